Source: an optimization exercise on an open RTL-to-GDS flow (aim: small area). Production flows keep margins and buffers that such runs may drop.
The RTL was checked by simulation tests, not by an equivalence proof against the original design.
Order is by start time. A run may have started before the one above it ended, and the first run may already hold edits.
The series may have gaps, and a smaller design here may also do less where the tests do not look.

==> design/flow/design.v <==
`timescale 1ns/1ns
module ov5640_sccb(
    input                   sysclk      ,    
    input                   rst_n       ,
    input                   start       ,
    input       [31:0]      cfg_data    ,
    output reg  [ 7:0]      rd_data     ,
    output reg              busy        ,
    output reg              done        ,
    output reg              cmos_sclk   ,
    input                   cmos_sdat_in ,
    output                  cmos_sdat_out,
    output                  cmos_sdat_oe 
);
localparam                  READ_JUMP_FROM  =   55  ;
localparam                  READ_JUMP_TO    =   76  ;
localparam                  WRITE_END_CNT   =   75  ;
localparam                  READ_END_CNT    =   117 ;
reg         [6:0]           cnt         ;
wire                        read        ;
reg                         cmos_sdat_r ;
reg         [31:0]          cfg_data_r  ;
reg                         sdat_dir    ;    
always @(posedge sysclk or negedge rst_n) begin
    if (rst_n == 1'b0) begin
        cfg_data_r <=  32'd0 ;
    end else if (start == 1'b1) begin
        cfg_data_r <=  cfg_data ;
    end
end
always @(posedge sysclk or negedge rst_n) begin
    if (rst_n == 1'b0) begin
        busy    <=  1'b0    ;
    end else if (start == 1'b1) begin
        busy    <=  1'b1    ;
    end else if (cnt == WRITE_END_CNT || cnt == READ_END_CNT) begin
        busy    <=  1'b0    ;
    end
end
always @(posedge sysclk or negedge rst_n) begin
    if (rst_n == 1'b0) begin
        done    <=  1'b0    ;
    end else if (cnt == WRITE_END_CNT || cnt == READ_END_CNT) begin
        done    <=  1'b1    ;
    end else begin
        done    <=  1'b0    ;
    end
end
always @(posedge sysclk or negedge rst_n) begin
    if (rst_n == 1'b0) begin
        cnt     <=  7'd0    ;
    end else if (cnt == WRITE_END_CNT || cnt == READ_END_CNT) begin
        cnt     <=  7'd0    ;
    end else if (read == 1'b1 && cnt == READ_JUMP_FROM) begin
        cnt     <=  READ_JUMP_TO    ;
    end else if (busy   == 1'b1) begin
        cnt     <=  cnt + 1'd1  ;
    end
end
assign read = cfg_data_r[24] ;
always @(negedge sysclk or negedge rst_n) begin
    if (rst_n == 1'b0) begin
        cmos_sclk   <=  1'b1    ;
    end else if (cnt >= READ_JUMP_TO+1 && cnt <= READ_JUMP_TO + 3) begin
        cmos_sclk   <=  1'b1    ;
    end else if (cnt >= 2) begin
        cmos_sclk   <=  ~cmos_sclk  ;
    end else begin
        cmos_sclk   <=  1'b1    ;
    end
end
always @(posedge sysclk or negedge rst_n) begin
    if (rst_n == 1'b0) begin
        cmos_sdat_r   <=  1'b1    ;
    end else if (busy == 1'b1) begin
        case (cnt[6:1])
              0:    cmos_sdat_r     <=  ~cnt[0]     ;   
              1:    cmos_sdat_r     <=  cfg_data_r[31] ;   
              2:    cmos_sdat_r     <=  cfg_data_r[30] ; 
              3:    cmos_sdat_r     <=  cfg_data_r[29] ; 
              4:    cmos_sdat_r     <=  cfg_data_r[28] ; 
              5:    cmos_sdat_r     <=  cfg_data_r[27] ; 
              6:    cmos_sdat_r     <=  cfg_data_r[26] ; 
              7:    cmos_sdat_r     <=  cfg_data_r[25] ; 
              8:    cmos_sdat_r     <=  1'b0        ; 
             10:    cmos_sdat_r     <=  cfg_data_r[23] ;   
             11:    cmos_sdat_r     <=  cfg_data_r[22] ; 
             12:    cmos_sdat_r     <=  cfg_data_r[21] ; 
             13:    cmos_sdat_r     <=  cfg_data_r[20] ; 
             14:    cmos_sdat_r     <=  cfg_data_r[19] ; 
             15:    cmos_sdat_r     <=  cfg_data_r[18] ; 
             16:    cmos_sdat_r     <=  cfg_data_r[17] ; 
             17:    cmos_sdat_r     <=  cfg_data_r[16] ; 
             19:    cmos_sdat_r     <=  cfg_data_r[15] ;   
             20:    cmos_sdat_r     <=  cfg_data_r[14] ; 
             21:    cmos_sdat_r     <=  cfg_data_r[13] ; 
             22:    cmos_sdat_r     <=  cfg_data_r[12] ; 
             23:    cmos_sdat_r     <=  cfg_data_r[11] ; 
             24:    cmos_sdat_r     <=  cfg_data_r[10] ; 
             25:    cmos_sdat_r     <=  cfg_data_r[09] ; 
             26:    cmos_sdat_r     <=  cfg_data_r[08] ; 
             28:    cmos_sdat_r     <=  cfg_data_r[07] ;   
             29:    cmos_sdat_r     <=  cfg_data_r[06] ; 
             30:    cmos_sdat_r     <=  cfg_data_r[05] ; 
             31:    cmos_sdat_r     <=  cfg_data_r[04] ; 
             32:    cmos_sdat_r     <=  cfg_data_r[03] ; 
             33:    cmos_sdat_r     <=  cfg_data_r[02] ; 
             34:    cmos_sdat_r     <=  cfg_data_r[01] ; 
             35:    cmos_sdat_r     <=  cfg_data_r[00] ; 
             37:    cmos_sdat_r     <=  cnt[0]      ;   
             38:    cmos_sdat_r     <=  cnt[0]      ;   
             39:    cmos_sdat_r     <=  ~cnt[0]     ;   
             40:    cmos_sdat_r     <=  cfg_data_r[31] ;   
             41:    cmos_sdat_r     <=  cfg_data_r[30] ; 
             42:    cmos_sdat_r     <=  cfg_data_r[29] ; 
             43:    cmos_sdat_r     <=  cfg_data_r[28] ; 
             44:    cmos_sdat_r     <=  cfg_data_r[27] ; 
             45:    cmos_sdat_r     <=  cfg_data_r[26] ; 
             46:    cmos_sdat_r     <=  cfg_data_r[25] ; 
             47:    cmos_sdat_r     <=  1'b1        ; 
             58:    cmos_sdat_r     <=  cnt[0]      ;   
            default: cmos_sdat_r    <=  1'b1        ;
        endcase
    end else begin
        cmos_sdat_r <=  1'b1    ;
    end
end
always @(posedge sysclk or negedge rst_n) begin
    if (rst_n == 1'b0) begin
        sdat_dir    <=  1'b0    ;
    end else begin
        case (cnt[6:1])
            9, 18, 27, 36, 48, 49, 50, 51, 52, 53, 54, 55, 56:   sdat_dir    <=  1'b1    ; 
            default: sdat_dir   <=  1'b0    ;
        endcase
    end
end
assign cmos_sdat_out = cmos_sdat_r  ;
assign cmos_sdat_oe  = ~sdat_dir    ;
always @(posedge sysclk or negedge rst_n) begin
    if (rst_n == 1'b0) begin
        rd_data <=  8'd0    ;
    end else if (sdat_dir == 1'b1 && cmos_sclk == 1'b1) begin
        rd_data <=  {rd_data[6:0], cmos_sdat_in}   ;
    end
end
endmodule
`timescale 1ns/1ns
module ov5640_cfg(
    input                   sysclk          ,   
    input                   rst_n           ,
    output                  cmos_sclk       ,
    input                   cmos_sdat_in    ,
    output                  cmos_sdat_out   ,
    output                  cmos_sdat_oe    ,
    output reg              cfg_done        ,
    output      [7:0]       rd_data         
);
localparam          CFG_REG_NUM =   304 ;
wire    [31:0]      cfg_reg[0:CFG_REG_NUM-1]    ;
reg     [ 8:0]      cfg_reg_addr                ;
wire                busy    ;
reg                 busy_r  ;
wire                done    ;
reg                 start   ;
always @(posedge sysclk) begin
    busy_r  <=  busy    ;
end
always @(posedge sysclk or negedge rst_n) begin
    if (rst_n == 1'b0) begin
        start   <=  1'b0    ;
    end else if (busy_r == 1'b0 && cfg_done == 1'b0) begin
        start   <=  1'b1    ;
    end else begin
        start   <=  1'b0    ;
    end
end
always @(posedge sysclk or negedge rst_n) begin
    if (rst_n == 1'b0) begin
        cfg_reg_addr    <=  9'd0    ;
    end else if (cfg_reg_addr == CFG_REG_NUM-1) begin
        cfg_reg_addr    <=  cfg_reg_addr    ;
    end else if (done == 1'b1) begin
        cfg_reg_addr    <=  cfg_reg_addr + 9'd1 ;
    end
end
always @(posedge sysclk or negedge rst_n) begin
    if (rst_n == 1'b0) begin
        cfg_done    <=  1'b0    ;
    end else if (cfg_reg_addr == CFG_REG_NUM-1 && done == 1'b1) begin
        cfg_done    <=  1'b1    ;
    end
end
ov5640_sccb u_ov5640_sccb(
    .sysclk                 (   sysclk                      ),        
    .rst_n                  (   rst_n                       ),
    .start                  (   start                       ),
    .cfg_data               (   cfg_reg[cfg_reg_addr]       ),
    .cmos_sclk              (   cmos_sclk                   ),
    .cmos_sdat_in           (   cmos_sdat_in                ),
    .cmos_sdat_out          (   cmos_sdat_out               ),
    .cmos_sdat_oe           (   cmos_sdat_oe                ),
    .done                   (   done                        ),
    .busy                   (   busy                        ),
    .rd_data                (   rd_data                     ) 
);
assign  cfg_reg[000]  =       {8'h78, 16'h3103, 8'h11};
assign  cfg_reg[001]  =       {8'h78, 16'h3008, 8'h82};
assign  cfg_reg[002]  =       {8'h78, 16'h3008, 8'h42};
assign  cfg_reg[003]  =       {8'h78, 16'h3103, 8'h03};
assign  cfg_reg[004]  =       {8'h78, 16'h3017, 8'hff};
assign  cfg_reg[005]  =       {8'h78, 16'h3018, 8'hff};
assign  cfg_reg[006]  =       {8'h78, 16'h3034, 8'h1A};
assign  cfg_reg[007]  =       {8'h78, 16'h3037, 8'h13};        
assign  cfg_reg[008]  =       {8'h78, 16'h3108, 8'h01};        
assign  cfg_reg[009]  =       {8'h78, 16'h3630, 8'h36};
assign  cfg_reg[010]  =       {8'h78, 16'h3631, 8'h0e};
assign  cfg_reg[011]  =       {8'h78, 16'h3632, 8'he2};
assign  cfg_reg[012]  =       {8'h78, 16'h3633, 8'h12};
assign  cfg_reg[013]  =       {8'h78, 16'h3621, 8'he0};
assign  cfg_reg[014]  =       {8'h78, 16'h3704, 8'ha0};
assign  cfg_reg[015]  =       {8'h78, 16'h3703, 8'h5a};
assign  cfg_reg[016]  =       {8'h78, 16'h3715, 8'h78};
assign  cfg_reg[017]  =       {8'h78, 16'h3717, 8'h01};
assign  cfg_reg[018]  =       {8'h78, 16'h370b, 8'h60};
assign  cfg_reg[019]  =       {8'h78, 16'h3705, 8'h1a};
assign  cfg_reg[020]  =       {8'h78, 16'h3905, 8'h02};
assign  cfg_reg[021]  =       {8'h78, 16'h3906, 8'h10};
assign  cfg_reg[022]  =       {8'h78, 16'h3901, 8'h0a};
assign  cfg_reg[023]  =       {8'h78, 16'h3731, 8'h12};
assign  cfg_reg[024]  =       {8'h78, 16'h3600, 8'h08};
assign  cfg_reg[025]  =       {8'h78, 16'h3601, 8'h33};
assign  cfg_reg[026]  =       {8'h78, 16'h302d, 8'h60};
assign  cfg_reg[027]  =       {8'h78, 16'h3620, 8'h52};
assign  cfg_reg[028]  =       {8'h78, 16'h371b, 8'h20};
assign  cfg_reg[029]  =       {8'h78, 16'h471c, 8'h50};
assign  cfg_reg[030]  =       {8'h78, 16'h3a13, 8'h43};
assign  cfg_reg[031]  =       {8'h78, 16'h3a18, 8'h00};
assign  cfg_reg[032]  =       {8'h78, 16'h3a19, 8'hf8};
assign  cfg_reg[033]  =       {8'h78, 16'h3635, 8'h13};
assign  cfg_reg[034]  =       {8'h78, 16'h3636, 8'h03};
assign  cfg_reg[035]  =       {8'h78, 16'h3634, 8'h40};
assign  cfg_reg[036]  =       {8'h78, 16'h3622, 8'h01};
assign  cfg_reg[037]  =       {8'h78, 16'h3c01, 8'h34};
assign  cfg_reg[038]  =       {8'h78, 16'h3c04, 8'h28};
assign  cfg_reg[039]  =       {8'h78, 16'h3c05, 8'h98};     
assign  cfg_reg[040]  =       {8'h78, 16'h3c06, 8'h00};
assign  cfg_reg[041]  =       {8'h78, 16'h3c07, 8'h08};
assign  cfg_reg[042]  =       {8'h78, 16'h3c08, 8'h00};
assign  cfg_reg[043]  =       {8'h78, 16'h3c09, 8'h1c};
assign  cfg_reg[044]  =       {8'h78, 16'h3c0a, 8'h9c};
assign  cfg_reg[045]  =       {8'h78, 16'h3c0b, 8'h40};
assign  cfg_reg[046]  =       {8'h78, 16'h3810, 8'h00};
assign  cfg_reg[047]  =       {8'h78, 16'h3811, 8'h10};
assign  cfg_reg[048]  =       {8'h78, 16'h3812, 8'h00};
assign  cfg_reg[049]  =       {8'h78, 16'h3708, 8'h64};
assign  cfg_reg[050]  =       {8'h78, 16'h4001, 8'h02};
assign  cfg_reg[051]  =       {8'h78, 16'h4005, 8'h1a};
assign  cfg_reg[052]  =       {8'h78, 16'h3000, 8'h00};
assign  cfg_reg[053]  =       {8'h78, 16'h3004, 8'hff};
assign  cfg_reg[054]  =       {8'h78, 16'h300e, 8'h58};
assign  cfg_reg[055]  =       {8'h78, 16'h302e, 8'h00};
assign  cfg_reg[056]  =       {8'h78, 16'h4300, 8'h61};   
assign  cfg_reg[057]  =       {8'h78, 16'h501f, 8'h01};
assign  cfg_reg[058]  =       {8'h78, 16'h440e, 8'h00};
assign  cfg_reg[059]  =       {8'h78, 16'h5000, 8'ha7};    
assign  cfg_reg[060]  =       {8'h78, 16'h3a0f, 8'h30};
assign  cfg_reg[061]  =       {8'h78, 16'h3a10, 8'h28};
assign  cfg_reg[062]  =       {8'h78, 16'h3a1b, 8'h30};
assign  cfg_reg[063]  =       {8'h78, 16'h3a1e, 8'h26};
assign  cfg_reg[064]  =       {8'h78, 16'h3a11, 8'h60};
assign  cfg_reg[065]  =       {8'h78, 16'h3a1f, 8'h14};
assign  cfg_reg[066]  =       {8'h78, 16'h5800, 8'h23};
assign  cfg_reg[067]  =       {8'h78, 16'h5801, 8'h14};
assign  cfg_reg[068]  =       {8'h78, 16'h5802, 8'h0f};
assign  cfg_reg[069]  =       {8'h78, 16'h5803, 8'h0f};  
assign  cfg_reg[070]  =       {8'h78, 16'h5804, 8'h12};
assign  cfg_reg[071]  =       {8'h78, 16'h5805, 8'h26};
assign  cfg_reg[072]  =       {8'h78, 16'h5806, 8'h0c};
assign  cfg_reg[073]  =       {8'h78, 16'h5807, 8'h08};
assign  cfg_reg[074]  =       {8'h78, 16'h5808, 8'h05};
assign  cfg_reg[075]  =       {8'h78, 16'h5809, 8'h05};
assign  cfg_reg[076]  =       {8'h78, 16'h580a, 8'h08};
assign  cfg_reg[077]  =       {8'h78, 16'h580b, 8'h0d};
assign  cfg_reg[078]  =       {8'h78, 16'h580c, 8'h08};
assign  cfg_reg[079]  =       {8'h78, 16'h580d, 8'h03};    
assign  cfg_reg[080]  =       {8'h78, 16'h580e, 8'h00};
assign  cfg_reg[081]  =       {8'h78, 16'h580f, 8'h00};
assign  cfg_reg[082]  =       {8'h78, 16'h5810, 8'h03};
assign  cfg_reg[083]  =       {8'h78, 16'h5811, 8'h09};
assign  cfg_reg[084]  =       {8'h78, 16'h5812, 8'h07};
assign  cfg_reg[085]  =       {8'h78, 16'h5813, 8'h03};
assign  cfg_reg[086]  =       {8'h78, 16'h5814, 8'h00};
assign  cfg_reg[087]  =       {8'h78, 16'h5815, 8'h01};
assign  cfg_reg[088]  =       {8'h78, 16'h5816, 8'h03};
assign  cfg_reg[089]  =       {8'h78, 16'h5817, 8'h08};  
assign  cfg_reg[090]  =       {8'h78, 16'h5818, 8'h0d};
assign  cfg_reg[091]  =       {8'h78, 16'h5819, 8'h08};
assign  cfg_reg[092]  =       {8'h78, 16'h581a, 8'h05};
assign  cfg_reg[093]  =       {8'h78, 16'h581b, 8'h06};
assign  cfg_reg[094]  =       {8'h78, 16'h581c, 8'h08};
assign  cfg_reg[095]  =       {8'h78, 16'h581d, 8'h0e};
assign  cfg_reg[096]  =       {8'h78, 16'h581e, 8'h29};
assign  cfg_reg[097]  =       {8'h78, 16'h581f, 8'h17};
assign  cfg_reg[098]  =       {8'h78, 16'h5820, 8'h11};
assign  cfg_reg[099]  =       {8'h78, 16'h5821, 8'h11};     
assign  cfg_reg[100]  =       {8'h78, 16'h5822, 8'h15};
assign  cfg_reg[101]  =       {8'h78, 16'h5823, 8'h28};
assign  cfg_reg[102]  =       {8'h78, 16'h5824, 8'h46};
assign  cfg_reg[103]  =       {8'h78, 16'h5825, 8'h26};
assign  cfg_reg[104]  =       {8'h78, 16'h5826, 8'h08};
assign  cfg_reg[105]  =       {8'h78, 16'h5827, 8'h26};
assign  cfg_reg[106]  =       {8'h78, 16'h5828, 8'h64};
assign  cfg_reg[107]  =       {8'h78, 16'h5829, 8'h26};
assign  cfg_reg[108]  =       {8'h78, 16'h582a, 8'h24};
assign  cfg_reg[109]  =       {8'h78, 16'h582b, 8'h22};       
assign  cfg_reg[110]  =       {8'h78, 16'h582c, 8'h24};
assign  cfg_reg[111]  =       {8'h78, 16'h582d, 8'h24};
assign  cfg_reg[112]  =       {8'h78, 16'h582e, 8'h06};
assign  cfg_reg[113]  =       {8'h78, 16'h582f, 8'h22};
assign  cfg_reg[114]  =       {8'h78, 16'h5830, 8'h40};
assign  cfg_reg[115]  =       {8'h78, 16'h5831, 8'h42};
assign  cfg_reg[116]  =       {8'h78, 16'h5832, 8'h24};
assign  cfg_reg[117]  =       {8'h78, 16'h5833, 8'h26};
assign  cfg_reg[118]  =       {8'h78, 16'h5834, 8'h24};
assign  cfg_reg[119]  =       {8'h78, 16'h5835, 8'h22};        
assign  cfg_reg[120]  =       {8'h78, 16'h5836, 8'h22};
assign  cfg_reg[121]  =       {8'h78, 16'h5837, 8'h26};
assign  cfg_reg[122]  =       {8'h78, 16'h5838, 8'h44};
assign  cfg_reg[123]  =       {8'h78, 16'h5839, 8'h24};
assign  cfg_reg[124]  =       {8'h78, 16'h583a, 8'h26};
assign  cfg_reg[125]  =       {8'h78, 16'h583b, 8'h28};
assign  cfg_reg[126]  =       {8'h78, 16'h583c, 8'h42};
assign  cfg_reg[127]  =       {8'h78, 16'h583d, 8'hce};
assign  cfg_reg[128]  =       {8'h78, 16'h5180, 8'hff};
assign  cfg_reg[129]  =       {8'h78, 16'h5181, 8'hf2};   
assign  cfg_reg[130]  =       {8'h78, 16'h5182, 8'h00};
assign  cfg_reg[131]  =       {8'h78, 16'h5183, 8'h14};
assign  cfg_reg[132]  =       {8'h78, 16'h5184, 8'h25};
assign  cfg_reg[133]  =       {8'h78, 16'h5185, 8'h24};
assign  cfg_reg[134]  =       {8'h78, 16'h5186, 8'h09};
assign  cfg_reg[135]  =       {8'h78, 16'h5187, 8'h09};
assign  cfg_reg[136]  =       {8'h78, 16'h5188, 8'h09};
assign  cfg_reg[137]  =       {8'h78, 16'h5189, 8'h75};
assign  cfg_reg[138]  =       {8'h78, 16'h518a, 8'h54};
assign  cfg_reg[139]  =       {8'h78, 16'h518b, 8'he0};   
assign  cfg_reg[140]  =       {8'h78, 16'h518c, 8'hb2};
assign  cfg_reg[141]  =       {8'h78, 16'h518d, 8'h42};
assign  cfg_reg[142]  =       {8'h78, 16'h518e, 8'h3d};
assign  cfg_reg[143]  =       {8'h78, 16'h518f, 8'h56};
assign  cfg_reg[144]  =       {8'h78, 16'h5190, 8'h46};
assign  cfg_reg[145]  =       {8'h78, 16'h5191, 8'hf8};
assign  cfg_reg[146]  =       {8'h78, 16'h5192, 8'h04};
assign  cfg_reg[147]  =       {8'h78, 16'h5193, 8'h70};
assign  cfg_reg[148]  =       {8'h78, 16'h5194, 8'hf0};
assign  cfg_reg[149]  =       {8'h78, 16'h5195, 8'hf0};   
assign  cfg_reg[150]  =       {8'h78, 16'h5196, 8'h03};
assign  cfg_reg[151]  =       {8'h78, 16'h5197, 8'h01};
assign  cfg_reg[152]  =       {8'h78, 16'h5198, 8'h04};
assign  cfg_reg[153]  =       {8'h78, 16'h5199, 8'h12};
assign  cfg_reg[154]  =       {8'h78, 16'h519a, 8'h04};
assign  cfg_reg[155]  =       {8'h78, 16'h519b, 8'h00};
assign  cfg_reg[156]  =       {8'h78, 16'h519c, 8'h06};
assign  cfg_reg[157]  =       {8'h78, 16'h519d, 8'h82};
assign  cfg_reg[158]  =       {8'h78, 16'h519e, 8'h38};
assign  cfg_reg[159]  =       {8'h78, 16'h5480, 8'h01};   
assign  cfg_reg[160]  =       {8'h78, 16'h5481, 8'h08};
assign  cfg_reg[161]  =       {8'h78, 16'h5482, 8'h14};
assign  cfg_reg[162]  =       {8'h78, 16'h5483, 8'h28};
assign  cfg_reg[163]  =       {8'h78, 16'h5484, 8'h51};
assign  cfg_reg[164]  =       {8'h78, 16'h5485, 8'h65};
assign  cfg_reg[165]  =       {8'h78, 16'h5486, 8'h71};
assign  cfg_reg[166]  =       {8'h78, 16'h5487, 8'h7d};
assign  cfg_reg[167]  =       {8'h78, 16'h5488, 8'h87};
assign  cfg_reg[168]  =       {8'h78, 16'h5489, 8'h91};
assign  cfg_reg[169]  =       {8'h78, 16'h548a, 8'h9a};   
assign  cfg_reg[170]  =       {8'h78, 16'h548b, 8'haa};
assign  cfg_reg[171]  =       {8'h78, 16'h548c, 8'hb8};
assign  cfg_reg[172]  =       {8'h78, 16'h548d, 8'hcd};
assign  cfg_reg[173]  =       {8'h78, 16'h548e, 8'hdd};
assign  cfg_reg[174]  =       {8'h78, 16'h548f, 8'hea};
assign  cfg_reg[175]  =       {8'h78, 16'h5490, 8'h1d};
assign  cfg_reg[176]  =       {8'h78, 16'h5381, 8'h1e};
assign  cfg_reg[177]  =       {8'h78, 16'h5382, 8'h5b};
assign  cfg_reg[178]  =       {8'h78, 16'h5383, 8'h08};
assign  cfg_reg[179]  =       {8'h78, 16'h5384, 8'h0a};  
assign  cfg_reg[180]  =       {8'h78, 16'h5385, 8'h7e};
assign  cfg_reg[181]  =       {8'h78, 16'h5386, 8'h88};
assign  cfg_reg[182]  =       {8'h78, 16'h5387, 8'h7c};
assign  cfg_reg[183]  =       {8'h78, 16'h5388, 8'h6c};
assign  cfg_reg[184]  =       {8'h78, 16'h5389, 8'h10};
assign  cfg_reg[185]  =       {8'h78, 16'h538a, 8'h01};
assign  cfg_reg[186]  =       {8'h78, 16'h538b, 8'h98};
assign  cfg_reg[187]  =       {8'h78, 16'h5580, 8'h06};
assign  cfg_reg[188]  =       {8'h78, 16'h5583, 8'h40};
assign  cfg_reg[189]  =       {8'h78, 16'h5584, 8'h10};  
assign  cfg_reg[190]  =       {8'h78, 16'h5589, 8'h10};
assign  cfg_reg[191]  =       {8'h78, 16'h558a, 8'h00};
assign  cfg_reg[192]  =       {8'h78, 16'h558b, 8'hf8};
assign  cfg_reg[193]  =       {8'h78, 16'h501d, 8'h40};
assign  cfg_reg[194]  =       {8'h78, 16'h5300, 8'h08};
assign  cfg_reg[195]  =       {8'h78, 16'h5301, 8'h30};
assign  cfg_reg[196]  =       {8'h78, 16'h5302, 8'h10};
assign  cfg_reg[197]  =       {8'h78, 16'h5303, 8'h00};
assign  cfg_reg[198]  =       {8'h78, 16'h5304, 8'h08};
assign  cfg_reg[199]  =       {8'h78, 16'h5305, 8'h30};  
assign  cfg_reg[200]  =       {8'h78, 16'h5306, 8'h08};
assign  cfg_reg[201]  =       {8'h78, 16'h5307, 8'h16};
assign  cfg_reg[202]  =       {8'h78, 16'h5309, 8'h08};
assign  cfg_reg[203]  =       {8'h78, 16'h530a, 8'h30};
assign  cfg_reg[204]  =       {8'h78, 16'h530b, 8'h04};
assign  cfg_reg[205]  =       {8'h78, 16'h530c, 8'h06};
assign  cfg_reg[206]  =       {8'h78, 16'h5025, 8'h00};
assign  cfg_reg[207]  =       {8'h78, 16'h3008, 8'h02};
assign  cfg_reg[208]  =       {8'h78, 16'h3035, 8'h11};
assign  cfg_reg[209]  =       {8'h78, 16'h3036, 8'h46}; 
assign  cfg_reg[210]  =       {8'h78, 16'h3c07, 8'h08};
assign  cfg_reg[211]  =       {8'h78, 16'h3820, 8'h41};
assign  cfg_reg[212]  =       {8'h78, 16'h3821, 8'h07};
assign  cfg_reg[213]  =       {8'h78, 16'h3814, 8'h31};
assign  cfg_reg[214]  =       {8'h78, 16'h3815, 8'h31};
assign  cfg_reg[215]  =       {8'h78, 16'h3800, 8'h00};
assign  cfg_reg[216]  =       {8'h78, 16'h3801, 8'h00};
assign  cfg_reg[217]  =       {8'h78, 16'h3802, 8'h00};
assign  cfg_reg[218]  =       {8'h78, 16'h3803, 8'h04};
assign  cfg_reg[219]  =       {8'h78, 16'h3804, 8'h0a};  
assign  cfg_reg[220]  =       {8'h78, 16'h3805, 8'h3f};
assign  cfg_reg[221]  =       {8'h78, 16'h3806, 8'h07};
assign  cfg_reg[222]  =       {8'h78, 16'h3807, 8'h9b};
assign  cfg_reg[223]  =       {8'h78, 16'h3808, 8'h03};
assign  cfg_reg[224]  =       {8'h78, 16'h3809, 8'h20};
assign  cfg_reg[225]  =       {8'h78, 16'h380a, 8'h02};
assign  cfg_reg[226]  =       {8'h78, 16'h380b, 8'h58};
assign  cfg_reg[227]  =       {8'h78, 16'h380c, 8'h07};
assign  cfg_reg[228]  =       {8'h78, 16'h380d, 8'h68};
assign  cfg_reg[229]  =       {8'h78, 16'h380e, 8'h03}; 
assign  cfg_reg[230]  =       {8'h78, 16'h380f, 8'hd8};
assign  cfg_reg[231]  =       {8'h78, 16'h3813, 8'h06};
assign  cfg_reg[232]  =       {8'h78, 16'h3618, 8'h00};
assign  cfg_reg[233]  =       {8'h78, 16'h3612, 8'h29};
assign  cfg_reg[234]  =       {8'h78, 16'h3709, 8'h52};
assign  cfg_reg[235]  =       {8'h78, 16'h370c, 8'h03};
assign  cfg_reg[236]  =       {8'h78, 16'h3a02, 8'h17};
assign  cfg_reg[237]  =       {8'h78, 16'h3a03, 8'h10};
assign  cfg_reg[238]  =       {8'h78, 16'h3a14, 8'h17};
assign  cfg_reg[239]  =       {8'h78, 16'h3a15, 8'h10}; 
assign  cfg_reg[240]  =       {8'h78, 16'h4004, 8'h02};
assign  cfg_reg[241]  =       {8'h78, 16'h3002, 8'h1c};
assign  cfg_reg[242]  =       {8'h78, 16'h3006, 8'hc3};
assign  cfg_reg[243]  =       {8'h78, 16'h4713, 8'h03};
assign  cfg_reg[244]  =       {8'h78, 16'h4407, 8'h04};
assign  cfg_reg[245]  =       {8'h78, 16'h460b, 8'h35};
assign  cfg_reg[246]  =       {8'h78, 16'h460c, 8'h22};
assign  cfg_reg[247]  =       {8'h78, 16'h4837, 8'h22};
assign  cfg_reg[248]  =       {8'h78, 16'h3824, 8'h02}; 
assign  cfg_reg[249]  =       {8'h78, 16'h5001, 8'ha3}; 
assign  cfg_reg[250]  =       {8'h78, 16'h3503, 8'h00};
assign  cfg_reg[251]  =       {8'h78, 16'h3035, 8'h21};        
assign  cfg_reg[252]  =       {8'h78, 16'h3036, 8'h69};
assign  cfg_reg[253]  =       {8'h78, 16'h3c07, 8'h07};
assign  cfg_reg[254]  =       {8'h78, 16'h3820, 8'h47};
assign  cfg_reg[255]  =       {8'h78, 16'h3821, 8'h07};
assign  cfg_reg[256]  =       {8'h78, 16'h3814, 8'h31};
assign  cfg_reg[257]  =       {8'h78, 16'h3815, 8'h31};
assign  cfg_reg[258]  =       {8'h78, 16'h3800, 8'h00};        
assign  cfg_reg[259]  =       {8'h78, 16'h3801, 8'h00};        
assign  cfg_reg[260]  =       {8'h78, 16'h3802, 8'h00};        
assign  cfg_reg[261]  =       {8'h78, 16'h3803, 8'hfa};        
assign  cfg_reg[262]  =       {8'h78, 16'h3804, 8'h0a};        
assign  cfg_reg[263]  =       {8'h78, 16'h3805, 8'h3f};        
assign  cfg_reg[264]  =       {8'h78, 16'h3806, 8'h06};        
assign  cfg_reg[265]  =       {8'h78, 16'h3807, 8'ha9};        
assign  cfg_reg[266]  =       {8'h78, 16'h3808, 8'h04};        
assign  cfg_reg[267]  =       {8'h78, 16'h3809, 8'h00};        
assign  cfg_reg[268]  =       {8'h78, 16'h380a, 8'h02};        
assign  cfg_reg[269]  =       {8'h78, 16'h380b, 8'hd0};        
assign  cfg_reg[270]  =       {8'h78, 16'h380c, 8'h07};        
assign  cfg_reg[271]  =       {8'h78, 16'h380d, 8'h64};        
assign  cfg_reg[272]  =       {8'h78, 16'h380e, 8'h02};        
assign  cfg_reg[273]  =       {8'h78, 16'h380f, 8'he4};        
assign  cfg_reg[274]  =       {8'h78, 16'h3813, 8'h04};        
assign  cfg_reg[275]  =       {8'h78, 16'h3618, 8'h00};
assign  cfg_reg[276]  =       {8'h78, 16'h3612, 8'h29};
assign  cfg_reg[277]  =       {8'h78, 16'h3709, 8'h52};
assign  cfg_reg[278]  =       {8'h78, 16'h370c, 8'h03};
assign  cfg_reg[279]  =       {8'h78, 16'h3a02, 8'h02}; 
assign  cfg_reg[280]  =       {8'h78, 16'h3a03, 8'he0};
assign  cfg_reg[281]  =       {8'h78, 16'h3a08, 8'h00};
assign  cfg_reg[282]  =       {8'h78, 16'h3a09, 8'h6f};
assign  cfg_reg[283]  =       {8'h78, 16'h3a0a, 8'h00};
assign  cfg_reg[284]  =       {8'h78, 16'h3a0b, 8'h5c};
assign  cfg_reg[285]  =       {8'h78, 16'h3a0e, 8'h06};
assign  cfg_reg[286]  =       {8'h78, 16'h3a0d, 8'h08};
assign  cfg_reg[287]  =       {8'h78, 16'h3a14, 8'h02};
assign  cfg_reg[288]  =       {8'h78, 16'h3a15, 8'he0};
assign  cfg_reg[289]  =       {8'h78, 16'h4004, 8'h02}; 
assign  cfg_reg[290]  =       {8'h78, 16'h3002, 8'h1c};
assign  cfg_reg[291]  =       {8'h78, 16'h3006, 8'hc3};
assign  cfg_reg[292]  =       {8'h78, 16'h4713, 8'h03};
assign  cfg_reg[293]  =       {8'h78, 16'h4407, 8'h04};
assign  cfg_reg[294]  =       {8'h78, 16'h460b, 8'h37};
assign  cfg_reg[295]  =       {8'h78, 16'h460c, 8'h20};
assign  cfg_reg[296]  =       {8'h78, 16'h4837, 8'h16};
assign  cfg_reg[297]  =       {8'h78, 16'h3824, 8'h04};        
assign  cfg_reg[298]  =       {8'h78, 16'h5001, 8'h83};
assign  cfg_reg[299]  =       {8'h78, 16'h3503, 8'h00}; 
assign  cfg_reg[300]  =       {8'h78, 16'h3016, 8'h02};
assign  cfg_reg[301]  =       {8'h78, 16'h3b07, 8'h0a};
assign  cfg_reg[302]  =       {8'h78, 16'h3b00, 8'h83};
assign  cfg_reg[303]  =       {8'h78, 16'h3b00, 8'h00};
endmodule
==> design/flow/run.sh <==
#!/bin/bash
# synth_recipe.tcl (not shown) runs the flow's synth.tcl, then flattens the netlist and writes it again
# the make line also repeats each setting of config.mk as NAME=value (left out here)
make -C /OpenROAD-flow-scripts/flow DESIGN_CONFIG=/design/flow/config.mk WORK_HOME=/design/flow/orfs CLKGATE_MAP_FILE= SYNTH_SCRIPT=/design/flow/synth_recipe.tcl finish
==> design/flow/config.mk <==
export PLATFORM = sky130hd
export DESIGN_NAME = ov5640_cfg
export DESIGN_NICKNAME = ov5640_cfg
export VERILOG_FILES = /design/flow/design.v
export SDC_FILE = /design/flow/constraint.sdc
export NUM_CORES = 4
export LEC_CHECK = 0
export CAP_MARGIN = 20
export CORE_MARGIN = 2
export CORE_UTILIZATION = 25
export PLACE_DENSITY = 0.45
export SLEW_MARGIN = 20
==> design/flow/constraint.sdc <==
create_clock -name core_clock -period 10.0 [get_ports {sysclk}]
set_input_delay 2.0000 -clock core_clock [delete_from_list [all_inputs] [get_ports {sysclk}]]
set_output_delay 2.0000 -clock core_clock [all_outputs]
set_load 0.01 [all_outputs]
==> results.yml, run 1 <==
status:
  outcome: "no timing/DRC/antenna violations"
clock_network:
  post_cts_resized: 0
  cts_tree: "built"
  cts_max_level: 2
  cts_max_path_buffers: 2
  postCtsHoldBufs: 0
  cts_setup_buffers: 0
  numCtsBuffers: 5
  clk_pin_slew_ns: 0.07
  cts.sinks: 55
  cts-root-buf: "clkbuf_16"
  clock_latency_ns: 0.38
setup_path:
  worstPathRequired_ns: 8.00
  end_kind: "output pin"
  cp_max_fo: 3
  crit_buf_inv: 1
  path_cells: "clkdlybuf4s50_1"
  slowest_delay_ns: 0.53
  cp.arrival_ns: 6.45
  cp_top_family: "flip-flops"
  worstSetupStartpointType: "flop"
  slowest_stage: "dfstp_2"
  path_class: "reg -> out"
route:
  drtIter0Drc: 1986
  viasPerCell: 7.51
  wl_um: 76100
  drc_errors: 0
  drtPass1Iterations: 6
  wl_per_cell_um: 46.3
  vias: 12347
  ant_nets: 0
yosys:
  ys_seq_elements: 55
  synth_edf_count: 0
  syn_area_per_cell_sq_um: 7.08
  synth_flop_cell: "dfrtp_1"
  synth_nets: 1237
  synth-adder-area-share_pct: 1.30
  synth_xor_area_share_pct: 1.70
  synth_seq_area_share_pct: 15.8
  async_flop_share_pct: 98.2
  synthSimpleGateAreaFrac_pct: 38.8
  synth_compound_gate_area_share_pct: 32.1
  synthMuxAreaShare_pct: 1.77
  ys_types: 99
  synth_top_family_by_area: "simple AND/OR/NAND/NOR gates"
  syn_area_sq_um: 8680
  synthCells: 1225
  yosys_warnings: 2
global_routing:
  first_global_vias: 11678
  grt_overflow: 0
  grt_antenna_before_repair: 6
  grt_max_degree: 54
  grt_pass1_wl_um: 104000
  grt_util_all_layers_pct: 41.8
timing:
  hold_viol: 0
  worstMarginPinSlew_ns: 1.31
  slew_violations: 0
  relSlewSlack_pct: 12.5
  skew_ns: 0.0853
  rsz0062_at_grt: "no"
  tns_ns: 0
  setup_viol: 0
die:
  dieArea_sq_um: 36200
  core_sq_um: 34400
  die_y_um: 190
  ios: 15
  start_util_pct: 25.2
  fp.dieW_um: 190
  rows: 68
place:
  dp_hpwl_um: 55100
  port_buffers: 14
  gp_congestion: 1.15
hold_path:
  hp-class: "reg -> reg"
flow_run:
  cap_violations: 0
final_layout:
  drive_gt1_share_pct: 12.7
  syn_to_final_growth_pct: 8.44
  layout_common_cells: "130 x nor2_1, 121 x nand2_1, 80 x o21ai_0"
  fin_nets: 1196
  layout_commonest_cell: "nor2_1"
==> per-layer routing <==
layer  GRT usage, %  wire length, um  up-vias
li1               -                -     4712
met1           51.4            28700     6060
met2           60.1            30500     1195
met3           14.8             9650      374
met4           30.1             7180        6
met5              0               76        -
==> cell type report <==
type                       instances  area, sq um
timing repair buffer              73          576
inverter                          15         56.3
clock inverter                     4         25.0
sequential                        55         1380
multi-input combinational       1033         6670
fill                            3919        25000
antenna                            5         12.5
tap                              455          569
clock buffer                       5          125
==> stage by stage <==
step	std cells	setup WS, ns	utilization, %	hold slack [ns]	cell area (sq um)
after floorplan	1225	2.46	-	0.345	8680
after global placement	1631	1.93	26.8	0.363	9230
after detailed placement	1632	1.94	26.9	0.373	9240
after CTS	1640	1.53	27.3	0.384	9390
after global routing	1640	1.52	27.3	0.398	9400
final	1645	1.55	27.4	0.381	9410
==> kinds of logic (layout without fill, tap and decap cells) <==
group	after synthesis	count (layout)
compound gates	407	407
mux	14	14
simple gates	587	587
other cells	0	5
flops	55	55
fa+ha+maj	9	9
xor+xnor	16	16
buf+inv	137	97
==> final timing paths <==
check	startpoint	endpoint	slack (ns)	depth (start not counted)
worst max-delay path	u_ov5640_sccb.cmos_sclk	cmos_sclk	1.55	1
worst max register to register	u_ov5640_sccb.cnt[1]	u_ov5640_sccb.cmos_sclk	3.34	4
worst min-delay path	busy_r	start	0.38	1
worst min register to register	busy_r	start	0.38	1
min in group asynchronous	rst_n	cfg_reg_addr[6]	1.91	2
max in group asynchronous	rst_n	u_ov5640_sccb.cmos_sclk	3.37	1
==> worst reg2reg max path, delay by kind of cell (launching register included) <==
kind / cells / cell delay (ns)
DFF: 1 / 0.74
AOI/OAI and AO/OA: 2 / 0.35
buffers and inverters: 1 / 0.28
adders and majority gates: 1 / 0.27
==> sequential cells by signal (all words and copies together), names as in the netlist <==
name                       count
u_ov5640_sccb.done             1
u_ov5640_sccb.sdat_dir         1
cfg_reg_addr                   9
u_ov5640_sccb.busy             1
u_ov5640_sccb.cfg_data_r      23
u_ov5640_sccb.cmos_sclk        1
busy_r                         1
u_ov5640_sccb.cmos_sdat_r      1
u_ov5640_sccb.rd_data          8
start                          1
cfg_done                       1
u_ov5640_sccb.cnt              7
==> synthesized netlist by cell type, types with 10 or more instances <==
master	count	share of area (%)
o22ai_1	53	3.8
a22oi_1	17	1.5
nand3_1	49	2.8
a211oi_1	17	1.5
nor3b_1	11	0.95
o221ai_1	11	1.1
a2111oi_0	12	1.2
o32ai_1	11	1.1
nor3_1	58	3.3
a31oi_1	31	2.2
buf_6	16	2.1
xnor2_1	12	1.2
buf_2	44	2.5
buf_4	10	0.87
inv_1	14	0.61
nor2_1	131	5.7
nor2b_1	15	1.1
nand2b_1	16	1.2
mux2_2	11	1.4
nor4_1	23	1.7
o2111ai_1	11	1.1
nand2_1	121	5.2
nand4_1	34	2.5
o21ai_0	80	4.6
dfrtp_1	52	15
and3_1	10	0.72
a21oi_1	65	3.7
clkbuf_1	45	1.9
a221oi_1	14	1.4
o211ai_1	11	0.95
Power of run 1 is not shown: the default activity estimate is doubtful for this run.
==> inputs of run 2 (changes only) <==
==> design/flow/design.v (replaced) <==
`timescale 1ns/1ns
module ov5640_sccb(
    input                   sysclk      ,    
    input                   rst_n       ,
    input                   run         ,    
    input                   tbit        ,    
    output      [ 4:0]      sel         ,
    output                  nxt         ,
    output reg  [ 7:0]      rd_data     ,
    output reg              cmos_sclk   ,
    input                   cmos_sdat_in ,
    output                  cmos_sdat_out,
    output                  cmos_sdat_oe
);
reg         [1:0]           byt ;
reg         [3:0]           bc ;
reg                         h   ;
wire        tail    = bc[3] & (bc[2] | bc[1] | bc[0]);    
wire        ack     = bc[3] & ~(bc[2] | bc[1] | bc[0]);   
assign sel = {byt, bc[2:0]};
assign nxt = byt[1] & byt[0] & (bc == 4'd10);
always @(posedge sysclk or negedge rst_n) begin
    if (rst_n == 1'b0) begin
        byt <= 2'd3;
        bc <= 4'd11;
        h   <= 1'b0;
    end else if (run == 1'b1) begin
        if (tail) begin
            {byt, bc} <= {byt, bc} + 6'd1;
            h          <= (bc == 4'd14);
        end else begin
            h <= ~h;
            if (h) begin
                if (ack && byt != 2'd3) begin
                    byt <= byt + 2'd1;
                    bc <= 4'd0;
                end else begin
                    bc <= bc + 4'd1;
                end
            end
        end
    end
end
assign cmos_sdat_out = tail ? ~(bc[0] & (bc[1] ~^ bc[2])) : tbit;
assign cmos_sdat_oe  = ~ack;
always @(negedge sysclk or negedge rst_n) begin
    if (rst_n == 1'b0)
        cmos_sclk <= 1'b1;
    else
        cmos_sclk <= ~h;
end
always @(posedge sysclk or negedge rst_n) begin
    if (rst_n == 1'b0)
        rd_data <= 8'd0;
    else if (ack && !h)
        rd_data <= {rd_data[6:0], cmos_sdat_in};
end
endmodule
`timescale 1ns/1ns
module ov5640_cfg(
    input                   sysclk          ,
    input                   rst_n           ,
    output                  cmos_sclk       ,
    input                   cmos_sdat_in    ,
    output                  cmos_sdat_out   ,
    output                  cmos_sdat_oe    ,
    output                  cfg_done        ,
    output      [7:0]       rd_data
);
localparam          CFG_REG_NUM =   304 ;
reg     [ 8:0]      addr    ;    
wire    [ 4:0]      sel     ;    
wire                nxt     ;    
wire                tbit    ;
assign cfg_done = addr[8] & addr[5] & addr[4];
always @(posedge sysclk or negedge rst_n) begin
    if (rst_n == 1'b0)
        addr <= 9'd0;
    else if (nxt == 1'b1)
        addr <= addr + 9'd1;
end
ov5640_sccb u_ov5640_sccb(
    .sysclk         ( sysclk        ),
    .rst_n          ( rst_n         ),
    .run            ( ~cfg_done     ),
    .tbit           ( tbit          ),
    .sel            ( sel           ),
    .nxt            ( nxt           ),
    .rd_data        ( rd_data       ),
    .cmos_sclk      ( cmos_sclk     ),
    .cmos_sdat_in   ( cmos_sdat_in  ),
    .cmos_sdat_out  ( cmos_sdat_out ),
    .cmos_sdat_oe   ( cmos_sdat_oe  )
);
reg     [23:0]      w;
wire    [31:0]      word = {8'h78, w};
assign tbit = word[~sel];
always @(*) begin
    case (addr)
    9'd0  : w = {16'h3103, 8'h11};
    9'd1  : w = {16'h3008, 8'h82};
    9'd2  : w = {16'h3008, 8'h42};
    9'd3  : w = {16'h3103, 8'h03};
    9'd4  : w = {16'h3017, 8'hff};
    9'd5  : w = {16'h3018, 8'hff};
    9'd6  : w = {16'h3034, 8'h1a};
    9'd7  : w = {16'h3037, 8'h13};
    9'd8  : w = {16'h3108, 8'h01};
    9'd9  : w = {16'h3630, 8'h36};
    9'd10 : w = {16'h3631, 8'h0e};
    9'd11 : w = {16'h3632, 8'he2};
    9'd12 : w = {16'h3633, 8'h12};
    9'd13 : w = {16'h3621, 8'he0};
    9'd14 : w = {16'h3704, 8'ha0};
    9'd15 : w = {16'h3703, 8'h5a};
    9'd16 : w = {16'h3715, 8'h78};
    9'd17 : w = {16'h3717, 8'h01};
    9'd18 : w = {16'h370b, 8'h60};
    9'd19 : w = {16'h3705, 8'h1a};
    9'd20 : w = {16'h3905, 8'h02};
    9'd21 : w = {16'h3906, 8'h10};
    9'd22 : w = {16'h3901, 8'h0a};
    9'd23 : w = {16'h3731, 8'h12};
    9'd24 : w = {16'h3600, 8'h08};
    9'd25 : w = {16'h3601, 8'h33};
    9'd26 : w = {16'h302d, 8'h60};
    9'd27 : w = {16'h3620, 8'h52};
    9'd28 : w = {16'h371b, 8'h20};
    9'd29 : w = {16'h471c, 8'h50};
    9'd30 : w = {16'h3a13, 8'h43};
    9'd31 : w = {16'h3a18, 8'h00};
    9'd32 : w = {16'h3a19, 8'hf8};
    9'd33 : w = {16'h3635, 8'h13};
    9'd34 : w = {16'h3636, 8'h03};
    9'd35 : w = {16'h3634, 8'h40};
    9'd36 : w = {16'h3622, 8'h01};
    9'd37 : w = {16'h3c01, 8'h34};
    9'd38 : w = {16'h3c04, 8'h28};
    9'd39 : w = {16'h3c05, 8'h98};
    9'd40 : w = {16'h3c06, 8'h00};
    9'd41 : w = {16'h3c07, 8'h08};
    9'd42 : w = {16'h3c08, 8'h00};
    9'd43 : w = {16'h3c09, 8'h1c};
    9'd44 : w = {16'h3c0a, 8'h9c};
    9'd45 : w = {16'h3c0b, 8'h40};
    9'd46 : w = {16'h3810, 8'h00};
    9'd47 : w = {16'h3811, 8'h10};
    9'd48 : w = {16'h3812, 8'h00};
    9'd49 : w = {16'h3708, 8'h64};
    9'd50 : w = {16'h4001, 8'h02};
    9'd51 : w = {16'h4005, 8'h1a};
    9'd52 : w = {16'h3000, 8'h00};
    9'd53 : w = {16'h3004, 8'hff};
    9'd54 : w = {16'h300e, 8'h58};
    9'd55 : w = {16'h302e, 8'h00};
    9'd56 : w = {16'h4300, 8'h61};
    9'd57 : w = {16'h501f, 8'h01};
    9'd58 : w = {16'h440e, 8'h00};
    9'd59 : w = {16'h5000, 8'ha7};
    9'd60 : w = {16'h3a0f, 8'h30};
    9'd61 : w = {16'h3a10, 8'h28};
    9'd62 : w = {16'h3a1b, 8'h30};
    9'd63 : w = {16'h3a1e, 8'h26};
    9'd64 : w = {16'h3a11, 8'h60};
    9'd65 : w = {16'h3a1f, 8'h14};
    9'd66 : w = {16'h5800, 8'h23};
    9'd67 : w = {16'h5801, 8'h14};
    9'd68 : w = {16'h5802, 8'h0f};
    9'd69 : w = {16'h5803, 8'h0f};
    9'd70 : w = {16'h5804, 8'h12};
    9'd71 : w = {16'h5805, 8'h26};
    9'd72 : w = {16'h5806, 8'h0c};
    9'd73 : w = {16'h5807, 8'h08};
    9'd74 : w = {16'h5808, 8'h05};
    9'd75 : w = {16'h5809, 8'h05};
    9'd76 : w = {16'h580a, 8'h08};
    9'd77 : w = {16'h580b, 8'h0d};
    9'd78 : w = {16'h580c, 8'h08};
    9'd79 : w = {16'h580d, 8'h03};
    9'd80 : w = {16'h580e, 8'h00};
    9'd81 : w = {16'h580f, 8'h00};
    9'd82 : w = {16'h5810, 8'h03};
    9'd83 : w = {16'h5811, 8'h09};
    9'd84 : w = {16'h5812, 8'h07};
    9'd85 : w = {16'h5813, 8'h03};
    9'd86 : w = {16'h5814, 8'h00};
    9'd87 : w = {16'h5815, 8'h01};
    9'd88 : w = {16'h5816, 8'h03};
    9'd89 : w = {16'h5817, 8'h08};
    9'd90 : w = {16'h5818, 8'h0d};
    9'd91 : w = {16'h5819, 8'h08};
    9'd92 : w = {16'h581a, 8'h05};
    9'd93 : w = {16'h581b, 8'h06};
    9'd94 : w = {16'h581c, 8'h08};
    9'd95 : w = {16'h581d, 8'h0e};
    9'd96 : w = {16'h581e, 8'h29};
    9'd97 : w = {16'h581f, 8'h17};
    9'd98 : w = {16'h5820, 8'h11};
    9'd99 : w = {16'h5821, 8'h11};
    9'd100: w = {16'h5822, 8'h15};
    9'd101: w = {16'h5823, 8'h28};
    9'd102: w = {16'h5824, 8'h46};
    9'd103: w = {16'h5825, 8'h26};
    9'd104: w = {16'h5826, 8'h08};
    9'd105: w = {16'h5827, 8'h26};
    9'd106: w = {16'h5828, 8'h64};
    9'd107: w = {16'h5829, 8'h26};
    9'd108: w = {16'h582a, 8'h24};
    9'd109: w = {16'h582b, 8'h22};
    9'd110: w = {16'h582c, 8'h24};
    9'd111: w = {16'h582d, 8'h24};
    9'd112: w = {16'h582e, 8'h06};
    9'd113: w = {16'h582f, 8'h22};
    9'd114: w = {16'h5830, 8'h40};
    9'd115: w = {16'h5831, 8'h42};
    9'd116: w = {16'h5832, 8'h24};
    9'd117: w = {16'h5833, 8'h26};
    9'd118: w = {16'h5834, 8'h24};
    9'd119: w = {16'h5835, 8'h22};
    9'd120: w = {16'h5836, 8'h22};
    9'd121: w = {16'h5837, 8'h26};
    9'd122: w = {16'h5838, 8'h44};
    9'd123: w = {16'h5839, 8'h24};
    9'd124: w = {16'h583a, 8'h26};
    9'd125: w = {16'h583b, 8'h28};
    9'd126: w = {16'h583c, 8'h42};
    9'd127: w = {16'h583d, 8'hce};
    9'd128: w = {16'h5180, 8'hff};
    9'd129: w = {16'h5181, 8'hf2};
    9'd130: w = {16'h5182, 8'h00};
    9'd131: w = {16'h5183, 8'h14};
    9'd132: w = {16'h5184, 8'h25};
    9'd133: w = {16'h5185, 8'h24};
    9'd134: w = {16'h5186, 8'h09};
    9'd135: w = {16'h5187, 8'h09};
    9'd136: w = {16'h5188, 8'h09};
    9'd137: w = {16'h5189, 8'h75};
    9'd138: w = {16'h518a, 8'h54};
    9'd139: w = {16'h518b, 8'he0};
    9'd140: w = {16'h518c, 8'hb2};
    9'd141: w = {16'h518d, 8'h42};
    9'd142: w = {16'h518e, 8'h3d};
    9'd143: w = {16'h518f, 8'h56};
    9'd144: w = {16'h5190, 8'h46};
    9'd145: w = {16'h5191, 8'hf8};
    9'd146: w = {16'h5192, 8'h04};
    9'd147: w = {16'h5193, 8'h70};
    9'd148: w = {16'h5194, 8'hf0};
    9'd149: w = {16'h5195, 8'hf0};
    9'd150: w = {16'h5196, 8'h03};
    9'd151: w = {16'h5197, 8'h01};
    9'd152: w = {16'h5198, 8'h04};
    9'd153: w = {16'h5199, 8'h12};
    9'd154: w = {16'h519a, 8'h04};
    9'd155: w = {16'h519b, 8'h00};
    9'd156: w = {16'h519c, 8'h06};
    9'd157: w = {16'h519d, 8'h82};
    9'd158: w = {16'h519e, 8'h38};
    9'd159: w = {16'h5480, 8'h01};
    9'd160: w = {16'h5481, 8'h08};
    9'd161: w = {16'h5482, 8'h14};
    9'd162: w = {16'h5483, 8'h28};
    9'd163: w = {16'h5484, 8'h51};
    9'd164: w = {16'h5485, 8'h65};
    9'd165: w = {16'h5486, 8'h71};
    9'd166: w = {16'h5487, 8'h7d};
    9'd167: w = {16'h5488, 8'h87};
    9'd168: w = {16'h5489, 8'h91};
    9'd169: w = {16'h548a, 8'h9a};
    9'd170: w = {16'h548b, 8'haa};
    9'd171: w = {16'h548c, 8'hb8};
    9'd172: w = {16'h548d, 8'hcd};
    9'd173: w = {16'h548e, 8'hdd};
    9'd174: w = {16'h548f, 8'hea};
    9'd175: w = {16'h5490, 8'h1d};
    9'd176: w = {16'h5381, 8'h1e};
    9'd177: w = {16'h5382, 8'h5b};
    9'd178: w = {16'h5383, 8'h08};
    9'd179: w = {16'h5384, 8'h0a};
    9'd180: w = {16'h5385, 8'h7e};
    9'd181: w = {16'h5386, 8'h88};
    9'd182: w = {16'h5387, 8'h7c};
    9'd183: w = {16'h5388, 8'h6c};
    9'd184: w = {16'h5389, 8'h10};
    9'd185: w = {16'h538a, 8'h01};
    9'd186: w = {16'h538b, 8'h98};
    9'd187: w = {16'h5580, 8'h06};
    9'd188: w = {16'h5583, 8'h40};
    9'd189: w = {16'h5584, 8'h10};
    9'd190: w = {16'h5589, 8'h10};
    9'd191: w = {16'h558a, 8'h00};
    9'd192: w = {16'h558b, 8'hf8};
    9'd193: w = {16'h501d, 8'h40};
    9'd194: w = {16'h5300, 8'h08};
    9'd195: w = {16'h5301, 8'h30};
    9'd196: w = {16'h5302, 8'h10};
    9'd197: w = {16'h5303, 8'h00};
    9'd198: w = {16'h5304, 8'h08};
    9'd199: w = {16'h5305, 8'h30};
    9'd200: w = {16'h5306, 8'h08};
    9'd201: w = {16'h5307, 8'h16};
    9'd202: w = {16'h5309, 8'h08};
    9'd203: w = {16'h530a, 8'h30};
    9'd204: w = {16'h530b, 8'h04};
    9'd205: w = {16'h530c, 8'h06};
    9'd206: w = {16'h5025, 8'h00};
    9'd207: w = {16'h3008, 8'h02};
    9'd208: w = {16'h3035, 8'h11};
    9'd209: w = {16'h3036, 8'h46};
    9'd210: w = {16'h3c07, 8'h08};
    9'd211: w = {16'h3820, 8'h41};
    9'd212: w = {16'h3821, 8'h07};
    9'd213: w = {16'h3814, 8'h31};
    9'd214: w = {16'h3815, 8'h31};
    9'd215: w = {16'h3800, 8'h00};
    9'd216: w = {16'h3801, 8'h00};
    9'd217: w = {16'h3802, 8'h00};
    9'd218: w = {16'h3803, 8'h04};
    9'd219: w = {16'h3804, 8'h0a};
    9'd220: w = {16'h3805, 8'h3f};
    9'd221: w = {16'h3806, 8'h07};
    9'd222: w = {16'h3807, 8'h9b};
    9'd223: w = {16'h3808, 8'h03};
    9'd224: w = {16'h3809, 8'h20};
    9'd225: w = {16'h380a, 8'h02};
    9'd226: w = {16'h380b, 8'h58};
    9'd227: w = {16'h380c, 8'h07};
    9'd228: w = {16'h380d, 8'h68};
    9'd229: w = {16'h380e, 8'h03};
    9'd230: w = {16'h380f, 8'hd8};
    9'd231: w = {16'h3813, 8'h06};
    9'd232: w = {16'h3618, 8'h00};
    9'd233: w = {16'h3612, 8'h29};
    9'd234: w = {16'h3709, 8'h52};
    9'd235: w = {16'h370c, 8'h03};
    9'd236: w = {16'h3a02, 8'h17};
    9'd237: w = {16'h3a03, 8'h10};
    9'd238: w = {16'h3a14, 8'h17};
    9'd239: w = {16'h3a15, 8'h10};
    9'd240: w = {16'h4004, 8'h02};
    9'd241: w = {16'h3002, 8'h1c};
    9'd242: w = {16'h3006, 8'hc3};
    9'd243: w = {16'h4713, 8'h03};
    9'd244: w = {16'h4407, 8'h04};
    9'd245: w = {16'h460b, 8'h35};
    9'd246: w = {16'h460c, 8'h22};
    9'd247: w = {16'h4837, 8'h22};
    9'd248: w = {16'h3824, 8'h02};
    9'd249: w = {16'h5001, 8'ha3};
    9'd250: w = {16'h3503, 8'h00};
    9'd251: w = {16'h3035, 8'h21};
    9'd252: w = {16'h3036, 8'h69};
    9'd253: w = {16'h3c07, 8'h07};
    9'd254: w = {16'h3820, 8'h47};
    9'd255: w = {16'h3821, 8'h07};
    9'd256: w = {16'h3814, 8'h31};
    9'd257: w = {16'h3815, 8'h31};
    9'd258: w = {16'h3800, 8'h00};
    9'd259: w = {16'h3801, 8'h00};
    9'd260: w = {16'h3802, 8'h00};
    9'd261: w = {16'h3803, 8'hfa};
    9'd262: w = {16'h3804, 8'h0a};
    9'd263: w = {16'h3805, 8'h3f};
    9'd264: w = {16'h3806, 8'h06};
    9'd265: w = {16'h3807, 8'ha9};
    9'd266: w = {16'h3808, 8'h04};
    9'd267: w = {16'h3809, 8'h00};
    9'd268: w = {16'h380a, 8'h02};
    9'd269: w = {16'h380b, 8'hd0};
    9'd270: w = {16'h380c, 8'h07};
    9'd271: w = {16'h380d, 8'h64};
    9'd272: w = {16'h380e, 8'h02};
    9'd273: w = {16'h380f, 8'he4};
    9'd274: w = {16'h3813, 8'h04};
    9'd275: w = {16'h3618, 8'h00};
    9'd276: w = {16'h3612, 8'h29};
    9'd277: w = {16'h3709, 8'h52};
    9'd278: w = {16'h370c, 8'h03};
    9'd279: w = {16'h3a02, 8'h02};
    9'd280: w = {16'h3a03, 8'he0};
    9'd281: w = {16'h3a08, 8'h00};
    9'd282: w = {16'h3a09, 8'h6f};
    9'd283: w = {16'h3a0a, 8'h00};
    9'd284: w = {16'h3a0b, 8'h5c};
    9'd285: w = {16'h3a0e, 8'h06};
    9'd286: w = {16'h3a0d, 8'h08};
    9'd287: w = {16'h3a14, 8'h02};
    9'd288: w = {16'h3a15, 8'he0};
    9'd289: w = {16'h4004, 8'h02};
    9'd290: w = {16'h3002, 8'h1c};
    9'd291: w = {16'h3006, 8'hc3};
    9'd292: w = {16'h4713, 8'h03};
    9'd293: w = {16'h4407, 8'h04};
    9'd294: w = {16'h460b, 8'h37};
    9'd295: w = {16'h460c, 8'h20};
    9'd296: w = {16'h4837, 8'h16};
    9'd297: w = {16'h3824, 8'h04};
    9'd298: w = {16'h5001, 8'h83};
    9'd299: w = {16'h3503, 8'h00};
    9'd300: w = {16'h3016, 8'h02};
    9'd301: w = {16'h3b07, 8'h0a};
    9'd302: w = {16'h3b00, 8'h83};
    9'd303: w = {16'h3b00, 8'h00};
    default: w = 24'bx;
    endcase
end
endmodule
--- a/design/flow/config.mk
+++ b/design/flow/config.mk
@@ -6,4 +6,5 @@
 export NUM_CORES = 4
 export LEC_CHECK = 0
+export ABC_AREA = 1
 export CAP_MARGIN = 20
 export CORE_MARGIN = 2
@@ -11,2 +12,3 @@
 export PLACE_DENSITY = 0.45
 export SLEW_MARGIN = 20
+export SYNTH_MEMORY_MAX_BITS = 65536
==> run 2 against run 1 <==
Net effect: register-to-register slack better by 1.2 ns; hold slack better by 0.11 ns; clock skew down 0.0083 ns; critical path type unchanged; utilization down 0.52 points; still clean; setup slack better by 0.086 ns; sequential share of layout area fell by 5.2 points; via count shrank 25%; synthesized area is 27% lower; first-iteration DRC count fell by 24%; wire length fell by 41%; synthesized cell count rose by 0.82%; critical endpoint unchanged.
==> results.yml, run 2 <==
timing:
  holdWs_ns: 0.488
  hold_viol: 0
  tns_ns: 0
  setup_viol: 0
  worstMarginPinSlew_ns: 0.872
  rsz0062_at_grt: "no"
  slew_violations: 0
  fin_ws_ns: 1.64
  skew_ns: 0.0771
  relSlewSlack_pct: 41.7
clock_network:
  clk_pin_slew_ns: 0.07
  cts_tree: "built"
  cts.sinks: 25
  clock_latency_ns: 0.34
  post_cts_resized: 0
  numCtsBuffers: 3
  postCtsHoldBufs: 0
  cts_setup_buffers: 0
  cts_max_level: 1
  cts_max_path_buffers: 2
  cts-root-buf: "clkbuf_16"
yosys:
  synth_area_leaders: "nand2_1 29%, nand3_1 13%, dfrtp_1 7.5%"
  synthCells: 1235
  synth.most_common_cell: "nand2_1"
  synth_seq_area_share_pct: 9.95
  yosys_warnings: 2
  synth_flop_cell: "dfrtp_1"
  synth_edf_count: 0
  ys_top_cells_by_count: "491 x nand2_1, 165 x nand3_1, 100 x nor2_1"
  synth_nets: 1271
  async_flop_share_pct: 100
  ys_seq_elements: 25
  syn_area_sq_um: 6360
  ys_types: 42
  yosysTopAreaCellShare_pct: 29.0
  synth_top_area_cell: "nand2_1"
  syn_area_per_cell_sq_um: 5.15
route:
  met3WireLength_um: 5870
  wl_met2_um: 18400
  drtIter0Drc: 1501
  drc_errors: 0
  ant_nets: 0
  drtPass1Iterations: 9
  viasPerCell: 6.07
  wl_um: 44700
  vias: 9288
  wl_per_cell_um: 29.2
  wl_met1_um: 17700
  highest_layer: "met4"
setup_path:
  path_class: "reg -> out"
  end_kind: "output pin"
  cp.depth: 1
  cp.arrival_ns: 6.36
  slowest_delay_ns: 0.52
  slowest_stage: "clkdlybuf4s50_1"
  worstPathRequired_ns: 8.00
  worstSetupStartpointType: "flop"
  path_cells: "clkdlybuf4s50_1"
  cp_max_fo: 1
  r2r_cells: 1
  cp_top_family: "buffers and inverters"
  crit_buf_inv: 1
final_layout:
  syn_to_final_growth_pct: 5.96
  diodes: 0
  layout_common_cells: "491 x nand2_1, 165 x nand3_1, 99 x nor2_1"
  largest_reg_flops: 9
  fin_nets: 1238
  drive_gt1_share_pct: 5.66
  layout_commonest_cell: "nand2_1"
  top_regs: "addr x9, u_ov5640_sccb.rd_data x8, u_ov5640_sccb.bc x4"
  top_register: "addr"
  utilization_pct: 26.8
die:
  fp.dieW_um: 164
  die_y_um: 164
  core_sq_um: 25100
  start_util_pct: 25.3
  dieArea_sq_um: 26700
  ios: 15
  rows: 58
global_routing:
  first_global_vias: 8511
  grt_antenna_before_repair: 0
  grt_util_all_layers_pct: 33.1
  grt_pass1_wl_um: 63300
  grt_max_degree: 57
  grt_overflow: 0
hold_path:
  min_delay_path_depth: 2
  hp-class: "reg -> reg"
place:
  dp_hpwl_um: 32000
  pre_cts_ws_ns: 1.99
  gp_congestion: 1.04
  port_buffers: 14
status:
  outcome: "no timing/DRC/antenna violations"
flow_run:
  cap_violations: 0
-- run 2: changes by cell type after synthesis, moves of 24 or more --
cell	change
nand3_1	+116
nor3_1	-47
inv_1	+65
ha_1	+24
nand2_1	+370
clkbuf_1	-28
o22ai_1	-52
dfrtp_1	-33
nor2_1	-31
-- run 2: through the flow --
step / area (sq um) / instances
floorplan: 6360 / 1235
global placement: 6660 / 1527
detailed placement: 6660 / 1527
CTS: 6740 / 1531
global route: 6740 / 1531
finish: 6740 / 1531
-- run 2: area by class of cell --
type	count	area (sq um)
Clock inverter	2	12.5
Tap cell	330	413
Clock buffer	3	75.1
Fill cell	3049	18400
Sequential cell	25	639
Inverter	90	338
Timing Repair Buffer	33	283
Multi-Input combinational cell	1048	4980
-- run 2: cells by family (layout without fill, tap and decap cells) --
family,count (synthesis),count (layout),synth area share (%)
buf+inv,162,128,11.8
fa+ha+maj,33,33,6.49
flops,25,25,9.95
simple gates,805,805,53.2
xor+xnor,8,8,1.10
compound gates,202,202,17.5
-- run 2: per-layer routing --
layer / global-route usage (%) / vias up
met4: 16.9 / 0
li1: - / 3974
met1: 44.6 / 4341
met3: 8.51 / 178
met2: 48.4 / 795
met5: 0 / -
-- run 2: path summary, 6_finish.rpt --
path	from	end	slack, ns
min in group asynchronous	rst_n	u_ov5640_sccb.bc[2]	2.10
min reg2reg	u_ov5640_sccb.rd_data[7]	u_ov5640_sccb.rd_data[7]	0.49
max	u_ov5640_sccb.cmos_sclk	cmos_sclk	1.64
max reg2reg	u_ov5640_sccb.h	u_ov5640_sccb.cmos_sclk	4.54
max in group asynchronous	rst_n	u_ov5640_sccb.cmos_sclk	2.67
min	u_ov5640_sccb.rd_data[7]	u_ov5640_sccb.rd_data[7]	0.49
Power of run 2 is not shown: the default activity estimate is doubtful for this run.
==> inputs of run 3 (changes only) <==
==> design/flow/flow/run.sh (new file) <==
#!/bin/bash
# Own flow: the standard layout, except that synthesis maps the logic with an
# area-oriented ABC script (flow/area.abc) instead of ORFS's speed script. Everything
# else in synthesis (and so every register, its name and cell) is the standard one.
set -euo pipefail
W=$(pwd)
# ORFS's synth.tcl with the ABC script swapped after synth_preamble.tcl has set abc_args
sed "s#^source \$::env(SCRIPTS_DIR)/synth_preamble.tcl#&\nset abc_args [lreplace \$abc_args 1 1 $W/flow/area.abc]#" \
  "$FLOW_HOME/scripts/synth.tcl" > "$W/synth_area.tcl"
grep -q "flow/area.abc" "$W/synth_area.tcl"
# The standard flow's synthesis script, sourcing the modified synth.tcl
sed "s#source \$::env(SCRIPTS_DIR)/synth.tcl#source $W/synth_area.tcl#" \
  "$W/synth_recipe.tcl" > "$W/synth_recipe_area.tcl"
grep -q "synth_area.tcl" "$W/synth_recipe_area.tcl"
bash standard.sh synth SYNTH_SCRIPT="$W/synth_recipe_area.tcl" > "$W/synth.log" 2>&1
grep -q "flow/area.abc" "$W"/orfs/logs/*/ov5640_cfg/base/1_2_yosys.log
bash standard.sh > "$W/layout.log" 2>&1
==> design/flow/flow/area.abc (new file) <==
strash
&get -n
&deepsyn -T 120
&put
dch -f
map -a
strash
dch -f
map -a
topo
==> design/flow/standard.sh (new file) <==
#!/bin/bash
# synth_recipe.tcl (not shown) runs the flow's synth.tcl, then flattens the netlist and writes it again
# the make line also repeats each setting of config.mk as NAME=value (left out here)
make -C /OpenROAD-flow-scripts/flow DESIGN_CONFIG=/design/flow/config.mk WORK_HOME=/design/flow/orfs CLKGATE_MAP_FILE= SYNTH_SCRIPT=/design/flow/synth_recipe.tcl "${@:-finish}"
--- a/design/flow/config.mk
+++ b/design/flow/config.mk
@@ -6,5 +6,4 @@
 export NUM_CORES = 4
 export LEC_CHECK = 0
-export ABC_AREA = 1
 export CAP_MARGIN = 20
 export CORE_MARGIN = 2
removed: design/flow/run.sh
==> run 3 against run 2 <==
Net effect: non-clock buffer count increased by 26; wire length rose by 5.1%; synthesized area shrank 19%; global-route usage is 9.1 points higher; setup slack better by 0.012 ns; critical endpoint unchanged.
==> results.yml, run 3 <==
status:
  outcome: "no timing/DRC/antenna violations"
final_layout:
  layout_common_cells: "197 x nor2_1, 119 x clkinv_1, 96 x nand2_1"
  largest_reg_flops: 9
  register_area_sq_um: 633
  multiInputGateArea_sq_um: 4080
  syn_to_final_growth_pct: 17.6
  top_register: "addr"
  layout_commonest_cell: "nor2_1"
  fin_nets: 989
  drive_gt1_share_pct: 6.20
  top_regs: "addr x9, u_ov5640_sccb.rd_data x8, u_ov5640_sccb.bc x4"
  fillerInstances: 2355
setup_path:
  slowest_stage: "clkdlybuf4s50_1"
  worstSetupStartpointType: "flop"
  worstPathRequired_ns: 8.00
  end_kind: "output pin"
  crit_buf_inv: 1
  path_cells: "clkdlybuf4s50_1"
  cp_max_fo: 1
  slowest_delay_ns: 0.52
  cp_top_family: "buffers and inverters"
  cp.arrival_ns: 6.35
  path_class: "reg -> out"
die:
  start_util_pct: 25.5
  fp.dieW_um: 148
  core_sq_um: 20200
  rows: 52
  die_y_um: 148
  dieArea_sq_um: 21800
  ios: 15
route:
  drtIter0Drc: 1735
  vias: 8607
  wl_um: 47000
  ant_nets: 0
  wl_per_cell_um: 38.4
  drc_errors: 0
  drtPass1Iterations: 8
  viasPerCell: 7.03
global_routing:
  grt_antenna_before_repair: 2
  grtUsageMet3_pct: 17.1
  grt_most_used_layer: "met2"
  grt_overflow: 0
  grt_util_all_layers_pct: 42.2
  use_met1_pct: 53.0
  grt_pass1_wl_um: 64500
  met2_usage_pct: 59.0
  grt_max_degree: 37
  first_global_vias: 8078
yosys:
  async_flop_share_pct: 100
  yosys_warnings: 2
  ys_top_cells_by_count: "198 x nor2_1, 119 x clkinv_1, 96 x nand2_1"
  synth_top_area_cell: "nor2_1"
  synth_nets: 925
  ys_types: 35
  syn_area_per_cell_sq_um: 5.80
  ys_seq_elements: 25
  synth_flop_cell: "dfrtp_1"
  synthCells: 889
  synth.most_common_cell: "nor2_1"
  syn_area_sq_um: 5150
  synth_area_leaders: "nor2_1 14%, dfrtp_1 9.2%, clkinv_1 8.7%"
  yosysTopAreaCellShare_pct: 14.4
  synth_seq_area_share_pct: 12.3
  synth_edf_count: 0
place:
  port_buffers: 14
  dp_hpwl_um: 35200
  gp_congestion: 1.13
clock_network:
  cts_tree: "built"
  clock_latency_ns: 0.33
  post_cts_resized: 0
  cts-root-buf: "clkbuf_16"
  cts.sinks: 25
  cts_max_path_buffers: 2
  cts_setup_buffers: 0
  cts_max_level: 1
  postCtsHoldBufs: 0
  numCtsBuffers: 3
  clk_pin_slew_ns: 0.07
hold_path:
  hp-class: "reg -> reg"
timing:
  rsz0062_at_grt: "no"
  slew_violations: 0
  worstMarginPinSlew_ns: 1.21
  tns_ns: 0
  hold_viol: 0
  relSlewSlack_pct: 18.4
  skew_ns: 0.0686
  setup_viol: 0
flow_run:
  cap_violations: 0
[run 3: cell types whose count changed after synthesis, sizes merged, moves of 17 or more]
cell / previous run / this run
buf: 54 / 0
clkbuf: 17 / 0
clkinv: 1 / 119
inv: 90 / 0
nand2: 500 / 96
nand3: 170 / 37
nor2: 107 / 198
nor3: 11 / 45
o2111ai: 1 / 18
[run 3: per-stage QoR]
step | cell area [sq um] | hold slack, ns | cells | worst slack, ns | util (%)
after floorplan | 5150 | 0.518 | 889 | 2.48 | -
after global placement | 5970 | 0.490 | 1218 | 1.99 | 29.5
after detailed placement | 5970 | 0.497 | 1218 | 1.99 | 29.5
after CTS | 6060 | 0.513 | 1222 | 1.64 | 29.9
after global routing | 6060 | 0.553 | 1222 | 1.61 | 29.9
final | 6060 | 0.510 | 1224 | 1.65 | 30.0
[run 3: per-layer routing]
metal  part of all wire (%)  vias to the layer above
li1                       -                     3394
met1                     37                     3992
met2                     38                      925
met3                     16                      296
met4                    9.4                        0
met5                      0                        -
[run 3: worst min-delay path: cells and delay by family, from the launching register on]
| family | cells | cell delay (ns) |
|---|---|---|
| compound gates | 1 | 0.06 |
| simple gates | 1 | 0.06 |
| flops | 1 | 0.36 |
[run 3: path summary, 6_finish.rpt]
| path | to | start | cells past startpoint | slack, ns |
|---|---|---|---|---|
| max | cmos_sclk | u_ov5640_sccb.cmos_sclk | 1 | 1.65 |
| min | u_ov5640_sccb.rd_data[4] | u_ov5640_sccb.rd_data[3] | 2 | 0.51 |
| max reg2reg | u_ov5640_sccb.cmos_sclk | u_ov5640_sccb.h | 1 | 4.46 |
| min reg2reg | u_ov5640_sccb.rd_data[4] | u_ov5640_sccb.rd_data[3] | 2 | 0.51 |
| max in group asynchronous | u_ov5640_sccb.cmos_sclk | rst_n | 2 | 2.66 |
| min in group asynchronous | u_ov5640_sccb.h | rst_n | 2 | 2.10 |
[run 3: kinds of logic (layout without fill, tap and decap cells)]
logic type                 Yosys count  in the layout  synth area share (%)
adders and majority gates           33             33                  8.01
and+or+nand+nor                    400            400                  32.3
buffers and inverters              119            182                  8.67
DFF                                 25             25                  12.3
AOI/OAI and AO/OA                  306            306                  37.7
xor gates and xnor gates             6              6                  1.02
other                                0              2                     0
[run 3: area by class of cell]
class                      instances  area share (%)
multi-input combinational        745            67.3
tap                              270            5.57
clock inverter                     2           0.206
clock buffer                       3            1.24
antenna                            2          0.0826
inverter                         118            7.31
timing repair buffer              59            7.88
sequential                        25            10.4
Power of run 3 is not shown: the default activity estimate is doubtful for this run.
==> inputs of run 4 (changes only) <==
--- a/design/flow/design.v
+++ b/design/flow/design.v
@@ -14,27 +14,31 @@
 );
 reg         [1:0]           byt ;
-reg         [3:0]           bc ;
+reg         [3:0]           bc  ;
 reg                         h   ;
+reg                         sdat;    
+reg         [1:0]           byt_n;   
+reg         [3:0]           bc_n ;
+reg                         h_n  ;
 wire        tail    = bc[3] & (bc[2] | bc[1] | bc[0]);    
 wire        ack     = bc[3] & ~(bc[2] | bc[1] | bc[0]);   
-assign sel = {byt, bc[2:0]};
+wire        tail_n  = bc_n[3] & (bc_n[2] | bc_n[1] | bc_n[0]);
+assign sel = {byt_n, bc_n[2:0]};
 assign nxt = byt[1] & byt[0] & (bc == 4'd10);
-always @(posedge sysclk or negedge rst_n) begin
-    if (rst_n == 1'b0) begin
-        byt <= 2'd3;
-        bc <= 4'd11;
-        h   <= 1'b0;
-    end else if (run == 1'b1) begin
+always @(*) begin
+    byt_n = byt;
+    bc_n  = bc;
+    h_n   = h;
+    if (run == 1'b1) begin
         if (tail) begin
-            {byt, bc} <= {byt, bc} + 6'd1;
-            h          <= (bc == 4'd14);
+            {byt_n, bc_n} = {byt, bc} + 6'd1;
+            h_n           = (bc == 4'd14);
         end else begin
-            h <= ~h;
+            h_n = ~h;
             if (h) begin
                 if (ack && byt != 2'd3) begin
-                    byt <= byt + 2'd1;
-                    bc <= 4'd0;
+                    byt_n = byt + 2'd1;
+                    bc_n  = 4'd0;
                 end else begin
-                    bc <= bc + 4'd1;
+                    bc_n  = bc + 4'd1;
                 end
             end
@@ -42,5 +46,18 @@
     end
 end
-assign cmos_sdat_out = tail ? ~(bc[0] & (bc[1] ~^ bc[2])) : tbit;
+always @(posedge sysclk or negedge rst_n) begin
+    if (rst_n == 1'b0) begin
+        byt  <= 2'd3;
+        bc   <= 4'd11;
+        h    <= 1'b0;
+        sdat <= 1'b1;
+    end else begin
+        byt  <= byt_n;
+        bc   <= bc_n;
+        h    <= h_n;
+        sdat <= tail_n ? ~(bc_n[0] & (bc_n[1] ~^ bc_n[2])) : tbit;
+    end
+end
+assign cmos_sdat_out = sdat;
 assign cmos_sdat_oe  = ~ack;
 always @(negedge sysclk or negedge rst_n) begin
--- a/design/flow/config.mk
+++ b/design/flow/config.mk
@@ -9,4 +9,6 @@
 export CORE_MARGIN = 2
 export CORE_UTILIZATION = 25
+export CTS_BUF_LIST = sky130_fd_sc_hd__clkbuf_8
+export GPL_TIMING_DRIVEN = 0
 export PLACE_DENSITY = 0.45
 export SLEW_MARGIN = 20
==> run 4 against run 3 <==
Net effect: still clean on timing, DRC and antenna; final cell count down 2.9%; first-iteration DRC count down 8.8%; setup slack better by 0.0026 ns; hold slack better by 0.0042 ns; synthesized area up 0.29%; sequential share of layout area up 0.88 points; synthesized cell count up 0.34%; count of clock-buffer cells in the layout unchanged; global-route usage down 1.7 points; cell area down 3.4%; non-clock buffer count down 38; flip-flop and latch count up 1; highest routed layer is now met5.
==> results.yml, run 4 <==
timing:
  skew_ns: 0.0537
  worstMarginPinSlew_ns: 1.20
  hold_viol: 0
  setup_viol: 0
  slew_violations: 0
  rsz0062_at_grt: "no"
  relSlewSlack_pct: 20.3
clock_network:
  cts_setup_buffers: 0
  clk_pin_slew_ns: 0.09
  cts_max_level: 1
  cts-root-buf: "clkbuf_8"
  postCtsHoldBufs: 0
  cts_max_path_buffers: 2
  post_cts_resized: 0
  cts_tree: "built"
  clock_latency_ns: 0.33
  cts.sinks: 26
  numCtsBuffers: 3
die:
  dieArea_sq_um: 21800
  rows: 52
  fp.dieW_um: 148
  core_sq_um: 20200
  ios: 15
  die_y_um: 148
  start_util_pct: 25.5
yosys:
  yosys_warnings: 2
  synth_area_leaders: "nor2_1 12%, clkinv_1 9.2%, dfrtp_1 9.2%"
  yosysTopAreaCellShare_pct: 11.9
  async_flop_share_pct: 100
  syn_area_sq_um: 5170
  synth_nets: 925
  synth_seq_area_share_pct: 12.8
  syn_area_per_cell_sq_um: 5.79
  synth_edf_count: 0
  synthCells: 892
  ys_types: 35
  synth_top_area_cell: "nor2_1"
  synth.most_common_cell: "nor2_1"
  ys_top_cells_by_count: "164 x nor2_1, 127 x clkinv_1, 111 x nand2_1"
  ys_seq_elements: 26
  synth_flop_cell: "dfrtp_1"
place:
  dp_hpwl_um: 33000
  gp_congestion: 1.10
  port_buffers: 14
setup_path:
  slowest_stage: "clkdlybuf4s50_1"
  worstPathRequired_ns: 8.00
  cp_top_family: "buffers and inverters"
  crit_buf_inv: 1
  end_kind: "output pin"
  slowest_delay_ns: 0.52
  path_cells: "clkdlybuf4s50_1"
  cp_max_fo: 1
  path_class: "reg -> out"
  worstSetupStartpointType: "flop"
  cp.arrival_ns: 6.35
route:
  wl_per_cell_um: 37.9
  drtPass1Iterations: 8
  drtIter0Drc: 1583
  drc_errors: 0
  wl_um: 45100
  vias: 8393
  viasPerCell: 7.06
  ant_nets: 0
global_routing:
  first_global_vias: 7900
  grt_antenna_before_repair: 3
  grt_max_degree: 35
  grt_util_all_layers_pct: 40.5
  grt_pass1_wl_um: 62100
  grt_overflow: 0
final_layout:
  fin_nets: 951
  utilization_pct: 29.0
  syn_to_final_growth_pct: 13.3
  fillerInstances: 2361
  layout_common_cells: "155 x nor2_1, 123 x clkinv_1, 111 x nand2_1"
  largest_reg_flops: 9
  layout_commonest_cell: "nor2_1"
  top_regs: "addr x9, u_ov5640_sccb.rd_data x8, u_ov5640_sccb.bc x4"
  drive_gt1_share_pct: 4.36
  top_register: "addr"
flow_run:
  cap_violations: 0
hold_path:
  hp-class: "reg -> reg"
status:
  outcome: "no timing/DRC/antenna violations"
-- run 4: cell count changes in the layout (fill, tap and decap cells not counted), moves of 10 or more --
cell	delta
buf_4	-44
nand3_1	+27
nor2_1	-42
nor3_1	-15
nand4_1	+10
nand2_1	+15
-- run 4: cell families (layout without fill, tap and decap cells) --
family / after synthesis / count (layout) / synth area share, %
and+or+nand+nor: 395 / 395 / 32.2
AOI/OAI and AO/OA: 304 / 304 / 36.7
buffers and inverters: 127 / 152 / 9.22
adders and majority gates: 30 / 30 / 7.26
DFF: 26 / 26 / 12.8
xor gates and xnor gates: 8 / 8 / 1.36
muxes: 2 / 2 / 0.436
other: 0 / 1 / 0
-- run 4: path summary, 6_finish.rpt --
path / from / end / slack (ns) / cells after the start
max: u_ov5640_sccb.cmos_sclk / cmos_sclk / 1.65 / 1
max in group asynchronous: rst_n / u_ov5640_sccb.cmos_sclk / 2.94 / 1
min in group asynchronous: rst_n / addr[8] / 1.71 / 1
min reg2reg: u_ov5640_sccb.rd_data[7] / u_ov5640_sccb.rd_data[7] / 0.51 / 1
max reg2reg: addr[2] / u_ov5640_sccb.sdat / 2.55 / 14
min: u_ov5640_sccb.rd_data[7] / u_ov5640_sccb.rd_data[7] / 0.51 / 1
-- run 4: per-stage QoR --
| step | cells | hold slack, ns | setup TNS, ns | cell area (sq um) | setup WS [ns] |
|---|---|---|---|---|---|
| after floorplan | 892 | 0.528 | 0 | 5170 | 2.48 |
| after global placement | 1176 | 0.499 | -0.0159 | 5650 | -0.0159 |
| after detailed placement | 1183 | 0.499 | 0 | 5810 | 1.99 |
| after CTS | 1187 | 0.521 | 0 | 5850 | 1.64 |
| after global routing | 1187 | 0.545 | 0 | 5860 | 1.62 |
| final | 1188 | 0.514 | 0 | 5860 | 1.65 |
-- run 4: layout make-up --
type                    count  area (sq um)  area share [%]
diodes                      1          2.50          0.0427
inverters                 126           478            8.16
clock inverters             2          8.76           0.150
repair buffers             21           249            4.25
flip-flops and latches     26           663            11.3
well taps                 270           338            5.77
multi-input cells         739          4080            69.6
clock buffers               3          41.3           0.705
-- run 4: layer usage --
layer / GRT usage (%) / part of all wire (%) / up-vias
li1: - / - / 3298
met1: 50.2 / 37 / 3992
met2: 58.9 / 40 / 832
met3: 13.5 / 14 / 269
met4: 28.7 / 9.3 / 2
met5: 0 / 0.053 / -
Power of run 4 is not shown: the default activity estimate is doubtful for this run.
==> inputs of run 5 (changes only) <==
--- a/design/flow/design.v
+++ b/design/flow/design.v
@@ -29,17 +29,15 @@
     bc_n  = bc;
     h_n   = h;
-    if (run == 1'b1) begin
-        if (tail) begin
-            {byt_n, bc_n} = {byt, bc} + 6'd1;
-            h_n           = (bc == 4'd14);
-        end else begin
-            h_n = ~h;
-            if (h) begin
-                if (ack && byt != 2'd3) begin
-                    byt_n = byt + 2'd1;
-                    bc_n  = 4'd0;
-                end else begin
-                    bc_n  = bc + 4'd1;
-                end
+    if (tail) begin
+        {byt_n, bc_n} = {byt, bc} + {5'd0, run};
+        h_n           = (bc == 4'd14);
+    end else begin
+        h_n = ~h;
+        if (h) begin
+            if (ack && byt != 2'd3) begin
+                byt_n = byt + 2'd1;
+                bc_n  = 4'd0;
+            end else begin
+                bc_n  = bc + 4'd1;
             end
         end
--- a/design/flow/flow/run.sh
+++ b/design/flow/flow/run.sh
@@ -3,4 +3,5 @@
 # area-oriented ABC script (flow/area.abc) instead of ORFS's speed script. Everything
 # else in synthesis (and so every register, its name and cell) is the standard one.
+# Port buffers use sky130_fd_sc_hd__buf_2.
 set -euo pipefail
 W=$(pwd)
@@ -15,3 +16,4 @@
 bash standard.sh synth SYNTH_SCRIPT="$W/synth_recipe_area.tcl" > "$W/synth.log" 2>&1
 grep -q "flow/area.abc" "$W"/orfs/logs/*/ov5640_cfg/base/1_2_yosys.log
-bash standard.sh > "$W/layout.log" 2>&1
+# ports get the small buf_2 as their buffer instead of clkdlybuf4s50_1
+bash standard.sh finish "BUFFER_PORTS_ARGS=-buffer_cell sky130_fd_sc_hd__buf_2" > "$W/layout.log" 2>&1
--- a/design/flow/config.mk
+++ b/design/flow/config.mk
@@ -6,5 +6,5 @@
 export NUM_CORES = 4
 export LEC_CHECK = 0
-export CAP_MARGIN = 20
+export CAP_MARGIN = 10
 export CORE_MARGIN = 2
 export CORE_UTILIZATION = 25
@@ -12,4 +12,4 @@
 export GPL_TIMING_DRIVEN = 0
 export PLACE_DENSITY = 0.45
-export SLEW_MARGIN = 20
+export SLEW_MARGIN = 10
 export SYNTH_MEMORY_MAX_BITS = 65536
==> run 5 against run 4 <==
Net effect: still clean on timing, DRC and antenna; synthesized cell count grew 1.3%; first-iteration DRC count grew 0.19%; count of clock-buffer cells in the layout is the same; via count shrank 0.61%; critical path depth is the same; hold slack gained 0.0017 ns; wire length grew 1.8%; synthesized area grew 1.1%; final cell count grew 0.76%; critical path type unchanged; critical endpoint unchanged.
==> results.yml, run 5 <==
yosys:
  synth_nets: 939
  async_flop_share_pct: 100
  ys_seq_elements: 26
  ys_top_cells_by_count: "224 x nor2_1, 134 x clkinv_1, 83 x a21oi_1"
  syn_area_sq_um: 5230
  synth_top_area_cell: "nor2_1"
  synth.most_common_cell: "nor2_1"
  synthCells: 904
  synth_edf_count: 0
  synth_area_leaders: "nor2_1 16%, clkinv_1 9.6%, dfrtp_1 9.1%"
  ys_types: 37
  yosysTopAreaCellShare_pct: 16.1
  syn_area_per_cell_sq_um: 5.78
  synth_flop_cell: "dfrtp_1"
  synth_seq_area_share_pct: 12.6
  yosys_warnings: 2
setup_path:
  r2r_start: "addr[4]"
  path_cells: "buf_2"
  r2r_cells: 16
  cp.arrival_ns: 5.95
  end_kind: "output pin"
  worstSetupStartpointType: "flop"
  path_class: "reg -> out"
  r2r_setup_slack_ns: 2.18
  crit_buf_inv: 1
  setup.worst_path.end: "cmos_sclk"
  crit_path_start: "u_ov5640_sccb.cmos_sclk"
  cp.depth: 1
  worstPathRequired_ns: 8.00
  cp_max_fo: 1
  cp_top_family: "flip-flops"
  slowest_stage: "dfstp_2"
  slowest_delay_ns: 0.50
  r2r-end: "u_ov5640_sccb.sdat"
die:
  start_util_pct: 25.7
  ios: 15
  rows: 52
  fp.dieW_um: 149
  die_y_um: 149
  dieArea_sq_um: 22100
  core_sq_um: 20400
timing:
  worstMarginPinSlew_ns: 1.30
  hold_viol: 0
  skew_ns: 0.0527
  setup_viol: 0
  rsz0062_at_grt: "no"
  relSlewSlack_pct: 12.9
  tns_ns: 0
  slew_violations: 0
route:
  drtIter0Drc: 1586
  wl_per_cell_um: 38.3
  wl_um: 45900
  viasPerCell: 6.97
  vias: 8342
  drtPass1Iterations: 6
  drc_errors: 0
  ant_nets: 0
global_routing:
  grt_util_all_layers_pct: 40.9
  met2_usage_pct: 60.0
  grt_max_degree: 32
  use_met1_pct: 49.4
  grtUsageMet3_pct: 13.8
  grt_overflow: 0
  grt_antenna_before_repair: 0
  grt_most_used_layer: "met2"
  grt_pass1_wl_um: 62500
  first_global_vias: 7867
clock_network:
  postCtsHoldBufs: 0
  cts-root-buf: "clkbuf_8"
  cts_tree: "built"
  cts.sinks: 26
  numCtsBuffers: 3
  cts_setup_buffers: 0
  clock_latency_ns: 0.33
  clk_pin_slew_ns: 0.10
  post_cts_resized: 0
  cts_max_path_buffers: 2
  cts_max_level: 1
place:
  dp_hpwl_um: 34200
  gp_congestion: 1.10
  port_buffers: 14
status:
  outcome: "no timing/DRC/antenna violations"
flow_run:
  cap_violations: 0
final_layout:
  top_register: "addr"
  syn_to_final_growth_pct: 9.32
  top_regs: "addr x9, u_ov5640_sccb.rd_data x8, u_ov5640_sccb.bc x4"
  drive_gt1_share_pct: 3.68
  fin_nets: 959
  layout_common_cells: "222 x nor2_1, 134 x clkinv_1, 83 x a21oi_1"
  layout_commonest_cell: "nor2_1"
  largest_reg_flops: 9
hold_path:
  min_delay_path_depth: 2
  hp-class: "reg -> reg"
-- run 5: changes by cell type in the layout (fill, tap and decap cells not counted), sizes merged, moves of 4 or more --
cell / previous run / this run
nor2: 164 / 224
nand2: 111 / 76
nand3: 64 / 31
clkdlybuf4s50: 13 / 0
o2111ai: 19 / 8
nor3: 30 / 40
a2111oi: 2 / 11
buf: 8 / 15
clkinv: 128 / 135
nand4: 21 / 14
o21ai: 88 / 82
o32ai: 0 / 6
o22ai: 9 / 14
nor4: 5 / 9
-- run 5: cell families after synthesis --
logic type / share of synthesized area (%)
buffers and inverters: 9.63
adder cells (fa/ha/maj): 7.66
AO/OA/AOI/OAI: 37.1
flip-flops: 12.6
AND/OR/NAND/NOR: 31.2
XOR/XNOR: 1.17
multiplexers: 0.623
-- run 5: final cells by class --
class	instances	area, sq um
clock inverter	2	8.76
clock buffer	3	41.3
multi-input combinational	744	4070
tap	270	338
sequential	26	662
inverter	133	499
antenna	4	10.0
fill	2464	14700
timing repair buffer	15	85.1
-- run 5: worst min-delay path by stage --
stage	end	start
6_report	u_ov5640_sccb.rd_data[1]	u_ov5640_sccb.rd_data[0]
5_1_grt	u_ov5640_sccb.rd_data[7]	u_ov5640_sccb.rd_data[6]
4_1_cts	u_ov5640_sccb.rd_data[1]	u_ov5640_sccb.rd_data[0]
3_5_place_dp	u_ov5640_sccb.rd_data[1]	u_ov5640_sccb.rd_data[0]
3_3_place_gp	u_ov5640_sccb.rd_data[1]	u_ov5640_sccb.rd_data[0]
2_1_floorplan	u_ov5640_sccb.byt[1]	u_ov5640_sccb.byt[0]
-- run 5: layer usage --
metal	vias up	wire length (um)
li1	3331	-
met2	829	18400
met1	3900	16600
met5	-	0
met3	282	6170
met4	0	4800
-- run 5: stage by stage --
step	cell area [sq um]	std cells	utilization [%]	hold slack [ns]	setup slack (ns)
after global placement	5630	1188	27.7	0.489	1.23
final	5710	1197	28.0	0.516	2.05
after CTS	5700	1193	28.0	0.515	2.03
after global routing	5700	1193	28.0	0.558	2.02
after floorplan	5230	904	-	0.518	2.48
after detailed placement	5660	1189	27.8	0.490	2.39
Power of run 5 is not shown: the default activity estimate is doubtful for this run.
==> inputs of run 6 (changes only) <==
==> design/flow/flow/run.sh (replaced) <==
#!/bin/bash
# Own flow: the standard layout, except for two things.
# 1. Synthesis maps the logic with area-oriented ABC scripts (flow/area1..4.abc) instead of
#    ORFS's speed script: it is run once per script, each in a folder of its own, and the
#    run with the smallest cell area is kept as the synthesis of the layout. Everything else
#    in synthesis (and so every register, its name and cell) is the standard one.
# 2. Port buffers use sky130_fd_sc_hd__buf_2.
set -euo pipefail
W=$(pwd)
for k in 1 2 3 4; do
  # ORFS's synth.tcl with the ABC script swapped after synth_preamble.tcl has set abc_args
  sed "s#^source \$::env(SCRIPTS_DIR)/synth_preamble.tcl#&\nset abc_args [lreplace \$abc_args 1 1 $W/flow/area$k.abc]#" \
    "$FLOW_HOME/scripts/synth.tcl" > "$W/synth_area$k.tcl"
  grep -q "flow/area$k.abc" "$W/synth_area$k.tcl"
  # The standard flow's synthesis script, sourcing the modified synth.tcl
  sed "s#source \$::env(SCRIPTS_DIR)/synth.tcl#source $W/synth_area$k.tcl#" \
    "$W/synth_recipe.tcl" > "$W/synth_recipe_area$k.tcl"
  grep -q "synth_area$k.tcl" "$W/synth_recipe_area$k.tcl"
  # standard.sh with its own ORFS work folder
  sed "s#WORK_HOME=$W/orfs #WORK_HOME=$W/orfs_$k #" standard.sh > "$W/standard_$k.sh"
  grep -q "WORK_HOME=$W/orfs_$k " "$W/standard_$k.sh"
  bash "$W/standard_$k.sh" synth SYNTH_SCRIPT="$W/synth_recipe_area$k.tcl" > "$W/synth_$k.log" 2>&1 &
done
wait
best=""; best_area=""
for k in 1 2 3 4; do
  rpt=$(ls "$W"/orfs_$k/reports/*/ov5640_cfg/base/synth_stat.txt 2>/dev/null || true)
  [[ -n "$rpt" && -f "$(ls "$W"/orfs_$k/results/*/ov5640_cfg/base/1_synth.odb 2>/dev/null)" ]] || continue
  grep -q "flow/area$k.abc" "$W"/orfs_$k/logs/*/ov5640_cfg/base/1_2_yosys.log || continue
  a=$(grep "Chip area for module" "$rpt" | awk '{print $NF}')
  echo "synthesis $k: area $a" >> "$W/synth_choice.log"
  if [[ -z "$best" ]] || awk -v a="$a" -v b="$best_area" 'BEGIN{exit !(a < b)}'; then best=$k; best_area=$a; fi
done
[[ -n "$best" ]]
echo "kept synthesis $best ($best_area)" >> "$W/synth_choice.log"
cp -a "$W/orfs_$best" "$W/orfs"
# ports get the small buf_2 as their buffer instead of clkdlybuf4s50_1
bash standard.sh finish "BUFFER_PORTS_ARGS=-buffer_cell sky130_fd_sc_hd__buf_2" > "$W/layout.log" 2>&1
==> design/flow/flow/area1.abc (new file) <==
strash
&get -n
&deepsyn -T 120
&put
dch -f
map -a
strash
dch -f
map -a
topo
==> design/flow/flow/area2.abc (new file) <==
strash
dch -f
map -a
strash
dch -f
map -a
strash
dch -f
map -a
strash
dch -f
map -a
strash
dch -f
map -a
strash
dch -f
map -a
topo
==> design/flow/flow/area3.abc (new file) <==
strash
&get -n
&deepsyn -T 120 -S 7
&put
dch -f
map -a
strash
dch -f
map -a
topo
==> design/flow/flow/area4.abc (new file) <==
strash
dch -f
map -a
mfs
strash
dch -f
map -a
mfs
strash
dch -f
map -a
topo
removed: design/flow/flow/area.abc
==> run 6 against run 5 <==
Net effect: still clean on timing, DRC and antenna; hold slack improved by 0.0092 ns; critical endpoint unchanged; synthesized area decreased by 1.3%; sequential share of layout area about the same; largest cell class unchanged; wire length increased by 0.31%; non-clock buffer count increased by 4.
==> results.yml, run 6 <==
global_routing:
  grt_antenna_before_repair: 1
  grt_max_degree: 34
  grtUsageMet3_pct: 12.5
  first_global_vias: 7616
  met2_usage_pct: 59.7
  use_met1_pct: 51.6
  grt_overflow: 0
  grt_pass1_wl_um: 62600
  grt_most_used_layer: "met2"
  grt_util_all_layers_pct: 41.2
final_layout:
  fin_nets: 943
  layout_common_cells: "202 x nor2_1, 124 x clkinv_1, 82 x o21ai_0, 82 x a21oi_1, 77 x nand2_1"
  layout_commonest_cell: "nor2_1"
  top_register: "addr"
  final_cells: 1178
  drive_gt1_share_pct: 4.85
  syn_to_final_growth_pct: 10.8
  largest_reg_flops: 9
  top_regs: "addr x9, u_ov5640_sccb.rd_data x8, u_ov5640_sccb.bc x4"
yosys:
  synth.most_common_cell: "nor2_1"
  yosysTopAreaCellShare_pct: 15.1
  ys_top_cells_by_count: "207 x nor2_1, 126 x clkinv_1, 82 x a21oi_1, 82 x o21ai_0, 77 x nand2_1"
  synthCells: 884
  yosys_warnings: 2
  synth_area_leaders: "nor2_1 15%, dfrtp_1 9.2%, clkinv_1 9.2%"
  syn_area_sq_um: 5160
  ys_types: 35
  synth_flop_cell: "dfrtp_1"
  synth_seq_area_share_pct: 12.8
  synth_edf_count: 0
  syn_area_per_cell_sq_um: 5.84
  async_flop_share_pct: 100
  synth_top_area_cell: "nor2_1"
  synth_nets: 919
  ys_seq_elements: 26
route:
  viasPerCell: 7.00
  drtIter0Drc: 1380
  vias: 8247
  wl_um: 46000
  drc_errors: 0
  wl_per_cell_um: 39.1
  drtPass1Iterations: 6
  ant_nets: 0
setup_path:
  slowest_stage: "dfstp_2"
  r2r_start: "addr[5]"
  end_kind: "output pin"
  cp_top_family: "flip-flops"
  crit_buf_inv: 1
  worstPathRequired_ns: 8.00
  slowest_delay_ns: 0.50
  cp.arrival_ns: 5.95
  path_class: "reg -> out"
  path_cells: "buf_2"
  cp_max_fo: 1
  worstSetupStartpointType: "flop"
  cp.depth: 1
  r2r_setup_slack_ns: 2.33
  setup.worst_path.end: "cmos_sclk"
  r2r-end: "u_ov5640_sccb.sdat"
  r2r_cells: 13
  crit_path_start: "u_ov5640_sccb.cmos_sclk"
die:
  rows: 52
  die_y_um: 148
  dieArea_sq_um: 21800
  ios: 15
  core_sq_um: 20200
  fp.dieW_um: 148
  start_util_pct: 25.5
timing:
  tns_ns: 0
  rsz0062_at_grt: "no"
  skew_ns: 0.0523
  worstMarginPinSlew_ns: 1.25
  setup_viol: 0
  slew_violations: 0
  hold_viol: 0
  relSlewSlack_pct: 16.2
clock_network:
  postCtsHoldBufs: 0
  cts.sinks: 26
  cts_max_level: 1
  clock_latency_ns: 0.34
  numCtsBuffers: 3
  cts_setup_buffers: 0
  cts_tree: "built"
  cts_max_path_buffers: 2
  clk_pin_slew_ns: 0.10
  post_cts_resized: 0
  cts-root-buf: "clkbuf_8"
place:
  dp_hpwl_um: 34700
  port_buffers: 14
  dp.cells: 1173
  gp_congestion: 1.08
hold_path:
  hp-class: "reg -> reg"
flow_run:
  cap_violations: 0
status:
  outcome: "no timing/DRC/antenna violations"
-- run 6: worst min-delay path by stage --
| stage | start | end | slack [ns] | depth (start not counted) |
|---|---|---|---|---|
| 6_report | u_ov5640_sccb.rd_data[5] | u_ov5640_sccb.rd_data[6] | 0.53 | 2 |
| 5_1_grt | u_ov5640_sccb.rd_data[3] | u_ov5640_sccb.rd_data[4] | 0.55 | 2 |
| 4_1_cts | u_ov5640_sccb.rd_data[3] | u_ov5640_sccb.rd_data[4] | 0.53 | 2 |
| 3_5_place_dp | u_ov5640_sccb.rd_data[0] | u_ov5640_sccb.rd_data[1] | 0.51 | 2 |
| 3_3_place_gp | u_ov5640_sccb.rd_data[0] | u_ov5640_sccb.rd_data[1] | 0.49 | 2 |
| 2_1_floorplan | u_ov5640_sccb.bc[3] | u_ov5640_sccb.bc[3] | 0.51 | 2 |
-- run 6: logic make-up after synthesis --
group,synth area share (%)
buf+inv,9.17
xor+xnor,1.19
mux,0.631
simple gates,30.7
flops,12.8
compound gates,37.7
fa+ha+maj,7.76
-- run 6: stage by stage --
step                      utilization (%)  worst slack [ns]  instance area [sq um]  hold WS [ns]
final                                28.2              2.05                   5710         0.525
after global routing                 28.2              2.00                   5710         0.553
after CTS                            28.2              2.03                   5710         0.530
after detailed placement             28.0              2.39                   5660         0.506
after global placement               27.5              1.26                   5570         0.494
after floorplan                         -              2.48                   5160         0.506
-- run 6: final cells by class --
type / count / area, sq um
Antenna cell: 1 / 2.50
Clock buffer: 3 / 41.3
Timing Repair Buffer: 19 / 150
Fill cell: 2412 / 14500
Sequential cell: 26 / 663
Tap cell: 270 / 338
Inverter: 125 / 472
Clock inverter: 2 / 8.76
Multi-Input combinational cell: 732 / 4040
-- run 6: metal layers --
metal	part of all wire (%)	up-vias
li1	-	3274
met4	9.3	2
met2	40	811
met3	13	232
met5	0.026	-
met1	37	3928
-- run 6: worst reg2reg max path, delay by kind of cell, from the launching register on --
family / cells / cell delay [ns]
compound gates: 8 / 2.70
buf+inv: 2 / 2.27
flops: 1 / 1.17
simple gates: 3 / 1.45
Power of run 6 is not shown: the default activity estimate is doubtful for this run.
==> inputs of run 7 (changes only) <==
==> design/flow/flow/area1.abc (replaced) <==
strash
&get -n
&deepsyn -T 120
&put
&get -n
&dch -f
&nf -R 1000 -p -F 8 -A 8 -C 32
&put
strash
&get -n
&dch -f
&nf -R 1000 -p -F 8 -A 8 -C 32
&put
strash
&get -n
&dch -f
&nf -R 1000 -p -F 8 -A 8 -C 32
&put
topo
==> design/flow/flow/area2.abc (replaced) <==
strash
&get -n
&deepsyn -T 120 -S 3
&put
&get -n
&dch -f
&nf -R 1000 -p -F 8 -A 8 -C 32
&put
strash
&get -n
&dch -f
&nf -R 1000 -p -F 8 -A 8 -C 32
&put
strash
&get -n
&dch -f
&nf -R 1000 -p -F 8 -A 8 -C 32
&put
topo
==> design/flow/flow/area3.abc (replaced) <==
strash
&get -n
&deepsyn -T 120 -S 1
&put
&get -n
&dch -f
&nf -R 1000 -p -F 8 -A 8 -C 32
&put
strash
&get -n
&dch -f
&nf -R 1000 -p -F 8 -A 8 -C 32
&put
strash
&get -n
&dch -f
&nf -R 1000 -p -F 8 -A 8 -C 32
&put
topo
==> design/flow/flow/area4.abc (replaced) <==
strash
&get -n
&deepsyn -T 120
&put
dch -f
map -a
strash
dch -f
map -a
topo
==> run 7 against run 6 <==
Net effect: synthesized area fell by 2.3%; global-route usage decreased by 4.4 points; cell area shrank 1.3%; non-clock buffer count grew 2; final cell count down 9.8%; clock skew up 0.00073 ns; largest cell class unchanged; first-iteration DRC count is 13% higher.
==> results.yml, run 7 <==
clock_network:
  postCtsHoldBufs: 0
  cts.sinks: 26
  clk_pin_slew_ns: 0.09
  cts_setup_buffers: 0
  post_cts_resized: 0
  cts_tree: "built"
  cts-root-buf: "clkbuf_8"
  clock_latency_ns: 0.33
  cts_max_path_buffers: 2
  cts_max_level: 1
  numCtsBuffers: 3
setup_path:
  slowest_stage: "dfstp_2"
  r2r_cells: 13
  cp_top_family: "flip-flops"
  slowest_delay_ns: 0.50
  cp_max_fo: 1
  path_cells: "buf_2"
  worstPathRequired_ns: 8.00
  crit_buf_inv: 1
  worstSetupStartpointType: "flop"
  r2r_start: "addr[1]"
  end_kind: "output pin"
  r2r-end: "u_ov5640_sccb.sdat"
  path_class: "reg -> out"
  r2r_setup_slack_ns: 3.31
  crit_path_start: "u_ov5640_sccb.cmos_sclk"
  cp.arrival_ns: 5.94
route:
  met3WireLength_um: 5510
  wl_met2_um: 16300
  viasPerCell: 7.54
  drc_errors: 0
  ant_nets: 0
  wl_per_cell_um: 38.1
  highest_layer: "met4"
  drtIter0Drc: 1558
  wl_um: 40500
  vias: 8012
  wl_met1_um: 14700
  drtPass1Iterations: 9
yosys:
  synth_seq_area_share_pct: 13.1
  yosysTopAreaCellShare_pct: 9.43
  synth_area_leaders: "dfrtp_1 9.4%, o21ai_0 8.7%, nand2_1 8.7%"
  synth_edf_count: 0
  ys_top_cells_by_count: "117 x nand2_1, 88 x o21ai_0, 86 x a21oi_1, 86 x nor2_1"
  synth_flop_cell: "dfrtp_1"
  synth_top_area_cell: "dfrtp_1"
  ys_seq_elements: 26
  synth_nets: 807
  ys_types: 54
  synth.most_common_cell: "nand2_1"
  synthCells: 772
  syn_area_per_cell_sq_um: 6.53
  yosys_warnings: 2
  syn_area_sq_um: 5040
  async_flop_share_pct: 100
place:
  dp_hpwl_um: 28200
  gp_congestion: 1.07
  port_buffers: 14
die:
  core_sq_um: 19700
  fp.dieW_um: 146
  die_y_um: 146
  ios: 15
  rows: 51
  dieArea_sq_um: 21300
  start_util_pct: 25.6
final_layout:
  top_regs: "addr x9, u_ov5640_sccb.rd_data x8, u_ov5640_sccb.bc x4"
  syn_to_final_growth_pct: 11.9
  layout_common_cells: "116 x nand2_1, 88 x o21ai_0, 86 x a21oi_1"
  fin_nets: 833
  top_register: "addr"
  largest_reg_flops: 9
  drive_gt1_share_pct: 5.40
  layout_commonest_cell: "nand2_1"
global_routing:
  grt_overflow: 0
  grt_util_all_layers_pct: 36.8
  grt_max_degree: 75
  grt_antenna_before_repair: 0
  grt_pass1_wl_um: 57400
  first_global_vias: 7610
status:
  outcome: "no timing/DRC/antenna violations"
timing:
  relSlewSlack_pct: 9.81
  rsz0062_at_grt: "no"
  worstMarginPinSlew_ns: 1.35
  setup_viol: 0
  hold_viol: 0
  slew_violations: 0
  tns_ns: 0
  skew_ns: 0.0530
hold_path:
  hp-class: "reg -> reg"
  holdPathEnd: "u_ov5640_sccb.rd_data[7]"
  min_delay_path_depth: 1
  worstHoldStart: "u_ov5640_sccb.rd_data[7]"
flow_run:
  cap_violations: 0
## run 7: logic make-up after synthesis
| group | share of synthesized area [%] |
|---|---|
| AO/OA/AOI/OAI | 44.6 |
| XOR/XNOR | 1.74 |
| adder cells (fa/ha/maj) | 7.94 |
| buffers and inverters | 1.42 |
| flip-flops | 13.1 |
| multiplexers | 1.99 |
| AND/OR/NAND/NOR | 29.3 |
## run 7: per-stage QoR
stage	worst slack, ns	hold slack [ns]	instances	area, sq um	util [%]
detailed placement	2.40	0.470	1058	5590	28.5
global route	2.02	0.497	1062	5640	28.7
finish	2.06	0.487	1063	5640	28.7
CTS	2.05	0.493	1062	5640	28.7
global placement	1.49	0.468	1051	5440	27.7
floorplan	2.48	0.529	772	5040	-
## run 7: final cells by class
class                      instances  area, sq um
antenna                            1         2.50
clock buffer                       3         41.3
clock inverter                     2         8.76
fill                            2324        14000
inverter                          18         67.6
multi-input combinational        727         4330
sequential                        26          667
tap                              265          332
timing repair buffer              21          190
## run 7: worst max path at each step
stage	endpoint	slack [ns]	cells past startpoint
after floorplan	cmos_sclk	2.48	0
after global placement	u_ov5640_sccb.sdat	1.49	15
after detailed placement	cmos_sclk	2.40	1
after CTS	cmos_sclk	2.05	1
after global routing	cmos_sclk	2.02	1
final	cmos_sclk	2.06	1
## run 7: metal layers
| metal | up-vias | global-route usage [%] |
|---|---|---|
| li1 | 3118 | - |
| met1 | 3785 | 45.7 |
| met2 | 843 | 53.8 |
| met3 | 266 | 11.3 |
| met4 | 0 | 26.1 |
| met5 | - | 0 |
Power of run 7 is not shown: the default activity estimate is doubtful for this run.
==> inputs of run 8 (changes only) <==
--- a/design/flow/flow/area1.abc
+++ b/design/flow/flow/area1.abc
@@ -1,5 +1,5 @@
 strash
 &get -n
-&deepsyn -T 120
+&deepsyn -T 300
 &put
 &get -n
--- a/design/flow/flow/area2.abc
+++ b/design/flow/flow/area2.abc
@@ -1,5 +1,5 @@
 strash
 &get -n
-&deepsyn -T 120 -S 3
+&deepsyn -T 300 -S 3
 &put
 &get -n
--- a/design/flow/flow/area3.abc
+++ b/design/flow/flow/area3.abc
@@ -1,5 +1,5 @@
 strash
 &get -n
-&deepsyn -T 120 -S 1
+&deepsyn -T 300 -S 1
 &put
 &get -n
==> design/flow/flow/area4.abc (replaced) <==
strash
&get -n
&deepsyn -T 300 -S 5
&put
&get -n
&dch -f
&nf -R 1000 -p -F 8 -A 8 -C 32
&put
strash
&get -n
&dch -f
&nf -R 1000 -p -F 8 -A 8 -C 32
&put
strash
&get -n
&dch -f
&nf -R 1000 -p -F 8 -A 8 -C 32
&put
topo
--- a/design/flow/config.mk
+++ b/design/flow/config.mk
@@ -12,4 +12,4 @@
 export GPL_TIMING_DRIVEN = 0
 export PLACE_DENSITY = 0.45
-export SLEW_MARGIN = 10
+export SLEW_MARGIN = 0
 export SYNTH_MEMORY_MAX_BITS = 65536
==> run 8 against run 7 <==
Net effect: flip-flop and latch count unchanged; via count up 0.52%; hold slack better by 0.00071 ns; sequential share of layout area shrank 0.11 points; non-clock buffer count grew 3; critical path depth unchanged; die area down 0.70%; first-iteration DRC count rose by 7.8%; clock skew up 0.0016 ns; setup slack worse by 0.0029 ns; global-route usage down 0.091 points; critical path type unchanged; critical endpoint unchanged.
==> results.yml, run 8 <==
clock_network:
  numCtsBuffers: 3
  cts_tree: "built"
  post_cts_resized: 0
  cts-root-buf: "clkbuf_8"
  cts_max_path_buffers: 2
  postCtsHoldBufs: 0
  cts_setup_buffers: 0
  clock_latency_ns: 0.33
  cts.sinks: 26
  clk_pin_slew_ns: 0.09
  cts_max_level: 1
global_routing:
  grt_antenna_before_repair: 0
  grt_max_degree: 44
  grt_pass1_wl_um: 56500
  grt_overflow: 0
  grt_util_all_layers_pct: 36.7
  first_global_vias: 7513
yosys:
  synth_nets: 809
  synth_edf_count: 0
  synth_area_leaders: "a21oi_1 10%, dfrtp_1 9.5%, o21ai_0 9.1%"
  yosys_warnings: 2
  yosysTopAreaCellShare_pct: 10.1
  synthCells: 774
  synth_top_area_cell: "a21oi_1"
  async_flop_share_pct: 100
  synth_flop_cell: "dfrtp_1"
  synth.most_common_cell: "nand2_1"
  ys_types: 48
  ys_top_cells_by_count: "107 x nand2_1, 101 x a21oi_1, 97 x nor2_1"
  syn_area_per_cell_sq_um: 6.46
  ys_seq_elements: 26
  synth_seq_area_share_pct: 13.2
  syn_area_sq_um: 5000
setup_path:
  crit_buf_inv: 1
  path_cells: "buf_2"
  cp_top_family: "flip-flops"
  cp_max_fo: 1
  slowest_delay_ns: 0.50
  worstPathRequired_ns: 8.00
  path_class: "reg -> out"
  cp.arrival_ns: 5.94
  worstSetupStartpointType: "flop"
  slowest_stage: "dfstp_2"
  end_kind: "output pin"
timing:
  slew_violations: 0
  tns_ns: 0
  worstMarginPinSlew_ns: 1.43
  hold_viol: 0
  setup_viol: 0
  holdWs_ns: 0.487
  relSlewSlack_pct: 4.72
  skew_ns: 0.0547
  rsz0062_at_grt: "no"
final_layout:
  top_regs: "addr x9, u_ov5640_sccb.rd_data x8, u_ov5640_sccb.bc x4"
  drive_gt1_share_pct: 5.61
  fillerInstances: 2280
  diodes: 0
  syn_to_final_growth_pct: 13.4
  top_register: "addr"
  layout_common_cells: "107 x nand2_1, 101 x a21oi_1, 92 x nor2_1"
  fin_nets: 838
  largest_reg_flops: 9
  layout_commonest_cell: "nand2_1"
route:
  drtPass1Iterations: 6
  wl_per_cell_um: 38.1
  drc_errors: 0
  viasPerCell: 7.55
  vias: 8054
  drtIter0Drc: 1679
  ant_nets: 0
  wl_um: 40700
die:
  die_y_um: 145
  start_util_pct: 25.6
  dieArea_sq_um: 21200
  rows: 51
  core_sq_um: 19500
  fp.dieW_um: 145
  ios: 15
flow_run:
  cap_violations: 0
hold_path:
  hp-class: "reg -> reg"
place:
  dp_hpwl_um: 28300
  gp_congestion: 1.06
  port_buffers: 14
status:
  outcome: "no timing/DRC/antenna violations"
[run 8: cell count changes after synthesis, sizes merged, moves of 7 or more]
cell,delta
a21oi,+15
a221oi,+13
nor2,+11
nand2,-10
o221ai,+9
nand2b,-8
nand4,-7
o311ai,-7
[run 8: kinds of logic (layout without fill, tap and decap cells)]
logic type | after synthesis | after routing | synth area share [%]
AO/OA/AOI/OAI | 366 | 366 | 46.2
flip-flops | 26 | 26 | 13.2
adder cells (fa/ha/maj) | 32 | 32 | 8.00
XOR/XNOR | 10 | 10 | 1.75
multiplexers | 10 | 10 | 2.20
buffers and inverters | 23 | 51 | 1.73
AND/OR/NAND/NOR | 307 | 307 | 27.0
[run 8: path summary, 6_finish.rpt]
kind,startpoint,endpoint,slack (ns),depth (start not counted)
max in group asynchronous,rst_n,u_ov5640_sccb.cmos_sclk,2.94,1
hold / removal,u_ov5640_sccb.rd_data[7],u_ov5640_sccb.rd_data[7],0.49,1
setup reg to reg,addr[1],u_ov5640_sccb.sdat,2.97,14
min in group asynchronous,rst_n,u_ov5640_sccb.rd_data[3],1.71,1
hold reg to reg,u_ov5640_sccb.rd_data[7],u_ov5640_sccb.rd_data[7],0.49,1
setup / recovery,u_ov5640_sccb.cmos_sclk,cmos_sclk,2.06,1
[run 8: metal layers]
metal / track usage, % / part of all wire, % / vias up / wire [um]
met4: 24.2 / 8.7 / 0 / 3530
met5: 0 / 0 / - / 0
met1: 45.3 / 36 / 3828 / 14700
met2: 55.0 / 41 / 863 / 16600
met3: 11.4 / 14 / 238 / 5770
li1: - / - / 3125 / -
[run 8: metrics by stage]
stage          worst slack (ns)  std cells  util (%)  area [sq um]
2_1_floorplan              2.48        774         -          5000
3_5_place_dp               2.39       1062      28.7          5610
3_3_place_gp              0.841       1053      27.7          5410
4_1_cts                    2.04       1066      29.0          5660
6_report                   2.06       1067      29.0          5670
5_1_grt                    2.02       1067      29.0          5670
[run 8: area by class of cell]
| cell class | count | area (sq um) | area share, % |
|---|---|---|---|
| Timing Repair Buffer | 24 | 265 | 4.68 |
| Sequential cell | 26 | 664 | 11.7 |
| Multi-Input combinational cell | 725 | 4280 | 75.4 |
| Clock buffer | 3 | 41.3 | 0.728 |
| Inverter | 22 | 82.6 | 1.46 |
| Clock inverter | 2 | 8.76 | 0.154 |
| Tap cell | 265 | 332 | 5.85 |
Power of run 8 is not shown: the default activity estimate is doubtful for this run.
==> inputs of run 9 (changes only) <==
--- a/design/flow/flow/run.sh
+++ b/design/flow/flow/run.sh
@@ -5,5 +5,6 @@
 #    run with the smallest cell area is kept as the synthesis of the layout. Everything else
 #    in synthesis (and so every register, its name and cell) is the standard one.
-# 2. Port buffers use sky130_fd_sc_hd__buf_2.
+# 2. Flip-flops that drive many loads get a stronger drive strength (flow/upsize.py).
+# 3. Port buffers use sky130_fd_sc_hd__buf_2.
 set -euo pipefail
 W=$(pwd)
@@ -35,4 +36,7 @@
 echo "kept synthesis $best ($best_area)" >> "$W/synth_choice.log"
 cp -a "$W/orfs_$best" "$W/orfs"
+# flip-flops with many loads get a stronger drive strength of the same cell; make then
+# rebuilds 1_synth.odb from the edited netlist
+python3 "$W/flow/upsize.py" "$(ls "$W"/orfs/results/*/ov5640_cfg/base/1_2_yosys.v)" > "$W/upsize.log" 2>&1
 # ports get the small buf_2 as their buffer instead of clkdlybuf4s50_1
 bash standard.sh finish "BUFFER_PORTS_ARGS=-buffer_cell sky130_fd_sc_hd__buf_2" > "$W/layout.log" 2>&1
==> design/flow/flow/upsize.py (new file) <==
#!/usr/bin/env python3
"""Give the flip-flops that drive many loads a stronger drive strength of the same cell
(dfrtp_1 -> dfrtp_2 / dfrtp_4, dfstp_2 -> dfstp_4), so that the layout needs fewer slew
buffers. Edits the synthesized netlist in place; only the cells' drive strengths change."""
import re
import sys

path = sys.argv[1]
src = open(path).read()
inst_re = re.compile(r'^(\s*)(sky130_fd_sc_hd__\w+)(\s+)(\S+)(\s*\()(.*?)\);', re.S | re.M)
outputs = {'X', 'Y', 'Q', 'Q_N', 'SUM', 'COUT', 'HI', 'LO'}
loads = {}
insts = []
for m in inst_re.finditer(src):
    pins = re.findall(r'\.(\w+)\(([^()]*)\)', m.group(6))
    insts.append((m, pins))
    for p, n in pins:
        n = n.strip()
        if p not in outputs and n:
            loads[n] = loads.get(n, 0) + 1
bigger = {
    'sky130_fd_sc_hd__dfrtp_1': [(28, 'sky130_fd_sc_hd__dfrtp_4'), (14, 'sky130_fd_sc_hd__dfrtp_2')],
    'sky130_fd_sc_hd__dfstp_2': [(28, 'sky130_fd_sc_hd__dfstp_4')],
}
out = []
last = 0
changed = 0
for m, pins in insts:
    cell = m.group(2)
    if cell not in bigger:
        continue
    q = [n.strip() for p, n in pins if p == 'Q']
    if not q:
        continue
    fo = loads.get(q[0], 0)
    for limit, new in bigger[cell]:
        if fo >= limit:
            out.append(src[last:m.start(2)])
            out.append(new)
            last = m.end(2)
            changed += 1
            print(f'{m.group(4)}: {cell} -> {new} ({fo} loads)')
            break
out.append(src[last:])
open(path, 'w').write(''.join(out))
print(f'{changed} flip-flops upsized')
--- a/design/flow/config.mk
+++ b/design/flow/config.mk
@@ -12,4 +12,4 @@
 export GPL_TIMING_DRIVEN = 0
 export PLACE_DENSITY = 0.45
-export SLEW_MARGIN = 0
+export SLEW_MARGIN = 10
 export SYNTH_MEMORY_MAX_BITS = 65536
==> run 9 against run 8 <==
Net effect: cell area decreased by 1.6%; still clean; highest routed layer is now met5; die area increased by 0.46%; setup slack improved by 0.0072 ns.
==> results.yml, run 9 <==
status:
  outcome: "no timing/DRC/antenna violations"
yosys:
  async_flop_share_pct: 100
  syn_area_sq_um: 5030
  ys_top_cells_by_count: "107 x nand2_1, 101 x a21oi_1, 97 x nor2_1"
  synth_area_leaders: "a21oi_1 10%, dfrtp_1 9.5%, o21ai_0 9.1%"
  yosys_warnings: 2
  synth_seq_area_share_pct: 13.2
  yosysTopAreaCellShare_pct: 10.1
  synth_edf_count: 0
  ys_chip_area_sq_um: 5000
  syn_area_per_cell_sq_um: 6.50
  ys_types: 48
  ys_seq_elements: 26
  synthCells: 774
  synth_nets: 809
  synth_top_area_cell: "a21oi_1"
  synth_flop_cell: "dfrtp_1"
  synth.most_common_cell: "nand2_1"
setup_path:
  cp_max_fo: 1
  cp_top_family: "flip-flops"
  path_class: "reg -> out"
  worstSetupStartpointType: "flop"
  end_kind: "output pin"
  r2r-end: "u_ov5640_sccb.sdat"
  slowest_stage: "dfstp_2"
  r2r_setup_slack_ns: 3.30
  cp.arrival_ns: 5.93
  crit_path_start: "u_ov5640_sccb.cmos_sclk"
  setup.worst_path.end: "cmos_sclk"
  cp.depth: 1
  slowest_delay_ns: 0.50
  r2r_start: "addr[3]"
  r2r_cells: 12
  path_cells: "buf_2"
  worstPathRequired_ns: 8.00
  crit_buf_inv: 1
global_routing:
  first_global_vias: 7509
  grt_antenna_before_repair: 6
  grt_pass1_wl_um: 56000
  grt_max_degree: 61
  grt_overflow: 0
  grt_util_all_layers_pct: 35.8
final_layout:
  fillerInstances: 2296
  top_register: "addr"
  drive_gt1_share_pct: 5.78
  largest_reg_flops: 9
  syn_to_final_growth_pct: 11.0
  layout_common_cells: "107 x nand2_1, 101 x a21oi_1, 91 x o21ai_0"
  register_area_sq_um: 683
  top_regs: "addr x9, u_ov5640_sccb.rd_data x8, u_ov5640_sccb.bc x4"
  fin_nets: 832
  layout_commonest_cell: "nand2_1"
  stdcell_area_sq_um: 5580
  multiInputGateArea_sq_um: 4290
clock_network:
  cts-root-buf: "clkbuf_8"
  post_cts_resized: 0
  cts_max_level: 1
  clock_latency_ns: 0.32
  cts_max_path_buffers: 2
  postCtsHoldBufs: 0
  cts.sinks: 26
  numCtsBuffers: 3
  cts_setup_buffers: 0
  clk_pin_slew_ns: 0.09
  cts_tree: "built"
place:
  gp_congestion: 1.06
  dp_hpwl_um: 26800
  port_buffers: 14
  dpl_cell_area_sq_um: 5530
die:
  die_y_um: 146
  core_sq_um: 19600
  start_util_pct: 25.7
  fp.dieW_um: 146
  ios: 15
  rows: 51
  dieArea_sq_um: 21300
timing:
  rsz0062_at_grt: "no"
  setup_viol: 0
  holdWs_ns: 0.485
  skew_ns: 0.0539
  hold_viol: 0
  relSlewSlack_pct: 7.98
  tns_ns: 0
  slew_violations: 0
  worstMarginPinSlew_ns: 1.38
hold_path:
  hp-class: "reg -> reg"
  min_delay_path_depth: 1
route:
  drc_errors: 0
  viasPerCell: 7.54
  vias: 8009
  wl_um: 39800
  ant_nets: 0
  wl_per_cell_um: 37.5
  drtPass1Iterations: 18
  drtIter0Drc: 1813
flow_run:
  cap_violations: 0
run 9: cells by family after synthesis:
| family | share of synthesized area (%) |
|---|---|
| AOI/OAI and AO/OA | 46.2 |
| adders and majority gates | 8.00 |
| buffers and inverters | 1.73 |
| DFF | 13.2 |
| xor gates and xnor gates | 1.75 |
| and+or+nand+nor | 27.0 |
| muxes | 2.20 |
run 9: cell type report:
type / count / area share [%]
inverter: 22 / 1.48
sequential: 26 / 12.2
tap: 265 / 5.94
timing repair buffer: 18 / 2.56
antenna: 1 / 0.0448
clock inverter: 2 / 0.157
clock buffer: 3 / 0.740
multi-input combinational: 725 / 76.8
run 9: how the worst min path moves through the flow:
stage / slack (ns) / to / startpoint
4_1_cts: 0.49 / u_ov5640_sccb.rd_data[7] / u_ov5640_sccb.rd_data[7]
6_report: 0.49 / u_ov5640_sccb.rd_data[7] / u_ov5640_sccb.rd_data[7]
2_1_floorplan: 0.52 / u_ov5640_sccb.byt[1] / u_ov5640_sccb.byt[0]
3_5_place_dp: 0.47 / u_ov5640_sccb.rd_data[7] / u_ov5640_sccb.rd_data[7]
3_3_place_gp: 0.46 / u_ov5640_sccb.rd_data[7] / u_ov5640_sccb.rd_data[7]
5_1_grt: 0.51 / u_ov5640_sccb.rd_data[7] / u_ov5640_sccb.rd_data[7]
run 9: through the flow:
| step | setup WS, ns | util, % | std cells |
|---|---|---|---|
| 2_1_floorplan | 2.48 | - | 774 |
| 5_1_grt | 2.03 | 28.5 | 1062 |
| 3_5_place_dp | 2.40 | 28.2 | 1057 |
| 3_3_place_gp | 2.39 | 27.7 | 1053 |
| 6_report | 2.07 | 28.5 | 1062 |
| 4_1_cts | 2.05 | 28.5 | 1061 |
run 9: layer usage:
metal | part of all wire (%) | wire [um] | GRT usage (%) | vias up
li1 | - | - | - | 3111
met1 | 36 | 14100 | 44.0 | 3743
met2 | 40 | 15800 | 51.7 | 878
met3 | 15 | 5950 | 13.1 | 271
met4 | 9.6 | 3830 | 24.9 | 6
met5 | 0.17 | 69 | 0 | -
Power of run 9 is not shown: the default activity estimate is doubtful for this run.
==> inputs of run 10 (changes only) <==
--- a/design/flow/flow/run.sh
+++ b/design/flow/flow/run.sh
@@ -5,5 +5,5 @@
 #    run with the smallest cell area is kept as the synthesis of the layout. Everything else
 #    in synthesis (and so every register, its name and cell) is the standard one.
-# 2. Flip-flops that drive many loads get a stronger drive strength (flow/upsize.py).
+# 2. Cells that drive many loads get a stronger drive strength (flow/upsize.py).
 # 3. Port buffers use sky130_fd_sc_hd__buf_2.
 set -euo pipefail
@@ -36,5 +36,5 @@
 echo "kept synthesis $best ($best_area)" >> "$W/synth_choice.log"
 cp -a "$W/orfs_$best" "$W/orfs"
-# flip-flops with many loads get a stronger drive strength of the same cell; make then
+# cells with many loads get a stronger drive strength of the same cell; make then
 # rebuilds 1_synth.odb from the edited netlist
 python3 "$W/flow/upsize.py" "$(ls "$W"/orfs/results/*/ov5640_cfg/base/1_2_yosys.v)" > "$W/upsize.log" 2>&1
==> design/flow/flow/cells.txt (new file) <==
a2111o_1
a2111o_2
a2111o_4
a2111oi_0
a2111oi_1
a2111oi_2
a2111oi_4
a211o_1
a211o_2
a211o_4
a211oi_1
a211oi_2
a211oi_4
a21bo_1
a21bo_2
a21bo_4
a21boi_0
a21boi_1
a21boi_2
a21boi_4
a21o_1
a21o_2
a21o_4
a21oi_1
a21oi_2
a21oi_4
a221o_1
a221o_2
a221o_4
a221oi_1
a221oi_2
a221oi_4
a222oi_1
a22o_1
a22o_2
a22o_4
a22oi_1
a22oi_2
a22oi_4
a2bb2o_1
a2bb2o_2
a2bb2o_4
a2bb2oi_1
a2bb2oi_2
a2bb2oi_4
a311o_1
a311o_2
a311o_4
a311oi_1
a311oi_2
a311oi_4
a31o_1
a31o_2
a31o_4
a31oi_1
a31oi_2
a31oi_4
a32o_1
a32o_2
a32o_4
a32oi_1
a32oi_2
a32oi_4
a41o_1
a41o_2
a41o_4
a41oi_1
a41oi_2
a41oi_4
and2_0
and2_1
and2_2
and2_4
and2b_1
and2b_2
and2b_4
and3_1
and3_2
and3_4
and3b_1
and3b_2
and3b_4
and4_1
and4_2
and4_4
and4b_1
and4b_2
and4b_4
and4bb_1
and4bb_2
and4bb_4
buf_1
buf_12
buf_16
buf_2
buf_4
buf_6
buf_8
bufbuf_16
bufbuf_8
bufinv_16
bufinv_8
clkbuf_1
clkbuf_16
clkbuf_2
clkbuf_4
clkbuf_8
clkdlybuf4s15_1
clkdlybuf4s15_2
clkdlybuf4s18_1
clkdlybuf4s18_2
clkdlybuf4s25_1
clkdlybuf4s25_2
clkdlybuf4s50_1
clkdlybuf4s50_2
clkinv_1
clkinv_16
clkinv_2
clkinv_4
clkinv_8
clkinvlp_2
clkinvlp_4
conb_1
decap_12
decap_3
decap_4
decap_6
decap_8
dfbbn_1
dfbbn_2
dfbbp_1
dfrbp_1
dfrbp_2
dfrtn_1
dfrtp_1
dfrtp_2
dfrtp_4
dfsbp_1
dfsbp_2
dfstp_1
dfstp_2
dfstp_4
dfxbp_1
dfxbp_2
dfxtp_1
dfxtp_2
dfxtp_4
diode_2
dlclkp_1
dlclkp_2
dlclkp_4
dlrbn_1
dlrbn_2
dlrbp_1
dlrbp_2
dlrtn_1
dlrtn_2
dlrtn_4
dlrtp_1
dlrtp_2
dlrtp_4
dlxbn_1
dlxbn_2
dlxbp_1
dlxtn_1
dlxtn_2
dlxtn_4
dlxtp_1
dlygate4sd1_1
dlygate4sd2_1
dlygate4sd3_1
dlymetal6s2s_1
dlymetal6s4s_1
dlymetal6s6s_1
ebufn_1
ebufn_2
ebufn_4
ebufn_8
edfxbp_1
edfxtp_1
einvn_0
einvn_1
einvn_2
einvn_4
einvn_8
einvp_1
einvp_2
einvp_4
einvp_8
fa_1
fa_2
fa_4
fah_1
fahcin_1
fahcon_1
ha_1
ha_2
ha_4
inv_1
inv_12
inv_16
inv_2
inv_4
inv_6
inv_8
macro_sparecell
maj3_1
maj3_2
maj3_4
mux2_1
mux2_2
mux2_4
mux2_8
mux2i_1
mux2i_2
mux2i_4
mux4_1
mux4_2
mux4_4
nand2_1
nand2_2
nand2_4
nand2_8
nand2b_1
nand2b_2
nand2b_4
nand3_1
nand3_2
nand3_4
nand3b_1
nand3b_2
nand3b_4
nand4_1
nand4_2
nand4_4
nand4b_1
nand4b_2
nand4b_4
nand4bb_1
nand4bb_2
nand4bb_4
nor2_1
nor2_2
nor2_4
nor2_8
nor2b_1
nor2b_2
nor2b_4
nor3_1
nor3_2
nor3_4
nor3b_1
nor3b_2
nor3b_4
nor4_1
nor4_2
nor4_4
nor4b_1
nor4b_2
nor4b_4
nor4bb_1
nor4bb_2
nor4bb_4
o2111a_1
o2111a_2
o2111a_4
o2111ai_1
o2111ai_2
o2111ai_4
o211a_1
o211a_2
o211a_4
o211ai_1
o211ai_2
o211ai_4
o21a_1
o21a_2
o21a_4
o21ai_0
o21ai_1
o21ai_2
o21ai_4
o21ba_1
o21ba_2
o21ba_4
o21bai_1
o21bai_2
o21bai_4
o221a_1
o221a_2
o221a_4
o221ai_1
o221ai_2
o221ai_4
o22a_1
o22a_2
o22a_4
o22ai_1
o22ai_2
o22ai_4
o2bb2a_1
o2bb2a_2
o2bb2a_4
o2bb2ai_1
o2bb2ai_2
o2bb2ai_4
o311a_1
o311a_2
o311a_4
o311ai_0
o311ai_1
o311ai_2
o311ai_4
o31a_1
o31a_2
o31a_4
o31ai_1
o31ai_2
o31ai_4
o32a_1
o32a_2
o32a_4
o32ai_1
o32ai_2
o32ai_4
o41a_1
o41a_2
o41a_4
o41ai_1
o41ai_2
o41ai_4
or2_0
or2_1
or2_2
or2_4
or2b_1
or2b_2
or2b_4
or3_1
or3_2
or3_4
or3b_1
or3b_2
or3b_4
or4_1
or4_2
or4_4
or4b_1
or4b_2
or4b_4
or4bb_1
or4bb_2
or4bb_4
sdfbbn_1
sdfbbn_2
sdfbbp_1
sdfrbp_1
sdfrbp_2
sdfrtn_1
sdfrtp_1
sdfrtp_2
sdfrtp_4
sdfsbp_1
sdfsbp_2
sdfstp_1
sdfstp_2
sdfstp_4
sdfxbp_1
sdfxbp_2
sdfxtp_1
sdfxtp_2
sdfxtp_4
sdlclkp_1
sdlclkp_2
sdlclkp_4
sedfxbp_1
sedfxbp_2
sedfxtp_1
sedfxtp_2
sedfxtp_4
xnor2_1
xnor2_2
xnor2_4
xnor3_1
xnor3_2
xnor3_4
xor2_1
xor2_2
xor2_4
xor3_1
xor3_2
xor3_4
==> design/flow/flow/upsize.py (replaced) <==
#!/usr/bin/env python3
"""Give cells that drive many loads a stronger drive strength of the same cell (nor2_1 ->
nor2_2 / nor2_4, dfrtp_1 -> dfrtp_2 / dfrtp_4, ...), so that the layout needs fewer and
smaller slew buffers. Edits the synthesized netlist in place; only drive strengths change,
so every register keeps its name and cell type. flow/cells.txt lists the library's cells."""
import os
import re
import sys

path = sys.argv[1]
here = os.path.dirname(os.path.abspath(__file__))
lib = set(open(os.path.join(here, 'cells.txt')).read().split())
src = open(path).read()
inst_re = re.compile(r'^(\s*)(sky130_fd_sc_hd__\w+)(\s+)(\S+)(\s*\()(.*?)\);', re.S | re.M)
outputs = {'X', 'Y', 'Q', 'Q_N', 'SUM', 'COUT', 'HI', 'LO'}
loads = {}
insts = []
for m in inst_re.finditer(src):
    pins = re.findall(r'\.(\w+)\(([^()]*)\)', m.group(6))
    insts.append((m, pins))
    for p, n in pins:
        n = n.strip()
        if p not in outputs and n:
            loads[n] = loads.get(n, 0) + 1


def stronger(cell, fo):
    """The cell of the same function with the drive strength for fo loads, or None."""
    base, _, size = cell.rpartition('_')
    if not size.isdigit() or base.startswith('sky130_fd_sc_hd__ha') or base.startswith('sky130_fd_sc_hd__fa'):
        return None
    want = 4 if fo >= 26 else 2 if fo >= 14 else 0
    if want <= int(size):
        return None
    name = base.replace('sky130_fd_sc_hd__', '')
    for s in (want, 2):
        if s > int(size) and f'{name}_{s}' in lib:
            return f'{base}_{s}'
    return None


out = []
last = 0
changed = 0
for m, pins in insts:
    cell = m.group(2)
    fo = max([loads.get(n.strip(), 0) for p, n in pins if p in outputs] or [0])
    new = stronger(cell, fo)
    if new is None:
        continue
    out.append(src[last:m.start(2)])
    out.append(new)
    last = m.end(2)
    changed += 1
    print(f'{m.group(4)}: {cell} -> {new} ({fo} loads)')
out.append(src[last:])
open(path, 'w').write(''.join(out))
print(f'{changed} cells upsized')
==> run 10 against run 9 <==
Net effect: wire length rose by 3.5%; count of clock-buffer cells in the layout did not move; via count fell by 0.22%; critical path type unchanged; largest cell class unchanged; highest routed layer is now met4.
==> results.yml, run 10 <==
die:
  ios: 15
  start_util_pct: 25.3
  fp.dieW_um: 146
  die_y_um: 146
  core_sq_um: 20000
  rows: 52
  dieArea_sq_um: 21400
final_layout:
  fin_nets: 831
  largest_reg_flops: 9
  top_regs: "addr x9, u_ov5640_sccb.rd_data x8, u_ov5640_sccb.bc x4"
  syn_to_final_growth_pct: 10.2
  layout_commonest_cell: "nand2_1"
  top_register: "addr"
  drive_gt1_share_pct: 6.67
  layout_common_cells: "103 x nand2_1, 101 x a21oi_1, 92 x nor2_1"
clock_network:
  cts_max_level: 1
  cts_tree: "built"
  cts_setup_buffers: 0
  cts-root-buf: "clkbuf_8"
  clk_pin_slew_ns: 0.09
  post_cts_resized: 0
  cts_max_path_buffers: 2
  numCtsBuffers: 3
  postCtsHoldBufs: 0
  clock_latency_ns: 0.33
  cts.sinks: 26
yosys:
  synth_nets: 809
  yosys_warnings: 2
  syn_area_sq_um: 5070
  syn_area_per_cell_sq_um: 6.55
  synthCells: 774
setup_path:
  slowest_stage: "dfstp_2"
  crit_buf_inv: 1
  cp_top_family: "flip-flops"
  cp.arrival_ns: 5.95
  r2r_cells: 14
  path_cells: "buf_2"
  r2r_start: "addr[0]"
  r2r_setup_slack_ns: 3.57
  worstSetupStartpointType: "flop"
  slowest_delay_ns: 0.50
  worstPathRequired_ns: 8.00
  end_kind: "output pin"
  path_class: "reg -> out"
  cp_max_fo: 1
  r2r-end: "u_ov5640_sccb.sdat"
hold_path:
  hp-class: "reg -> reg"
  holdPathEnd: "u_ov5640_sccb.rd_data[7]"
  min_delay_path_depth: 1
  worstHoldStart: "u_ov5640_sccb.rd_data[7]"
global_routing:
  first_global_vias: 7570
  grt_antenna_before_repair: 1
  grt_pass1_wl_um: 57500
  grt_max_degree: 61
  grt_overflow: 0
  grt_util_all_layers_pct: 37.2
route:
  drc_errors: 0
  viasPerCell: 7.48
  wl_um: 41200
  drtIter0Drc: 1602
  drtPass1Iterations: 6
  wl_per_cell_um: 38.5
  ant_nets: 0
  vias: 7991
timing:
  skew_ns: 0.0560
  relSlewSlack_pct: 14.3
  setup_viol: 0
  worstMarginPinSlew_ns: 1.28
  tns_ns: 0
  hold_viol: 0
  rsz0062_at_grt: "no"
  holdWs_ns: 0.485
  slew_violations: 0
place:
  dp_hpwl_um: 28200
  port_buffers: 14
  gp_congestion: 1.04
flow_run:
  cap_violations: 0
status:
  outcome: "no timing/DRC/antenna violations"
==> run 10: how the worst max path moves through the flow <==
stage                                  from         to  slack (ns)  cells after the start
finish              u_ov5640_sccb.cmos_sclk  cmos_sclk        2.05                      1
detailed placement  u_ov5640_sccb.cmos_sclk  cmos_sclk        2.38                      1
floorplan           u_ov5640_sccb.cmos_sclk  cmos_sclk        2.48                      0
global route        u_ov5640_sccb.cmos_sclk  cmos_sclk        2.02                      1
CTS                 u_ov5640_sccb.cmos_sclk  cmos_sclk        2.04                      1
global placement    u_ov5640_sccb.cmos_sclk  cmos_sclk        2.39                      1
==> run 10: cell type report <==
cell class / count / area [sq um]
fill: 2357 / 14500
sequential: 26 / 686
multi-input combinational: 725 / 4290
clock inverter: 2 / 8.76
inverter: 22 / 90.1
tap: 270 / 338
antenna: 3 / 7.51
clock buffer: 3 / 41.3
timing repair buffer: 17 / 120
==> run 10: per-layer routing <==
layer	GRT usage, %	vias up	routed length (um)
li1	-	3114	-
met1	47.4	3835	15500
met2	55.5	796	16900
met3	9.81	246	5120
met4	24.2	0	3660
met5	0	-	0
==> run 10: through the flow <==
stage | utilization, % | area (sq um) | std cells | setup WS, ns
after detailed placement | 27.6 | 5520 | 1060 | 2.38
after global routing | 27.8 | 5580 | 1065 | 2.02
after CTS | 27.8 | 5570 | 1064 | 2.04
final | 27.9 | 5580 | 1068 | 2.05
after floorplan | - | 5070 | 774 | 2.48
after global placement | 27.3 | 5480 | 1058 | 2.39
==> run 10: worst reg2reg max path, cell delays in order (launching register included) <==
cell	delay, ns
dfrtp_2	0.80
clkinv_1	0.74
ha_1	1.27
nand2_1	0.30
nor2_1	0.85
a21oi_1	0.32
a32oi_1	0.31
o211ai_1	0.14
o211ai_1	0.14
a31oi_1	0.16
o311ai_0	0.62
nand3_1	0.24
o21ai_0	0.15
a222oi_1	0.13
a31oi_1	0.18
Power of run 10 is not shown: the default activity estimate is doubtful for this run.
==> inputs of run 11 (changes only) <==
==> design/flow/flow/run.sh (replaced) <==
#!/bin/bash
# Own flow: the standard layout, except for three things.
# 1. Synthesis maps the logic with area-oriented ABC scripts (flow/area1..4.abc) instead of
#    ORFS's speed script, once per script, each in an ORFS work folder of its own.
#    Everything else in synthesis (and so every register, its name and cell) is the
#    standard one.
# 2. Cells that drive many loads get a stronger drive strength (flow/upsize.py), either
#    flip-flops only or all cells.
# 3. Port buffers use sky130_fd_sc_hd__buf_2.
# Each synthesis, with each of the two upsizings, is placed up to the resizer's repair
# (3_4_place_resized); the one with the smallest cell area there (tap cells left out) is
# copied to orfs/ and finished there with standard.sh.
set -euo pipefail
W=$(pwd)
PORTS="BUFFER_PORTS_ARGS=-buffer_cell sky130_fd_sc_hd__buf_2"
for k in 1 2 3 4; do
  # ORFS's synth.tcl with the ABC script swapped after synth_preamble.tcl has set abc_args
  sed "s#^source \$::env(SCRIPTS_DIR)/synth_preamble.tcl#&\nset abc_args [lreplace \$abc_args 1 1 $W/flow/area$k.abc]#" \
    "$FLOW_HOME/scripts/synth.tcl" > "$W/synth_area$k.tcl"
  grep -q "flow/area$k.abc" "$W/synth_area$k.tcl"
  # The standard flow's synthesis script, sourcing the modified synth.tcl
  sed "s#source \$::env(SCRIPTS_DIR)/synth.tcl#source $W/synth_area$k.tcl#" \
    "$W/synth_recipe.tcl" > "$W/synth_recipe_area$k.tcl"
  grep -q "synth_area$k.tcl" "$W/synth_recipe_area$k.tcl"
  # standard.sh with its own ORFS work folder
  sed "s#WORK_HOME=$W/orfs #WORK_HOME=$W/orfs_$k #" standard.sh > "$W/standard_$k.sh"
  grep -q "WORK_HOME=$W/orfs_$k " "$W/standard_$k.sh"
  bash "$W/standard_$k.sh" synth SYNTH_SCRIPT="$W/synth_recipe_area$k.tcl" > "$W/synth_$k.log" 2>&1 &
done
wait
cands=""
for k in 1 2 3 4; do
  [[ -f "$(ls "$W"/orfs_$k/results/*/ov5640_cfg/base/1_synth.odb 2>/dev/null)" ]] || continue
  grep -q "flow/area$k.abc" "$W"/orfs_$k/logs/*/ov5640_cfg/base/1_2_yosys.log || continue
  for u in f a; do
    c=${k}$u
    cp -a "$W/orfs_$k" "$W/orfs_$c"
    sed "s#WORK_HOME=$W/orfs #WORK_HOME=$W/orfs_$c #" standard.sh > "$W/standard_$c.sh"
    grep -q "WORK_HOME=$W/orfs_$c " "$W/standard_$c.sh"
    if [[ $u == f ]]; then arg=flops; else arg=all; fi
    python3 "$W/flow/upsize.py" "$(ls "$W"/orfs_$c/results/*/ov5640_cfg/base/1_2_yosys.v)" $arg > "$W/upsize_$c.log" 2>&1
    cands="$cands $c"
  done
done
# place every candidate up to the repair, four at a time
n=0
for c in $cands; do
  bash "$W/standard_$c.sh" 3_4_place_resized "$PORTS" > "$W/place_$c.log" 2>&1 &
  n=$((n + 1))
  if (( n % 4 == 0 )); then wait; fi
done
wait
best=""; best_area=""
for c in $cands; do
  L="$(ls -d "$W"/orfs_$c/logs/*/ov5640_cfg/base)"
  [[ -f "$L/3_4_place_resized.log" && -f "$(ls "$W"/orfs_$c/results/*/ov5640_cfg/base/3_4_place_resized.odb 2>/dev/null)" ]] || continue
  a21=$(grep -o 'Design area [0-9.]*' "$L/2_1_floorplan.log" | tail -1 | awk '{print $3}')
  a23=$(grep -o 'Design area [0-9.]*' "$L/2_3_floorplan_tapcell.log" | tail -1 | awk '{print $3}')
  a34=$(grep -o 'Design area [0-9.]*' "$L/3_4_place_resized.log" | tail -1 | awk '{print $3}')
  a=$((a34 - (a23 - a21)))
  echo "candidate $c: synthesis $(grep 'Chip area for module' "$(ls "$W"/orfs_$c/reports/*/ov5640_cfg/base/synth_stat.txt)" | awk '{print $NF}'), after repair without taps $a" >> "$W/choice.log"
  if [[ -z "$best" ]] || (( a < best_area )); then best=$c; best_area=$a; fi
done
[[ -n "$best" ]]
echo "kept candidate $best ($best_area)" >> "$W/choice.log"
cp -a "$W/orfs_$best" "$W/orfs"
bash standard.sh finish "$PORTS" > "$W/layout.log" 2>&1
--- a/design/flow/flow/upsize.py
+++ b/design/flow/flow/upsize.py
@@ -3,5 +3,6 @@
 nor2_2 / nor2_4, dfrtp_1 -> dfrtp_2 / dfrtp_4, ...), so that the layout needs fewer and
 smaller slew buffers. Edits the synthesized netlist in place; only drive strengths change,
-so every register keeps its name and cell type. flow/cells.txt lists the library's cells."""
+so every register keeps its name and cell type. flow/cells.txt lists the library's cells.
+With a second argument "flops", only flip-flops are upsized."""
 import os
 import re
@@ -9,4 +10,5 @@
 
 path = sys.argv[1]
+flops_only = len(sys.argv) > 2 and sys.argv[2] == 'flops'
 here = os.path.dirname(os.path.abspath(__file__))
 lib = set(open(os.path.join(here, 'cells.txt')).read().split())
@@ -29,4 +31,6 @@
     base, _, size = cell.rpartition('_')
     if not size.isdigit() or base.startswith('sky130_fd_sc_hd__ha') or base.startswith('sky130_fd_sc_hd__fa'):
+        return None
+    if flops_only and not base.startswith('sky130_fd_sc_hd__df'):
         return None
     want = 4 if fo >= 26 else 2 if fo >= 14 else 0
==> run 11 against run 10 <==
Net effect: largest cell class unchanged; setup slack got worse by 0.0013 ns; highest routed layer unchanged; cell area decreased by 0.49%; flip-flop and latch count is the same; first-iteration DRC count rose by 18%; synthesized area barely moved; still clean on timing, DRC and antenna; register-to-register slack improved by 0.23 ns; hold slack lost 0.0020 ns; critical path type unchanged; clock skew shrank 0.0047 ns.
==> results.yml, run 11 <==
status:
  outcome: "no timing/DRC/antenna violations"
timing:
  skew_ns: 0.0513
  hold_viol: 0
  worstMarginPinSlew_ns: 1.39
  rsz0062_at_grt: "no"
  setup_viol: 0
  relSlewSlack_pct: 6.99
  tns_ns: 0
  slew_violations: 0
final_layout:
  largest_reg_flops: 9
  drive_gt1_share_pct: 5.59
  fin_nets: 823
  top_register: "addr"
  layout_common_cells: "111 x nand2_1, 104 x o21ai_0, 96 x nor2_1"
  syn_to_final_growth_pct: 9.76
  top_regs: "addr x9, u_ov5640_sccb.rd_data x8, u_ov5640_sccb.bc x4"
  layout_commonest_cell: "nand2_1"
setup_path:
  crit_buf_inv: 1
  cp.depth: 1
  cp_top_family: "flip-flops"
  cp.arrival_ns: 5.95
  cp_max_fo: 1
  worstPathRequired_ns: 8.00
  end_kind: "output pin"
  r2r_start: "addr[1]"
  crit_path_start: "u_ov5640_sccb.cmos_sclk"
  slowest_delay_ns: 0.50
  worstSetupStartpointType: "flop"
  path_cells: "buf_2"
  r2r_cells: 14
  path_class: "reg -> out"
  slowest_stage: "dfstp_2"
route:
  ant_nets: 0
  wl_um: 40900
  wl_per_cell_um: 38.7
  drtPass1Iterations: 9
  vias: 8083
  viasPerCell: 7.64
  drc_errors: 0
  drtIter0Drc: 1896
yosys:
  yosysTopAreaCellShare_pct: 10.4
  ys_types: 51
  async_flop_share_pct: 100
  synth_area_leaders: "o21ai_0 10%, dfrtp_1 9.5%, a21oi_1 8.6%"
  ys_chip_area_sq_um: 5020
  synth_nets: 802
  syn_area_sq_um: 5060
  synth.most_common_cell: "nand2_1"
  synth_top_area_cell: "o21ai_0"
  syn_area_per_cell_sq_um: 6.60
  yosys_warnings: 2
  synth_edf_count: 0
  synth_seq_area_share_pct: 13.1
  ys_top_cells_by_count: "111 x nand2_1, 104 x o21ai_0, 101 x nor2_1"
  synthCells: 767
  ys_seq_elements: 26
  synth_flop_cell: "dfrtp_1"
clock_network:
  cts-root-buf: "clkbuf_8"
  cts_max_path_buffers: 2
  clk_pin_slew_ns: 0.09
  numCtsBuffers: 3
  cts_tree: "built"
  cts_max_level: 1
  postCtsHoldBufs: 0
  cts_setup_buffers: 0
  cts.sinks: 26
  clock_latency_ns: 0.33
  post_cts_resized: 0
hold_path:
  hp-class: "reg -> reg"
  worstHoldStart: "u_ov5640_sccb.rd_data[7]"
  min_delay_path_depth: 1
die:
  die_y_um: 146
  start_util_pct: 25.3
  fp.dieW_um: 146
  dieArea_sq_um: 21400
  ios: 15
  core_sq_um: 20000
  rows: 52
place:
  port_buffers: 14
  gp_congestion: 1.09
  dp_hpwl_um: 27600
global_routing:
  first_global_vias: 7569
  grt_pass1_wl_um: 57300
  grt_antenna_before_repair: 0
  grt_max_degree: 58
  grt_util_all_layers_pct: 37.0
  grt_overflow: 0
flow_run:
  cap_violations: 0
[run 11: worst paths after layout]
path | end | slack, ns
max | cmos_sclk | 2.05
min | u_ov5640_sccb.rd_data[7] | 0.48
max reg2reg | u_ov5640_sccb.sdat | 3.80
min reg2reg | u_ov5640_sccb.rd_data[7] | 0.48
max in group asynchronous | u_ov5640_sccb.cmos_sclk | 2.94
min in group asynchronous | u_ov5640_sccb.rd_data[1] | 1.71
[run 11: final cells by class]
class                   instances  area [sq um]
clock buffers                   3          41.3
diodes                          1          2.50
repair buffers                 16          96.3
clock inverters                 2          8.76
well taps                     270           338
multi-input cells             727          4320
inverters                      13          60.1
fillers                      2368         14500
flip-flops and latches         26           687
[run 11: metal layers]
metal  up-vias  track usage (%)  share of wire [%]
met5         -                0                  0
met2       877             53.5                 39
met4         0             22.6                9.1
li1       3116                -                  -
met3       289             17.0                 17
met1      3801             44.6                 35
[run 11: per-stage QoR]
step / hold WS (ns) / worst slack, ns / utilization (%) / instance area, sq um / std cells
global placement: 0.464 / 2.39 / 27.3 / 5470 / 1051
CTS: 0.491 / 2.05 / 27.7 / 5550 / 1057
finish: 0.483 / 2.05 / 27.7 / 5560 / 1058
detailed placement: 0.469 / 2.39 / 27.5 / 5510 / 1053
global route: 0.504 / 2.04 / 27.7 / 5550 / 1057
floorplan: 0.516 / 2.48 / - / 5060 / 767
[run 11: cells by family (layout without fill, tap and decap cells)]
group                      after synthesis  count (layout)  share of synthesized area [%]
AOI/OAI and AO/OA                      367             367                           47.1
and+or+nand+nor                        307             307                           26.6
adders and majority gates               32              32                           7.98
DFF                                     26              26                           13.1
buffers and inverters                   14              34                           1.05
xor gates and xnor gates                12              12                           2.09
muxes                                    9               9                           1.99
other                                    0               1                              0
Power of run 11 is not shown: the default activity estimate is doubtful for this run.
==> inputs of run 12 (changes only) <==
--- a/design/flow/flow/run.sh
+++ b/design/flow/flow/run.sh
@@ -1,5 +1,6 @@
 #!/bin/bash
 # Own flow: the standard layout, except for three things.
-# 1. Synthesis maps the logic with area-oriented ABC scripts (flow/area1..4.abc) instead of
+# 1. Synthesis maps the logic with area-oriented ABC scripts (flow/area1..8.abc, which differ
+#    in deepsyn's random seed) instead of
 #    ORFS's speed script, once per script, each in an ORFS work folder of its own.
 #    Everything else in synthesis (and so every register, its name and cell) is the
@@ -14,5 +15,5 @@
 W=$(pwd)
 PORTS="BUFFER_PORTS_ARGS=-buffer_cell sky130_fd_sc_hd__buf_2"
-for k in 1 2 3 4; do
+for k in 1 2 3 4 5 6 7 8; do
   # ORFS's synth.tcl with the ABC script swapped after synth_preamble.tcl has set abc_args
   sed "s#^source \$::env(SCRIPTS_DIR)/synth_preamble.tcl#&\nset abc_args [lreplace \$abc_args 1 1 $W/flow/area$k.abc]#" \
@@ -27,8 +28,10 @@
   grep -q "WORK_HOME=$W/orfs_$k " "$W/standard_$k.sh"
   bash "$W/standard_$k.sh" synth SYNTH_SCRIPT="$W/synth_recipe_area$k.tcl" > "$W/synth_$k.log" 2>&1 &
+  # four at a time
+  if (( k % 4 == 0 )); then wait; fi
 done
 wait
 cands=""
-for k in 1 2 3 4; do
+for k in 1 2 3 4 5 6 7 8; do
   [[ -f "$(ls "$W"/orfs_$k/results/*/ov5640_cfg/base/1_synth.odb 2>/dev/null)" ]] || continue
   grep -q "flow/area$k.abc" "$W"/orfs_$k/logs/*/ov5640_cfg/base/1_2_yosys.log || continue
--- a/design/flow/flow/area1.abc
+++ b/design/flow/flow/area1.abc
@@ -1,5 +1,5 @@
 strash
 &get -n
-&deepsyn -T 300
+&deepsyn -T 300 -S 0
 &put
 &get -n
==> design/flow/flow/area5.abc (new file) <==
strash
&get -n
&deepsyn -T 300 -S 2
&put
&get -n
&dch -f
&nf -R 1000 -p -F 8 -A 8 -C 32
&put
strash
&get -n
&dch -f
&nf -R 1000 -p -F 8 -A 8 -C 32
&put
strash
&get -n
&dch -f
&nf -R 1000 -p -F 8 -A 8 -C 32
&put
topo
==> design/flow/flow/area6.abc (new file) <==
strash
&get -n
&deepsyn -T 300 -S 4
&put
&get -n
&dch -f
&nf -R 1000 -p -F 8 -A 8 -C 32
&put
strash
&get -n
&dch -f
&nf -R 1000 -p -F 8 -A 8 -C 32
&put
strash
&get -n
&dch -f
&nf -R 1000 -p -F 8 -A 8 -C 32
&put
topo
==> design/flow/flow/area7.abc (new file) <==
strash
&get -n
&deepsyn -T 300 -S 6
&put
&get -n
&dch -f
&nf -R 1000 -p -F 8 -A 8 -C 32
&put
strash
&get -n
&dch -f
&nf -R 1000 -p -F 8 -A 8 -C 32
&put
strash
&get -n
&dch -f
&nf -R 1000 -p -F 8 -A 8 -C 32
&put
topo
==> design/flow/flow/area8.abc (new file) <==
strash
&get -n
&deepsyn -T 300 -S 7
&put
&get -n
&dch -f
&nf -R 1000 -p -F 8 -A 8 -C 32
&put
strash
&get -n
&dch -f
&nf -R 1000 -p -F 8 -A 8 -C 32
&put
strash
&get -n
&dch -f
&nf -R 1000 -p -F 8 -A 8 -C 32
&put
topo
==> run 12 against run 11 <==
Net effect: sequential share of layout area shrank 0.065 points; count of clock-buffer cells in the layout is the same; global-route usage shrank 0.80 points; wire length shrank 2.6%; final cell count shrank 1.2%; critical path type unchanged; highest routed layer unchanged.
==> results.yml, run 12 <==
status:
  outcome: "no timing/DRC/antenna violations"
place:
  port_buffers: 14
  dp_hpwl_um: 26800
  dpl_cell_area_sq_um: 5470
  dp.cells: 1038
  gp_congestion: 1.08
timing:
  rsz0062_at_grt: "no"
  skew_ns: 0.0516
  hold_viol: 0
  setup_viol: 0
  relSlewSlack_pct: 16.4
  slew_violations: 0
  worstMarginPinSlew_ns: 1.25
  tns_ns: 0
route:
  drtPass1Iterations: 10
  wl_per_cell_um: 38.2
  viasPerCell: 7.61
  drtIter0Drc: 1878
  vias: 7955
  drc_errors: 0
  ant_nets: 0
  wl_um: 39900
setup_path:
  r2r_cells: 16
  slowest_stage: "dfstp_2"
  worstSetupStartpointType: "flop"
  cp_top_family: "flip-flops"
  path_cells: "buf_2"
  slowest_delay_ns: 0.50
  end_kind: "output pin"
  path_class: "reg -> out"
  r2r_start: "addr[5]"
  cp_max_fo: 1
  cp.arrival_ns: 5.95
  r2r_setup_slack_ns: 3.37
  crit_buf_inv: 1
  worstPathRequired_ns: 8.00
  r2r-end: "u_ov5640_sccb.sdat"
clock_network:
  cts_max_level: 1
  cts_max_path_buffers: 2
  clk_pin_slew_ns: 0.09
  numCtsBuffers: 3
  post_cts_resized: 0
  cts.sinks: 26
  cts_setup_buffers: 0
  cts-root-buf: "clkbuf_8"
  cts_tree: "built"
  clock_latency_ns: 0.33
  postCtsHoldBufs: 0
hold_path:
  min_delay_path_depth: 1
  holdPathEnd: "u_ov5640_sccb.rd_data[7]"
  hp-class: "reg -> reg"
  worstHoldStart: "u_ov5640_sccb.rd_data[7]"
die:
  ios: 15
  die_y_um: 146
  rows: 52
  fp.dieW_um: 146
  dieArea_sq_um: 21400
  core_sq_um: 20000
  start_util_pct: 25.2
final_layout:
  diodes: 0
  syn_to_final_growth_pct: 9.76
  layout_commonest_cell: "nand2_1"
  drive_gt1_share_pct: 6.84
  top_regs: "addr x9, u_ov5640_sccb.rd_data x8, u_ov5640_sccb.bc x4"
  layout_common_cells: "98 x nand2_1, 82 x a21oi_1, 79 x nor2_1"
  stdcell_area_sq_um: 5550
  largest_reg_flops: 9
  fin_nets: 811
  top_register: "addr"
  final_cells: 1045
  utilization_pct: 27.7
yosys:
  synth_nets: 789
  syn_area_per_cell_sq_um: 6.70
  synthCells: 754
  syn_area_sq_um: 5050
  yosys_warnings: 2
global_routing:
  grt_overflow: 0
  grt_max_degree: 68
  first_global_vias: 7458
  grt_antenna_before_repair: 0
  grt_pass1_wl_um: 56300
  grt_util_all_layers_pct: 36.2
flow_run:
  cap_violations: 0
## run 12: layer usage
metal | part of all wire, % | global-route usage (%) | up-vias | wire, um
met2 | 40 | 53.5 | 878 | 15900
li1 | - | - | 3080 | -
met5 | 0 | 0 | - | 0
met4 | 9.0 | 21.0 | 0 | 3600
met3 | 15 | 13.3 | 280 | 6000
met1 | 36 | 45.2 | 3717 | 14400
## run 12: metrics by stage
stage                     hold slack (ns)  setup slack [ns]
after floorplan                     0.529              2.48
after global placement              0.468              2.39
after detailed placement            0.479              2.39
after CTS                           0.501              2.04
after global routing                0.506              2.02
final                               0.497              2.05
## run 12: worst max-delay path by stage
stage | from | end | depth (start not counted)
after floorplan | u_ov5640_sccb.cmos_sclk | cmos_sclk | 0
after global placement | u_ov5640_sccb.cmos_sclk | cmos_sclk | 1
after detailed placement | u_ov5640_sccb.cmos_sclk | cmos_sclk | 1
after CTS | u_ov5640_sccb.cmos_sclk | cmos_sclk | 1
after global routing | u_ov5640_sccb.cmos_sclk | cmos_sclk | 1
final | u_ov5640_sccb.cmos_sclk | cmos_sclk | 1
## run 12: final cells by class
| type | count | area (sq um) |
|---|---|---|
| timing repair buffer | 17 | 90.1 |
| fill | 2382 | 14500 |
| sequential | 26 | 682 |
| tap | 270 | 338 |
| clock buffer | 3 | 41.3 |
| multi-input combinational | 706 | 4290 |
| inverter | 21 | 92.6 |
| clock inverter | 2 | 8.76 |
Power of run 12 is not shown: the default activity estimate is doubtful for this run.
